This is an optimization exercise on Yosys and OpenROAD, whose aim is small area, not a production implementation. At most, simulation tests tie the RTL to the original design; equivalence was not proved. Runs are listed by start time; runs that overlapped did not see each other's results, and the first one shown may already differ from the original design. The series may have gaps, and a smaller design here may also do less where the tests do not look. For runs 2, 12 and 15, only the layout was checked, not whether the RTL still works. Power and IR drop assume default switching activity.

==> design/flow/design.v <==
module Subtract(
	input wire n_rst,
	input wire clk,
	input wire signed [7:0] A,
	input wire signed [7:0] B,
	output reg signed [8:0] C,
	output reg signed [7:0] D,
	output reg signed [14:0] E,
	output reg signed [7:0] F
);
always@(posedge clk or negedge n_rst) begin
	if(!n_rst) begin
		C <= 9'sd0;
		D <= 8'sd0;
		E <= 15'sd0;
		F <= 8'sd0;
	end
	else begin
		C <= A + B;
		D <= A - B;
		E <= A * B;
		F <= (B == 8'sd0) ? 8'sd0 : A / B;
	end
end
endmodule
==> design/flow/run.sh <==
#!/bin/bash
# synth_recipe.tcl (not shown) runs the flow's synth.tcl, then flattens the netlist and writes it again
# the make line also repeats each setting of config.mk as NAME=value (left out here)
make -C /OpenROAD-flow-scripts/flow DESIGN_CONFIG=/design/flow/config.mk WORK_HOME=/design/flow/orfs CLKGATE_MAP_FILE= SYNTH_SCRIPT=/design/flow/synth_recipe.tcl finish
==> design/flow/config.mk <==
export PLATFORM = sky130hd
export DESIGN_NAME = Subtract
export DESIGN_NICKNAME = Subtract
export VERILOG_FILES = /design/flow/design.v
export SDC_FILE = /design/flow/constraint.sdc
export NUM_CORES = 4
export LEC_CHECK = 0
export CAP_MARGIN = 20
export CORE_MARGIN = 2
export CORE_UTILIZATION = 35
export PLACE_DENSITY = 0.6
export SLEW_MARGIN = 20
==> design/flow/constraint.sdc <==
create_clock -name core_clock -period 16.0 [get_ports {clk}]
set_input_delay 3.2000 -clock core_clock [delete_from_list [all_inputs] [get_ports {clk}]]
set_output_delay 3.2000 -clock core_clock [all_outputs]
set_load 0.01 [all_outputs]
==> results of run 1 <==
-- cell type report --
| cell class | count | area [um^2] |
|---|---|---|
| fill | 1590 | 9308 |
| multi-input combinational | 515 | 4757 |
| sequential | 39 | 975.9 |
| timing repair buffer | 91 | 830.8 |
| inverter | 86 | 322.8 |
| tap | 220 | 275.3 |
| clock buffer | 5 | 125.1 |
| clock inverter | 3 | 47.55 |
-- final timing paths --
check                       from     to  slack [ns]  cells after the start
max in group asynchronous  n_rst   D[0]       12.43                      1
worst max-delay path        B[0]   F[7]        0.60                     56
worst min-delay path       n_rst  E[12]        3.02                      1
min in group core_clock     B[1]   C[1]        3.54                      5
-- repair_timing --
action                                  CTS  global route
endpoints found under the setup margin    4             8
hold endpoints to repair                  0             0
pin swaps                                 0            15
setup buffers                             0             7
gates resized for setup                   2            32
-- synthesized netlist by cell type (8+ instances only) --
master                     number  area, um^2
sky130_fd_sc_hd__clkbuf_1      15       56.30
sky130_fd_sc_hd__dfrtp_1       39       975.9
sky130_fd_sc_hd__nand2b_1      13       81.33
sky130_fd_sc_hd__nand2_1       44       165.2
sky130_fd_sc_hd__inv_1         85       319.1
sky130_fd_sc_hd__and2_1        25       156.4
sky130_fd_sc_hd__nor2_1        38       142.6
sky130_fd_sc_hd__or3_1         10       62.56
sky130_fd_sc_hd__ha_1          80        1001
sky130_fd_sc_hd__o21ai_0       18       90.09
sky130_fd_sc_hd__nor3_1        10       50.05
sky130_fd_sc_hd__xor2_1        17       148.9
sky130_fd_sc_hd__a21o_1         9       67.56
sky130_fd_sc_hd__a21oi_1       33       165.2
sky130_fd_sc_hd__o21a_1         8       60.06
sky130_fd_sc_hd__xnor2_1       38       332.8
sky130_fd_sc_hd__fa_1          54        1081
sky130_fd_sc_hd__o31ai_1       11       82.58
-- sequential cells by signal, summed over array words and instances, names as in the netlist --
register	count
F	8
E	15
C	8
D	8
-- power groups by stage --
stage               Clock [mW]  Sequential [mW]  Combinational, mW
global route             0.128            0.149              0.783
finish                   0.119            0.145              0.698
CTS                      0.123            0.146              0.661
floorplan                    0            0.166              0.451
global placement             0            0.147              0.642
detailed placement           0            0.148              0.655
-- kinds of logic after synthesis --
family,Yosys count,share of synthesized area
xor+xnor,55,0.08059
flops,39,0.1633
simple gates,183,0.1664
compound gates,131,0.1509
buf+inv,107,0.06908
fa+ha+maj,134,0.3483
mux,12,0.02135
-- per-layer routing --
metal | vias to the layer above | share of wire | wire length (um)
li1 | 2398 | - | -
met1 | 2451 | 0.48 | 7558
met2 | 127 | 0.47 | 7365
met5 | - | 0 | 0
met3 | 20 | 0.041 | 642
met4 | 0 | 0.016 | 253
-- through the flow --
step | std cells | cell area (um^2) | TNS, ns
after floorplan | 661 | 5987 | 0
after global placement | 944 | 6940 | -0.07658
after detailed placement | 944 | 6940 | -1.994
after CTS | 952 | 7126 | 0
after global routing | 959 | 7335 | -0.09526
final | 959 | 7335 | 0
-- cells in the final DEF (no fill, tap or decap), drive strengths merged, types with 17 or more instances in the layout --
master         count
a21oi             33
fa                54
inv               86
and2              25
xnor2             38
xor2              17
clkdlybuf4s50     55
nor2              39
nand2             44
ha                80
dfrtp             39
buf               35
o21ai             18
==> impl.org, run 1 <==
** Synth
- For this run, asynchronously set or reset flops after synthesis account for 1.000.
- Mean instance size in the synthesized netlist :: 9.042 um^2
- For this run, the number of Yosys warnings is 1.
- The share of the Yosys chip area taken by registers is 0.1633.
- The most used flip-flop cell after synthesis is sky130_fd_sc_hd__dfrtp_1.
- Synthesis produced 661 cells.
- Number of storage elements in the synthesis netlist :: 39
- Area of the mapped netlist :: 5977 um^2
- Number of distinct standard cells referenced by the synthesized netlist :: 72
- Net Count, Synth :: 813
- Counting flops with a built-in enable in the synthesized netlist gives 0.

** GRT
- In the global route stage, overall resource usage came out at 0.1806.
- The first global-routing pass estimated 26.03 mm of wire.
- For met3 alone, demand over resource in global routing was 0.02027.
- Maximum number of pins on one net before global-route repair :: 40
- In the global route stage, met2 resource usage came out at 0.2919.
- met2 is the most crowded layer.
- Number of antenna violations at the first check in global routing :: 0
- The number of global-route vias before repair is 5060.
- In the global route stage, met1 resource usage came out at 0.2563.
- The total overflow left after global routing is 0.

** STA
- Maximum operating frequency :: about 65 MHz
- Relative slew slack :: 0.4249
- Final hold analysis gives a worst-case slack of 3.019 ns.
- Of the available clock period, the critical path in the final layout requires 0.9622.
- Number of failing setup endpoints in the final timing report :: 0
- Worst Tran Pin Value :: 0.8626 ns
- Minimum clock period after layout :: ~15 ns
- Final hold violation count :: 0
- Once routing completed, OpenROAD measured the worst setup slack at around 0.6 ns.
- The final max-slew violation count is 0.

** Critical path
- Crit path launch type :: input port
- The worst setup path is captured at a flip-flop.
- Delay of the slowest critical-path stage :: between 0.5 and 0.6 ns
- The slowest stage of the critical path belongs to the cell sky130_fd_sc_hd__or4_1.
- Largest fanout on the critical path :: 16
- Counting both buffers and inverters, the worst setup path holds a total of 7.
- Kind of cell with the highest combined delay on the critical path :: compound AO/OA/AOI/OAI gates
- Data arrives at the worst endpoint at 15.60 ns.
- Required time of the critical path :: 16.21 ns
- Start-to-end type of the worst setup path :: input port to flip-flop
- Most numerous cell on the critical path :: sky130_fd_sc_hd__ha_1

** Die
- During I/O placement, the number of pins put on the boundary was 58.
- The initialized floorplan defines 47 standard-cell rows.
- From left edge to right edge, the die measures about 130 um.
- The floorplan step defined a die boundary enclosing 18140 um^2.
- Die boundary height :: 134.7 um
- Core footprint :: 16640 um^2
- Initial standard-cell utilization of the core :: 0.3591

** CTS
- CTS tree :: done
- Clock slew at reported path FFs :: 0.07 ns
- H-tree levels :: 2
- CTS placed an instance of sky130_fd_sc_hd__clkbuf_16 at the clock tree root.
- For this design, the CTS-stage hold fixing added 0 buffers.
- Maximum number of buffers from clock root to sink :: 2
- Buffers inserted during clock tree synthesis total 5.
- The clock net in this run drives a total of 39 sinks.

** Routing
- The count of nets left with antenna violations once routing finished came out at 0.
- Before antenna repair, the detailed router went through 5 iterations.
- After detailed routing, the total wire length is 15.82 mm.
- Remaining DRCs :: 0
- Ratio of routed vias to standard cells :: around 5.2
- Dividing the detail-routed wire length by the instance count gives between 15 and 20 um.
- Via count :: 4996
- Starting DRT DRC Count :: between 300 and 400

** Pwr
- Proportion of total power due to net switching :: 0.4303
- Final Power :: 0.9624 mW
- The share of total power dissipated in sequential elements is 0.151.
- For this design the static power due to leakage is 3.425 nW.
- Peak supply drop :: 0.06380 mV
- Total power divided by cell area :: 131.2 nW/um^2
- Proportion of power drawn by combinational gates :: 0.725
- In this run the power spent charging and discharging nets is 0.4141 mW.
- Share of power burned in the clock network :: 0.124
- Cell Int Power :: 0.5482 mW

** Placement
- Port buffering added 57 buffers.
- Routability-driven placement finished with a final weighted congestion of 0.9131.
- Final HPWL from detailed placement :: 12.77 mm
- Pre-CTS setup slack :: -0.3764 ns

** Outcome
- The run finished with no timing, DRC or antenna violations.

** Final layout
- Growth of design area from synthesis to finish :: 22.71%
- Share of final-layout standard cells stronger than drive strength 1 :: 0.1218
- Antenna diode count :: 0
- After the last flow step, the layout net total stands at 890.
- For this run, the share of the core covered by cells in the final layout is 0.4407.

** Job
- The tool flagged a number of max-cap violations equal to 0.

** Min path
- The tightest min-delay check is of the input port to async pin type.
==> run 2, diff against run 1 <==
==> design/flow/design.v (replaced) <==
module Subtract(
	input wire n_rst,
	input wire clk,
	input wire signed [7:0] A,
	input wire signed [7:0] B,
	output wire signed [8:0] C,
	output wire signed [7:0] D,
	output wire signed [14:0] E,
	output wire signed [7:0] F
);
reg [7:0] a, b;
always@(posedge clk or negedge n_rst) begin
	if(!n_rst) begin
		a <= 8'd0;
		b <= 8'd0;
	end
	else begin
		a <= A;
		b <= B;
	end
end
wire s1;
assign s1 = a[0] ^ b[0];
wire c2;
assign c2 = a[0] & b[0];
wire s3;
assign s3 = a[1] ^ b[1] ^ c2;
wire c4;
assign c4 = (a[1] & b[1]) | (c2 & (a[1] ^ b[1]));
wire s5;
assign s5 = a[2] ^ b[2] ^ c4;
wire c6;
assign c6 = (a[2] & b[2]) | (c4 & (a[2] ^ b[2]));
wire s7;
assign s7 = a[3] ^ b[3] ^ c6;
wire c8;
assign c8 = (a[3] & b[3]) | (c6 & (a[3] ^ b[3]));
wire s9;
assign s9 = a[4] ^ b[4] ^ c8;
wire c10;
assign c10 = (a[4] & b[4]) | (c8 & (a[4] ^ b[4]));
wire s11;
assign s11 = a[5] ^ b[5] ^ c10;
wire c12;
assign c12 = (a[5] & b[5]) | (c10 & (a[5] ^ b[5]));
wire s13;
assign s13 = a[6] ^ b[6] ^ c12;
wire c14;
assign c14 = (a[6] & b[6]) | (c12 & (a[6] ^ b[6]));
wire s15;
assign s15 = a[7] ^ b[7] ^ c14;
wire c16;
assign c16 = (a[7] & b[7]) | (c14 & (a[7] ^ b[7]));
wire n17;
assign n17 = a[7] ^ b[7] ^ c16;
assign C = {n17, s15, s13, s11, s9, s7, s5, s3, s1};
wire n18;
assign n18 = ~b[0];
wire n19;
assign n19 = ~b[1];
wire n20;
assign n20 = ~b[2];
wire n21;
assign n21 = ~b[3];
wire n22;
assign n22 = ~b[4];
wire n23;
assign n23 = ~b[5];
wire n24;
assign n24 = ~b[6];
wire n25;
assign n25 = ~b[7];
wire s26;
assign s26 = a[0] ^ n18 ^ 1'b1;
wire c27;
assign c27 = (a[0] & n18) | (1'b1 & (a[0] ^ n18));
wire s28;
assign s28 = a[1] ^ n19 ^ c27;
wire c29;
assign c29 = (a[1] & n19) | (c27 & (a[1] ^ n19));
wire s30;
assign s30 = a[2] ^ n20 ^ c29;
wire c31;
assign c31 = (a[2] & n20) | (c29 & (a[2] ^ n20));
wire s32;
assign s32 = a[3] ^ n21 ^ c31;
wire c33;
assign c33 = (a[3] & n21) | (c31 & (a[3] ^ n21));
wire s34;
assign s34 = a[4] ^ n22 ^ c33;
wire c35;
assign c35 = (a[4] & n22) | (c33 & (a[4] ^ n22));
wire s36;
assign s36 = a[5] ^ n23 ^ c35;
wire c37;
assign c37 = (a[5] & n23) | (c35 & (a[5] ^ n23));
wire s38;
assign s38 = a[6] ^ n24 ^ c37;
wire c39;
assign c39 = (a[6] & n24) | (c37 & (a[6] ^ n24));
wire s40;
assign s40 = a[7] ^ n25 ^ c39;
wire c41;
assign c41 = (a[7] & n25) | (c39 & (a[7] ^ n25));
assign D = {s40, s38, s36, s34, s32, s30, s28, s26};
wire p42;
assign p42 = a[0] & b[0];
wire p43;
assign p43 = a[0] & b[1];
wire p44;
assign p44 = a[0] & b[2];
wire p45;
assign p45 = a[0] & b[3];
wire p46;
assign p46 = a[0] & b[4];
wire p47;
assign p47 = a[0] & b[5];
wire p48;
assign p48 = a[0] & b[6];
wire p49;
assign p49 = ~(a[0] & b[7]);
wire p50;
assign p50 = a[1] & b[0];
wire p51;
assign p51 = a[1] & b[1];
wire p52;
assign p52 = a[1] & b[2];
wire p53;
assign p53 = a[1] & b[3];
wire p54;
assign p54 = a[1] & b[4];
wire p55;
assign p55 = a[1] & b[5];
wire p56;
assign p56 = a[1] & b[6];
wire p57;
assign p57 = ~(a[1] & b[7]);
wire p58;
assign p58 = a[2] & b[0];
wire p59;
assign p59 = a[2] & b[1];
wire p60;
assign p60 = a[2] & b[2];
wire p61;
assign p61 = a[2] & b[3];
wire p62;
assign p62 = a[2] & b[4];
wire p63;
assign p63 = a[2] & b[5];
wire p64;
assign p64 = a[2] & b[6];
wire p65;
assign p65 = ~(a[2] & b[7]);
wire p66;
assign p66 = a[3] & b[0];
wire p67;
assign p67 = a[3] & b[1];
wire p68;
assign p68 = a[3] & b[2];
wire p69;
assign p69 = a[3] & b[3];
wire p70;
assign p70 = a[3] & b[4];
wire p71;
assign p71 = a[3] & b[5];
wire p72;
assign p72 = a[3] & b[6];
wire p73;
assign p73 = ~(a[3] & b[7]);
wire p74;
assign p74 = a[4] & b[0];
wire p75;
assign p75 = a[4] & b[1];
wire p76;
assign p76 = a[4] & b[2];
wire p77;
assign p77 = a[4] & b[3];
wire p78;
assign p78 = a[4] & b[4];
wire p79;
assign p79 = a[4] & b[5];
wire p80;
assign p80 = a[4] & b[6];
wire p81;
assign p81 = ~(a[4] & b[7]);
wire p82;
assign p82 = a[5] & b[0];
wire p83;
assign p83 = a[5] & b[1];
wire p84;
assign p84 = a[5] & b[2];
wire p85;
assign p85 = a[5] & b[3];
wire p86;
assign p86 = a[5] & b[4];
wire p87;
assign p87 = a[5] & b[5];
wire p88;
assign p88 = a[5] & b[6];
wire p89;
assign p89 = ~(a[5] & b[7]);
wire p90;
assign p90 = a[6] & b[0];
wire p91;
assign p91 = a[6] & b[1];
wire p92;
assign p92 = a[6] & b[2];
wire p93;
assign p93 = a[6] & b[3];
wire p94;
assign p94 = a[6] & b[4];
wire p95;
assign p95 = a[6] & b[5];
wire p96;
assign p96 = a[6] & b[6];
wire p97;
assign p97 = ~(a[6] & b[7]);
wire p98;
assign p98 = ~(a[7] & b[0]);
wire p99;
assign p99 = ~(a[7] & b[1]);
wire p100;
assign p100 = ~(a[7] & b[2]);
wire p101;
assign p101 = ~(a[7] & b[3]);
wire p102;
assign p102 = ~(a[7] & b[4]);
wire p103;
assign p103 = ~(a[7] & b[5]);
wire p104;
assign p104 = ~(a[7] & b[6]);
wire p105;
assign p105 = a[7] & b[7];
wire s106;
assign s106 = p48 ^ p55;
wire c107;
assign c107 = p48 & p55;
wire s108;
assign s108 = p49 ^ p56 ^ p63;
wire c109;
assign c109 = (p49 & p56) | (p63 & (p49 ^ p56));
wire s110;
assign s110 = p70 ^ p77;
wire c111;
assign c111 = p70 & p77;
wire s112;
assign s112 = p57 ^ p64 ^ p71;
wire c113;
assign c113 = (p57 & p64) | (p71 & (p57 ^ p64));
wire s114;
assign s114 = p78 ^ p85 ^ p92;
wire c115;
assign c115 = (p78 & p85) | (p92 & (p78 ^ p85));
wire s116;
assign s116 = p65 ^ p72 ^ p79;
wire c117;
assign c117 = (p65 & p72) | (p79 & (p65 ^ p72));
wire s118;
assign s118 = p46 ^ p53;
wire c119;
assign c119 = p46 & p53;
wire s120;
assign s120 = p47 ^ p54 ^ p61;
wire c121;
assign c121 = (p47 & p54) | (p61 & (p47 ^ p54));
wire s122;
assign s122 = p68 ^ p75;
wire c123;
assign c123 = p68 & p75;
wire s124;
assign s124 = s106 ^ p62 ^ p69;
wire c125;
assign c125 = (s106 & p62) | (p69 & (s106 ^ p62));
wire s126;
assign s126 = p76 ^ p83 ^ p90;
wire c127;
assign c127 = (p76 & p83) | (p90 & (p76 ^ p83));
wire s128;
assign s128 = c107 ^ s108 ^ s110;
wire c129;
assign c129 = (c107 & s108) | (s110 & (c107 ^ s108));
wire s130;
assign s130 = p84 ^ p91 ^ p98;
wire c131;
assign c131 = (p84 & p91) | (p98 & (p84 ^ p91));
wire s132;
assign s132 = c109 ^ c111 ^ s112;
wire c133;
assign c133 = (c109 & c111) | (s112 & (c109 ^ c111));
wire s134;
assign s134 = s114 ^ p99 ^ 1'b1;
wire c135;
assign c135 = (s114 & p99) | (1'b1 & (s114 ^ p99));
wire s136;
assign s136 = c113 ^ c115 ^ s116;
wire c137;
assign c137 = (c113 & c115) | (s116 & (c113 ^ c115));
wire s138;
assign s138 = p86 ^ p93 ^ p100;
wire c139;
assign c139 = (p86 & p93) | (p100 & (p86 ^ p93));
wire s140;
assign s140 = c117 ^ p73 ^ p80;
wire c141;
assign c141 = (c117 & p73) | (p80 & (c117 ^ p73));
wire s142;
assign s142 = p87 ^ p94 ^ p101;
wire c143;
assign c143 = (p87 & p94) | (p101 & (p87 ^ p94));
wire s144;
assign s144 = p81 ^ p88 ^ p95;
wire c145;
assign c145 = (p81 & p88) | (p95 & (p81 ^ p88));
wire s146;
assign s146 = p45 ^ p52;
wire c147;
assign c147 = p45 & p52;
wire s148;
assign s148 = s118 ^ p60 ^ p67;
wire c149;
assign c149 = (s118 & p60) | (p67 & (s118 ^ p60));
wire s150;
assign s150 = c119 ^ s120 ^ s122;
wire c151;
assign c151 = (c119 & s120) | (s122 & (c119 ^ s120));
wire s152;
assign s152 = c121 ^ c123 ^ s124;
wire c153;
assign c153 = (c121 & c123) | (s124 & (c121 ^ c123));
wire s154;
assign s154 = c125 ^ c127 ^ s128;
wire c155;
assign c155 = (c125 & c127) | (s128 & (c125 ^ c127));
wire s156;
assign s156 = c129 ^ c131 ^ s132;
wire c157;
assign c157 = (c129 & c131) | (s132 & (c129 ^ c131));
wire s158;
assign s158 = c133 ^ c135 ^ s136;
wire c159;
assign c159 = (c133 & c135) | (s136 & (c133 ^ c135));
wire s160;
assign s160 = c137 ^ c139 ^ s140;
wire c161;
assign c161 = (c137 & c139) | (s140 & (c137 ^ c139));
wire s162;
assign s162 = c141 ^ c143 ^ s144;
wire c163;
assign c163 = (c141 & c143) | (s144 & (c141 ^ c143));
wire s164;
assign s164 = c145 ^ p89 ^ p96;
wire c165;
assign c165 = (c145 & p89) | (p96 & (c145 ^ p89));
wire s166;
assign s166 = p44 ^ p51;
wire c167;
assign c167 = p44 & p51;
wire s168;
assign s168 = s146 ^ p59 ^ p66;
wire c169;
assign c169 = (s146 & p59) | (p66 & (s146 ^ p59));
wire s170;
assign s170 = c147 ^ s148 ^ p74;
wire c171;
assign c171 = (c147 & s148) | (p74 & (c147 ^ s148));
wire s172;
assign s172 = c149 ^ s150 ^ p82;
wire c173;
assign c173 = (c149 & s150) | (p82 & (c149 ^ s150));
wire s174;
assign s174 = c151 ^ s152 ^ s126;
wire c175;
assign c175 = (c151 & s152) | (s126 & (c151 ^ s152));
wire s176;
assign s176 = c153 ^ s154 ^ s130;
wire c177;
assign c177 = (c153 & s154) | (s130 & (c153 ^ s154));
wire s178;
assign s178 = c155 ^ s156 ^ s134;
wire c179;
assign c179 = (c155 & s156) | (s134 & (c155 ^ s156));
wire s180;
assign s180 = c157 ^ s158 ^ s138;
wire c181;
assign c181 = (c157 & s158) | (s138 & (c157 ^ s158));
wire s182;
assign s182 = c159 ^ s160 ^ s142;
wire c183;
assign c183 = (c159 & s160) | (s142 & (c159 ^ s160));
wire s184;
assign s184 = c161 ^ s162 ^ p102;
wire c185;
assign c185 = (c161 & s162) | (p102 & (c161 ^ s162));
wire s186;
assign s186 = c163 ^ s164 ^ p103;
wire c187;
assign c187 = (c163 & s164) | (p103 & (c163 ^ s164));
wire s188;
assign s188 = c165 ^ p97 ^ p104;
wire c189;
assign c189 = (c165 & p97) | (p104 & (c165 ^ p97));
wire s190;
assign s190 = p43 ^ p50;
wire c191;
assign c191 = p43 & p50;
wire s192;
assign s192 = s166 ^ p58 ^ c191;
wire c193;
assign c193 = (s166 & p58) | (c191 & (s166 ^ p58));
wire s194;
assign s194 = c167 ^ s168 ^ c193;
wire c195;
assign c195 = (c167 & s168) | (c193 & (c167 ^ s168));
wire s196;
assign s196 = c169 ^ s170 ^ c195;
wire c197;
assign c197 = (c169 & s170) | (c195 & (c169 ^ s170));
wire s198;
assign s198 = c171 ^ s172 ^ c197;
wire c199;
assign c199 = (c171 & s172) | (c197 & (c171 ^ s172));
wire s200;
assign s200 = c173 ^ s174 ^ c199;
wire c201;
assign c201 = (c173 & s174) | (c199 & (c173 ^ s174));
wire s202;
assign s202 = c175 ^ s176 ^ c201;
wire c203;
assign c203 = (c175 & s176) | (c201 & (c175 ^ s176));
wire s204;
assign s204 = c177 ^ s178 ^ c203;
wire c205;
assign c205 = (c177 & s178) | (c203 & (c177 ^ s178));
wire s206;
assign s206 = c179 ^ s180 ^ c205;
wire c207;
assign c207 = (c179 & s180) | (c205 & (c179 ^ s180));
wire s208;
assign s208 = c181 ^ s182 ^ c207;
wire c209;
assign c209 = (c181 & s182) | (c207 & (c181 ^ s182));
wire s210;
assign s210 = c183 ^ s184 ^ c209;
wire c211;
assign c211 = (c183 & s184) | (c209 & (c183 ^ s184));
wire s212;
assign s212 = c185 ^ s186 ^ c211;
wire c213;
assign c213 = (c185 & s186) | (c211 & (c185 ^ s186));
wire s214;
assign s214 = c187 ^ s188 ^ c213;
wire c215;
assign c215 = (c187 & s188) | (c213 & (c187 ^ s188));
wire n216;
assign n216 = c189 ^ p105 ^ c215;
assign E = {n216, s214, s212, s210, s208, s206, s204, s202, s200, s198, s196, s194, s192, s190, p42};
wire ua217;
assign ua217 = a[1] ^ (a[7] & a[0]);
wire or218;
assign or218 = a[0] | a[1];
wire ua219;
assign ua219 = a[2] ^ (a[7] & or218);
wire or220;
assign or220 = or218 | a[2];
wire ua221;
assign ua221 = a[3] ^ (a[7] & or220);
wire or222;
assign or222 = or220 | a[3];
wire ua223;
assign ua223 = a[4] ^ (a[7] & or222);
wire or224;
assign or224 = or222 | a[4];
wire ua225;
assign ua225 = a[5] ^ (a[7] & or224);
wire or226;
assign or226 = or224 | a[5];
wire ua227;
assign ua227 = a[6] ^ (a[7] & or226);
wire or228;
assign or228 = or226 | a[6];
wire ua229;
assign ua229 = a[7] ^ (a[7] & or228);
wire d230;
assign d230 = b[0] ^ ~b[7];
wire d231;
assign d231 = b[1] ^ ~b[7];
wire d232;
assign d232 = b[2] ^ ~b[7];
wire d233;
assign d233 = b[3] ^ ~b[7];
wire d234;
assign d234 = b[4] ^ ~b[7];
wire d235;
assign d235 = b[5] ^ ~b[7];
wire d236;
assign d236 = b[6] ^ ~b[7];
wire d237;
assign d237 = b[7] ^ ~b[7];
wire ci238;
assign ci238 = ~b[7];
wire bz239;
assign bz239 = ~(|b);
wire hd240;
assign hd240 = ~bz239;
wire hd241;
assign hd241 = hd240 & d237;
wire hd242;
assign hd242 = hd241 & d236;
wire hd243;
assign hd243 = hd242 & d235;
wire hd244;
assign hd244 = hd243 & d234;
wire hd245;
assign hd245 = hd244 & d233;
wire hd246;
assign hd246 = hd245 & d232;
wire hd247;
assign hd247 = hd246 & d231;
wire s248;
assign s248 = ua229 ^ d230 ^ ci238;
wire c249;
assign c249 = (ua229 & d230) | (ci238 & (ua229 ^ d230));
wire q250;
assign q250 = c249 & hd247;
wire r251;
assign r251 = q250 ? s248 : ua229;
wire s252;
assign s252 = ua227 ^ d230 ^ ci238;
wire c253;
assign c253 = (ua227 & d230) | (ci238 & (ua227 ^ d230));
wire s254;
assign s254 = r251 ^ d231 ^ c253;
wire c255;
assign c255 = (r251 & d231) | (c253 & (r251 ^ d231));
wire q256;
assign q256 = c255 & hd246;
wire r257;
assign r257 = q256 ? s252 : ua227;
wire r258;
assign r258 = q256 ? s254 : r251;
wire s259;
assign s259 = ua225 ^ d230 ^ ci238;
wire c260;
assign c260 = (ua225 & d230) | (ci238 & (ua225 ^ d230));
wire s261;
assign s261 = r257 ^ d231 ^ c260;
wire c262;
assign c262 = (r257 & d231) | (c260 & (r257 ^ d231));
wire s263;
assign s263 = r258 ^ d232 ^ c262;
wire c264;
assign c264 = (r258 & d232) | (c262 & (r258 ^ d232));
wire q265;
assign q265 = c264 & hd245;
wire r266;
assign r266 = q265 ? s259 : ua225;
wire r267;
assign r267 = q265 ? s261 : r257;
wire r268;
assign r268 = q265 ? s263 : r258;
wire s269;
assign s269 = ua223 ^ d230 ^ ci238;
wire c270;
assign c270 = (ua223 & d230) | (ci238 & (ua223 ^ d230));
wire s271;
assign s271 = r266 ^ d231 ^ c270;
wire c272;
assign c272 = (r266 & d231) | (c270 & (r266 ^ d231));
wire s273;
assign s273 = r267 ^ d232 ^ c272;
wire c274;
assign c274 = (r267 & d232) | (c272 & (r267 ^ d232));
wire s275;
assign s275 = r268 ^ d233 ^ c274;
wire c276;
assign c276 = (r268 & d233) | (c274 & (r268 ^ d233));
wire q277;
assign q277 = c276 & hd244;
wire r278;
assign r278 = q277 ? s269 : ua223;
wire r279;
assign r279 = q277 ? s271 : r266;
wire r280;
assign r280 = q277 ? s273 : r267;
wire r281;
assign r281 = q277 ? s275 : r268;
wire s282;
assign s282 = ua221 ^ d230 ^ ci238;
wire c283;
assign c283 = (ua221 & d230) | (ci238 & (ua221 ^ d230));
wire s284;
assign s284 = r278 ^ d231 ^ c283;
wire c285;
assign c285 = (r278 & d231) | (c283 & (r278 ^ d231));
wire s286;
assign s286 = r279 ^ d232 ^ c285;
wire c287;
assign c287 = (r279 & d232) | (c285 & (r279 ^ d232));
wire s288;
assign s288 = r280 ^ d233 ^ c287;
wire c289;
assign c289 = (r280 & d233) | (c287 & (r280 ^ d233));
wire s290;
assign s290 = r281 ^ d234 ^ c289;
wire c291;
assign c291 = (r281 & d234) | (c289 & (r281 ^ d234));
wire q292;
assign q292 = c291 & hd243;
wire r293;
assign r293 = q292 ? s282 : ua221;
wire r294;
assign r294 = q292 ? s284 : r278;
wire r295;
assign r295 = q292 ? s286 : r279;
wire r296;
assign r296 = q292 ? s288 : r280;
wire r297;
assign r297 = q292 ? s290 : r281;
wire s298;
assign s298 = ua219 ^ d230 ^ ci238;
wire c299;
assign c299 = (ua219 & d230) | (ci238 & (ua219 ^ d230));
wire s300;
assign s300 = r293 ^ d231 ^ c299;
wire c301;
assign c301 = (r293 & d231) | (c299 & (r293 ^ d231));
wire s302;
assign s302 = r294 ^ d232 ^ c301;
wire c303;
assign c303 = (r294 & d232) | (c301 & (r294 ^ d232));
wire s304;
assign s304 = r295 ^ d233 ^ c303;
wire c305;
assign c305 = (r295 & d233) | (c303 & (r295 ^ d233));
wire s306;
assign s306 = r296 ^ d234 ^ c305;
wire c307;
assign c307 = (r296 & d234) | (c305 & (r296 ^ d234));
wire s308;
assign s308 = r297 ^ d235 ^ c307;
wire c309;
assign c309 = (r297 & d235) | (c307 & (r297 ^ d235));
wire q310;
assign q310 = c309 & hd242;
wire r311;
assign r311 = q310 ? s298 : ua219;
wire r312;
assign r312 = q310 ? s300 : r293;
wire r313;
assign r313 = q310 ? s302 : r294;
wire r314;
assign r314 = q310 ? s304 : r295;
wire r315;
assign r315 = q310 ? s306 : r296;
wire r316;
assign r316 = q310 ? s308 : r297;
wire s317;
assign s317 = ua217 ^ d230 ^ ci238;
wire c318;
assign c318 = (ua217 & d230) | (ci238 & (ua217 ^ d230));
wire s319;
assign s319 = r311 ^ d231 ^ c318;
wire c320;
assign c320 = (r311 & d231) | (c318 & (r311 ^ d231));
wire s321;
assign s321 = r312 ^ d232 ^ c320;
wire c322;
assign c322 = (r312 & d232) | (c320 & (r312 ^ d232));
wire s323;
assign s323 = r313 ^ d233 ^ c322;
wire c324;
assign c324 = (r313 & d233) | (c322 & (r313 ^ d233));
wire s325;
assign s325 = r314 ^ d234 ^ c324;
wire c326;
assign c326 = (r314 & d234) | (c324 & (r314 ^ d234));
wire s327;
assign s327 = r315 ^ d235 ^ c326;
wire c328;
assign c328 = (r315 & d235) | (c326 & (r315 ^ d235));
wire s329;
assign s329 = r316 ^ d236 ^ c328;
wire c330;
assign c330 = (r316 & d236) | (c328 & (r316 ^ d236));
wire q331;
assign q331 = c330 & hd241;
wire r332;
assign r332 = q331 ? s317 : ua217;
wire r333;
assign r333 = q331 ? s319 : r311;
wire r334;
assign r334 = q331 ? s321 : r312;
wire r335;
assign r335 = q331 ? s323 : r313;
wire r336;
assign r336 = q331 ? s325 : r314;
wire r337;
assign r337 = q331 ? s327 : r315;
wire r338;
assign r338 = q331 ? s329 : r316;
wire s339;
assign s339 = a[0] ^ d230 ^ ci238;
wire c340;
assign c340 = (a[0] & d230) | (ci238 & (a[0] ^ d230));
wire s341;
assign s341 = r332 ^ d231 ^ c340;
wire c342;
assign c342 = (r332 & d231) | (c340 & (r332 ^ d231));
wire s343;
assign s343 = r333 ^ d232 ^ c342;
wire c344;
assign c344 = (r333 & d232) | (c342 & (r333 ^ d232));
wire s345;
assign s345 = r334 ^ d233 ^ c344;
wire c346;
assign c346 = (r334 & d233) | (c344 & (r334 ^ d233));
wire s347;
assign s347 = r335 ^ d234 ^ c346;
wire c348;
assign c348 = (r335 & d234) | (c346 & (r335 ^ d234));
wire s349;
assign s349 = r336 ^ d235 ^ c348;
wire c350;
assign c350 = (r336 & d235) | (c348 & (r336 ^ d235));
wire s351;
assign s351 = r337 ^ d236 ^ c350;
wire c352;
assign c352 = (r337 & d236) | (c350 & (r337 ^ d236));
wire s353;
assign s353 = r338 ^ d237 ^ c352;
wire c354;
assign c354 = (r338 & d237) | (c352 & (r338 ^ d237));
wire q355;
assign q355 = c354 & hd240;
wire sq356;
assign sq356 = a[7] ^ b[7];
wire f357;
assign f357 = q331 ^ (sq356 & q355);
wire or358;
assign or358 = q355 | q331;
wire f359;
assign f359 = q310 ^ (sq356 & or358);
wire or360;
assign or360 = or358 | q310;
wire f361;
assign f361 = q292 ^ (sq356 & or360);
wire or362;
assign or362 = or360 | q292;
wire f363;
assign f363 = q277 ^ (sq356 & or362);
wire or364;
assign or364 = or362 | q277;
wire f365;
assign f365 = q265 ^ (sq356 & or364);
wire or366;
assign or366 = or364 | q265;
wire f367;
assign f367 = q256 ^ (sq356 & or366);
wire or368;
assign or368 = or366 | q256;
wire f369;
assign f369 = q250 ^ (sq356 & or368);
assign F = {f369, f367, f365, f363, f361, f359, f357, q355};
endmodule
==> run 2 against run 1 <==
The layout now fails its checks (setup timing). Via count is 29% lower. Non-clock buffer count grew 57. Cell area shrank 21%. Clock power is 54% lower. Setup slack got worse by 1.2 ns. Hold slack better by 0.37 ns. Critical endpoint is now F[5]. Core utilization increased by 2.3 points.
==> impl.org, run 2 <==
** Pwr
- Share of power burned in the clock network :: 0.090 (was 0.124)
- The proportion of power drawn by combinational gates was 0.837 (was 0.725).
- The switching fraction of total power is 0.4203 (was 0.4303).
- Leakage component of the power :: 2.727 nW (was 3.425 nW)
- Total power divided by cell area :: 105.1 nW/um^2 (was 131.2 nW/um^2)
- Cell Int Power :: 0.3541 mW (was 0.5482 mW)
- Net Sw Power :: 0.2567 mW (was 0.4141 mW)
- The power after layout was 0.6108 mW (was 0.9624 mW).
- The portion of total power attributed to sequential cells was 0.073 (was 0.151).
- The maximum resistive drop on vdd came to 0.05765 mV (was 0.06380 mV).

** Synth
- Yosys warnings :: 1 (unchanged)
- Number of storage elements in the synthesis netlist :: 16 (was 39)
- The number of flops mapped to enable cells by yosys came to 0 (unchanged).
- Primary flip-flop cell chosen by synthesis mapping :: sky130_fd_sc_hd__dfrtp_1 (unchanged)
- Top cells by area, synth :: sky130_fd_sc_hd__fa_1 (37%), sky130_fd_sc_hd__dfrtp_1 (9.0%), sky130_fd_sc_hd__inv_1 (7.2%) (was sky130_fd_sc_hd__fa_1 (18%), sky130_fd_sc_hd__ha_1 (17%), sky130_fd_sc_hd__dfrtp_1 (16%))
- The synthesized area per cell is 9.316 um^2 (was 9.042 um^2).
- The cell type with the largest total area after synthesis is sky130_fd_sc_hd__fa_1 (unchanged).
- The fraction of synthesized cell area taken by the top area cell type came to 0.3702 (was 0.1809).
- The net count after synthesis was 600 (was 813).
- Share of flip-flops with an asynchronous set or reset after synthesis :: 1.000 (unchanged)
- Synthesized netlist cell count :: 476 (was 661)
- Number of distinct standard cells referenced by the synthesized netlist :: 56 (was 72)
- Sequential area share after synthesis :: 0.09029 (was 0.1633)
- Synth cell count leaders :: sky130_fd_sc_hd__inv_1 (85), sky130_fd_sc_hd__fa_1 (82), sky130_fd_sc_hd__buf_4 (40), sky130_fd_sc_hd__nor2_1 (34), sky130_fd_sc_hd__nand2_1 (33) (was sky130_fd_sc_hd__inv_1 (85), sky130_fd_sc_hd__ha_1 (80), sky130_fd_sc_hd__fa_1 (54), sky130_fd_sc_hd__nand2_1 (44), sky130_fd_sc_hd__dfrtp_1 (39))
- The netlist area before placement is 4434 um^2 (was 5977 um^2).
- The most common cell in the synthesized netlist is sky130_fd_sc_hd__inv_1 (unchanged).

** GRT
- The maximum number of pins on one net before global-route repair is 21 (was 40).
- The leftover overflow at the end of global routing is 0 (unchanged).
- First-pass GRT wire length :: 18.66 mm (was 26.03 mm)
- The number of antenna violations at the first check in global routing came to 0 (unchanged).
- GR Util All Layers :: 0.1798 (was 0.1806)
- The number of global-route vias before repair is 3720 (was 5060).

** Final layout
- The total inserted antenna cells was 0 (unchanged).
- The final design area excluding fillers came to 5811 um^2 (was 7335 um^2).
- The final instance count without filler cells came to 745 (was 959).
- Fin util :: 0.4642 (was 0.4407)
- Growth of design area from synthesis to finish :: 31.04% (was 22.71%)
- Highest-count cells in the layout ignoring fill and taps :: sky130_fd_sc_hd__buf_4 (86), sky130_fd_sc_hd__inv_1 (78), sky130_fd_sc_hd__fa_1 (61) (was sky130_fd_sc_hd__inv_1 (85), sky130_fd_sc_hd__ha_1 (77), sky130_fd_sc_hd__clkdlybuf4s50_1 (55))
- Share of final-layout standard cells stronger than drive strength 1 :: 0.3211 (was 0.1218)
- The net total in the final layout was 698 (was 890).
- Leading registers by flop count :: a x8, b x8
- Leading cell type in the layout, fill and taps excluded :: sky130_fd_sc_hd__buf_4 (was sky130_fd_sc_hd__inv_1)

** CTS
- Clock sink count :: 16 (was 39)
- CTS tree :: done (unchanged)
- The hold buffer count at CTS is 0 (unchanged).
- The buffer depth of the longest clock path came to 2 (unchanged).
- The total number of H-tree levels was 1 (was 2).
- The number of buffers inserted during clock tree synthesis came to 3 (was 5).
- Clock slew at reported path FFs :: 0.05 ns (was 0.07 ns)
- Library cell used as clock root buffer :: sky130_fd_sc_hd__clkbuf_16 (unchanged)

** Die
- Rows :: 41 (was 47)
- The full die area was 13590 um^2 (was 18140 um^2).
- The starting density of the core came to 0.3543 (was 0.3591).
- Die boundary height :: 116.6 um (was 134.7 um)
- Core footprint :: 12520 um^2 (was 16640 um^2)
- Count of boundary I/O pins :: 58 (unchanged)
- Width of the chip :: 116.6 um (was 134.7 um)

** Critical path
- Required time of the critical path :: 12.80 ns (was 16.21 ns)
- Delay of the slowest critical-path stage :: 0.55 ns (was 0.51 ns)
- The worst-path maximum fanout is 4 (was 16).
- Crit path max-delay cell type :: sky130_fd_sc_hd__or4_4 (was sky130_fd_sc_hd__or4_1)
- Worst EP arrival :: 13.42 ns (was 15.60 ns)
- Kind of end point of the critical path :: primary output (was flip-flop)
- Crit path launch type :: flip-flop (was input port)
- Start-to-end type of the worst setup path :: flip-flop to primary output (was input port to flip-flop)
- Most numerous cell on the critical path :: sky130_fd_sc_hd__fa_2 (was sky130_fd_sc_hd__ha_1)

** Outcome
- Run status :: failed layout checks (was no timing/DRC/antenna violations)
- Failed layout checks :: setup timing

** STA
- Final hold violation count :: 0 (unchanged)
- Setup repair after global routing could not meet its margin everywhere.
- Post-route clock period utilization :: 1.039 (was 0.9622)
- Worst-case setup margin in the final layout :: -0.6191 ns (was 0.6043 ns)
- Number of failing setup endpoints in the final timing report :: 8 (was 0)
- The minimum clock period is 16.62 ns (was 15.40 ns).
- The hold slack came to 3.387 ns (was 3.019 ns).
- The final max-slew violation count came to 0 (unchanged).
- Maximum operating frequency :: 60.17 MHz (was 64.95 MHz)
- Worst Tran Pin Value :: 0.8902 ns (was 0.8626 ns)
- The normalized max-slew margin is 0.4023 (was 0.4249).

** Routing
- Detailed-router iteration count before antenna repair :: 5 (unchanged)
- Total Routed Length :: 11.56 mm (was 15.82 mm)
- The remaining antenna violation count came to 0 (unchanged).
- The number of vias per cell is 4.765 (was 5.210).
- Routed len/inst :: 15.51 um (was 16.50 um)
- The total via count in the routed design came to 3550 (was 4996).
- Starting DRT DRC Count :: 183 (was 367)
- Remaining DRCs :: 0 (unchanged)

** Placement
- Instance count after placement with tap cells included :: 722 (was 944)
- The detailed-placement wirelength estimate came to 9.686 mm (was 12.77 mm).
- Total of buffers placed on input and output ports :: 57 (unchanged)
- Final RePlAce weighted congestion :: 0.8775 (was 0.9131)
- Dpl cell area :: 5489 um^2 (was 6940 um^2)

** Min path
- The worst hold path begins at B[6].
- Along the worst hold path, the cell count comes to 1.
- Min-Delay Path Class :: input port to flip-flop (was input port to async pin)
- Sink of the worst hold path :: b[6]

** Job
- The number of max-cap violations came to 0 (unchanged).
==> run 2: cell count changes after synthesis, sizes merged, moves of 7 or more <==
cell    change
a21oi      -23
buf        +41
clkbuf      -7
dfrtp      -23
fa         +28
ha         -56
nand2      -10
nand2b     -12
o21a        -7
o21ai      -10
xnor2      -21
xor2       -11
==> run 2: area by class of cell <==
cell class	count	area [um^2]
Clock buffer	4	88.84
Fill cell	1251	6706
Inverter	88	330.3
Multi-Input combinational cell	317	3541
Sequential cell	16	402.9
Tap cell	172	215.2
Timing Repair Buffer	148	1232
==> run 2: cell families after synthesis <==
kind of cell | Yosys count | share of synthesized area
muxes | 14 | 0.03471
buffers and inverters | 143 | 0.1665
AOI/OAI and AO/OA | 46 | 0.07477
adders and majority gates | 106 | 0.4379
xor gates and xnor gates | 23 | 0.04712
and+or+nand+nor | 128 | 0.1487
DFF | 16 | 0.09029
==> run 2: critical path: cells and delay by family, from the launching register on <==
family,cells,cell delay (ns)
xor+xnor,7,1.12
buf+inv,17,1.77
compound gates,6,1.09
flops,1,0.37
fa+ha+maj,21,6.35
mux,1,0.33
simple gates,12,2.15
==> run 2: metal layers <==
metal | global-route usage | up-vias | part of all wire
li1 | - | 1633 | -
met1 | 0.2488 | 1803 | 0.44
met2 | 0.3000 | 97 | 0.49
met3 | 0.02647 | 17 | 0.055
met4 | 0.04157 | 0 | 0.018
met5 | 0 | - | 0
==> run 2: timing repair <==
item	CTS	global route
pin swaps	8	13
setup buffers	15	5
gates resized for setup	39	22
endpoints found under the setup margin	8	8
==> run 2: power by group through the flow <==
stage | Combinational [mW] | Sequential (mW) | Clock [mW]
final | 0.511 | 0.0446 | 0.0549
after global placement | 0.470 | 0.0451 | 0
after CTS | 0.492 | 0.0446 | 0.0557
after floorplan | 0.349 | 0.0473 | 0
after detailed placement | 0.477 | 0.0453 | 0
after global routing | 0.569 | 0.0448 | 0.0568
==> run 2: worst max path at each step <==
stage | start | end | slack [ns] | cells after the start
after floorplan | a[1] | F[5] | -0.39 | 63
final | a[1] | F[5] | -0.62 | 64
after global placement | a[1] | F[5] | -0.35 | 60
after detailed placement | a[1] | F[5] | -0.74 | 60
after CTS | a[1] | F[5] | -0.55 | 62
after global routing | a[1] | F[5] | -1.09 | 62
==> run 2: metrics by stage <==
step | TNS [ns] | setup slack [ns]
2_1_floorplan | -1.379 | -0.3881
3_3_place_gp | -1.505 | -0.3527
3_5_place_dp | -4.332 | -0.7444
4_1_cts | -3.310 | -0.5459
5_1_grt | -7.160 | -1.086
6_report | -3.186 | -0.6191
==> run 3, diff against run 2 <==
--- a/design/flow/design.v
+++ b/design/flow/design.v
@@ -684,81 +684,67 @@
 assign c330 = (r316 & d236) | (c328 & (r316 ^ d236));
 wire q331;
 assign q331 = c330 & hd241;
-wire r332;
-assign r332 = q331 ? s317 : ua217;
-wire r333;
-assign r333 = q331 ? s319 : r311;
-wire r334;
-assign r334 = q331 ? s321 : r312;
-wire r335;
-assign r335 = q331 ? s323 : r313;
-wire r336;
-assign r336 = q331 ? s325 : r314;
-wire r337;
-assign r337 = q331 ? s327 : r315;
-wire r338;
-assign r338 = q331 ? s329 : r316;
-wire s339;
-assign s339 = a[0] ^ d230 ^ ci238;
-wire c340;
-assign c340 = (a[0] & d230) | (ci238 & (a[0] ^ d230));
-wire s341;
-assign s341 = r332 ^ d231 ^ c340;
-wire c342;
-assign c342 = (r332 & d231) | (c340 & (r332 ^ d231));
-wire s343;
-assign s343 = r333 ^ d232 ^ c342;
-wire c344;
-assign c344 = (r333 & d232) | (c342 & (r333 ^ d232));
-wire s345;
-assign s345 = r334 ^ d233 ^ c344;
-wire c346;
-assign c346 = (r334 & d233) | (c344 & (r334 ^ d233));
-wire s347;
-assign s347 = r335 ^ d234 ^ c346;
-wire c348;
-assign c348 = (r335 & d234) | (c346 & (r335 ^ d234));
-wire s349;
-assign s349 = r336 ^ d235 ^ c348;
-wire c350;
-assign c350 = (r336 & d235) | (c348 & (r336 ^ d235));
-wire s351;
-assign s351 = r337 ^ d236 ^ c350;
-wire c352;
-assign c352 = (r337 & d236) | (c350 & (r337 ^ d236));
-wire s353;
-assign s353 = r338 ^ d237 ^ c352;
-wire c354;
-assign c354 = (r338 & d237) | (c352 & (r338 ^ d237));
-wire q355;
-assign q355 = c354 & hd240;
-wire sq356;
-assign sq356 = a[7] ^ b[7];
-wire f357;
-assign f357 = q331 ^ (sq356 & q355);
-wire or358;
-assign or358 = q355 | q331;
-wire f359;
-assign f359 = q310 ^ (sq356 & or358);
-wire or360;
-assign or360 = or358 | q310;
-wire f361;
-assign f361 = q292 ^ (sq356 & or360);
-wire or362;
-assign or362 = or360 | q292;
-wire f363;
-assign f363 = q277 ^ (sq356 & or362);
-wire or364;
-assign or364 = or362 | q277;
-wire f365;
-assign f365 = q265 ^ (sq356 & or364);
-wire or366;
-assign or366 = or364 | q265;
-wire f367;
-assign f367 = q256 ^ (sq356 & or366);
-wire or368;
-assign or368 = or366 | q256;
-wire f369;
-assign f369 = q250 ^ (sq356 & or368);
-assign F = {f369, f367, f365, f363, f361, f359, f357, q355};
+wire m332;
+assign m332 = (a[0] & d230) | (ci238 & (a[0] | d230));
+wire m333;
+assign m333 = (s317 & d231) | (m332 & (s317 | d231));
+wire m334;
+assign m334 = (s319 & d232) | (m333 & (s319 | d232));
+wire m335;
+assign m335 = (s321 & d233) | (m334 & (s321 | d233));
+wire m336;
+assign m336 = (s323 & d234) | (m335 & (s323 | d234));
+wire m337;
+assign m337 = (s325 & d235) | (m336 & (s325 | d235));
+wire m338;
+assign m338 = (s327 & d236) | (m337 & (s327 | d236));
+wire m339;
+assign m339 = (s329 & d237) | (m338 & (s329 | d237));
+wire m340;
+assign m340 = (a[0] & d230) | (ci238 & (a[0] | d230));
+wire m341;
+assign m341 = (ua217 & d231) | (m340 & (ua217 | d231));
+wire m342;
+assign m342 = (r311 & d232) | (m341 & (r311 | d232));
+wire m343;
+assign m343 = (r312 & d233) | (m342 & (r312 | d233));
+wire m344;
+assign m344 = (r313 & d234) | (m343 & (r313 | d234));
+wire m345;
+assign m345 = (r314 & d235) | (m344 & (r314 | d235));
+wire m346;
+assign m346 = (r315 & d236) | (m345 & (r315 | d236));
+wire m347;
+assign m347 = (r316 & d237) | (m346 & (r316 | d237));
+wire q348;
+assign q348 = (q331 ? m339 : m347) & hd240;
+wire sq349;
+assign sq349 = a[7] ^ b[7];
+wire f350;
+assign f350 = q331 ^ (sq349 & q348);
+wire or351;
+assign or351 = q348 | q331;
+wire f352;
+assign f352 = q310 ^ (sq349 & or351);
+wire or353;
+assign or353 = or351 | q310;
+wire f354;
+assign f354 = q292 ^ (sq349 & or353);
+wire or355;
+assign or355 = or353 | q292;
+wire f356;
+assign f356 = q277 ^ (sq349 & or355);
+wire or357;
+assign or357 = or355 | q277;
+wire f358;
+assign f358 = q265 ^ (sq349 & or357);
+wire or359;
+assign or359 = or357 | q265;
+wire f360;
+assign f360 = q256 ^ (sq349 & or359);
+wire or361;
+assign or361 = or359 | q256;
+wire f362;
+assign f362 = q250 ^ (sq349 & or361);
+assign F = {f362, f360, f358, f356, f354, f352, f350, q348};
 endmodule
--- a/design/flow/config.mk
+++ b/design/flow/config.mk
@@ -5,6 +5,7 @@
 export SDC_FILE = /design/flow/constraint.sdc
 export NUM_CORES = 4
 export LEC_CHECK = 0
+export ABC_AREA = 1
 export CAP_MARGIN = 20
 export CORE_MARGIN = 2
 export CORE_UTILIZATION = 35
==> run 3 against run 2 <==
Power down 19%. Now clean on timing, DRC and antenna. Global-route usage down 3.0 points. Largest power group unchanged. Largest cell class unchanged. Critical endpoint is now F[7]. Routed wire length down 12%. Combinational power down 22%. Critical path depth up 4. Flip-flop and latch count unchanged.
==> impl.org, run 3 <==
** Die
- Die Area :: 14200 um^2 (was 13590 um^2)
- The vertical die dimension came to 119.2 um (was 116.6 um).
- The total number of placement rows was 42 (was 41).
- The I/O pin count came to 58 (unchanged).
- The horizontal die dimension came to 119.2 um (was 116.6 um).
- Initial standard-cell utilization of the core :: 0.3547 (was 0.3543)
- The area of the core is 13090 um^2 (was 12520 um^2).

** Routing
- Routed len/inst :: 12.64 um (was 15.51 um)
- The remaining antenna violation count is 0 (unchanged).
- Detailed-router iteration count before antenna repair :: 4 (was 5)
- The number of vias per cell came to 4.393 (was 4.765).
- The total detailed-routing wirelength is 10.18 mm (was 11.56 mm).
- The remaining routing DRC violations is 0 (unchanged).
- The number of DRC markers in iteration 0 was 154 (was 183).
- Via count :: 3536 (was 3550)

** Job
- Max-cap violation count :: 0 (unchanged)

** GRT
- The wire length of the first global-routing pass came to 17.27 mm (was 18.66 mm).
- GR Util All Layers :: 0.1501 (was 0.1798)
- The maximum number of pins on one net before global-route repair was 24 (was 21).
- The leftover overflow at the end of global routing was 0 (unchanged).
- The number of antenna violations at the first check in global routing was 0 (unchanged).
- The number of global-route vias before repair is 3592 (was 3720).

** Final layout
- The most common cell after layout, fill and taps aside is sky130_fd_sc_hd__inv_1 (was sky130_fd_sc_hd__buf_4).
- The sequential cell area is 406.6 um^2 (was 402.9 um^2).
- Final #Nets :: 749 (was 698)
- The layout cell share with drive strength beyond 1 is 0.1574 (was 0.3211).
- The area overhead of the layout relative to synthesis came to 18.25% (was 31.04%).
- # fillers :: 1326 (was 1251)
- Area of the multi-input gates :: 3292 um^2 (was 3541 um^2)
- Highest-count cells in the layout ignoring fill and taps :: sky130_fd_sc_hd__inv_1 (148), sky130_fd_sc_hd__nand2_1 (134), sky130_fd_sc_hd__fa_1 (80) (was sky130_fd_sc_hd__buf_4 (86), sky130_fd_sc_hd__inv_1 (78), sky130_fd_sc_hd__fa_1 (61))
- Leading registers by flop count: a x8, b x8 (unchanged).
- Antenna diode count :: 0 (unchanged)

** Synth
- The most common cell in the synthesized netlist was sky130_fd_sc_hd__inv_1 (unchanged).
- Number of storage elements in the synthesis netlist :: 16 (unchanged)
- The number of flops mapped to enable cells by yosys was 0 (unchanged).
- Synth top area share :: 0.3537 (was 0.3702)
- Adder-cell share of the synthesized area :: 0.4023 (was 0.4379)
- Top cells by area, synth :: sky130_fd_sc_hd__fa_1 (35%), sky130_fd_sc_hd__inv_1 (12%), sky130_fd_sc_hd__nand2_1 (11%) (was sky130_fd_sc_hd__fa_1 (37%), sky130_fd_sc_hd__dfrtp_1 (9.0%), sky130_fd_sc_hd__inv_1 (7.2%))
- Share of cell area taken by muxes after synthesis :: 0 (was 0.03471)
- The synthesis warning total is 1 (unchanged).
- Mean instance size in the synthesized netlist :: 7.879 um^2 (was 9.316 um^2)
- Sequential area share after synthesis :: 0.08628 (was 0.09029)
- The combinational family with the most area after synthesis was adder cells (unchanged).
- The netlist area before placement is 4641 um^2 (was 4434 um^2).
- The xor and xnor area share after synthesis was 0.04880 (was 0.04712).
- Synth cell count leaders :: sky130_fd_sc_hd__inv_1 (153), sky130_fd_sc_hd__nand2_1 (135), sky130_fd_sc_hd__fa_1 (82), sky130_fd_sc_hd__buf_4 (45) (was sky130_fd_sc_hd__inv_1 (85), sky130_fd_sc_hd__fa_1 (82), sky130_fd_sc_hd__buf_4 (40), sky130_fd_sc_hd__nor2_1 (34), sky130_fd_sc_hd__nand2_1 (33))
- Synthesized netlist cell count :: 589 (was 476)
- The cell type with the largest total area after synthesis was sky130_fd_sc_hd__fa_1 (unchanged).
- Number of distinct standard cells referenced by the synthesized netlist :: 38 (was 56)
- Compound-gate portion of the synthesized area :: 0.02831 (was 0.07477)
- The net count after synthesis is 707 (was 600).
- Primary flip-flop cell chosen by synthesis mapping :: sky130_fd_sc_hd__dfrtp_1 (unchanged)
- The post-synthesis simple-gate area fraction came to 0.2173 (was 0.1487).
- The share of synthesized flip-flops with an asynchronous set or reset was 1.000 (unchanged).

** Critical path
- Crit path max-delay cell type :: sky130_fd_sc_hd__dfrtp_2 (was sky130_fd_sc_hd__or4_4)
- Largest fanout on the critical path :: 8 (was 4)
- The class of the most critical setup path is flip-flop to primary output (unchanged).
- The kind of cell with the highest combined delay on the critical path is adder cells (unchanged).
- The critical path arrival is 12.01 ns (was 13.42 ns).
- The most frequent cell on the critical path was sky130_fd_sc_hd__fa_1 (was sky130_fd_sc_hd__fa_2).
- The stage delay of the slowest cell on the critical path is 0.45 ns (was 0.55 ns).
- Required time of the critical path :: 12.80 ns (about the same)
- The critical path endpoint category was a primary output (unchanged).
- The total buffers and inverters traversed by the critical path is 22 (was 17).
- The launching element type of the critical path is a flip-flop (unchanged).

** Placement
- Total of buffers placed on input and output ports :: 57 (unchanged)
- Final RePlAce weighted congestion :: 0.8614 (was 0.8775)
- The detailed-placement wirelength estimate came to 8.520 mm (was 9.686 mm).
- Pre-CTS setup slack :: 0.2011 ns (was -0.7444 ns)

** STA
- The minimum clock period came to 15.21 ns (was 16.62 ns).
- The final critical-path share of the clock period was 0.9507 (was 1.039).
- Number of slew-limit violations in the final report :: 0 (unchanged)
- The fmax is 65.74 MHz (was 60.17 MHz).
- Relative slew slack :: 0.4293 (was 0.4023)
- The transition at the pin with the smallest max-transition slack is 0.8534 ns (was 0.8902 ns).
- Final hold violation count :: 0 (unchanged)
- Worst-case setup margin in the final layout :: 0.7896 ns (was -0.6191 ns)
- Worst hold slack :: 3.389 ns (was 3.387 ns)
- The total setup violations reported at the end of the flow was 0 (was 8).

** CTS
- Hold buffers post-CTS :: 0 (unchanged)
- CTS tree :: done (unchanged)
- The CTS sink count was 16 (unchanged).
- H-tree levels :: 1 (unchanged)
- The library cell used as clock root buffer was sky130_fd_sc_hd__clkbuf_16 (unchanged).
- Clock slew at reported path FFs :: 0.05 ns (about the same)
- The number of buffers inserted during clock tree synthesis was 3 (unchanged).
- The buffer depth of the longest clock path came to 2 (unchanged).

** Pwr
- The maximum resistive drop on vdd is 0.06940 mV (was 0.05765 mV).
- Leakage component of the power :: 3.009 nW (was 2.727 nW)
- The ratio of total power to cell area is 89.95 nW/um^2 (was 105.1 nW/um^2).

** Outcome
- Run status: no timing/DRC/antenna violations (was failed layout checks).

** Min path
- The type of the tightest min-delay check is input port to flip-flop (unchanged).
## run 3: changes by cell type in the layout (fill, tap and decap cells not counted), moves of 8 or more
cell                      change
sky130_fd_sc_hd__and2_1      -19
sky130_fd_sc_hd__nand3_1     +11
sky130_fd_sc_hd__nor2_1      -18
sky130_fd_sc_hd__buf_2        -8
sky130_fd_sc_hd__inv_1       +70
sky130_fd_sc_hd__buf_4       -46
sky130_fd_sc_hd__fa_2        -19
sky130_fd_sc_hd__nand2_1    +107
sky130_fd_sc_hd__xnor2_1     -11
sky130_fd_sc_hd__fa_1        +19
## run 3: repair_timing
| item | CTS | global route |
|---|---|---|
| setup endpoints to repair | 3 | 8 |
| resized for setup | 2 | 29 |
| setup buffers | 0 | 20 |
| pin swaps | 0 | 3 |
## run 3: layout make-up
class,count,area share
multi-input combinational,353,0.5999
timing repair buffer,97,0.1610
inverter,160,0.1113
sequential,16,0.07410
tap,176,0.04013
clock buffer,3,0.01368
## run 3: cell families after synthesis
| group | Yosys count |
|---|---|
| buf+inv | 220 |
| simple gates | 214 |
| fa+ha+maj | 100 |
| compound gates | 20 |
| xor+xnor | 19 |
| flops | 16 |
## run 3: stage by stage
step | instance area [um^2] | util | std cells | total power [mW] | setup TNS, ns
2_1_floorplan | 4641 | - | 589 | 0.3539 | 0
3_3_place_gp | 5175 | 0.3955 | 782 | 0.4412 | 0
3_5_place_dp | 5175 | 0.3955 | 782 | 0.4434 | 0
4_1_cts | 5256 | 0.4017 | 785 | 0.4962 | 0
5_1_grt | 5488 | 0.4194 | 805 | 0.5479 | -0.03916
6_report | 5488 | 0.4194 | 805 | 0.4936 | 0
## run 3: per-layer routing
metal	GRT usage	part of all wire	vias up
met4	0.01339	0.0076	0
met5	0	0	-
met3	0.02490	0.047	6
met1	0.2072	0.45	1736
li1	-	-	1729
met2	0.2575	0.50	65
## run 3: worst paths after layout
| kind | startpoint | to | slack [ns] | cells after the start |
|---|---|---|---|---|
| setup / recovery | b[7] | F[7] | 0.79 | 68 |
| hold / removal | B[2] | b[2] | 3.39 | 1 |
| max in group asynchronous | n_rst | b[1] | 11.93 | 1 |
| min in group asynchronous | n_rst | a[7] | 3.44 | 1 |
## run 3: power breakdown
part | internal, mW | leakage (nW) | switching, mW
clock | 0.0329 | 0.0370 | 0.0165
sequential | 0.0427 | 0.184 | 0.00273
combinational | 0.201 | 2.79 | 0.197
==> run 4, diff against run 3 <==
--- a/design/flow/config.mk
+++ b/design/flow/config.mk
@@ -8,6 +8,6 @@
 export ABC_AREA = 1
 export CAP_MARGIN = 20
 export CORE_MARGIN = 2
-export CORE_UTILIZATION = 35
-export PLACE_DENSITY = 0.6
+export CORE_UTILIZATION = 60
+export PLACE_DENSITY = 0.75
 export SLEW_MARGIN = 20
==> run 4 against run 3 <==
Still clean on timing, DRC and antenna. Maximum frequency shrank 0.84%. Critical path depth down 1. Flip-flop and latch count stayed put. Non-clock buffer count decreased by 14. Power shrank 2.3%. Hold slack worse by 0.018 ns. Cell area down 3.8%. Critical path type unchanged. Largest power group unchanged.
==> impl.org, run 4 <==
** Synth
- The share of the yosys chip area belonging to registers is 0.08628 (unchanged).
- Synth top area share :: 0.3537 (unchanged)
- Synth cell count leaders :: sky130_fd_sc_hd__inv_1 (153), sky130_fd_sc_hd__nand2_1 (135), sky130_fd_sc_hd__fa_1 (82), sky130_fd_sc_hd__buf_4 (45) (unchanged)
- The flip-flop and latch count after synthesis came to 16 (unchanged).
- The netlist area before placement came to 4641 um^2 (unchanged).
- The share of synthesized flip-flops with an asynchronous set or reset is 1.000 (unchanged).
- Top cells by area, synth :: sky130_fd_sc_hd__fa_1 (35%), sky130_fd_sc_hd__inv_1 (12%), sky130_fd_sc_hd__nand2_1 (11%) (unchanged)
- Primary flip-flop cell chosen by synthesis mapping :: sky130_fd_sc_hd__dfrtp_1 (unchanged)
- Number of distinct standard cells referenced by the synthesized netlist :: 38 (unchanged)
- Mean instance size in the synthesized netlist :: 7.879 um^2 (unchanged)
- Net Count, Synth :: 707 (unchanged)
- The cell type with the largest total area after synthesis was sky130_fd_sc_hd__fa_1 (unchanged).
- The synthesized netlist cell count is 589 (unchanged).
- Yosys warnings :: 1 (unchanged)
- The number of flops mapped to enable cells by yosys is 0 (unchanged).
- The most common cell in the synthesized netlist was sky130_fd_sc_hd__inv_1 (unchanged).

** Placement
- The detailed-placement wirelength estimate came to 8.293 mm (was 8.520 mm).
- Total of buffers placed on input and output ports :: 57 (unchanged)
- The cell count after placement came to 705 (was 782).
- Final RePlAce weighted congestion :: 0.8954 (was 0.8614)

** Die
- Rows :: 32 (was 42)
- Count of boundary I/O pins :: 58 (unchanged)
- The starting density of the core is 0.6100 (was 0.3547).
- The area of the core came to 7607 um^2 (was 13090 um^2).
- The vertical die dimension came to 91.95 um (was 119.2 um).
- Width of the chip :: 91.95 um (was 119.2 um)
- The full die area was 8454 um^2 (was 14200 um^2).

** GRT
- The leftover overflow at the end of global routing came to 0 (unchanged).
- The maximum number of pins on one net before global-route repair was 24 (unchanged).
- Via count of the first global-routing pass :: 3677 (was 3592)
- The number of antenna violations at the first check in global routing is 0 (unchanged).
- GR Util All Layers :: 0.2574 (was 0.1501)
- The wire length of the first global-routing pass was 17.20 mm (was 17.27 mm).

** CTS
- Maximum number of buffers from clock root to sink :: 2 (unchanged)
- The total number of H-tree levels was 1 (unchanged).
- Library cell used as clock root buffer :: sky130_fd_sc_hd__clkbuf_8 (was sky130_fd_sc_hd__clkbuf_16)
- Clock sink count :: 16 (unchanged)
- The clock transition at the registers of the reported paths came to 0.08 ns (was 0.05 ns).
- Number of buffers created by CTS :: 3 (unchanged)
- The clock tree from TritonCTS is done (unchanged).
- The hold buffer count at CTS came to 0 (unchanged).

** Final layout
- Leading registers by flop count: a x8, b x8 (unchanged).
- Highest-count cells in the layout ignoring fill and taps: sky130_fd_sc_hd__inv_1 (150), sky130_fd_sc_hd__nand2_1 (133), sky130_fd_sc_hd__fa_1 (78) (was sky130_fd_sc_hd__inv_1 (148), sky130_fd_sc_hd__nand2_1 (134), sky130_fd_sc_hd__fa_1 (80)).
- The net total in the final layout came to 735 (was 749).
- Fin util :: 0.6941 (was 0.4194)
- The total inserted antenna cells came to 0 (unchanged).
- Final cell count without fillers :: 718 (was 805)
- The area overhead of the layout relative to synthesis was 13.78% (was 18.25%).
- Share of final-layout standard cells stronger than drive strength 1 :: 0.1412 (was 0.1574)
- Leading cell type in the layout, fill and taps excluded :: sky130_fd_sc_hd__inv_1 (unchanged)

** Routing
- Ratio of routed vias to standard cells :: 5.079 (was 4.393)
- The total detailed-routing wirelength is 10.26 mm (was 10.18 mm).
- Antenna Nets Post-Route :: 0 (unchanged)
- The number of DRC markers in iteration 0 came to 295 (was 154).
- The remaining routing DRC violations was 0 (unchanged).
- The routed wire length per instance came to 14.28 um (was 12.64 um).
- The total via count in the routed design came to 3647 (was 3536).
- The total iterations of the first detailed-routing run is 5 (was 4).

** Critical path
- The stage delay of the slowest cell on the critical path is 0.53 ns (was 0.45 ns).
- The critical path endpoint category was a primary output (unchanged).
- Kind of cell with the highest combined delay on the critical path :: adder cells (unchanged)
- Worst EP arrival :: 12.14 ns (was 12.01 ns)
- Start-to-end type of the worst setup path :: flip-flop to primary output (unchanged)
- Crit path max-delay cell type :: sky130_fd_sc_hd__fa_2 (was sky130_fd_sc_hd__dfrtp_2)
- Required time of the critical path :: 12.80 ns (about the same)
- Largest fanout on the critical path :: 7 (was 8)
- The launching element type of the critical path is a flip-flop (unchanged).
- Buf/Inv on CP :: 21 (was 22)

** STA
- Post-route clock period utilization :: 0.9587 (was 0.9507)
- Setup repair after global routing could not meet its margin everywhere.
- Worst Tran Pin Value :: 0.8388 ns (was 0.8534 ns)
- The total setup violations reported at the end of the flow came to 0 (unchanged).
- Relative slew slack :: 0.4391 (was 0.4293)
- Number of slew-limit violations in the final report :: 0 (unchanged)
- The minimum clock period came to 15.34 ns (was 15.21 ns).
- Final hold violation count :: 0 (unchanged)
- Maximum operating frequency :: 65.19 MHz (was 65.74 MHz)

** Pwr
- The ratio of total power to cell area is 91.32 nW/um^2 (was 89.95 nW/um^2).
- Leakage component of the power :: 2.934 nW (was 3.009 nW)
- Peak supply drop :: 0.1094 mV (was 0.06940 mV)

** Job
- The number of max-cap violations is 0 (unchanged).

** Min path
- The type of the tightest min-delay check is input port to flip-flop (unchanged).

** Outcome
- Run status: no timing/DRC/antenna violations (unchanged).
run 4: cell counts after synthesis:
No cell type changed its count.
run 4: cell families (layout without fill, tap and decap cells):
| family | count (synthesis) | count (layout) | share of synthesized area |
|---|---|---|---|
| flip-flops | 16 | 16 | 0.08628 |
| buffers and inverters | 220 | 247 | 0.2170 |
| AND/OR/NAND/NOR | 214 | 214 | 0.2173 |
| AO/OA/AOI/OAI | 20 | 20 | 0.02831 |
| adder cells (fa/ha/maj) | 100 | 100 | 0.4023 |
| XOR/XNOR | 19 | 19 | 0.04880 |
run 4: final timing paths:
check | from | to | depth (start not counted)
max | b[7] | F[7] | 67
min | A[2] | a[2] | 1
max in group asynchronous | n_rst | b[2] | 1
min in group asynchronous | n_rst | b[7] | 1
run 4: through the flow:
| step | setup WS [ns] | TNS, ns | hold slack, ns | cell area (um^2) | power (mW) |
|---|---|---|---|---|---|
| floorplan | 1.342 | 0 | 2.904 | 4641 | 0.3539 |
| global placement | 0.4982 | 0 | 3.645 | 5060 | 0.4317 |
| detailed placement | 0.1321 | 0 | 3.648 | 5060 | 0.4399 |
| CTS | 0.06374 | 0 | 3.368 | 5135 | 0.4821 |
| global route | -0.05293 | -0.07886 | 3.367 | 5280 | 0.5388 |
| finish | 0.6601 | 0 | 3.371 | 5280 | 0.4822 |
run 4: power by group:
part,total [mW],switching [mW],internal (mW)
sequential,0.0468,0.00424,0.0426
clock,0.0391,0.0172,0.0219
combinational,0.396,0.198,0.198
total,0.482,0.219,0.263
run 4: final cells by class:
| cell class | instances | area (um^2) |
|---|---|---|
| multi-input cells | 353 | 3291 |
| fillers | 611 | 2327 |
| flip-flops and latches | 16 | 405.4 |
| clock buffers | 4 | 55.05 |
| inverters | 160 | 605.6 |
| well taps | 102 | 127.6 |
| repair buffers | 83 | 795.8 |
run 4: layer usage:
layer	vias to the layer above	part of all wire	track usage
li1	1703	-	-
met1	1784	0.43	0.3731
met2	143	0.49	0.4252
met3	17	0.064	0.02465
met4	0	0.015	0.05597
met5	-	0	0
run 4: what timing repair did:
| action | 4_1_cts | 5_1_grt |
|---|---|---|
| setup endpoints to repair | 3 | 8 |
| buffers inserted | 0 | 9 |
| pin swaps | 0 | 6 |
| resized for setup | 5 | 28 |
==> run 5, diff against run 4 <==
==> design/flow/flow/run.sh (new file) <==
#!/bin/bash
# Standard layout (standard.sh) with two changes to synthesis:
#  - ABC maps with the area script in flow/abc_area.script
#  - no full/half-adder cell extraction (ADDER_MAP_FILE empty), so ABC maps all logic
# The ORFS scripts are copied unchanged except for abc_area.script.
set -euo pipefail
cp -r "$FLOW_HOME/scripts" ./scripts_mod
cp flow/abc_area.script ./scripts_mod/abc_area.script
bash standard.sh SCRIPTS_DIR="$PWD/scripts_mod" ABC_AREA=1 ADDER_MAP_FILE= finish > standard_flow.log 2>&1
==> design/flow/flow/abc_area.script (new file) <==
strash
dc2
dch -f
amap
strash
dch -f
amap
topo
stime -c
==> design/flow/standard.sh (new file) <==
#!/bin/bash
# synth_recipe.tcl (not shown) runs the flow's synth.tcl, then flattens the netlist and writes it again
# the make line also repeats each setting of config.mk as NAME=value (left out here)
make -C /OpenROAD-flow-scripts/flow DESIGN_CONFIG=/design/flow/config.mk WORK_HOME=/design/flow/orfs CLKGATE_MAP_FILE= SYNTH_SCRIPT=/design/flow/synth_recipe.tcl "${@:-finish}"
removed: design/flow/run.sh
==> run 5 against run 4 <==
Via count is 26% higher. Non-clock buffer count fell by 10. Maximum frequency rose by 1.5%.
==> impl.org, run 5 <==
** GRT
- First-pass GRT wire length :: 16.35 mm (was 17.20 mm)
- Via count of the first global-routing pass :: 3698 (was 3677)
- The global routing usage summed across all routing layers came to 0.3045 (was 0.2574).
- Maximum number of pins on one net before global-route repair :: 19 (was 24)
- The number of antenna violations at the first check in global routing came to 0 (unchanged).
- Overflow left after global routing :: 0 (unchanged)

** Synth
- Most repeated cell in the gate-level netlist after synthesis :: sky130_fd_sc_hd__nor2_1 (was sky130_fd_sc_hd__inv_1)
- The distinct cell type count after synthesis came to 30 (was 38).
- Synthesized netlist cell count :: 670 (was 589)
- Primary flip-flop cell chosen by synthesis mapping :: sky130_fd_sc_hd__dfrtp_1 (unchanged)
- The fraction of synthesized cell area taken by the top area cell type was 0.1692 (was 0.3537).
- The net count after synthesis is 688 (was 707).
- Yosys warnings :: 1 (unchanged)
- Top cells by area, synth: sky130_fd_sc_hd__nor2_1 (17%), sky130_fd_sc_hd__o21ai_0 (14%), sky130_fd_sc_hd__nand2_1 (11%) (was sky130_fd_sc_hd__fa_1 (35%), sky130_fd_sc_hd__inv_1 (12%), sky130_fd_sc_hd__nand2_1 (11%)).
- The number of flops mapped to enable cells by yosys is 0 (unchanged).
- Share of flip-flops with an asynchronous set or reset after synthesis :: 1.000 (unchanged)
- The netlist area before placement was 3595 um^2 (was 4641 um^2).
- The synthesized area per cell is 5.365 um^2 (was 7.879 um^2).
- The flip-flop and latch count after synthesis came to 16 (unchanged).
- Sequential area share after synthesis :: 0.1114 (was 0.08628)
- Synth cell count leaders :: sky130_fd_sc_hd__nor2_1 (162), sky130_fd_sc_hd__nand2_1 (110), sky130_fd_sc_hd__o21ai_0 (102), sky130_fd_sc_hd__a21oi_1 (68), sky130_fd_sc_hd__clkinv_1 (60) (was sky130_fd_sc_hd__inv_1 (153), sky130_fd_sc_hd__nand2_1 (135), sky130_fd_sc_hd__fa_1 (82), sky130_fd_sc_hd__buf_4 (45))
- Cell type with the largest total area after synthesis :: sky130_fd_sc_hd__nor2_1 (was sky130_fd_sc_hd__fa_1)

** Routing
- Ratio of routed vias to standard cells :: 5.896 (was 5.079)
- The routed wire length per instance is 13.50 um (was 14.28 um).
- The number of DRC markers in iteration 0 came to 510 (was 295).
- Antenna Nets Post-Route :: 0 (unchanged)
- Remaining DRCs :: 0 (unchanged)
- Via count :: 4611 (was 3647)
- The total detailed-routing wirelength was 10.55 mm (was 10.26 mm).
- The total iterations of the first detailed-routing run came to 6 (was 5).

** STA
- Minimum clock period after layout :: 15.12 ns (was 15.34 ns)
- The hold slack is 3.359 ns (was 3.371 ns).
- Number of failing setup endpoints in the final timing report :: 0 (unchanged)
- Final hold violation count :: 0 (unchanged)
- The sum of negative setup slack came to 0 ns (unchanged).
- The transition at the pin with the smallest max-transition slack was 0.7066 ns (was 0.8388 ns).
- The fmax is 66.14 MHz (was 65.19 MHz).
- Number of slew-limit violations in the final report :: 0 (unchanged)
- The normalized max-slew margin came to 0.5289 (was 0.4391).
- Post-route clock period utilization :: 0.9450 (was 0.9587)

** Placement
- The total of buffers placed on input and output ports came to 57 (unchanged).
- Final RePlAce weighted congestion :: 1.021 (was 0.8954)
- Final HPWL from detailed placement :: 8.154 mm (was 8.293 mm)

** CTS
- Clock sink count :: 16 (unchanged)
- Number of buffers created by CTS :: 3 (unchanged)
- The clock tree from TritonCTS was done (unchanged).
- Clock slew at reported path FFs :: 0.06 ns (was 0.08 ns)
- H-tree levels :: 1 (unchanged)
- The buffer depth of the longest clock path is 2 (unchanged).
- The library cell used as clock root buffer is sky130_fd_sc_hd__clkbuf_8 (unchanged).

** Critical path
- Kind of end point of the critical path :: primary output (unchanged)
- The worst-path maximum fanout was 7 (unchanged).
- Worst EP arrival :: 11.92 ns (was 12.14 ns)
- Delay of the slowest critical-path stage :: 0.55 ns (was 0.53 ns)
- Most numerous cell on the critical path :: sky130_fd_sc_hd__nor2_1
- Required time of the critical path :: 12.80 ns (about the same)
- Crit path max-delay cell type :: sky130_fd_sc_hd__clkdlybuf4s50_1 (was sky130_fd_sc_hd__fa_2)
- The launching element type of the critical path is a flip-flop (unchanged).
- The class of the most critical setup path was flip-flop to primary output (unchanged).

** Die
- Core footprint :: 5851 um^2 (was 7607 um^2)
- The horizontal die dimension was 81.40 um (was 91.95 um).
- Count of boundary I/O pins :: 58 (unchanged)
- Rows :: 28 (was 32)
- Die Area :: 6626 um^2 (was 8454 um^2)
- Die boundary height :: 81.40 um (was 91.95 um)
- Initial standard-cell utilization of the core :: 0.6144 (was 0.6100)

** Final layout
- The net total in the final layout is 726 (was 735).
- The final core utilization came to 0.7273 (was 0.6941).
- The most common cell after layout, fill and taps aside was sky130_fd_sc_hd__nor2_1 (was sky130_fd_sc_hd__inv_1).
- Antenna diode count :: 0 (unchanged)
- The area overhead of the layout relative to synthesis came to 18.38% (was 13.78%).
- Highest-count cells in the layout ignoring fill and taps: sky130_fd_sc_hd__nor2_1 (156), sky130_fd_sc_hd__nand2_1 (110), sky130_fd_sc_hd__o21ai_0 (98) (was sky130_fd_sc_hd__inv_1 (150), sky130_fd_sc_hd__nand2_1 (133), sky130_fd_sc_hd__fa_1 (78)).
- The number of fillers in the final layout is 540 (was 611).
- The layout cell share with drive strength beyond 1 was 0.06789 (was 0.1412).
- Leading registers by flop count :: a x8, b x8 (unchanged)

** Job
- Max-cap violation count :: 0 (unchanged)

** Pwr
- The switching power summed over all nets is 0.1520 mW (was 0.2194 mW).
- Proportion of power drawn by combinational gates :: 0.749 (was 0.822)
- The clock network power share is 0.106 (was 0.081).
- Peak supply drop :: 0.08001 mV (was 0.1094 mV)
- Cell Int Power :: 0.1760 mW (was 0.2627 mW)
- The portion of total power attributed to sequential cells was 0.145 (was 0.097).
- The ratio of total power to cell area came to 77.09 nW/um^2 (was 91.32 nW/um^2).
- Proportion of total power due to net switching :: 0.4634 (was 0.4551)
- The leakage component of the power came to 1.663 nW (was 2.934 nW).

** Min path
- Min-Delay Path Class :: input port to async pin (was input port to flip-flop)

** Outcome
- Run status: no timing/DRC/antenna violations (unchanged).
-- run 5: cell types whose count changed after synthesis, sizes merged, moves of 15 or more --
cell and change:
fa -82, nand2 -30, a22oi +18, o21ai +90
clkinv +60, o21a +27, nand3 -26, nor2 +143
o22ai +15, a21oi +65, ha -18, inv -160
-- run 5: worst max-delay path, delay by kind of cell (launching register included) --
family | cells | cell delay (ns)
DFF | 1 | 0.51
AOI/OAI and AO/OA | 31 | 4.57
and+or+nand+nor | 34 | 4.42
buffers and inverters | 14 | 2.14
-- run 5: layer usage --
layer  wire, um  part of all wire  track usage  vias to the layer above
li1           -                 -            -                     2363
met1       4522              0.43       0.4097                     1968
met2       4887              0.46       0.5148                      242
met3        928             0.088      0.03556                       38
met4        215             0.020      0.07627                        0
met5          0                 0            0                        -
-- run 5: final timing paths --
kind / start / to / depth (start not counted)
worst max-delay path: b[4] / F[7] / 79
max in group asynchronous: n_rst / b[2] / 1
min in group core_clock: B[2] / b[2] / 1
worst min-delay path: n_rst / a[4] / 1
-- run 5: kinds of logic after synthesis --
| kind of cell | Yosys count | synth area share |
|---|---|---|
| compound gates | 261 | 0.4236 |
| xor+xnor | 1 | 0.002437 |
| buf+inv | 100 | 0.1462 |
| flops | 16 | 0.1114 |
| simple gates | 292 | 0.3164 |
-- run 5: layout make-up --
cell class              count  area (um^2)  share of cell area
multi-input cells         554         2770              0.6510
repair buffers             73        690.7              0.1623
flip-flops and latches     16        402.9             0.09468
inverters                  60        242.7             0.05704
well taps                  75        93.84             0.02205
clock buffers               4        55.05             0.01294
-- run 5: power groups by stage --
stage	logic (mW)	registers (mW)	clock network, mW
CTS	0.239	0.0470	0.0351
floorplan	0.190	0.0461	0
global placement	0.231	0.0475	0
detailed placement	0.237	0.0476	0
finish	0.246	0.0475	0.0349
global route	0.275	0.0475	0.0375
-- run 5: repair_timing --
item                                    4_1_cts  5_1_grt
gates cloned                                  0        0
buffers inserted                              0       10
hold buffers                                  0        0
endpoints found under the setup margin        4        8
pin swaps                                     0        6
resized for setup                             5       31
-- run 5: per-stage QoR --
| step | cells | instance area [um^2] | setup WS, ns | power [mW] |
|---|---|---|---|---|
| floorplan | 670 | 3595 | 2.156 | 0.2358 |
| global placement | 768 | 4004 | 0.3873 | 0.2787 |
| detailed placement | 768 | 4004 | -0.07813 | 0.2846 |
| CTS | 772 | 4074 | 0.1276 | 0.3206 |
| global route | 782 | 4255 | -0.2033 | 0.3602 |
| finish | 782 | 4255 | 0.8803 | 0.3281 |
==> run 6, diff against run 5 <==
==> design/flow/flow/run.sh (replaced) <==
#!/bin/bash
# Standard layout (standard.sh) with two changes to synthesis:
#  - ABC maps with the area script in flow/abc_area.script
#  - port buffers are buf_1 cells
#  - no full/half-adder cell extraction (ADDER_MAP_FILE empty), so ABC maps all logic
# The ORFS scripts are copied unchanged except for abc_area.script.
set -euo pipefail
cp -r "$FLOW_HOME/scripts" ./scripts_mod
cp flow/abc_area.script ./scripts_mod/abc_area.script
bash standard.sh SCRIPTS_DIR="$PWD/scripts_mod" ABC_AREA=1 ADDER_MAP_FILE= BUFFER_PORTS_ARGS="-buffer_cell sky130_fd_sc_hd__buf_1" finish > standard_flow.log 2>&1
==> run 6 against run 5 <==
Still clean. Critical path depth rose by 1. Cell area shrank 8.5%. First-iteration DRC count down 39%. Sequential power about the same. Power fell by 12%. Maximum frequency increased by 0.61%. Setup slack better by 0.091 ns. Sequential share of layout area increased by 0.88 points. Core utilization fell by 6.2 points. Area after synthesis did not move. Largest power group unchanged. Highest routed layer unchanged.
==> impl.org, run 6 <==
** GRT
- The maximum number of pins on one net before global-route repair came to 19 (unchanged).
- The number of global-route vias before repair came to 3741 (was 3698).
- GR Util All Layers :: 0.2980 (was 0.3045)
- Overflow left after global routing :: 0 (unchanged)
- Number of antenna violations at the first check in global routing :: 0 (unchanged)
- The wire length of the first global-routing pass came to 16.09 mm (was 16.35 mm).

** CTS
- CTS tree :: done (unchanged)
- The library cell used as clock root buffer was sky130_fd_sc_hd__clkbuf_8 (unchanged).
- The total number of H-tree levels came to 1 (unchanged).
- The buffer depth of the longest clock path was 2 (unchanged).
- The CTS sink count came to 16 (unchanged).
- The number of buffers inserted during clock tree synthesis was 3 (unchanged).
- Clock slew at reported path FFs :: 0.06 ns (about the same)

** STA
- Relative slew slack :: 0.4571 (was 0.5289)
- Worst-case setup margin in the final layout :: 0.9715 ns (was 0.8803 ns)
- Final hold violation count :: 0 (unchanged)
- Post-route clock period utilization :: 0.9393 (was 0.9450)
- Minimum clock period after layout :: 15.03 ns (was 15.12 ns)
- Number of failing setup endpoints in the final timing report :: 0 (unchanged)
- The transition at the pin with the smallest max-transition slack was 0.8144 ns (was 0.7066 ns).
- The fmax came to 66.54 MHz (was 66.14 MHz).
- Number of slew-limit violations in the final report :: 0 (unchanged)

** Job
- Max-cap violation count :: 0 (unchanged)

** Final layout
- The total inserted antenna cells is 0 (unchanged).
- Highest-count cells in the layout ignoring fill and taps: sky130_fd_sc_hd__nor2_1 (157), sky130_fd_sc_hd__nand2_1 (110), sky130_fd_sc_hd__o21ai_0 (99) (was sky130_fd_sc_hd__nor2_1 (156), sky130_fd_sc_hd__nand2_1 (110), sky130_fd_sc_hd__o21ai_0 (98)).
- The layout cell share with drive strength beyond 1 is 0.06365 (was 0.06789).
- Final instance area :: 3895 um^2 (was 4255 um^2)
- Leading cell type in the layout, fill and taps excluded :: sky130_fd_sc_hd__nor2_1 (unchanged)
- The net total in the final layout is 726 (unchanged).
- Growth of design area from synthesis to finish :: 8.354% (was 18.38%)
- Leading registers by flop count :: a x8, b x8 (unchanged)

** Routing
- The total via count in the routed design came to 4625 (was 4611).
- The routed wire length per instance was 13.23 um (was 13.50 um).
- Detailed-router iteration count before antenna repair :: 5 (was 6)
- Total Routed Length :: 10.35 mm (was 10.55 mm)
- Antenna Nets Post-Route :: 0 (unchanged)
- The number of vias per cell came to 5.914 (was 5.896).
- The remaining routing DRC violations is 0 (unchanged).
- Starting DRT DRC Count :: 309 (was 510)

** Synth
- The distinct cell type count after synthesis was 30 (unchanged).
- Net Count, Synth :: 688 (unchanged)
- Synth cell count leaders :: sky130_fd_sc_hd__nor2_1 (162), sky130_fd_sc_hd__nand2_1 (110), sky130_fd_sc_hd__o21ai_0 (102), sky130_fd_sc_hd__a21oi_1 (68), sky130_fd_sc_hd__clkinv_1 (60) (unchanged)
- Yosys warnings :: 1 (unchanged)
- Most repeated cell in the gate-level netlist after synthesis :: sky130_fd_sc_hd__nor2_1 (unchanged)
- Area of the mapped netlist :: 3595 um^2 (unchanged)
- Cell type with the largest total area after synthesis :: sky130_fd_sc_hd__nor2_1 (unchanged)
- Primary flip-flop cell chosen by synthesis mapping :: sky130_fd_sc_hd__dfrtp_1 (unchanged)
- Top cells by area, synth :: sky130_fd_sc_hd__nor2_1 (17%), sky130_fd_sc_hd__o21ai_0 (14%), sky130_fd_sc_hd__nand2_1 (11%) (unchanged)
- Synthesized netlist cell count :: 670 (unchanged)
- Number of enable flip-flop cells after synthesis :: 0 (unchanged)
- Mean instance size in the synthesized netlist :: 5.365 um^2 (unchanged)
- Sequential area share after synthesis :: 0.1114 (unchanged)
- The share of synthesized flip-flops with an asynchronous set or reset is 1.000 (unchanged).
- The flip-flop and latch count after synthesis is 16 (unchanged).
- The fraction of synthesized cell area taken by the top area cell type came to 0.1692 (unchanged).

** Critical path
- Crit path launch type :: flip-flop (unchanged)
- The worst-path maximum fanout was 8 (was 7).
- Most numerous cell on the critical path :: sky130_fd_sc_hd__nor2_1 (unchanged)
- The stage delay of the slowest cell on the critical path came to 0.47 ns (was 0.55 ns).
- Buf/Inv on CP :: 14 (unchanged)
- Start-to-end type of the worst setup path :: flip-flop to primary output (unchanged)
- The required arrival time at the worst endpoint was 12.80 ns (about the same).
- Kind of cell with the highest combined delay on the critical path :: compound AO/OA/AOI/OAI gates (unchanged)
- The critical path endpoint category is a primary output (unchanged).
- Crit path max-delay cell type :: sky130_fd_sc_hd__dfrtp_1 (was sky130_fd_sc_hd__clkdlybuf4s50_1)
- The critical path arrival came to 11.83 ns (was 11.92 ns).
- The beginning of the critical path was b[1] (was b[4]).

** Placement
- The total of buffers placed on input and output ports came to 57 (unchanged).
- Dpl cell area :: 3647 um^2 (was 4004 um^2)
- Pre-CTS setup slack :: 0.4387 ns (was -0.07813 ns)
- Final HPWL from detailed placement :: 8.005 mm (was 8.154 mm)
- The weighted congestion reported at the end of routability-driven placement was 0.9436 (was 1.021).

** Die
- Width of the chip :: 81.40 um (unchanged)
- The full die area is 6626 um^2 (unchanged).
- Rows :: 28 (unchanged)
- Die boundary height :: 81.40 um (unchanged)
- Core footprint :: 5851 um^2 (unchanged)
- Count of boundary I/O pins :: 58 (unchanged)
- The starting density of the core is 0.6144 (unchanged).

** Pwr
- Total power divided by cell area :: 74.39 nW/um^2 (was 77.09 nW/um^2)
- The power after layout is 0.2897 mW (was 0.3281 mW).
- The maximum resistive drop on vdd came to 0.06208 mV (was 0.08001 mV).
- The leakage component of the power is 1.508 nW (was 1.663 nW).

** Min path
- The type of the tightest min-delay check is input port to async pin (unchanged).

** Outcome
- Run status :: no timing/DRC/antenna violations (unchanged)
==> run 6: cell type report <==
| type | instances | area (um^2) |
|---|---|---|
| Multi-Input combinational cell | 554 | 2765 |
| Fill cell | 575 | 1956 |
| Sequential cell | 16 | 402.9 |
| Timing Repair Buffer | 73 | 334.1 |
| Inverter | 60 | 244.0 |
| Tap cell | 75 | 93.84 |
| Clock buffer | 4 | 55.05 |
==> run 6: worst max path at each step <==
stage / endpoint / slack [ns] / cells after the start
after global routing: F[7] / -0.18 / 81
after detailed placement: F[7] / 0.44 / 79
final: F[7] / 0.97 / 80
after global placement: F[7] / 0.88 / 79
after CTS: F[7] / 0.12 / 79
after floorplan: F[7] / 2.16 / 79
==> run 6: metrics by stage <==
| stage | setup TNS (ns) | hold WS (ns) | std cells | util |
|---|---|---|---|---|
| floorplan | 0 | 2.904 | 670 | - |
| global placement | 0 | 3.299 | 768 | 0.6234 |
| detailed placement | 0 | 3.301 | 768 | 0.6234 |
| CTS | 0 | 3.043 | 772 | 0.6328 |
| global route | -0.3104 | 3.042 | 782 | 0.6657 |
| finish | 0 | 3.024 | 782 | 0.6657 |
==> run 6: report_power, final <==
group / leakage [nW] / switching [mW] / internal, mW / total [mW]
Combinational: 1.29 / 0.133 / 0.0745 / 0.208
Clock: 0.0288 / 0.0125 / 0.0218 / 0.0343
Sequential: 0.184 / 0.00499 / 0.0426 / 0.0476
Total: 1.51 / 0.151 / 0.139 / 0.290
==> run 6: timing repair <==
item,CTS,global route
endpoints found under the setup margin,0,8
gates resized for setup,0,32
endpoints found under the hold margin,0,0
hold buffers,0,0
buffers inserted,0,10
==> run 6: cells by family (layout without fill, tap and decap cells) <==
kind of cell,count (synthesis),count (layout),share of synthesized area
buffers and inverters,100,137,0.1462
AO/OA/AOI/OAI,261,261,0.4236
flip-flops,16,16,0.1114
AND/OR/NAND/NOR,292,292,0.3164
XOR/XNOR,1,1,0.002437
==> run 6: layer usage <==
metal  track usage  part of all wire  up-vias
met5             0                 0        -
met4       0.07288             0.022        0
met3       0.02222             0.081       36
met2        0.5074              0.45      221
met1        0.4067              0.44     1990
li1              -                 -     2378
==> run 7, diff against run 6 <==
==> design/flow/design.v (replaced) <==
module Subtract(
	input wire n_rst,
	input wire clk,
	input wire signed [7:0] A,
	input wire signed [7:0] B,
	output wire signed [8:0] C,
	output wire signed [7:0] D,
	output wire signed [14:0] E,
	output wire signed [7:0] F
);
reg [7:0] a, b;
always@(posedge clk or negedge n_rst) begin
	if(!n_rst) begin
		a <= 8'd0;
		b <= 8'd0;
	end
	else begin
		a <= A;
		b <= B;
	end
end
wire s1;
assign s1 = a[0] ^ b[0];
wire c2;
assign c2 = a[0] & b[0];
wire s3;
assign s3 = a[1] ^ b[1] ^ c2;
wire c4;
assign c4 = (a[1] & b[1]) | (c2 & (a[1] ^ b[1]));
wire s5;
assign s5 = a[2] ^ b[2] ^ c4;
wire c6;
assign c6 = (a[2] & b[2]) | (c4 & (a[2] ^ b[2]));
wire s7;
assign s7 = a[3] ^ b[3] ^ c6;
wire c8;
assign c8 = (a[3] & b[3]) | (c6 & (a[3] ^ b[3]));
wire s9;
assign s9 = a[4] ^ b[4] ^ c8;
wire c10;
assign c10 = (a[4] & b[4]) | (c8 & (a[4] ^ b[4]));
wire s11;
assign s11 = a[5] ^ b[5] ^ c10;
wire c12;
assign c12 = (a[5] & b[5]) | (c10 & (a[5] ^ b[5]));
wire s13;
assign s13 = a[6] ^ b[6] ^ c12;
wire c14;
assign c14 = (a[6] & b[6]) | (c12 & (a[6] ^ b[6]));
wire s15;
assign s15 = a[7] ^ b[7] ^ c14;
wire c16;
assign c16 = (a[7] & b[7]) | (c14 & (a[7] ^ b[7]));
wire n17;
assign n17 = a[7] ^ b[7] ^ c16;
assign C = {n17, s15, s13, s11, s9, s7, s5, s3, s1};
wire n18;
assign n18 = ~b[0];
wire n19;
assign n19 = ~b[1];
wire n20;
assign n20 = ~b[2];
wire n21;
assign n21 = ~b[3];
wire n22;
assign n22 = ~b[4];
wire n23;
assign n23 = ~b[5];
wire n24;
assign n24 = ~b[6];
wire n25;
assign n25 = ~b[7];
wire s26;
assign s26 = a[0] ^ n18 ^ 1'b1;
wire c27;
assign c27 = (a[0] & n18) | (1'b1 & (a[0] ^ n18));
wire s28;
assign s28 = a[1] ^ n19 ^ c27;
wire c29;
assign c29 = (a[1] & n19) | (c27 & (a[1] ^ n19));
wire s30;
assign s30 = a[2] ^ n20 ^ c29;
wire c31;
assign c31 = (a[2] & n20) | (c29 & (a[2] ^ n20));
wire s32;
assign s32 = a[3] ^ n21 ^ c31;
wire c33;
assign c33 = (a[3] & n21) | (c31 & (a[3] ^ n21));
wire s34;
assign s34 = a[4] ^ n22 ^ c33;
wire c35;
assign c35 = (a[4] & n22) | (c33 & (a[4] ^ n22));
wire s36;
assign s36 = a[5] ^ n23 ^ c35;
wire c37;
assign c37 = (a[5] & n23) | (c35 & (a[5] ^ n23));
wire s38;
assign s38 = a[6] ^ n24 ^ c37;
wire c39;
assign c39 = (a[6] & n24) | (c37 & (a[6] ^ n24));
wire s40;
assign s40 = a[7] ^ n25 ^ c39;
wire c41;
assign c41 = (a[7] & n25) | (c39 & (a[7] ^ n25));
assign D = {s40, s38, s36, s34, s32, s30, s28, s26};
wire p42;
assign p42 = a[0] & b[0];
wire p43;
assign p43 = a[0] & b[1];
wire p44;
assign p44 = a[0] & b[2];
wire p45;
assign p45 = a[0] & b[3];
wire p46;
assign p46 = a[0] & b[4];
wire p47;
assign p47 = a[0] & b[5];
wire p48;
assign p48 = a[0] & b[6];
wire p49;
assign p49 = ~(a[0] & b[7]);
wire p50;
assign p50 = a[1] & b[0];
wire p51;
assign p51 = a[1] & b[1];
wire p52;
assign p52 = a[1] & b[2];
wire p53;
assign p53 = a[1] & b[3];
wire p54;
assign p54 = a[1] & b[4];
wire p55;
assign p55 = a[1] & b[5];
wire p56;
assign p56 = a[1] & b[6];
wire p57;
assign p57 = ~(a[1] & b[7]);
wire p58;
assign p58 = a[2] & b[0];
wire p59;
assign p59 = a[2] & b[1];
wire p60;
assign p60 = a[2] & b[2];
wire p61;
assign p61 = a[2] & b[3];
wire p62;
assign p62 = a[2] & b[4];
wire p63;
assign p63 = a[2] & b[5];
wire p64;
assign p64 = a[2] & b[6];
wire p65;
assign p65 = ~(a[2] & b[7]);
wire p66;
assign p66 = a[3] & b[0];
wire p67;
assign p67 = a[3] & b[1];
wire p68;
assign p68 = a[3] & b[2];
wire p69;
assign p69 = a[3] & b[3];
wire p70;
assign p70 = a[3] & b[4];
wire p71;
assign p71 = a[3] & b[5];
wire p72;
assign p72 = a[3] & b[6];
wire p73;
assign p73 = ~(a[3] & b[7]);
wire p74;
assign p74 = a[4] & b[0];
wire p75;
assign p75 = a[4] & b[1];
wire p76;
assign p76 = a[4] & b[2];
wire p77;
assign p77 = a[4] & b[3];
wire p78;
assign p78 = a[4] & b[4];
wire p79;
assign p79 = a[4] & b[5];
wire p80;
assign p80 = a[4] & b[6];
wire p81;
assign p81 = ~(a[4] & b[7]);
wire p82;
assign p82 = a[5] & b[0];
wire p83;
assign p83 = a[5] & b[1];
wire p84;
assign p84 = a[5] & b[2];
wire p85;
assign p85 = a[5] & b[3];
wire p86;
assign p86 = a[5] & b[4];
wire p87;
assign p87 = a[5] & b[5];
wire p88;
assign p88 = a[5] & b[6];
wire p89;
assign p89 = ~(a[5] & b[7]);
wire p90;
assign p90 = a[6] & b[0];
wire p91;
assign p91 = a[6] & b[1];
wire p92;
assign p92 = a[6] & b[2];
wire p93;
assign p93 = a[6] & b[3];
wire p94;
assign p94 = a[6] & b[4];
wire p95;
assign p95 = a[6] & b[5];
wire p96;
assign p96 = a[6] & b[6];
wire p97;
assign p97 = ~(a[6] & b[7]);
wire p98;
assign p98 = ~(a[7] & b[0]);
wire p99;
assign p99 = ~(a[7] & b[1]);
wire p100;
assign p100 = ~(a[7] & b[2]);
wire p101;
assign p101 = ~(a[7] & b[3]);
wire p102;
assign p102 = ~(a[7] & b[4]);
wire p103;
assign p103 = ~(a[7] & b[5]);
wire p104;
assign p104 = ~(a[7] & b[6]);
wire p105;
assign p105 = a[7] & b[7];
wire bo106;
assign bo106 = b[0] ^ 1'b0;
wire bt107;
assign bt107 = (b[1] & ~b[0] & ~1'b0) | (~b[1] & b[0] & 1'b0);
wire pp108;
assign pp108 = (bo106 & a[0]) ^ b[1];
wire pp109;
assign pp109 = ((bo106 & a[1]) | (bt107 & a[0])) ^ b[1];
wire pp110;
assign pp110 = ((bo106 & a[2]) | (bt107 & a[1])) ^ b[1];
wire pp111;
assign pp111 = ((bo106 & a[3]) | (bt107 & a[2])) ^ b[1];
wire pp112;
assign pp112 = ((bo106 & a[4]) | (bt107 & a[3])) ^ b[1];
wire pp113;
assign pp113 = ((bo106 & a[5]) | (bt107 & a[4])) ^ b[1];
wire pp114;
assign pp114 = ((bo106 & a[6]) | (bt107 & a[5])) ^ b[1];
wire pp115;
assign pp115 = ((bo106 & a[7]) | (bt107 & a[6])) ^ b[1];
wire pp116;
assign pp116 = ((bo106 & a[7]) | (bt107 & a[7])) ^ b[1];
wire ps117;
assign ps117 = ~pp116;
wire bo118;
assign bo118 = b[2] ^ b[1];
wire bt119;
assign bt119 = (b[3] & ~b[2] & ~b[1]) | (~b[3] & b[2] & b[1]);
wire pp120;
assign pp120 = (bo118 & a[0]) ^ b[3];
wire pp121;
assign pp121 = ((bo118 & a[1]) | (bt119 & a[0])) ^ b[3];
wire pp122;
assign pp122 = ((bo118 & a[2]) | (bt119 & a[1])) ^ b[3];
wire pp123;
assign pp123 = ((bo118 & a[3]) | (bt119 & a[2])) ^ b[3];
wire pp124;
assign pp124 = ((bo118 & a[4]) | (bt119 & a[3])) ^ b[3];
wire pp125;
assign pp125 = ((bo118 & a[5]) | (bt119 & a[4])) ^ b[3];
wire pp126;
assign pp126 = ((bo118 & a[6]) | (bt119 & a[5])) ^ b[3];
wire pp127;
assign pp127 = ((bo118 & a[7]) | (bt119 & a[6])) ^ b[3];
wire pp128;
assign pp128 = ((bo118 & a[7]) | (bt119 & a[7])) ^ b[3];
wire ps129;
assign ps129 = ~pp128;
wire bo130;
assign bo130 = b[4] ^ b[3];
wire bt131;
assign bt131 = (b[5] & ~b[4] & ~b[3]) | (~b[5] & b[4] & b[3]);
wire pp132;
assign pp132 = (bo130 & a[0]) ^ b[5];
wire pp133;
assign pp133 = ((bo130 & a[1]) | (bt131 & a[0])) ^ b[5];
wire pp134;
assign pp134 = ((bo130 & a[2]) | (bt131 & a[1])) ^ b[5];
wire pp135;
assign pp135 = ((bo130 & a[3]) | (bt131 & a[2])) ^ b[5];
wire pp136;
assign pp136 = ((bo130 & a[4]) | (bt131 & a[3])) ^ b[5];
wire pp137;
assign pp137 = ((bo130 & a[5]) | (bt131 & a[4])) ^ b[5];
wire pp138;
assign pp138 = ((bo130 & a[6]) | (bt131 & a[5])) ^ b[5];
wire pp139;
assign pp139 = ((bo130 & a[7]) | (bt131 & a[6])) ^ b[5];
wire pp140;
assign pp140 = ((bo130 & a[7]) | (bt131 & a[7])) ^ b[5];
wire ps141;
assign ps141 = ~pp140;
wire bo142;
assign bo142 = b[6] ^ b[5];
wire bt143;
assign bt143 = (b[7] & ~b[6] & ~b[5]) | (~b[7] & b[6] & b[5]);
wire pp144;
assign pp144 = (bo142 & a[0]) ^ b[7];
wire pp145;
assign pp145 = ((bo142 & a[1]) | (bt143 & a[0])) ^ b[7];
wire pp146;
assign pp146 = ((bo142 & a[2]) | (bt143 & a[1])) ^ b[7];
wire pp147;
assign pp147 = ((bo142 & a[3]) | (bt143 & a[2])) ^ b[7];
wire pp148;
assign pp148 = ((bo142 & a[4]) | (bt143 & a[3])) ^ b[7];
wire pp149;
assign pp149 = ((bo142 & a[5]) | (bt143 & a[4])) ^ b[7];
wire pp150;
assign pp150 = ((bo142 & a[6]) | (bt143 & a[5])) ^ b[7];
wire pp151;
assign pp151 = ((bo142 & a[7]) | (bt143 & a[6])) ^ b[7];
wire pp152;
assign pp152 = ((bo142 & a[7]) | (bt143 & a[7])) ^ b[7];
wire ps153;
assign ps153 = ~pp152;
wire s154;
assign s154 = pp114 ^ pp124;
wire c155;
assign c155 = pp114 & pp124;
wire s156;
assign s156 = pp115 ^ pp125;
wire c157;
assign c157 = pp115 & pp125;
wire s158;
assign s158 = ps117 ^ pp126 ^ pp136;
wire c159;
assign c159 = (ps117 & pp126) | (pp136 & (ps117 ^ pp126));
wire s160;
assign s160 = pp127 ^ pp137;
wire c161;
assign c161 = pp127 & pp137;
wire s162;
assign s162 = pp112 ^ pp122;
wire c163;
assign c163 = pp112 & pp122;
wire s164;
assign s164 = pp113 ^ pp123;
wire c165;
assign c165 = pp113 & pp123;
wire s166;
assign s166 = s154 ^ pp134 ^ pp144;
wire c167;
assign c167 = (s154 & pp134) | (pp144 & (s154 ^ pp134));
wire s168;
assign s168 = c155 ^ s156 ^ pp135;
wire c169;
assign c169 = (c155 & s156) | (pp135 & (c155 ^ s156));
wire s170;
assign s170 = c157 ^ s158 ^ pp146;
wire c171;
assign c171 = (c157 & s158) | (pp146 & (c157 ^ s158));
wire s172;
assign s172 = c159 ^ s160 ^ pp147;
wire c173;
assign c173 = (c159 & s160) | (pp147 & (c159 ^ s160));
wire s174;
assign s174 = c161 ^ ps129 ^ pp138;
wire c175;
assign c175 = (c161 & ps129) | (pp138 & (c161 ^ ps129));
wire s176;
assign s176 = pp139 ^ pp149;
wire c177;
assign c177 = pp139 & pp149;
wire s178;
assign s178 = pp110 ^ pp120;
wire c179;
assign c179 = pp110 & pp120;
wire s180;
assign s180 = pp111 ^ pp121;
wire c181;
assign c181 = pp111 & pp121;
wire s182;
assign s182 = s162 ^ pp132 ^ b[5];
wire c183;
assign c183 = (s162 & pp132) | (b[5] & (s162 ^ pp132));
wire s184;
assign s184 = c163 ^ s164 ^ pp133;
wire c185;
assign c185 = (c163 & s164) | (pp133 & (c163 ^ s164));
wire s186;
assign s186 = c165 ^ s166 ^ b[7];
wire c187;
assign c187 = (c165 & s166) | (b[7] & (c165 ^ s166));
wire s188;
assign s188 = c167 ^ s168 ^ pp145;
wire c189;
assign c189 = (c167 & s168) | (pp145 & (c167 ^ s168));
wire s190;
assign s190 = c169 ^ s170 ^ 1'b1;
wire c191;
assign c191 = (c169 & s170) | (1'b1 & (c169 ^ s170));
wire s192;
assign s192 = c171 ^ s172 ^ 1'b1;
wire c193;
assign c193 = (c171 & s172) | (1'b1 & (c171 ^ s172));
wire s194;
assign s194 = c173 ^ s174 ^ pp148;
wire c195;
assign c195 = (c173 & s174) | (pp148 & (c173 ^ s174));
wire s196;
assign s196 = c175 ^ s176 ^ 1'b1;
wire c197;
assign c197 = (c175 & s176) | (1'b1 & (c175 ^ s176));
wire s198;
assign s198 = c177 ^ ps141 ^ pp150;
wire c199;
assign c199 = (c177 & ps141) | (pp150 & (c177 ^ ps141));
wire s200;
assign s200 = pp151 ^ 1'b1;
wire c201;
assign c201 = pp151 & 1'b1;
wire s202;
assign s202 = pp108 ^ b[1];
wire c203;
assign c203 = pp108 & b[1];
wire s204;
assign s204 = pp109 ^ c203;
wire c205;
assign c205 = pp109 & c203;
wire s206;
assign s206 = s178 ^ b[3] ^ c205;
wire c207;
assign c207 = (s178 & b[3]) | (c205 & (s178 ^ b[3]));
wire s208;
assign s208 = c179 ^ s180 ^ c207;
wire c209;
assign c209 = (c179 & s180) | (c207 & (c179 ^ s180));
wire s210;
assign s210 = c181 ^ s182 ^ c209;
wire c211;
assign c211 = (c181 & s182) | (c209 & (c181 ^ s182));
wire s212;
assign s212 = c183 ^ s184 ^ c211;
wire c213;
assign c213 = (c183 & s184) | (c211 & (c183 ^ s184));
wire s214;
assign s214 = c185 ^ s186 ^ c213;
wire c215;
assign c215 = (c185 & s186) | (c213 & (c185 ^ s186));
wire s216;
assign s216 = c187 ^ s188 ^ c215;
wire c217;
assign c217 = (c187 & s188) | (c215 & (c187 ^ s188));
wire s218;
assign s218 = c189 ^ s190 ^ c217;
wire c219;
assign c219 = (c189 & s190) | (c217 & (c189 ^ s190));
wire s220;
assign s220 = c191 ^ s192 ^ c219;
wire c221;
assign c221 = (c191 & s192) | (c219 & (c191 ^ s192));
wire s222;
assign s222 = c193 ^ s194 ^ c221;
wire c223;
assign c223 = (c193 & s194) | (c221 & (c193 ^ s194));
wire s224;
assign s224 = c195 ^ s196 ^ c223;
wire c225;
assign c225 = (c195 & s196) | (c223 & (c195 ^ s196));
wire s226;
assign s226 = c197 ^ s198 ^ c225;
wire c227;
assign c227 = (c197 & s198) | (c225 & (c197 ^ s198));
wire s228;
assign s228 = c199 ^ s200 ^ c227;
wire c229;
assign c229 = (c199 & s200) | (c227 & (c199 ^ s200));
wire n230;
assign n230 = c201 ^ ps153 ^ c229;
assign E = {n230, s228, s226, s224, s222, s220, s218, s216, s214, s212, s210, s208, s206, s204, s202};
wire ua231;
assign ua231 = a[1] ^ (a[7] & a[0]);
wire or232;
assign or232 = a[0] | a[1];
wire ua233;
assign ua233 = a[2] ^ (a[7] & or232);
wire or234;
assign or234 = or232 | a[2];
wire ua235;
assign ua235 = a[3] ^ (a[7] & or234);
wire or236;
assign or236 = or234 | a[3];
wire ua237;
assign ua237 = a[4] ^ (a[7] & or236);
wire or238;
assign or238 = or236 | a[4];
wire ua239;
assign ua239 = a[5] ^ (a[7] & or238);
wire or240;
assign or240 = or238 | a[5];
wire ua241;
assign ua241 = a[6] ^ (a[7] & or240);
wire or242;
assign or242 = or240 | a[6];
wire ua243;
assign ua243 = a[7] ^ (a[7] & or242);
wire d244;
assign d244 = b[0] ^ ~b[7];
wire d245;
assign d245 = b[1] ^ ~b[7];
wire d246;
assign d246 = b[2] ^ ~b[7];
wire d247;
assign d247 = b[3] ^ ~b[7];
wire d248;
assign d248 = b[4] ^ ~b[7];
wire d249;
assign d249 = b[5] ^ ~b[7];
wire d250;
assign d250 = b[6] ^ ~b[7];
wire d251;
assign d251 = b[7] ^ ~b[7];
wire ci252;
assign ci252 = ~b[7];
wire bz253;
assign bz253 = ~(|b);
wire hd254;
assign hd254 = ~bz253;
wire hd255;
assign hd255 = hd254 & d251;
wire hd256;
assign hd256 = hd255 & d250;
wire hd257;
assign hd257 = hd256 & d249;
wire hd258;
assign hd258 = hd257 & d248;
wire hd259;
assign hd259 = hd258 & d247;
wire hd260;
assign hd260 = hd259 & d246;
wire hd261;
assign hd261 = hd260 & d245;
wire s262;
assign s262 = ua243 ^ d244 ^ ci252;
wire c263;
assign c263 = (ua243 & d244) | (ci252 & (ua243 ^ d244));
wire q264;
assign q264 = c263 & hd261;
wire r265;
assign r265 = q264 ? s262 : ua243;
wire s266;
assign s266 = ua241 ^ d244 ^ ci252;
wire c267;
assign c267 = (ua241 & d244) | (ci252 & (ua241 ^ d244));
wire s268;
assign s268 = r265 ^ d245 ^ c267;
wire c269;
assign c269 = (r265 & d245) | (c267 & (r265 ^ d245));
wire q270;
assign q270 = c269 & hd260;
wire r271;
assign r271 = q270 ? s266 : ua241;
wire r272;
assign r272 = q270 ? s268 : r265;
wire s273;
assign s273 = ua239 ^ d244 ^ ci252;
wire c274;
assign c274 = (ua239 & d244) | (ci252 & (ua239 ^ d244));
wire s275;
assign s275 = r271 ^ d245 ^ c274;
wire c276;
assign c276 = (r271 & d245) | (c274 & (r271 ^ d245));
wire s277;
assign s277 = r272 ^ d246 ^ c276;
wire c278;
assign c278 = (r272 & d246) | (c276 & (r272 ^ d246));
wire q279;
assign q279 = c278 & hd259;
wire r280;
assign r280 = q279 ? s273 : ua239;
wire r281;
assign r281 = q279 ? s275 : r271;
wire r282;
assign r282 = q279 ? s277 : r272;
wire s283;
assign s283 = ua237 ^ d244 ^ ci252;
wire c284;
assign c284 = (ua237 & d244) | (ci252 & (ua237 ^ d244));
wire s285;
assign s285 = r280 ^ d245 ^ c284;
wire c286;
assign c286 = (r280 & d245) | (c284 & (r280 ^ d245));
wire s287;
assign s287 = r281 ^ d246 ^ c286;
wire c288;
assign c288 = (r281 & d246) | (c286 & (r281 ^ d246));
wire s289;
assign s289 = r282 ^ d247 ^ c288;
wire c290;
assign c290 = (r282 & d247) | (c288 & (r282 ^ d247));
wire q291;
assign q291 = c290 & hd258;
wire r292;
assign r292 = q291 ? s283 : ua237;
wire r293;
assign r293 = q291 ? s285 : r280;
wire r294;
assign r294 = q291 ? s287 : r281;
wire r295;
assign r295 = q291 ? s289 : r282;
wire s296;
assign s296 = ua235 ^ d244 ^ ci252;
wire c297;
assign c297 = (ua235 & d244) | (ci252 & (ua235 ^ d244));
wire s298;
assign s298 = r292 ^ d245 ^ c297;
wire c299;
assign c299 = (r292 & d245) | (c297 & (r292 ^ d245));
wire s300;
assign s300 = r293 ^ d246 ^ c299;
wire c301;
assign c301 = (r293 & d246) | (c299 & (r293 ^ d246));
wire s302;
assign s302 = r294 ^ d247 ^ c301;
wire c303;
assign c303 = (r294 & d247) | (c301 & (r294 ^ d247));
wire s304;
assign s304 = r295 ^ d248 ^ c303;
wire c305;
assign c305 = (r295 & d248) | (c303 & (r295 ^ d248));
wire q306;
assign q306 = c305 & hd257;
wire r307;
assign r307 = q306 ? s296 : ua235;
wire r308;
assign r308 = q306 ? s298 : r292;
wire r309;
assign r309 = q306 ? s300 : r293;
wire r310;
assign r310 = q306 ? s302 : r294;
wire r311;
assign r311 = q306 ? s304 : r295;
wire s312;
assign s312 = ua233 ^ d244 ^ ci252;
wire c313;
assign c313 = (ua233 & d244) | (ci252 & (ua233 ^ d244));
wire s314;
assign s314 = r307 ^ d245 ^ c313;
wire c315;
assign c315 = (r307 & d245) | (c313 & (r307 ^ d245));
wire s316;
assign s316 = r308 ^ d246 ^ c315;
wire c317;
assign c317 = (r308 & d246) | (c315 & (r308 ^ d246));
wire s318;
assign s318 = r309 ^ d247 ^ c317;
wire c319;
assign c319 = (r309 & d247) | (c317 & (r309 ^ d247));
wire s320;
assign s320 = r310 ^ d248 ^ c319;
wire c321;
assign c321 = (r310 & d248) | (c319 & (r310 ^ d248));
wire s322;
assign s322 = r311 ^ d249 ^ c321;
wire c323;
assign c323 = (r311 & d249) | (c321 & (r311 ^ d249));
wire q324;
assign q324 = c323 & hd256;
wire r325;
assign r325 = q324 ? s312 : ua233;
wire r326;
assign r326 = q324 ? s314 : r307;
wire r327;
assign r327 = q324 ? s316 : r308;
wire r328;
assign r328 = q324 ? s318 : r309;
wire r329;
assign r329 = q324 ? s320 : r310;
wire r330;
assign r330 = q324 ? s322 : r311;
wire s331;
assign s331 = ua231 ^ d244 ^ ci252;
wire c332;
assign c332 = (ua231 & d244) | (ci252 & (ua231 ^ d244));
wire s333;
assign s333 = r325 ^ d245 ^ c332;
wire c334;
assign c334 = (r325 & d245) | (c332 & (r325 ^ d245));
wire s335;
assign s335 = r326 ^ d246 ^ c334;
wire c336;
assign c336 = (r326 & d246) | (c334 & (r326 ^ d246));
wire s337;
assign s337 = r327 ^ d247 ^ c336;
wire c338;
assign c338 = (r327 & d247) | (c336 & (r327 ^ d247));
wire s339;
assign s339 = r328 ^ d248 ^ c338;
wire c340;
assign c340 = (r328 & d248) | (c338 & (r328 ^ d248));
wire s341;
assign s341 = r329 ^ d249 ^ c340;
wire c342;
assign c342 = (r329 & d249) | (c340 & (r329 ^ d249));
wire s343;
assign s343 = r330 ^ d250 ^ c342;
wire c344;
assign c344 = (r330 & d250) | (c342 & (r330 ^ d250));
wire q345;
assign q345 = c344 & hd255;
wire m346;
assign m346 = (a[0] & d244) | (ci252 & (a[0] | d244));
wire m347;
assign m347 = (s331 & d245) | (m346 & (s331 | d245));
wire m348;
assign m348 = (s333 & d246) | (m347 & (s333 | d246));
wire m349;
assign m349 = (s335 & d247) | (m348 & (s335 | d247));
wire m350;
assign m350 = (s337 & d248) | (m349 & (s337 | d248));
wire m351;
assign m351 = (s339 & d249) | (m350 & (s339 | d249));
wire m352;
assign m352 = (s341 & d250) | (m351 & (s341 | d250));
wire m353;
assign m353 = (s343 & d251) | (m352 & (s343 | d251));
wire m354;
assign m354 = (a[0] & d244) | (ci252 & (a[0] | d244));
wire m355;
assign m355 = (ua231 & d245) | (m354 & (ua231 | d245));
wire m356;
assign m356 = (r325 & d246) | (m355 & (r325 | d246));
wire m357;
assign m357 = (r326 & d247) | (m356 & (r326 | d247));
wire m358;
assign m358 = (r327 & d248) | (m357 & (r327 | d248));
wire m359;
assign m359 = (r328 & d249) | (m358 & (r328 | d249));
wire m360;
assign m360 = (r329 & d250) | (m359 & (r329 | d250));
wire m361;
assign m361 = (r330 & d251) | (m360 & (r330 | d251));
wire q362;
assign q362 = (q345 ? m353 : m361) & hd254;
wire sq363;
assign sq363 = a[7] ^ b[7];
wire f364;
assign f364 = q345 ^ (sq363 & q362);
wire or365;
assign or365 = q362 | q345;
wire f366;
assign f366 = q324 ^ (sq363 & or365);
wire or367;
assign or367 = or365 | q324;
wire f368;
assign f368 = q306 ^ (sq363 & or367);
wire or369;
assign or369 = or367 | q306;
wire f370;
assign f370 = q291 ^ (sq363 & or369);
wire or371;
assign or371 = or369 | q291;
wire f372;
assign f372 = q279 ^ (sq363 & or371);
wire or373;
assign or373 = or371 | q279;
wire f374;
assign f374 = q270 ^ (sq363 & or373);
wire or375;
assign or375 = or373 | q270;
wire f376;
assign f376 = q264 ^ (sq363 & or375);
assign F = {f376, f374, f372, f370, f368, f366, f364, q362};
endmodule
==> run 7 against run 6 <==
First-iteration DRC count down 27%. Critical path depth down 11. Clock power down 2%. Global-route usage down 1.9 points. Setup slack better by 0.68 ns. Sequential power down 3%. Hold slack worse by 0.013 ns. Routed wire length down 15%. Flip-flop and latch count unchanged. Largest power group unchanged. Highest routed layer unchanged.
==> impl.org, run 7 <==
** Critical path
- The launching element type of the critical path is a flip-flop (unchanged).
- The worst-path cell with the longest stage delay was sky130_fd_sc_hd__o22ai_1 (was sky130_fd_sc_hd__dfrtp_1).
- Delay of the slowest critical-path stage :: 0.47 ns (about the same)
- The beginning of the critical path is b[7] (was b[1]).
- The instance count on the critical path was 69 (was 80).
- Required time of the critical path :: 12.80 ns (about the same)
- Kind of cell with the highest combined delay on the critical path :: compound AO/OA/AOI/OAI gates (unchanged)
- The critical path arrival came to 11.15 ns (was 11.83 ns).
- The endpoint of the most critical setup path is F[7] (unchanged).
- Buf/Inv on CP :: 12 (was 14)
- The class of the most critical setup path is flip-flop to primary output (unchanged).
- The worst-path maximum fanout was 27 (was 8).
- Kind of end point of the critical path :: primary output (unchanged)

** Final layout
- Highest-count cells in the layout ignoring fill and taps: sky130_fd_sc_hd__nor2_1 (128), sky130_fd_sc_hd__nand2_1 (94), sky130_fd_sc_hd__a21oi_1 (80) (was sky130_fd_sc_hd__nor2_1 (157), sky130_fd_sc_hd__nand2_1 (110), sky130_fd_sc_hd__o21ai_0 (99)).
- Growth of design area from synthesis to finish :: 7.300% (was 8.354%)
- The layout cell share with drive strength beyond 1 came to 0.05496 (was 0.06365).
- The most common cell after layout, fill and taps aside was sky130_fd_sc_hd__nor2_1 (unchanged).
- Antenna diode count :: 0 (unchanged)
- Final instance area :: 3660 um^2 (was 3895 um^2)
- The net total in the final layout came to 674 (was 726).
- Leading registers by flop count: a x8, b x8 (unchanged).
- Final cell count without fillers :: 727 (was 782)

** STA
- The final critical-path share of the clock period came to 0.8970 (was 0.9393).
- The sum of negative setup slack is 0 ns (unchanged).
- Unrepaired setup endpoints after global routing :: no
- The normalized max-slew margin came to 0.3815 (was 0.4571).
- Maximum operating frequency :: 69.67 MHz (was 66.54 MHz)
- Number of slew-limit violations in the final report :: 0 (unchanged)
- Worst Tran Pin Value :: 0.9181 ns (was 0.8144 ns)
- The minimum clock period is 14.35 ns (was 15.03 ns).
- The number of hold violations in the final report came to 0 (unchanged).
- Number of failing setup endpoints in the final timing report :: 0 (unchanged)

** Placement
- Total of buffers placed on input and output ports :: 57 (unchanged)
- Dpl cell area :: 3520 um^2 (was 3647 um^2)
- The detailed-placement wirelength estimate was 7.075 mm (was 8.005 mm).
- The weighted congestion reported at the end of routability-driven placement was 0.9763 (was 0.9436).
- The cell count after placement came to 721 (was 768).

** GRT
- The layer with the highest usage is met2 (unchanged).
- Via count of the first global-routing pass :: 3481 (was 3741)
- Overflow left after global routing :: 0 (unchanged)
- Met3 capacity usage during global routing :: 0.01697 (was 0.02222)
- The number of antenna violations at the first check in global routing is 0 (unchanged).
- The wire length of the first global-routing pass was 14.79 mm (was 16.09 mm).
- GR Util All Layers :: 0.2788 (was 0.2980)
- Maximum number of pins on one net before global-route repair :: 28 (was 19)
- Met1 Track Usage GR :: 0.3944 (was 0.4067)
- The met2 global-route usage is 0.4754 (was 0.5074).

** Routing
- The routed wire length per instance was 12.16 um (was 13.23 um).
- Via count :: 4210 (was 4625)
- Starting DRT DRC Count :: 226 (was 309)
- The total detailed-routing wirelength was 8.838 mm (was 10.35 mm).
- Detailed-router iteration count before antenna repair :: 5 (unchanged)
- The number of vias per cell is 5.791 (was 5.914).
- Remaining DRCs :: 0 (unchanged)
- The remaining antenna violation count is 0 (unchanged).

** Synth
- Synth cell count leaders :: sky130_fd_sc_hd__nor2_1 (129), sky130_fd_sc_hd__nand2_1 (94), sky130_fd_sc_hd__a21oi_1 (80), sky130_fd_sc_hd__o21ai_0 (79), sky130_fd_sc_hd__clkinv_1 (52) (was sky130_fd_sc_hd__nor2_1 (162), sky130_fd_sc_hd__nand2_1 (110), sky130_fd_sc_hd__o21ai_0 (102), sky130_fd_sc_hd__a21oi_1 (68), sky130_fd_sc_hd__clkinv_1 (60))
- Number of distinct standard cells referenced by the synthesized netlist :: 30 (unchanged)
- The synthesized area per cell came to 5.519 um^2 (was 5.365 um^2).
- Share of flip-flops with an asynchronous set or reset after synthesis :: 1.000 (unchanged)
- The most common cell in the synthesized netlist is sky130_fd_sc_hd__nor2_1 (unchanged).
- The synthesis warning total came to 1 (unchanged).
- The netlist area before placement is 3411 um^2 (was 3595 um^2).
- The share of the yosys chip area belonging to registers is 0.1174 (was 0.1114).
- The flip-flop and latch count after synthesis is 16 (unchanged).
- The fraction of synthesized cell area taken by the top area cell type was 0.1420 (was 0.1692).
- The synthesized netlist cell count was 618 (was 670).
- Net Count, Synth :: 636 (was 688)
- Primary flip-flop cell chosen by synthesis mapping :: sky130_fd_sc_hd__dfrtp_1 (unchanged)
- Top cells by area, synth: sky130_fd_sc_hd__nor2_1 (14%), sky130_fd_sc_hd__a21oi_1 (12%), sky130_fd_sc_hd__dfrtp_1 (12%) (was sky130_fd_sc_hd__nor2_1 (17%), sky130_fd_sc_hd__o21ai_0 (14%), sky130_fd_sc_hd__nand2_1 (11%)).
- The cell type with the largest total area after synthesis is sky130_fd_sc_hd__nor2_1 (unchanged).
- Number of enable flip-flop cells after synthesis :: 0 (unchanged)

** Die
- The vertical die dimension is 79.40 um (was 81.40 um).
- The full die area came to 6304 um^2 (was 6626 um^2).
- Rows :: 27 (was 28)
- The horizontal die dimension came to 79.40 um (was 81.40 um).
- Initial standard-cell utilization of the core :: 0.6194 (was 0.6144)
- The area of the core is 5507 um^2 (was 5851 um^2).
- The I/O pin count came to 58 (unchanged).

** Pwr
- Peak supply drop :: 0.09088 mV (was 0.06208 mV)
- The ratio of total power to cell area came to 78.83 nW/um^2 (was 74.39 nW/um^2).
- Leakage component of the power :: 1.337 nW (was 1.508 nW)

** CTS
- The clock tree from TritonCTS was done (unchanged).
- The buffer depth of the longest clock path is 2 (unchanged).
- Number of buffers created by CTS :: 3 (unchanged)
- H-tree levels :: 1 (unchanged)
- The library cell used as clock root buffer was sky130_fd_sc_hd__clkbuf_8 (unchanged).
- Clock slew at reported path FFs :: 0.06 ns (about the same)
- The CTS sink count came to 16 (unchanged).

** Min path
- The type of the tightest min-delay check is input port to async pin (unchanged).

** Job
- The number of max-cap violations was 0 (unchanged).

** Outcome
- Run status :: no timing/DRC/antenna violations (unchanged)
==> run 7: per-stage QoR <==
stage / hold WS, ns / util / setup slack (ns) / power [mW]
2_1_floorplan: 2.904 / - / 1.582 / 0.2405
3_3_place_gp: 3.288 / 0.6392 / 1.358 / 0.2458
3_5_place_dp: 3.294 / 0.6392 / 0.9574 / 0.2509
4_1_cts: 3.034 / 0.6492 / 0.6521 / 0.2857
5_1_grt: 3.038 / 0.6646 / 0.01596 / 0.3217
6_report: 3.011 / 0.6646 / 1.647 / 0.2885
==> run 7: cell type report <==
type | count | area (um^2)
tap | 72 | 90.09
clock buffer | 4 | 55.05
sequential | 16 | 401.6
timing repair buffer | 73 | 334.1
inverter | 52 | 202.7
multi-input combinational | 510 | 2576
fill | 543 | 1847
==> run 7: per-layer routing <==
metal  up-vias  routed length [um]
met4         0                  78
met1      1794                4332
met5         -                   0
met3         8                 537
li1       2256                   -
met2       152                3889
==> run 7: worst min path at each step <==
stage                      from    to  slack [ns]  cells after the start
after floorplan           n_rst  a[0]        2.90                      0
after global placement    n_rst  b[5]        3.29                      1
after detailed placement  n_rst  b[7]        3.29                      1
after CTS                 n_rst  b[7]        3.03                      1
after global routing       A[5]  a[5]        3.04                      1
final                     n_rst  b[5]        3.01                      1
==> run 7: where the power goes <==
group	switching, mW	total (mW)	internal [mW]
registers	0.00350	0.0461	0.0426
clock network	0.0118	0.0335	0.0217
logic	0.134	0.209	0.0747
total	0.149	0.288	0.139
==> run 7: repair_timing <==
action / in CTS / in global routing
endpoints found under the setup margin: 0 / 8
setup buffers: 0 / 2
hold buffers: 0 / 0
gates resized for setup: 0 / 18
==> run 7: cell families (layout without fill, tap and decap cells) <==
| kind of cell | after synthesis | count (layout) | synth area share |
|---|---|---|---|
| and+or+nand+nor | 249 | 249 | 0.2902 |
| DFF | 16 | 16 | 0.1174 |
| buffers and inverters | 92 | 129 | 0.1453 |
| AOI/OAI and AO/OA | 261 | 261 | 0.4472 |
==> run 8, diff against run 7 <==
--- a/design/flow/config.mk
+++ b/design/flow/config.mk
@@ -9,5 +9,6 @@
 export CAP_MARGIN = 20
 export CORE_MARGIN = 2
 export CORE_UTILIZATION = 60
+export GPL_TIMING_DRIVEN = 0
 export PLACE_DENSITY = 0.75
 export SLEW_MARGIN = 20
==> run 8 against run 7 <==
Global-route usage increased by 1.7 points. Setup slack got worse by 0.67 ns. Power increased by 15%. Sequential share of layout area decreased by 0.77 points. Final cell count increased by 5.4%. Clock-buffer cell count decreased by 1. Cell area increased by 11%. Still clean. Largest power group unchanged. Hold slack improved by 0.015 ns. Combinational power increased by 22%. Synthesized cell count unchanged. Via count increased by 9.2%.
==> impl.org, run 8 <==
** Placement
- Total of buffers placed on input and output ports :: 57 (unchanged)
- Dpl cell area :: 3715 um^2 (was 3520 um^2)
- Final HPWL from detailed placement :: 7.278 mm (was 7.075 mm)
- Final RePlAce weighted congestion :: 0.9131 (was 0.9763)
- Instance count after placement with tap cells included :: 747 (was 721)

** Die
- The horizontal die dimension came to 79.40 um (unchanged).
- The starting density of the core is 0.6194 (unchanged).
- Count of boundary I/O pins :: 58 (unchanged)
- The area of the core is 5507 um^2 (unchanged).
- Rows :: 27 (unchanged)
- Die Area :: 6304 um^2 (unchanged)
- The vertical die dimension came to 79.40 um (unchanged).

** Synth
- The fraction of synthesized area in multiplexers was 0 (unchanged).
- The top flip-flop cell by instance count after synthesis is sky130_fd_sc_hd__dfrtp_1 (unchanged).
- The xor and xnor area share after synthesis came to 0 (unchanged).
- The combinational family with the most area after synthesis was compound AO/OA/AOI/OAI gates (unchanged).
- Share of flip-flops with an asynchronous set or reset after synthesis :: 1.000 (unchanged)
- The flip-flop and latch count after synthesis was 16 (unchanged).
- Synth cell count leaders: sky130_fd_sc_hd__nor2_1 (129), sky130_fd_sc_hd__nand2_1 (94), sky130_fd_sc_hd__a21oi_1 (80), sky130_fd_sc_hd__o21ai_0 (79), sky130_fd_sc_hd__clkinv_1 (52) (unchanged).
- Number of enable flip-flop cells after synthesis :: 0 (unchanged)
- The synthesized area per cell is 5.519 um^2 (unchanged).
- Synthesized netlist cell count :: 618 (unchanged)
- Net Count, Synth :: 636 (unchanged)
- The area fraction in compound gates after synthesis came to 0.4472 (unchanged).
- The cell type with the largest total area after synthesis is sky130_fd_sc_hd__nor2_1 (unchanged).
- The post-synthesis simple-gate area fraction came to 0.2902 (unchanged).
- The most common cell in the synthesized netlist is sky130_fd_sc_hd__nor2_1 (unchanged).
- Sequential area share after synthesis :: 0.1174 (unchanged)
- The fraction of synthesized cell area taken by the top area cell type is 0.1420 (unchanged).
- Number of distinct standard cells referenced by the synthesized netlist :: 30 (unchanged)
- Adder-cell share of the synthesized area :: 0 (unchanged)
- The synthesis warning total came to 1 (unchanged).
- Area of the mapped netlist :: 3411 um^2 (unchanged)
- Top cells by area, synth :: sky130_fd_sc_hd__nor2_1 (14%), sky130_fd_sc_hd__a21oi_1 (12%), sky130_fd_sc_hd__dfrtp_1 (12%) (unchanged)

** Final layout
- The number of fillers in the final layout is 497 (was 543).
- The final design area excluding fillers came to 4048 um^2 (was 3660 um^2).
- Highest-count cells in the layout ignoring fill and taps: sky130_fd_sc_hd__nor2_1 (127), sky130_fd_sc_hd__nand2_1 (94), sky130_fd_sc_hd__a21oi_1 (79) (was sky130_fd_sc_hd__nor2_1 (128), sky130_fd_sc_hd__nand2_1 (94), sky130_fd_sc_hd__a21oi_1 (80)).
- Antenna diode count :: 0 (unchanged)
- The total area of multi-input combinational cells is 2648 um^2 (was 2576 um^2).
- Leading registers by flop count: a x8, b x8 (unchanged).
- Growth of design area from synthesis to finish :: 18.67% (was 7.300%)
- The final instance count without filler cells is 766 (was 727).
- The net total in the final layout came to 714 (was 674).
- Share of final-layout standard cells stronger than drive strength 1 :: 0.1297 (was 0.05496)
- Area taken by flip-flops and latches :: 412.9 um^2 (was 401.6 um^2)
- The most common cell after layout, fill and taps aside is sky130_fd_sc_hd__nor2_1 (unchanged).

** Routing
- Total Routed Length :: 10.07 mm (was 8.838 mm)
- The number of DRC markers in iteration 0 was 376 (was 226).
- The total via count in the routed design is 4596 (was 4210).
- Detailed-router iteration count before antenna repair :: 5 (unchanged)
- The number of vias per cell is 6.000 (was 5.791).
- Antenna Nets Post-Route :: 0 (unchanged)
- Remaining DRCs :: 0 (unchanged)
- Routed len/inst :: 13.15 um (was 12.16 um)

** STA
- Worst hold slack :: 3.026 ns (was 3.011 ns)
- Relative slew slack :: 0.3722 (was 0.3815)
- The transition at the pin with the smallest max-transition slack is 0.9319 ns (was 0.9181 ns).
- Post-route clock period utilization :: 0.9389 (was 0.8970)
- The number of hold violations in the final report is 0 (unchanged).
- Minimum clock period after layout :: 15.02 ns (was 14.35 ns)
- Number of slew-limit violations in the final report :: 0 (unchanged)
- Number of failing setup endpoints in the final timing report :: 0 (unchanged)
- Maximum operating frequency :: 66.56 MHz (was 69.67 MHz)

** CTS
- Hold buffers post-CTS :: 0 (unchanged)
- The clock transition at the registers of the reported paths came to 0.06 ns (about the same).
- Maximum number of buffers from clock root to sink :: 2 (unchanged)
- The CTS sink count is 16 (unchanged).
- CTS tree :: done (unchanged)
- H-tree levels :: 1 (unchanged)
- The library cell used as clock root buffer is sky130_fd_sc_hd__clkbuf_8 (unchanged).
- The number of buffers inserted during clock tree synthesis came to 3 (unchanged).

** Pwr
- Final Power :: 0.3308 mW (was 0.2885 mW)
- Leakage component of the power :: 1.534 nW (was 1.337 nW)
- The ratio of total power to cell area was 81.74 nW/um^2 (was 78.83 nW/um^2).
- The maximum resistive drop on vdd is 0.09295 mV (was 0.09088 mV).

** Critical path
- The required arrival time at the worst endpoint is 12.80 ns (about the same).
- Start-to-end type of the worst setup path :: flip-flop to primary output (unchanged)
- Most numerous cell on the critical path :: sky130_fd_sc_hd__nor2_1
- Delay of the slowest critical-path stage :: 0.55 ns (was 0.47 ns)
- Buf/Inv on CP :: 11 (was 12)
- The critical path arrival came to 11.82 ns (was 11.15 ns).
- Kind of end point of the critical path :: primary output (unchanged)
- The kind of cell with the highest combined delay on the critical path is compound AO/OA/AOI/OAI gates (unchanged).
- Crit path max-delay cell type :: sky130_fd_sc_hd__dfrtp_4 (was sky130_fd_sc_hd__o22ai_1)
- The launching element type of the critical path is a flip-flop (unchanged).
- The beginning of the critical path was b[5] (was b[7]).
- The worst-path maximum fanout was 13 (was 27).

** GRT
- The global routing usage summed across all routing layers came to 0.2957 (was 0.2788).
- First-pass GRT wire length :: 15.70 mm (was 14.79 mm)
- Via count of the first global-routing pass :: 3769 (was 3481)
- Maximum number of pins on one net before global-route repair :: 29 (was 28)
- Number of antenna violations at the first check in global routing :: 0 (unchanged)
- Overflow left after global routing :: 0 (unchanged)

** Job
- Max-cap violation count :: 0 (unchanged)

** Min path
- Min-Delay Path Class :: input port to async pin (unchanged)

** Outcome
- Run status :: no timing/DRC/antenna violations (unchanged)
-- run 8: cell counts after synthesis --
Identical to the previous run, type by type.
-- run 8: cells by family after synthesis --
kind of cell,count (synthesis)
and+or+nand+nor,249
AOI/OAI and AO/OA,261
DFF,16
buffers and inverters,92
-- run 8: layer usage --
| layer | share of wire | up-vias | global-route usage |
|---|---|---|---|
| li1 | - | 2330 | - |
| met1 | 0.44 | 1982 | 0.3983 |
| met2 | 0.46 | 258 | 0.5017 |
| met3 | 0.075 | 26 | 0.01923 |
| met4 | 0.018 | 0 | 0.1000 |
| met5 | 0 | - | 0 |
-- run 8: cell type report --
type,instances,share of cell area
multi-input combinational,510,0.6541
timing repair buffer,73,0.08408
inverter,52,0.05317
clock buffer,3,0.01020
sequential,16,0.1020
tap,72,0.02226
buffer,40,0.07419
-- run 8: final timing paths --
path / endpoint / cells past startpoint
hold / removal: b[5] / 1
max in group asynchronous: b[3] / 1
setup / recovery: F[7] / 70
min in group core_clock: b[0] / 1
-- run 8: per-stage QoR --
stage | utilization | setup WS, ns | setup TNS [ns]
floorplan | - | 1.582 | 0
CTS | 0.6905 | 0.04608 | 0
finish | 0.7351 | 0.9771 | 0
global placement | 0.6746 | -0.4251 | -1.032
detailed placement | 0.6746 | -0.9632 | -4.019
global route | 0.7351 | -0.1584 | -0.2994
-- run 8: what timing repair did --
action                     CTS  global route
hold endpoints to repair     0             0
pin swaps                    0             7
resized for setup           12            30
setup endpoints to repair    8             8
setup buffers                0            16
-- run 8: report_power, final --
| group | internal, mW | switching, mW |
|---|---|---|
| Clock | 0.0166 | 0.0118 |
| Combinational | 0.108 | 0.147 |
| Sequential | 0.0428 | 0.00508 |
| Total | 0.167 | 0.163 |
==> run 9, diff against run 8 <==
==> design/flow/flow/abc_area.script (replaced) <==
strash
&get -n
&deepsyn -T 30
&put
dch -f
amap
topo
stime -c
--- a/design/flow/config.mk
+++ b/design/flow/config.mk
@@ -9,6 +9,5 @@
 export CAP_MARGIN = 20
 export CORE_MARGIN = 2
 export CORE_UTILIZATION = 60
-export GPL_TIMING_DRIVEN = 0
 export PLACE_DENSITY = 0.75
 export SLEW_MARGIN = 20
==> run 9 against run 8 <==
Flip-flop and latch count unchanged. Critical path depth shrank 14. Maximum frequency up 4.3%. Die area fell by 2.8%. Sequential share of layout area up 1.7 points. Cell area fell by 17%. Clock power up 32%. Non-clock buffer count fell by 56. Power fell by 14%. Hold slack improved by 0.0059 ns. Routed wire length decreased by 8.5%. Area after synthesis decreased by 2.9%. Critical endpoint unchanged.
==> impl.org, run 9 <==
** Placement
- Final HPWL from detailed placement :: 7.386 mm (was 7.278 mm)
- The pre-CTS setup slack came to 2.176 ns (was -0.9632 ns).
- Dpl cell area :: 3316 um^2 (was 3715 um^2)
- The cell count after placement was 686 (was 747).
- Total of buffers placed on input and output ports :: 57 (unchanged)
- Final RePlAce weighted congestion :: 0.9639 (was 0.9131)

** Pwr
- Peak supply drop :: 0.06987 mV (was 0.09295 mV)
- The switching fraction of total power was 0.5362 (was 0.4940).
- The leakage component of the power came to 1.208 nW (was 1.534 nW).
- Share of power burned in the clock network :: 0.132 (was 0.086)
- The proportion of power drawn by combinational gates came to 0.697 (was 0.769).
- Cell Int Power :: 0.1315 mW (was 0.1674 mW)
- The ratio of total power to cell area came to 84.13 nW/um^2 (was 81.74 nW/um^2).
- The switching power summed over all nets is 0.1521 mW (was 0.1634 mW).
- Seq pwr share :: 0.172 (was 0.145)
- The power after layout came to 0.2836 mW (was 0.3308 mW).

** Synth
- The distinct cell type count after synthesis came to 31 (was 30).
- Synth cell count leaders :: sky130_fd_sc_hd__nor2_1 (111), sky130_fd_sc_hd__o21ai_0 (88), sky130_fd_sc_hd__nand2_1 (87), sky130_fd_sc_hd__a21oi_1 (80), sky130_fd_sc_hd__clkinv_1 (55) (was sky130_fd_sc_hd__nor2_1 (129), sky130_fd_sc_hd__nand2_1 (94), sky130_fd_sc_hd__a21oi_1 (80), sky130_fd_sc_hd__o21ai_0 (79), sky130_fd_sc_hd__clkinv_1 (52))
- The synthesized area per cell was 5.548 um^2 (was 5.519 um^2).
- The top flip-flop cell by instance count after synthesis is sky130_fd_sc_hd__dfrtp_1 (unchanged).
- Area of the mapped netlist :: 3312 um^2 (was 3411 um^2)
- The net count after synthesis is 615 (was 636).
- Top cells by area, synth :: sky130_fd_sc_hd__o21ai_0 (13%), sky130_fd_sc_hd__nor2_1 (13%), sky130_fd_sc_hd__a21oi_1 (12%) (was sky130_fd_sc_hd__nor2_1 (14%), sky130_fd_sc_hd__a21oi_1 (12%), sky130_fd_sc_hd__dfrtp_1 (12%))
- Cell type with the largest total area after synthesis :: sky130_fd_sc_hd__o21ai_0 (was sky130_fd_sc_hd__nor2_1)
- The flip-flop and latch count after synthesis came to 16 (unchanged).
- The synthesis warning total came to 1 (unchanged).
- Synthesized netlist cell count :: 597 (was 618)
- Number of enable flip-flop cells after synthesis :: 0 (unchanged)
- The share of the yosys chip area belonging to registers is 0.1209 (was 0.1174).
- The fraction of synthesized cell area taken by the top area cell type is 0.1330 (was 0.1420).
- Share of flip-flops with an asynchronous set or reset after synthesis :: 1.000 (unchanged)
- Most repeated cell in the gate-level netlist after synthesis :: sky130_fd_sc_hd__nor2_1 (unchanged)

** CTS
- H-tree levels :: 1 (unchanged)
- Resized Gates After CTS :: 0 (was 12)
- The number of buffers inserted during clock tree synthesis is 3 (unchanged).
- Hold buffers post-CTS :: 0 (unchanged)
- Maximum number of buffers from clock root to sink :: 2 (unchanged)
- The clock transition at the registers of the reported paths is 0.07 ns (was 0.06 ns).
- The CTS sink count is 16 (unchanged).
- The number of setup buffers added after CTS came to 0 (unchanged).
- CTS tree :: done (unchanged)
- The library cell used as clock root buffer is sky130_fd_sc_hd__clkbuf_8 (unchanged).

** Final layout
- Final instance area :: 3371 um^2 (was 4048 um^2)
- Leading cell type in the layout, fill and taps excluded :: sky130_fd_sc_hd__nor2_1 (unchanged)
- The final core utilization is 0.6236 (was 0.7351).
- The layout cell share with drive strength beyond 1 came to 0.006472 (was 0.1297).
- Leading registers by flop count :: a x8, b x8 (unchanged)
- Highest-count cells in the layout ignoring fill and taps :: sky130_fd_sc_hd__nor2_1 (111), sky130_fd_sc_hd__o21ai_0 (88), sky130_fd_sc_hd__nand2_1 (87) (was sky130_fd_sc_hd__nor2_1 (127), sky130_fd_sc_hd__nand2_1 (94), sky130_fd_sc_hd__a21oi_1 (79))
- Final #Nets :: 637 (was 714)
- The final instance count without filler cells came to 690 (was 766).
- The area overhead of the layout relative to synthesis came to 1.776% (was 18.67%).
- Antenna diode count :: 0 (unchanged)

** Die
- The full die area came to 6130 um^2 (was 6304 um^2).
- Width of the chip :: 78.30 um (was 79.40 um)
- Count of boundary I/O pins :: 58 (unchanged)
- The area of the core is 5405 um^2 (was 5507 um^2).
- Initial standard-cell utilization of the core :: 0.6127 (was 0.6194)
- The total number of placement rows came to 27 (unchanged).
- Die boundary height :: 78.30 um (was 79.40 um)

** Routing
- The total via count in the routed design came to 4156 (was 4596).
- The remaining routing DRC violations was 0 (unchanged).
- The routed wire length per instance is 13.35 um (was 13.15 um).
- Ratio of routed vias to standard cells :: 6.023 (was 6.000)
- The total iterations of the first detailed-routing run came to 5 (unchanged).
- Antenna Nets Post-Route :: 0 (unchanged)
- The number of DRC markers in iteration 0 came to 508 (was 376).
- The total detailed-routing wirelength was 9.211 mm (was 10.07 mm).

** Critical path
- Kind of end point of the critical path :: primary output (unchanged)
- Required time of the critical path :: 12.80 ns (about the same)
- Largest fanout on the critical path :: 21 (was 13)
- Worst EP arrival :: 11.20 ns (was 11.82 ns)
- The most frequent cell on the critical path is sky130_fd_sc_hd__nor2_1 (unchanged).
- The class of the most critical setup path is flip-flop to primary output (unchanged).
- The worst-path cell with the longest stage delay was sky130_fd_sc_hd__o21ai_0 (was sky130_fd_sc_hd__dfrtp_4).
- The launching element type of the critical path was a flip-flop (unchanged).
- Delay of the slowest critical-path stage :: 0.86 ns (was 0.55 ns)

** STA
- The sum of negative setup slack came to 0 ns (unchanged).
- The final max-slew violation count came to 0 (unchanged).
- Minimum clock period after layout :: 14.40 ns (was 15.02 ns)
- Final hold violation count :: 0 (unchanged)
- The normalized max-slew margin came to 0.3292 (was 0.3722).
- The final critical-path share of the clock period is 0.9000 (was 0.9389).
- The fmax came to 69.45 MHz (was 66.56 MHz).
- Worst Tran Pin Value :: 0.9956 ns (was 0.9319 ns)
- The hold slack was 3.031 ns (was 3.026 ns).
- Worst-case setup margin in the final layout :: 1.601 ns (was 0.9771 ns)
- Unrepaired setup endpoints after global routing :: no
- Number of failing setup endpoints in the final timing report :: 0 (unchanged)

** GRT
- The leftover overflow at the end of global routing is 0 (unchanged).
- The number of global-route vias before repair came to 3536 (was 3769).
- The maximum number of pins on one net before global-route repair came to 25 (was 29).
- Number of antenna violations at the first check in global routing :: 0 (unchanged)
- The wire length of the first global-routing pass is 15.77 mm (was 15.70 mm).
- The global routing usage summed across all routing layers is 0.3084 (was 0.2957).

** Outcome
- Run status :: no timing/DRC/antenna violations (unchanged)

** Job
- The number of max-cap violations came to 0 (unchanged).

** Min path
- The type of the tightest min-delay check is input port to async pin (unchanged).
[run 9: cell types whose count changed in the layout (fill, tap and decap cells not counted), sizes merged, moves of 4 or more]
cell and change:
buf -54, and2 -5, nor2 -18, inv -6, nand2 -7, o21ai +9, clkinv +13, o21a -8
clkinvlp -4, a22oi -4, o22ai +7
[run 9: worst max-delay path by stage]
stage | from | to | slack [ns]
2_1_floorplan | b[5] | F[7] | 3.89
6_report | b[5] | F[7] | 1.60
3_3_place_gp | b[5] | F[7] | 2.28
3_5_place_dp | b[7] | F[7] | 2.18
5_1_grt | b[5] | F[7] | 0.08
4_1_cts | b[7] | F[7] | 1.83
[run 9: worst max-delay path: cells and delay by family, from the launching register on]
family / cells / cell delay, ns
flops: 1 / 0.74
simple gates: 23 / 3.35
buf+inv: 5 / 0.98
compound gates: 28 / 5.87
[run 9: power groups by stage]
stage                     sequential (mW)  combinational [mW]  clock, mW
final                              0.0487               0.198     0.0374
after global routing               0.0491               0.226     0.0386
after CTS                          0.0483               0.196     0.0371
after detailed placement           0.0490               0.195          0
after global placement             0.0489               0.192          0
after floorplan                    0.0472               0.188          0
[run 9: cells by family after synthesis]
kind of cell,synth area share
AO/OA/AOI/OAI,0.4666
buffers and inverters,0.1530
flip-flops,0.1209
AND/OR/NAND/NOR,0.2595
[run 9: layout make-up]
| cell class | count | area [um^2] |
|---|---|---|
| sequential | 16 | 400.4 |
| tap | 72 | 90.09 |
| timing repair buffer | 57 | 214.0 |
| fill | 560 | 2034 |
| inverter | 55 | 206.4 |
| clock buffer | 4 | 55.05 |
| multi-input combinational | 486 | 2405 |
[run 9: routing by layer]
| metal | routed length [um] | track usage | up-vias |
|---|---|---|---|
| li1 | - | - | 2168 |
| met1 | 4098 | 0.4297 | 1746 |
| met2 | 4043 | 0.5017 | 206 |
| met3 | 852 | 0.02874 | 36 |
| met4 | 217 | 0.1018 | 0 |
| met5 | 0 | 0 | - |
==> run 10, diff against run 9 <==
--- a/design/flow/config.mk
+++ b/design/flow/config.mk
@@ -9,5 +9,6 @@
 export CAP_MARGIN = 20
 export CORE_MARGIN = 2
 export CORE_UTILIZATION = 60
+export CTS_BUF_LIST = sky130_fd_sc_hd__clkbuf_4
 export PLACE_DENSITY = 0.75
 export SLEW_MARGIN = 20
==> run 10 against run 9 <==
Clock-buffer cell count down 1. Routed wire length up 0.25%. Clock power is 38% lower. Highest routed layer unchanged. First-iteration DRC count is 12% lower. Global-route usage decreased by 0.097 points. Flip-flop and latch count unchanged. Via count increased by 0.60%. Core utilization fell by 0.53 points. Area after synthesis stayed put. Hold slack worse by 0.055 ns. Combinational power hardly changed. Maximum frequency down 0.17%. Critical path type unchanged.
==> impl.org, run 10 <==
** Routing
- Remaining DRCs :: 0 (unchanged)
- Routed len/inst :: 13.38 um (was 13.35 um)
- Ratio of routed vias to standard cells :: 6.059 (was 6.023)
- Via count :: 4181 (was 4156)
- The total detailed-routing wirelength came to 9.234 mm (was 9.211 mm).
- The number of DRC markers in iteration 0 is 446 (was 508).
- The remaining antenna violation count is 0 (unchanged).
- The total iterations of the first detailed-routing run was 5 (unchanged).

** Final layout
- The total inserted antenna cells is 0 (unchanged).
- The layout cell share with drive strength beyond 1 was 0.004854 (was 0.006472).
- The final instance count without filler cells was 690 (unchanged).
- The most common cell after layout, fill and taps aside was sky130_fd_sc_hd__nor2_1 (unchanged).
- Leading registers by flop count: a x8, b x8 (unchanged).
- Highest-count cells in the layout ignoring fill and taps :: sky130_fd_sc_hd__nor2_1 (111), sky130_fd_sc_hd__o21ai_0 (88), sky130_fd_sc_hd__nand2_1 (87) (unchanged)
- The area overhead of the layout relative to synthesis came to 0.9068% (was 1.776%).
- Final instance area :: 3342 um^2 (was 3371 um^2)
- The net total in the final layout is 637 (unchanged).

** Placement
- Total of buffers placed on input and output ports :: 57 (unchanged)
- The cell count after placement is 686 (unchanged).
- The weighted congestion reported at the end of routability-driven placement was 0.9639 (unchanged).
- The placement-stage cell area was 3316 um^2 (unchanged).
- Final HPWL from detailed placement :: 7.386 mm (unchanged)

** STA
- The fmax was 69.33 MHz (was 69.45 MHz).
- Final hold violation count :: 0 (unchanged)
- The transition at the pin with the smallest max-transition slack is 0.9532 ns (was 0.9956 ns).
- The final max-slew violation count is 0 (unchanged).
- The minimum clock period is 14.42 ns (was 14.40 ns).
- The sum of negative setup slack came to 0 ns (unchanged).
- The hold slack came to 2.976 ns (was 3.031 ns).
- The final critical-path share of the clock period was 0.9015 (was 0.9000).
- Unrepaired setup endpoints after global routing :: no (unchanged)
- The total setup violations reported at the end of the flow was 0 (unchanged).
- Relative slew slack :: 0.3579 (was 0.3292)

** CTS
- The clock tree from TritonCTS is done (unchanged).
- Library cell used as clock root buffer :: sky130_fd_sc_hd__clkbuf_4 (was sky130_fd_sc_hd__clkbuf_8)
- Clock slew at reported path FFs :: 0.10 ns (was 0.07 ns)
- H-tree levels :: 1 (unchanged)
- Clock sink count :: 16 (unchanged)
- Resized Gates After CTS :: 0 (unchanged)
- The number of setup buffers added after CTS was 0 (unchanged).
- Maximum number of buffers from clock root to sink :: 2 (unchanged)
- The number of buffers inserted during clock tree synthesis is 3 (unchanged).
- The hold buffer count at CTS came to 0 (unchanged).

** Job
- The number of max-cap violations is 0 (unchanged).

** Synth
- The net count after synthesis was 615 (unchanged).
- Cell type with the largest total area after synthesis :: sky130_fd_sc_hd__o21ai_0 (unchanged)
- The fraction of synthesized cell area taken by the top area cell type came to 0.1330 (unchanged).
- Top cells by area, synth :: sky130_fd_sc_hd__o21ai_0 (13%), sky130_fd_sc_hd__nor2_1 (13%), sky130_fd_sc_hd__a21oi_1 (12%) (unchanged)
- The synthesis warning total is 1 (unchanged).
- Number of enable flip-flop cells after synthesis :: 0 (unchanged)
- The top flip-flop cell by instance count after synthesis was sky130_fd_sc_hd__dfrtp_1 (unchanged).
- The flip-flop and latch count after synthesis is 16 (unchanged).
- Number of distinct standard cells referenced by the synthesized netlist :: 31 (unchanged)
- Mean instance size in the synthesized netlist :: 5.548 um^2 (unchanged)
- The synthesized netlist cell count is 597 (unchanged).
- Share of flip-flops with an asynchronous set or reset after synthesis :: 1.000 (unchanged)
- Synth cell count leaders: sky130_fd_sc_hd__nor2_1 (111), sky130_fd_sc_hd__o21ai_0 (88), sky130_fd_sc_hd__nand2_1 (87), sky130_fd_sc_hd__a21oi_1 (80), sky130_fd_sc_hd__clkinv_1 (55) (unchanged).
- The share of the yosys chip area belonging to registers came to 0.1209 (unchanged).
- Area of the mapped netlist :: 3312 um^2 (unchanged)
- Most repeated cell in the gate-level netlist after synthesis :: sky130_fd_sc_hd__nor2_1 (unchanged)

** GRT
- Met3 capacity usage during global routing :: 0.02759 (was 0.02874)
- GR Util All Layers :: 0.3074 (was 0.3084)
- The number of antenna violations at the first check in global routing came to 0 (unchanged).
- The met2 global-route usage is 0.4966 (was 0.5017).
- The number of global-route vias before repair came to 3524 (was 3536).
- First-pass GRT wire length :: 15.74 mm (was 15.77 mm)
- The layer with the highest usage is met2 (unchanged).
- Met1 Track Usage GR :: 0.4283 (was 0.4297)
- The maximum number of pins on one net before global-route repair is 25 (unchanged).
- The leftover overflow at the end of global routing is 0 (unchanged).

** Die
- Initial standard-cell utilization of the core :: 0.6127 (unchanged)
- Die boundary height :: 78.30 um (unchanged)
- Die Area :: 6130 um^2 (unchanged)
- The total number of placement rows came to 27 (unchanged).
- Core footprint :: 5405 um^2 (unchanged)
- Width of the chip :: 78.30 um (unchanged)
- Count of boundary I/O pins :: 58 (unchanged)

** Pwr
- The leakage component of the power is 1.195 nW (was 1.208 nW).
- Peak supply drop :: 0.05674 mV (was 0.06987 mV)
- The ratio of total power to cell area is 80.69 nW/um^2 (was 84.13 nW/um^2).

** Critical path
- Start-to-end type of the worst setup path :: flip-flop to primary output (unchanged)
- Worst EP arrival :: 11.22 ns (was 11.20 ns)
- The most frequent cell on the critical path is sky130_fd_sc_hd__nor2_1 (unchanged).
- Delay of the slowest critical-path stage :: 0.83 ns (was 0.86 ns)
- The critical path endpoint category is a primary output (unchanged).
- Required time of the critical path :: 12.80 ns (about the same)
- Crit path launch type :: flip-flop (unchanged)
- The worst-path maximum fanout came to 21 (unchanged).
- Crit path max-delay cell type :: sky130_fd_sc_hd__o21ai_0 (unchanged)

** Outcome
- Run status: no timing/DRC/antenna violations (unchanged).

** Min path
- The type of the tightest min-delay check was input port to async pin (unchanged).
[run 10: cell counts after synthesis]
Identical to the previous run, type by type.
[run 10: power by group]
group          switching, mW  leakage, nW  internal, mW
clock                 0.0142       0.0154       0.00912
sequential           0.00627        0.186        0.0424
combinational          0.130        0.993        0.0672
[run 10: area by class of cell]
type,count,area (um^2)
multi-input combinational,486,2405
tap,72,90.09
sequential,16,400.4
inverter,55,206.4
clock inverter,1,3.754
timing repair buffer,57,214.0
clock buffer,3,22.52
fill,561,2063
[run 10: metal layers]
layer	up-vias	share of wire
li1	2163	-
met1	1781	0.45
met2	202	0.44
met3	35	0.088
met4	0	0.026
met5	-	0
[run 10: cell families (layout without fill, tap and decap cells)]
| kind of cell | after synthesis | after routing | synth area share |
|---|---|---|---|
| buf+inv | 95 | 116 | 0.1530 |
| simple gates | 218 | 218 | 0.2595 |
| compound gates | 268 | 268 | 0.4666 |
| flops | 16 | 16 | 0.1209 |
[run 10: worst max path at each step]
stage,startpoint,endpoint,slack [ns],cells past startpoint
2_1_floorplan,b[5],F[7],3.89,56
3_3_place_gp,b[5],F[7],2.28,56
3_5_place_dp,b[7],F[7],2.18,53
4_1_cts,b[7],F[7],1.77,53
5_1_grt,b[5],F[7],0.02,56
6_report,b[5],F[7],1.58,56
[run 10: critical path, delay by kind of cell, from the launching register on]
family          cells  cell delay [ns]
simple gates       23             3.34
compound gates     28             5.85
flops               1             0.75
buf+inv             5             0.97
[run 10: metrics by stage]
stage	total power, mW	util	setup WS (ns)
floorplan	0.2357	-	3.889
global placement	0.2409	0.6134	2.283
detailed placement	0.2440	0.6134	2.176
CTS	0.2677	0.6183	1.771
global route	0.2998	0.6183	0.02149
finish	0.2697	0.6183	1.576
==> run 11, diff against run 10 <==
==> design/flow/flow/run.sh (replaced) <==
#!/bin/bash
# Standard layout (standard.sh) with two changes to synthesis:
#  - ABC maps with the area script in flow/abc_area.script
#  - port buffers are buf_1 cells
#  - clock tree: clkbuf_4 buffers, larger sink clusters, no dummy loads
#  - no full/half-adder cell extraction (ADDER_MAP_FILE empty), so ABC maps all logic
# The ORFS scripts are copied unchanged except for abc_area.script.
set -euo pipefail
cp -r "$FLOW_HOME/scripts" ./scripts_mod
cp flow/abc_area.script ./scripts_mod/abc_area.script
bash standard.sh SCRIPTS_DIR="$PWD/scripts_mod" ABC_AREA=1 ADDER_MAP_FILE= BUFFER_PORTS_ARGS="-buffer_cell sky130_fd_sc_hd__buf_1" CTS_ARGS="-sink_clustering_enable -repair_clock_nets -buf_list sky130_fd_sc_hd__clkbuf_4 -dont_use_dummy_load -sink_clustering_size 20 -sink_clustering_max_diameter 200" finish > standard_flow.log 2>&1
--- a/design/flow/config.mk
+++ b/design/flow/config.mk
@@ -9,6 +9,5 @@
 export CAP_MARGIN = 20
 export CORE_MARGIN = 2
 export CORE_UTILIZATION = 60
-export CTS_BUF_LIST = sky130_fd_sc_hd__clkbuf_4
 export PLACE_DENSITY = 0.75
 export SLEW_MARGIN = 20
==> run 11 against run 10 <==
Still clean on timing, DRC and antenna. Power down 0.25%. Combinational power hardly changed. Area after synthesis unchanged. Clock-buffer cell count is the same. Highest routed layer unchanged.
==> impl.org, run 11 <==
** Placement
- The detailed-placement wirelength estimate is 7.386 mm (unchanged).
- Total of buffers placed on input and output ports :: 57 (unchanged)
- Final RePlAce weighted congestion :: 0.9639 (unchanged)

** Final layout
- Share of final-layout standard cells stronger than drive strength 1 :: 0.004862 (was 0.004854)
- Leading cell type in the layout, fill and taps excluded :: sky130_fd_sc_hd__nor2_1 (unchanged)
- Area of the multi-input gates :: 2405 um^2 (unchanged)
- # fillers :: 563 (was 561)
- The total inserted antenna cells is 0 (unchanged).
- Highest-count cells in the layout ignoring fill and taps: sky130_fd_sc_hd__nor2_1 (111), sky130_fd_sc_hd__o21ai_0 (88), sky130_fd_sc_hd__nand2_1 (87) (unchanged).
- Growth of design area from synthesis to finish :: 0.7933% (was 0.9068%)
- Area taken by flip-flops and latches :: 400.4 um^2 (unchanged)
- Leading registers by flop count: a x8, b x8 (unchanged).
- The net total in the final layout came to 637 (unchanged).

** Pwr
- The switching fraction of total power is 0.5599 (was 0.5598).
- Net Sw Power :: 0.1506 mW (was 0.1510 mW)
- Total power divided by cell area :: 80.58 nW/um^2 (was 80.69 nW/um^2)
- The proportion of power drawn by combinational gates came to 0.735 (was 0.733).
- Share of power burned in the clock network :: 0.084 (was 0.087)
- The maximum resistive drop on vdd is 0.05674 mV (about the same).
- Cell Int Power :: 0.1184 mW (was 0.1187 mW)
- The leakage component of the power came to 1.193 nW (was 1.195 nW).
- The portion of total power attributed to sequential cells was 0.181 (was 0.180).

** CTS
- The CTS sink count came to 16 (unchanged).
- Library cell used as clock root buffer :: sky130_fd_sc_hd__clkbuf_4 (unchanged)
- The number of setup buffers added after CTS came to 0 (unchanged).
- Number of buffers created by CTS :: 3 (unchanged)
- Maximum number of buffers from clock root to sink :: 2 (unchanged)
- H-tree levels :: 1 (unchanged)
- Resized Gates After CTS :: 0 (unchanged)
- The hold buffer count at CTS was 0 (unchanged).
- The clock transition at the registers of the reported paths is 0.10 ns (about the same).
- CTS tree :: done (unchanged)

** STA
- Maximum operating frequency :: 69.04 MHz (was 69.33 MHz)
- The final critical-path share of the clock period came to 0.9052 (was 0.9015).
- The total setup violations reported at the end of the flow came to 0 (unchanged).
- The sum of negative setup slack is 0 ns (unchanged).
- The number of hold violations in the final report was 0 (unchanged).
- The minimum clock period was 14.48 ns (was 14.42 ns).
- Relative slew slack :: 0.3379 (was 0.3579)
- Unrepaired setup endpoints after global routing :: no (unchanged)
- Worst Tran Pin Value :: 0.9828 ns (was 0.9532 ns)
- The final max-slew violation count was 0 (unchanged).
- The hold slack is 2.981 ns (was 2.976 ns).

** Synth
- The net count after synthesis was 615 (unchanged).
- Synth cell count leaders: sky130_fd_sc_hd__nor2_1 (111), sky130_fd_sc_hd__o21ai_0 (88), sky130_fd_sc_hd__nand2_1 (87), sky130_fd_sc_hd__a21oi_1 (80), sky130_fd_sc_hd__clkinv_1 (55) (unchanged).
- Number of storage elements in the synthesis netlist :: 16 (unchanged)
- The distinct cell type count after synthesis is 31 (unchanged).
- The share of the yosys chip area belonging to registers is 0.1209 (unchanged).
- Number of enable flip-flop cells after synthesis :: 0 (unchanged)
- Most repeated cell in the gate-level netlist after synthesis :: sky130_fd_sc_hd__nor2_1 (unchanged)
- Yosys warnings :: 1 (unchanged)
- Area of the mapped netlist :: 3312 um^2 (unchanged)
- Mean instance size in the synthesized netlist :: 5.548 um^2 (unchanged)
- The synthesized netlist cell count came to 597 (unchanged).
- The top flip-flop cell by instance count after synthesis is sky130_fd_sc_hd__dfrtp_1 (unchanged).
- Cell type with the largest total area after synthesis :: sky130_fd_sc_hd__o21ai_0 (unchanged)
- Share of flip-flops with an asynchronous set or reset after synthesis :: 1.000 (unchanged)
- Top cells by area, synth: sky130_fd_sc_hd__o21ai_0 (13%), sky130_fd_sc_hd__nor2_1 (13%), sky130_fd_sc_hd__a21oi_1 (12%) (unchanged).
- The fraction of synthesized cell area taken by the top area cell type came to 0.1330 (unchanged).

** GRT
- Overflow left after global routing :: 0 (unchanged)
- The number of antenna violations at the first check in global routing is 0 (unchanged).
- The maximum number of pins on one net before global-route repair was 25 (unchanged).
- GR Util All Layers :: 0.3074 (unchanged)
- Via count of the first global-routing pass :: 3524 (unchanged)
- First-pass GRT wire length :: 15.74 mm (unchanged)

** Routing
- Via count :: 4164 (was 4181)
- Ratio of routed vias to standard cells :: 6.044 (was 6.059)
- Remaining DRCs :: 0 (unchanged)
- The number of DRC markers in iteration 0 is 380 (was 446).
- The total iterations of the first detailed-routing run was 5 (unchanged).
- The remaining antenna violation count was 0 (unchanged).
- Routed len/inst :: 13.45 um (was 13.38 um)
- Total Routed Length :: 9.265 mm (was 9.234 mm)

** Critical path
- The launching element type of the critical path is a flip-flop (unchanged).
- The worst-path maximum fanout came to 21 (unchanged).
- Start-to-end type of the worst setup path :: flip-flop to primary output (unchanged)
- The most frequent cell on the critical path was sky130_fd_sc_hd__nor2_1 (unchanged).
- The worst-path cell with the longest stage delay is sky130_fd_sc_hd__o21ai_0 (unchanged).
- Required time of the critical path :: 12.80 ns (about the same)
- The critical path endpoint category is a primary output (unchanged).
- Delay of the slowest critical-path stage :: 0.85 ns (was 0.83 ns)
- The critical path arrival came to 11.28 ns (was 11.22 ns).

** Die
- Core footprint :: 5405 um^2 (unchanged)
- Width of the chip :: 78.30 um (unchanged)
- The I/O pin count is 58 (unchanged).
- Initial standard-cell utilization of the core :: 0.6127 (unchanged)
- The vertical die dimension was 78.30 um (unchanged).
- The full die area is 6130 um^2 (unchanged).
- The total number of placement rows came to 27 (unchanged).

** Min path
- The type of the tightest min-delay check was input port to async pin (unchanged).

** Outcome
- Run status :: no timing/DRC/antenna violations (unchanged)

** Job
- Max-cap violation count :: 0 (unchanged)
run 11: cell types whose count changed in the layout (fill, tap and decap cells not counted), sizes merged:
cell,change
clkinv,-1
run 11: how the worst max path moves through the flow:
| stage | startpoint | to | slack (ns) | cells after the start |
|---|---|---|---|---|
| 2_1_floorplan | b[5] | F[7] | 3.89 | 56 |
| 3_3_place_gp | b[5] | F[7] | 2.28 | 56 |
| 3_5_place_dp | b[7] | F[7] | 2.18 | 53 |
| 4_1_cts | b[7] | F[7] | 1.78 | 53 |
| 5_1_grt | b[5] | F[7] | 0.03 | 56 |
| 6_report | b[5] | F[7] | 1.52 | 56 |
run 11: layout make-up:
type / instances / share of cell area
tap: 72 / 0.02699
inverter: 55 / 0.06184
timing repair buffer: 57 / 0.06409
sequential: 16 / 0.1199
multi-input combinational: 486 / 0.7204
clock buffer: 3 / 0.006747
run 11: kinds of logic after synthesis:
family / synth area share
AOI/OAI and AO/OA: 0.4666
buffers and inverters: 0.1530
DFF: 0.1209
and+or+nand+nor: 0.2595
run 11: power groups by stage:
| stage | Clock [mW] | Sequential (mW) | Combinational (mW) |
|---|---|---|---|
| final | 0.0227 | 0.0487 | 0.198 |
| after floorplan | 0 | 0.0472 | 0.188 |
| after detailed placement | 0 | 0.0490 | 0.195 |
| after global routing | 0.0240 | 0.0491 | 0.226 |
| after global placement | 0 | 0.0489 | 0.192 |
| after CTS | 0.0222 | 0.0482 | 0.196 |
run 11: per-layer routing:
layer  share of wire  vias up  wire [um]  global-route usage
li1                -     2164          -                   -
met1            0.44     1750       4068              0.4283
met2            0.44      217       4066              0.4966
met3           0.097       33        896             0.02759
met4           0.025        0        233              0.1105
met5               0        -          0                   0
run 11: metrics by stage:
stage / instances / setup WS, ns / instance area [um^2] / util / total power [mW]
after global routing: 689 / 0.03338 / 3338 / 0.6176 / 0.2987
after global placement: 686 / 2.283 / 3316 / 0.6134 / 0.2409
final: 689 / 1.516 / 3338 / 0.6176 / 0.2690
after CTS: 689 / 1.782 / 3338 / 0.6176 / 0.2666
after floorplan: 597 / 3.889 / 3312 / - / 0.2357
after detailed placement: 686 / 2.176 / 3316 / 0.6134 / 0.2440
run 11: worst max-delay path, delay by kind of cell, from the launching register on:
kind            cells  cell delay [ns]
compound gates     28             5.85
buf+inv             5             0.98
flops               1             0.77
simple gates       23             3.36
==> run 12, diff against run 11 <==
--- a/design/flow/design.v
+++ b/design/flow/design.v
@@ -482,297 +482,247 @@
 wire n230;
 assign n230 = c201 ^ ps153 ^ c229;
 assign E = {n230, s228, s226, s224, s222, s220, s218, s216, s214, s212, s210, s208, s206, s204, s202};
-wire ua231;
-assign ua231 = a[1] ^ (a[7] & a[0]);
-wire or232;
-assign or232 = a[0] | a[1];
-wire ua233;
-assign ua233 = a[2] ^ (a[7] & or232);
-wire or234;
-assign or234 = or232 | a[2];
-wire ua235;
-assign ua235 = a[3] ^ (a[7] & or234);
-wire or236;
-assign or236 = or234 | a[3];
-wire ua237;
-assign ua237 = a[4] ^ (a[7] & or236);
-wire or238;
-assign or238 = or236 | a[4];
-wire ua239;
-assign ua239 = a[5] ^ (a[7] & or238);
-wire or240;
-assign or240 = or238 | a[5];
-wire ua241;
-assign ua241 = a[6] ^ (a[7] & or240);
-wire or242;
-assign or242 = or240 | a[6];
-wire ua243;
-assign ua243 = a[7] ^ (a[7] & or242);
-wire d244;
-assign d244 = b[0] ^ ~b[7];
-wire d245;
-assign d245 = b[1] ^ ~b[7];
-wire d246;
-assign d246 = b[2] ^ ~b[7];
-wire d247;
-assign d247 = b[3] ^ ~b[7];
-wire d248;
-assign d248 = b[4] ^ ~b[7];
-wire d249;
-assign d249 = b[5] ^ ~b[7];
-wire d250;
-assign d250 = b[6] ^ ~b[7];
-wire d251;
-assign d251 = b[7] ^ ~b[7];
-wire ci252;
-assign ci252 = ~b[7];
-wire bz253;
-assign bz253 = ~(|b);
-wire hd254;
-assign hd254 = ~bz253;
-wire hd255;
-assign hd255 = hd254 & d251;
-wire hd256;
-assign hd256 = hd255 & d250;
-wire hd257;
-assign hd257 = hd256 & d249;
-wire hd258;
-assign hd258 = hd257 & d248;
-wire hd259;
-assign hd259 = hd258 & d247;
-wire hd260;
-assign hd260 = hd259 & d246;
-wire hd261;
-assign hd261 = hd260 & d245;
-wire s262;
-assign s262 = ua243 ^ d244 ^ ci252;
-wire c263;
-assign c263 = (ua243 & d244) | (ci252 & (ua243 ^ d244));
-wire q264;
-assign q264 = c263 & hd261;
-wire r265;
-assign r265 = q264 ? s262 : ua243;
-wire s266;
-assign s266 = ua241 ^ d244 ^ ci252;
-wire c267;
-assign c267 = (ua241 & d244) | (ci252 & (ua241 ^ d244));
-wire s268;
-assign s268 = r265 ^ d245 ^ c267;
-wire c269;
-assign c269 = (r265 & d245) | (c267 & (r265 ^ d245));
-wire q270;
-assign q270 = c269 & hd260;
-wire r271;
-assign r271 = q270 ? s266 : ua241;
-wire r272;
-assign r272 = q270 ? s268 : r265;
+wire [7:0] uabs231 = a[7] ? -a : a;
+wire d232;
+assign d232 = b[0] ^ ~b[7];
+wire d233;
+assign d233 = b[1] ^ ~b[7];
+wire d234;
+assign d234 = b[2] ^ ~b[7];
+wire d235;
+assign d235 = b[3] ^ ~b[7];
+wire d236;
+assign d236 = b[4] ^ ~b[7];
+wire d237;
+assign d237 = b[5] ^ ~b[7];
+wire d238;
+assign d238 = b[6] ^ ~b[7];
+wire d239;
+assign d239 = b[7] ^ ~b[7];
+wire ci240;
+assign ci240 = ~b[7];
+wire bz241;
+assign bz241 = ~(|b);
+wire hd242;
+assign hd242 = ~bz241;
+wire hd243;
+assign hd243 = hd242 & d239;
+wire hd244;
+assign hd244 = hd243 & d238;
+wire hd245;
+assign hd245 = hd244 & d237;
+wire hd246;
+assign hd246 = hd245 & d236;
+wire hd247;
+assign hd247 = hd246 & d235;
+wire hd248;
+assign hd248 = hd247 & d234;
+wire hd249;
+assign hd249 = hd248 & d233;
+wire s250;
+assign s250 = uabs231[7] ^ d232 ^ ci240;
+wire c251;
+assign c251 = (uabs231[7] & d232) | (ci240 & (uabs231[7] ^ d232));
+wire q252;
+assign q252 = c251 & hd249;
+wire r253;
+assign r253 = q252 ? s250 : uabs231[7];
+wire s254;
+assign s254 = uabs231[6] ^ d232 ^ ci240;
+wire c255;
+assign c255 = (uabs231[6] & d232) | (ci240 & (uabs231[6] ^ d232));
+wire s256;
+assign s256 = r253 ^ d233 ^ c255;
+wire c257;
+assign c257 = (r253 & d233) | (c255 & (r253 ^ d233));
+wire q258;
+assign q258 = c257 & hd248;
+wire r259;
+assign r259 = q258 ? s254 : uabs231[6];
+wire r260;
+assign r260 = q258 ? s256 : r253;
+wire s261;
+assign s261 = uabs231[5] ^ d232 ^ ci240;
+wire c262;
+assign c262 = (uabs231[5] & d232) | (ci240 & (uabs231[5] ^ d232));
+wire s263;
+assign s263 = r259 ^ d233 ^ c262;
+wire c264;
+assign c264 = (r259 & d233) | (c262 & (r259 ^ d233));
+wire s265;
+assign s265 = r260 ^ d234 ^ c264;
+wire c266;
+assign c266 = (r260 & d234) | (c264 & (r260 ^ d234));
+wire q267;
+assign q267 = c266 & hd247;
+wire r268;
+assign r268 = q267 ? s261 : uabs231[5];
+wire r269;
+assign r269 = q267 ? s263 : r259;
+wire r270;
+assign r270 = q267 ? s265 : r260;
+wire s271;
+assign s271 = uabs231[4] ^ d232 ^ ci240;
+wire c272;
+assign c272 = (uabs231[4] & d232) | (ci240 & (uabs231[4] ^ d232));
 wire s273;
-assign s273 = ua239 ^ d244 ^ ci252;
+assign s273 = r268 ^ d233 ^ c272;
 wire c274;
-assign c274 = (ua239 & d244) | (ci252 & (ua239 ^ d244));
+assign c274 = (r268 & d233) | (c272 & (r268 ^ d233));
 wire s275;
-assign s275 = r271 ^ d245 ^ c274;
+assign s275 = r269 ^ d234 ^ c274;
 wire c276;
-assign c276 = (r271 & d245) | (c274 & (r271 ^ d245));
+assign c276 = (r269 & d234) | (c274 & (r269 ^ d234));
 wire s277;
-assign s277 = r272 ^ d246 ^ c276;
+assign s277 = r270 ^ d235 ^ c276;
 wire c278;
-assign c278 = (r272 & d246) | (c276 & (r272 ^ d246));
+assign c278 = (r270 & d235) | (c276 & (r270 ^ d235));
 wire q279;
-assign q279 = c278 & hd259;
+assign q279 = c278 & hd246;
 wire r280;
-assign r280 = q279 ? s273 : ua239;
+assign r280 = q279 ? s271 : uabs231[4];
 wire r281;
-assign r281 = q279 ? s275 : r271;
+assign r281 = q279 ? s273 : r268;
 wire r282;
-assign r282 = q279 ? s277 : r272;
-wire s283;
-assign s283 = ua237 ^ d244 ^ ci252;
-wire c284;
-assign c284 = (ua237 & d244) | (ci252 & (ua237 ^ d244));
-wire s285;
-assign s285 = r280 ^ d245 ^ c284;
-wire c286;
-assign c286 = (r280 & d245) | (c284 & (r280 ^ d245));
-wire s287;
-assign s287 = r281 ^ d246 ^ c286;
-wire c288;
-assign c288 = (r281 & d246) | (c286 & (r281 ^ d246));
-wire s289;
-assign s289 = r282 ^ d247 ^ c288;
-wire c290;
-assign c290 = (r282 & d247) | (c288 & (r282 ^ d247));
-wire q291;
-assign q291 = c290 & hd258;
-wire r292;
-assign r292 = q291 ? s283 : ua237;
-wire r293;
-assign r293 = q291 ? s285 : r280;
-wire r294;
-assign r294 = q291 ? s287 : r281;
+assign r282 = q279 ? s275 : r269;
+wire r283;
+assign r283 = q279 ? s277 : r270;
+wire s284;
+assign s284 = uabs231[3] ^ d232 ^ ci240;
+wire c285;
+assign c285 = (uabs231[3] & d232) | (ci240 & (uabs231[3] ^ d232));
+wire s286;
+assign s286 = r280 ^ d233 ^ c285;
+wire c287;
+assign c287 = (r280 & d233) | (c285 & (r280 ^ d233));
+wire s288;
+assign s288 = r281 ^ d234 ^ c287;
+wire c289;
+assign c289 = (r281 & d234) | (c287 & (r281 ^ d234));
+wire s290;
+assign s290 = r282 ^ d235 ^ c289;
+wire c291;
+assign c291 = (r282 & d235) | (c289 & (r282 ^ d235));
+wire s292;
+assign s292 = r283 ^ d236 ^ c291;
+wire c293;
+assign c293 = (r283 & d236) | (c291 & (r283 ^ d236));
+wire q294;
+assign q294 = c293 & hd245;
 wire r295;
-assign r295 = q291 ? s289 : r282;
-wire s296;
-assign s296 = ua235 ^ d244 ^ ci252;
-wire c297;
-assign c297 = (ua235 & d244) | (ci252 & (ua235 ^ d244));
-wire s298;
-assign s298 = r292 ^ d245 ^ c297;
-wire c299;
-assign c299 = (r292 & d245) | (c297 & (r292 ^ d245));
+assign r295 = q294 ? s284 : uabs231[3];
+wire r296;
+assign r296 = q294 ? s286 : r280;
+wire r297;
+assign r297 = q294 ? s288 : r281;
+wire r298;
+assign r298 = q294 ? s290 : r282;
+wire r299;
+assign r299 = q294 ? s292 : r283;
 wire s300;
-assign s300 = r293 ^ d246 ^ c299;
+assign s300 = uabs231[2] ^ d232 ^ ci240;
 wire c301;
-assign c301 = (r293 & d246) | (c299 & (r293 ^ d246));
+assign c301 = (uabs231[2] & d232) | (ci240 & (uabs231[2] ^ d232));
 wire s302;
-assign s302 = r294 ^ d247 ^ c301;
+assign s302 = r295 ^ d233 ^ c301;
 wire c303;
-assign c303 = (r294 & d247) | (c301 & (r294 ^ d247));
+assign c303 = (r295 & d233) | (c301 & (r295 ^ d233));
 wire s304;
-assign s304 = r295 ^ d248 ^ c303;
+assign s304 = r296 ^ d234 ^ c303;
 wire c305;
-assign c305 = (r295 & d248) | (c303 & (r295 ^ d248));
-wire q306;
-assign q306 = c305 & hd257;
-wire r307;
-assign r307 = q306 ? s296 : ua235;
-wire r308;
-assign r308 = q306 ? s298 : r292;
-wire r309;
-assign r309 = q306 ? s300 : r293;
-wire r310;
-assign r310 = q306 ? s302 : r294;
-wire r311;
-assign r311 = q306 ? s304 : r295;
-wire s312;
-assign s312 = ua233 ^ d244 ^ ci252;
-wire c313;
-assign c313 = (ua233 & d244) | (ci252 & (ua233 ^ d244));
-wire s314;
-assign s314 = r307 ^ d245 ^ c313;
-wire c315;
-assign c315 = (r307 & d245) | (c313 & (r307 ^ d245));
-wire s316;
-assign s316 = r308 ^ d246 ^ c315;
-wire c317;
-assign c317 = (r308 & d246) | (c315 & (r308 ^ d246));
-wire s318;
-assign s318 = r309 ^ d247 ^ c317;
-wire c319;
-assign c319 = (r309 & d247) | (c317 & (r309 ^ d247));
-wire s320;
-assign s320 = r310 ^ d248 ^ c319;
-wire c321;
-assign c321 = (r310 & d248) | (c319 & (r310 ^ d248));
-wire s322;
-assign s322 = r311 ^ d249 ^ c321;
-wire c323;
-assign c323 = (r311 & d249) | (c321 & (r311 ^ d249));
-wire q324;
-assign q324 = c323 & hd256;
-wire r325;
-assign r325 = q324 ? s312 : ua233;
-wire r326;
-assign r326 = q324 ? s314 : r307;
-wire r327;
-assign r327 = q324 ? s316 : r308;
-wire r328;
-assign r328 = q324 ? s318 : r309;
-wire r329;
-assign r329 = q324 ? s320 : r310;
-wire r330;
-assign r330 = q324 ? s322 : r311;
+assign c305 = (r296 & d234) | (c303 & (r296 ^ d234));
+wire s306;
+assign s306 = r297 ^ d235 ^ c305;
+wire c307;
+assign c307 = (r297 & d235) | (c305 & (r297 ^ d235));
+wire s308;
+assign s308 = r298 ^ d236 ^ c307;
+wire c309;
+assign c309 = (r298 & d236) | (c307 & (r298 ^ d236));
+wire s310;
+assign s310 = r299 ^ d237 ^ c309;
+wire c311;
+assign c311 = (r299 & d237) | (c309 & (r299 ^ d237));
+wire q312;
+assign q312 = c311 & hd244;
+wire r313;
+assign r313 = q312 ? s300 : uabs231[2];
+wire r314;
+assign r314 = q312 ? s302 : r295;
+wire r315;
+assign r315 = q312 ? s304 : r296;
+wire r316;
+assign r316 = q312 ? s306 : r297;
+wire r317;
+assign r317 = q312 ? s308 : r298;
+wire r318;
+assign r318 = q312 ? s310 : r299;
+wire s319;
+assign s319 = uabs231[1] ^ d232 ^ ci240;
+wire c320;
+assign c320 = (uabs231[1] & d232) | (ci240 & (uabs231[1] ^ d232));
+wire s321;
+assign s321 = r313 ^ d233 ^ c320;
+wire c322;
+assign c322 = (r313 & d233) | (c320 & (r313 ^ d233));
+wire s323;
+assign s323 = r314 ^ d234 ^ c322;
+wire c324;
+assign c324 = (r314 & d234) | (c322 & (r314 ^ d234));
+wire s325;
+assign s325 = r315 ^ d235 ^ c324;
+wire c326;
+assign c326 = (r315 & d235) | (c324 & (r315 ^ d235));
+wire s327;
+assign s327 = r316 ^ d236 ^ c326;
+wire c328;
+assign c328 = (r316 & d236) | (c326 & (r316 ^ d236));
+wire s329;
+assign s329 = r317 ^ d237 ^ c328;
+wire c330;
+assign c330 = (r317 & d237) | (c328 & (r317 ^ d237));
 wire s331;
-assign s331 = ua231 ^ d244 ^ ci252;
+assign s331 = r318 ^ d238 ^ c330;
 wire c332;
-assign c332 = (ua231 & d244) | (ci252 & (ua231 ^ d244));
-wire s333;
-assign s333 = r325 ^ d245 ^ c332;
-wire c334;
-assign c334 = (r325 & d245) | (c332 & (r325 ^ d245));
-wire s335;
-assign s335 = r326 ^ d246 ^ c334;
-wire c336;
-assign c336 = (r326 & d246) | (c334 & (r326 ^ d246));
-wire s337;
-assign s337 = r327 ^ d247 ^ c336;
-wire c338;
-assign c338 = (r327 & d247) | (c336 & (r327 ^ d247));
-wire s339;
-assign s339 = r328 ^ d248 ^ c338;
-wire c340;
-assign c340 = (r328 & d248) | (c338 & (r328 ^ d248));
-wire s341;
-assign s341 = r329 ^ d249 ^ c340;
-wire c342;
-assign c342 = (r329 & d249) | (c340 & (r329 ^ d249));
-wire s343;
-assign s343 = r330 ^ d250 ^ c342;
-wire c344;
-assign c344 = (r330 & d250) | (c342 & (r330 ^ d250));
-wire q345;
-assign q345 = c344 & hd255;
+assign c332 = (r318 & d238) | (c330 & (r318 ^ d238));
+wire q333;
+assign q333 = c332 & hd243;
+wire m334;
+assign m334 = (uabs231[0] & d232) | (ci240 & (uabs231[0] | d232));
+wire m335;
+assign m335 = (s319 & d233) | (m334 & (s319 | d233));
+wire m336;
+assign m336 = (s321 & d234) | (m335 & (s321 | d234));
+wire m337;
+assign m337 = (s323 & d235) | (m336 & (s323 | d235));
+wire m338;
+assign m338 = (s325 & d236) | (m337 & (s325 | d236));
+wire m339;
+assign m339 = (s327 & d237) | (m338 & (s327 | d237));
+wire m340;
+assign m340 = (s329 & d238) | (m339 & (s329 | d238));
+wire m341;
+assign m341 = (s331 & d239) | (m340 & (s331 | d239));
+wire m342;
+assign m342 = (uabs231[0] & d232) | (ci240 & (uabs231[0] | d232));
+wire m343;
+assign m343 = (uabs231[1] & d233) | (m342 & (uabs231[1] | d233));
+wire m344;
+assign m344 = (r313 & d234) | (m343 & (r313 | d234));
+wire m345;
+assign m345 = (r314 & d235) | (m344 & (r314 | d235));
 wire m346;
-assign m346 = (a[0] & d244) | (ci252 & (a[0] | d244));
+assign m346 = (r315 & d236) | (m345 & (r315 | d236));
 wire m347;
-assign m347 = (s331 & d245) | (m346 & (s331 | d245));
+assign m347 = (r316 & d237) | (m346 & (r316 | d237));
 wire m348;
-assign m348 = (s333 & d246) | (m347 & (s333 | d246));
+assign m348 = (r317 & d238) | (m347 & (r317 | d238));
 wire m349;
-assign m349 = (s335 & d247) | (m348 & (s335 | d247));
-wire m350;
-assign m350 = (s337 & d248) | (m349 & (s337 | d248));
-wire m351;
-assign m351 = (s339 & d249) | (m350 & (s339 | d249));
-wire m352;
-assign m352 = (s341 & d250) | (m351 & (s341 | d250));
-wire m353;
-assign m353 = (s343 & d251) | (m352 & (s343 | d251));
-wire m354;
-assign m354 = (a[0] & d244) | (ci252 & (a[0] | d244));
-wire m355;
-assign m355 = (ua231 & d245) | (m354 & (ua231 | d245));
-wire m356;
-assign m356 = (r325 & d246) | (m355 & (r325 | d246));
-wire m357;
-assign m357 = (r326 & d247) | (m356 & (r326 | d247));
-wire m358;
-assign m358 = (r327 & d248) | (m357 & (r327 | d248));
-wire m359;
-assign m359 = (r328 & d249) | (m358 & (r328 | d249));
-wire m360;
-assign m360 = (r329 & d250) | (m359 & (r329 | d250));
-wire m361;
-assign m361 = (r330 & d251) | (m360 & (r330 | d251));
-wire q362;
-assign q362 = (q345 ? m353 : m361) & hd254;
-wire sq363;
-assign sq363 = a[7] ^ b[7];
-wire f364;
-assign f364 = q345 ^ (sq363 & q362);
-wire or365;
-assign or365 = q362 | q345;
-wire f366;
-assign f366 = q324 ^ (sq363 & or365);
-wire or367;
-assign or367 = or365 | q324;
-wire f368;
-assign f368 = q306 ^ (sq363 & or367);
-wire or369;
-assign or369 = or367 | q306;
-wire f370;
-assign f370 = q291 ^ (sq363 & or369);
-wire or371;
-assign or371 = or369 | q291;
-wire f372;
-assign f372 = q279 ^ (sq363 & or371);
-wire or373;
-assign or373 = or371 | q279;
-wire f374;
-assign f374 = q270 ^ (sq363 & or373);
-wire or375;
-assign or375 = or373 | q270;
-wire f376;
-assign f376 = q264 ^ (sq363 & or375);
-assign F = {f376, f374, f372, f370, f368, f366, f364, q362};
+assign m349 = (r318 & d239) | (m348 & (r318 | d239));
+wire q350;
+assign q350 = (q333 ? m341 : m349) & hd242;
+wire sq351;
+assign sq351 = a[7] ^ b[7];
+wire [7:0] qmag = {q252, q258, q267, q279, q294, q312, q333, q350};
+assign F = sq351 ? -qmag : qmag;
 endmodule
==> run 12 against run 11 <==
Via count fell by 1.8%. First-iteration DRC count grew 12%. Power fell by 0.26%. Largest power group unchanged. Highest routed layer unchanged. Hold slack improved by 0.0073 ns.
==> impl.org, run 12 <==
** Pwr
- The leakage component of the power is 1.218 nW (was 1.193 nW).
- The maximum resistive drop on vdd came to 0.07130 mV (was 0.05674 mV).
- Total power divided by cell area :: 79.54 nW/um^2 (was 80.58 nW/um^2)

** Placement
- Instance count after placement with tap cells included :: 689 (was 686)
- Final RePlAce weighted congestion :: 0.9705 (was 0.9639)
- Total of buffers placed on input and output ports :: 57 (unchanged)
- The detailed-placement wirelength estimate was 7.079 mm (was 7.386 mm).

** STA
- Relative slew slack :: 0.3746 (was 0.3379)
- The number of hold violations in the final report is 0 (unchanged).
- The fmax came to 69.63 MHz (was 69.04 MHz).
- The transition at the pin with the smallest max-transition slack is 0.9381 ns (was 0.9828 ns).
- The sum of negative setup slack is 0 ns (unchanged).
- Post-route clock period utilization :: 0.8977 (was 0.9052)
- Worst hold slack :: 2.989 ns (was 2.981 ns)
- Unrepaired setup endpoints after global routing: no (unchanged).
- The final max-slew violation count was 0 (unchanged).
- The minimum clock period was 14.36 ns (was 14.48 ns).
- The total setup violations reported at the end of the flow came to 0 (unchanged).

** Final layout
- Leading registers by flop count :: a x8, b x8 (unchanged)
- The final core utilization is 0.6522 (was 0.6176).
- Final cell count without fillers :: 692 (was 689)
- Leading cell type in the layout, fill and taps excluded :: sky130_fd_sc_hd__nor2_1 (unchanged)
- Highest-count cells in the layout ignoring fill and taps :: sky130_fd_sc_hd__nor2_1 (107), sky130_fd_sc_hd__nand2_1 (97), sky130_fd_sc_hd__a21oi_1 (85) (was sky130_fd_sc_hd__nor2_1 (111), sky130_fd_sc_hd__o21ai_0 (88), sky130_fd_sc_hd__nand2_1 (87))
- Growth of design area from synthesis to finish :: 2.980% (was 0.7933%)
- Final #Nets :: 642 (was 637)
- Antenna diode count :: 0 (unchanged)
- The layout cell share with drive strength beyond 1 came to 0.01286 (was 0.004862).

** Min path
- Min-Delay Path Class :: input port to async pin (unchanged)

** Routing
- The routed wire length per instance came to 12.85 um (was 13.45 um).
- The total iterations of the first detailed-routing run is 5 (unchanged).
- The number of vias per cell was 5.910 (was 6.044).
- The total via count in the routed design came to 4090 (was 4164).
- The remaining routing DRC violations came to 0 (unchanged).
- Starting DRT DRC Count :: 427 (was 380)
- Antenna Nets Post-Route :: 0 (unchanged)
- The total detailed-routing wirelength is 8.893 mm (was 9.265 mm).

** Synth
- The top flip-flop cell by instance count after synthesis is sky130_fd_sc_hd__dfrtp_1 (unchanged).
- Top cells by area, synth :: sky130_fd_sc_hd__a21oi_1 (13%), sky130_fd_sc_hd__o21ai_0 (13%), sky130_fd_sc_hd__nor2_1 (12%) (was sky130_fd_sc_hd__o21ai_0 (13%), sky130_fd_sc_hd__nor2_1 (13%), sky130_fd_sc_hd__a21oi_1 (12%))
- The synthesized area per cell came to 5.524 um^2 (was 5.548 um^2).
- The netlist area before placement is 3276 um^2 (was 3312 um^2).
- The fraction of synthesized cell area taken by the top area cell type is 0.1299 (was 0.1330).
- Number of storage elements in the synthesis netlist :: 16 (unchanged)
- Synthesized netlist cell count :: 593 (was 597)
- The distinct cell type count after synthesis was 30 (was 31).
- The cell type with the largest total area after synthesis was sky130_fd_sc_hd__a21oi_1 (was sky130_fd_sc_hd__o21ai_0).
- The number of flops mapped to enable cells by yosys was 0 (unchanged).
- Net Count, Synth :: 611 (was 615)
- Synth cell count leaders: sky130_fd_sc_hd__nor2_1 (107), sky130_fd_sc_hd__nand2_1 (97), sky130_fd_sc_hd__a21oi_1 (85), sky130_fd_sc_hd__o21ai_0 (83), sky130_fd_sc_hd__o22ai_1 (50) (was sky130_fd_sc_hd__nor2_1 (111), sky130_fd_sc_hd__o21ai_0 (88), sky130_fd_sc_hd__nand2_1 (87), sky130_fd_sc_hd__a21oi_1 (80), sky130_fd_sc_hd__clkinv_1 (55)).
- The share of the yosys chip area belonging to registers was 0.1222 (was 0.1209).
- The synthesis warning total was 1 (unchanged).
- Most repeated cell in the gate-level netlist after synthesis :: sky130_fd_sc_hd__nor2_1 (unchanged)
- Share of flip-flops with an asynchronous set or reset after synthesis :: 1.000 (unchanged)

** Die
- Rows :: 26 (was 27)
- Core footprint :: 5172 um^2 (was 5405 um^2)
- The starting density of the core is 0.6333 (was 0.6127).
- Count of boundary I/O pins :: 58 (unchanged)
- Width of the chip :: 77.89 um (was 78.30 um)
- Die boundary height :: 77.89 um (was 78.30 um)
- The full die area was 6066 um^2 (was 6130 um^2).

** GRT
- GR Util All Layers :: 0.2979 (was 0.3074)
- The maximum number of pins on one net before global-route repair is 28 (was 25).
- The number of global-route vias before repair came to 3575 (was 3524).
- Number of antenna violations at the first check in global routing :: 0 (unchanged)
- The wire length of the first global-routing pass was 15.44 mm (was 15.74 mm).
- The leftover overflow at the end of global routing was 0 (unchanged).

** CTS
- The CTS sink count is 16 (unchanged).
- Resized Gates After CTS :: 0 (unchanged)
- H-tree levels :: 1 (unchanged)
- Maximum number of buffers from clock root to sink :: 2 (unchanged)
- Number of buffers created by CTS :: 3 (unchanged)
- The library cell used as clock root buffer was sky130_fd_sc_hd__clkbuf_4 (unchanged).
- CTS tree :: done (unchanged)
- The number of setup buffers added after CTS came to 0 (unchanged).
- Clock slew at reported path FFs :: 0.10 ns (about the same)
- Hold buffers post-CTS :: 0 (unchanged)

** Critical path
- The class of the most critical setup path is flip-flop to primary output (unchanged).
- Crit path launch type :: flip-flop (unchanged)
- The total buffers and inverters traversed by the critical path is 6 (was 5).
- The worst-path maximum fanout is 22 (was 21).
- Kind of end point of the critical path :: primary output (unchanged)
- The required arrival time at the worst endpoint is 12.80 ns (about the same).
- Crit path max-delay cell type :: sky130_fd_sc_hd__o22ai_1 (was sky130_fd_sc_hd__o21ai_0)
- Delay of the slowest critical-path stage :: 0.56 ns (was 0.85 ns)
- Kind of cell with the highest combined delay on the critical path :: compound AO/OA/AOI/OAI gates (unchanged)
- Worst EP arrival :: 11.16 ns (was 11.28 ns)

** Job
- Max-cap violation count :: 0 (unchanged)

** Outcome
- Run status :: no timing/DRC/antenna violations (unchanged)
==> run 12: cell types whose count changed in the layout (fill, tap and decap cells not counted), sizes merged, moves of 3 or more <==
cell / change
nand2: +10
o21a: +7
clkinv: -6
a21oi: +5
o21ai: -5
a211oi: -4
nor2: -4
a221oi: -3
nand3: +3
o32ai: -3
==> run 12: cell families (layout without fill, tap and decap cells) <==
family	Yosys count	count (layout)	synth area share
simple gates	227	227	0.2731
compound gates	268	268	0.4729
buf+inv	82	111	0.1318
flops	16	16	0.1222
==> run 12: area by class of cell <==
cell class / count / area (um^2)
clock buffer: 3 / 22.52
fill: 527 / 1799
inverter: 49 / 183.9
multi-input combinational: 495 / 2447
sequential: 16 / 402.9
tap: 70 / 87.58
timing repair buffer: 59 / 229.0
==> run 12: routing by layer <==
metal | vias up | GRT usage | share of wire
met1 | 1699 | 0.4101 | 0.46
met5 | - | 0 | 0
met2 | 188 | 0.4828 | 0.44
li1 | 2180 | - | -
met4 | 0 | 0.09107 | 0.015
met3 | 23 | 0.03837 | 0.084
==> run 12: metrics by stage <==
step           power, mW  setup slack, ns  area [um^2]
2_1_floorplan     0.2297            3.538         3276
3_3_place_gp      0.2393            2.425         3344
3_5_place_dp      0.2437            1.883         3344
4_1_cts           0.2676            1.476         3367
5_1_grt           0.3009           0.1792         3373
6_report          0.2683            1.638         3373
==> run 12: final timing paths <==
check	startpoint	slack (ns)	endpoint	cells past startpoint
worst max-delay path	b[7]	1.64	F[6]	58
min in group core_clock	B[3]	2.99	b[3]	1
worst min-delay path	n_rst	2.99	a[7]	1
max in group asynchronous	n_rst	12.39	b[5]	1
==> run 12: power breakdown <==
group	total [mW]	leakage [nW]	switching, mW	internal (mW)
combinational	0.198	1.02	0.130	0.0684
sequential	0.0477	0.184	0.00522	0.0425
clock	0.0227	0.0138	0.0139	0.00879
total	0.268	1.22	0.149	0.120
==> run 13, diff against run 12 <==
==> design/flow/design.v (replaced) <==
module Subtract(
	input wire n_rst,
	input wire clk,
	input wire signed [7:0] A,
	input wire signed [7:0] B,
	output wire signed [8:0] C,
	output wire signed [7:0] D,
	output wire signed [14:0] E,
	output wire signed [7:0] F
);
reg [7:0] a, b;
always@(posedge clk or negedge n_rst) begin
	if(!n_rst) begin
		a <= 8'd0;
		b <= 8'd0;
	end
	else begin
		a <= A;
		b <= B;
	end
end
wire s1;
assign s1 = a[0] ^ b[0];
wire c2;
assign c2 = a[0] & b[0];
wire s3;
assign s3 = a[1] ^ b[1] ^ c2;
wire c4;
assign c4 = (a[1] & b[1]) | (c2 & (a[1] ^ b[1]));
wire s5;
assign s5 = a[2] ^ b[2] ^ c4;
wire c6;
assign c6 = (a[2] & b[2]) | (c4 & (a[2] ^ b[2]));
wire s7;
assign s7 = a[3] ^ b[3] ^ c6;
wire c8;
assign c8 = (a[3] & b[3]) | (c6 & (a[3] ^ b[3]));
wire s9;
assign s9 = a[4] ^ b[4] ^ c8;
wire c10;
assign c10 = (a[4] & b[4]) | (c8 & (a[4] ^ b[4]));
wire s11;
assign s11 = a[5] ^ b[5] ^ c10;
wire c12;
assign c12 = (a[5] & b[5]) | (c10 & (a[5] ^ b[5]));
wire s13;
assign s13 = a[6] ^ b[6] ^ c12;
wire c14;
assign c14 = (a[6] & b[6]) | (c12 & (a[6] ^ b[6]));
wire s15;
assign s15 = a[7] ^ b[7] ^ c14;
wire c16;
assign c16 = (a[7] & b[7]) | (c14 & (a[7] ^ b[7]));
wire n17;
assign n17 = a[7] ^ b[7] ^ c16;
assign C = {a[7], a} + {b[7], b};
wire n18;
assign n18 = ~b[0];
wire n19;
assign n19 = ~b[1];
wire n20;
assign n20 = ~b[2];
wire n21;
assign n21 = ~b[3];
wire n22;
assign n22 = ~b[4];
wire n23;
assign n23 = ~b[5];
wire n24;
assign n24 = ~b[6];
wire n25;
assign n25 = ~b[7];
wire s26;
assign s26 = a[0] ^ n18 ^ 1'b1;
wire c27;
assign c27 = (a[0] & n18) | (1'b1 & (a[0] ^ n18));
wire s28;
assign s28 = a[1] ^ n19 ^ c27;
wire c29;
assign c29 = (a[1] & n19) | (c27 & (a[1] ^ n19));
wire s30;
assign s30 = a[2] ^ n20 ^ c29;
wire c31;
assign c31 = (a[2] & n20) | (c29 & (a[2] ^ n20));
wire s32;
assign s32 = a[3] ^ n21 ^ c31;
wire c33;
assign c33 = (a[3] & n21) | (c31 & (a[3] ^ n21));
wire s34;
assign s34 = a[4] ^ n22 ^ c33;
wire c35;
assign c35 = (a[4] & n22) | (c33 & (a[4] ^ n22));
wire s36;
assign s36 = a[5] ^ n23 ^ c35;
wire c37;
assign c37 = (a[5] & n23) | (c35 & (a[5] ^ n23));
wire s38;
assign s38 = a[6] ^ n24 ^ c37;
wire c39;
assign c39 = (a[6] & n24) | (c37 & (a[6] ^ n24));
wire s40;
assign s40 = a[7] ^ n25 ^ c39;
wire c41;
assign c41 = (a[7] & n25) | (c39 & (a[7] ^ n25));
assign D = a - b;
wire p42;
assign p42 = a[0] & b[0];
wire p43;
assign p43 = a[0] & b[1];
wire p44;
assign p44 = a[0] & b[2];
wire p45;
assign p45 = a[0] & b[3];
wire p46;
assign p46 = a[0] & b[4];
wire p47;
assign p47 = a[0] & b[5];
wire p48;
assign p48 = a[0] & b[6];
wire p49;
assign p49 = ~(a[0] & b[7]);
wire p50;
assign p50 = a[1] & b[0];
wire p51;
assign p51 = a[1] & b[1];
wire p52;
assign p52 = a[1] & b[2];
wire p53;
assign p53 = a[1] & b[3];
wire p54;
assign p54 = a[1] & b[4];
wire p55;
assign p55 = a[1] & b[5];
wire p56;
assign p56 = a[1] & b[6];
wire p57;
assign p57 = ~(a[1] & b[7]);
wire p58;
assign p58 = a[2] & b[0];
wire p59;
assign p59 = a[2] & b[1];
wire p60;
assign p60 = a[2] & b[2];
wire p61;
assign p61 = a[2] & b[3];
wire p62;
assign p62 = a[2] & b[4];
wire p63;
assign p63 = a[2] & b[5];
wire p64;
assign p64 = a[2] & b[6];
wire p65;
assign p65 = ~(a[2] & b[7]);
wire p66;
assign p66 = a[3] & b[0];
wire p67;
assign p67 = a[3] & b[1];
wire p68;
assign p68 = a[3] & b[2];
wire p69;
assign p69 = a[3] & b[3];
wire p70;
assign p70 = a[3] & b[4];
wire p71;
assign p71 = a[3] & b[5];
wire p72;
assign p72 = a[3] & b[6];
wire p73;
assign p73 = ~(a[3] & b[7]);
wire p74;
assign p74 = a[4] & b[0];
wire p75;
assign p75 = a[4] & b[1];
wire p76;
assign p76 = a[4] & b[2];
wire p77;
assign p77 = a[4] & b[3];
wire p78;
assign p78 = a[4] & b[4];
wire p79;
assign p79 = a[4] & b[5];
wire p80;
assign p80 = a[4] & b[6];
wire p81;
assign p81 = ~(a[4] & b[7]);
wire p82;
assign p82 = a[5] & b[0];
wire p83;
assign p83 = a[5] & b[1];
wire p84;
assign p84 = a[5] & b[2];
wire p85;
assign p85 = a[5] & b[3];
wire p86;
assign p86 = a[5] & b[4];
wire p87;
assign p87 = a[5] & b[5];
wire p88;
assign p88 = a[5] & b[6];
wire p89;
assign p89 = ~(a[5] & b[7]);
wire p90;
assign p90 = a[6] & b[0];
wire p91;
assign p91 = a[6] & b[1];
wire p92;
assign p92 = a[6] & b[2];
wire p93;
assign p93 = a[6] & b[3];
wire p94;
assign p94 = a[6] & b[4];
wire p95;
assign p95 = a[6] & b[5];
wire p96;
assign p96 = a[6] & b[6];
wire p97;
assign p97 = ~(a[6] & b[7]);
wire p98;
assign p98 = ~(a[7] & b[0]);
wire p99;
assign p99 = ~(a[7] & b[1]);
wire p100;
assign p100 = ~(a[7] & b[2]);
wire p101;
assign p101 = ~(a[7] & b[3]);
wire p102;
assign p102 = ~(a[7] & b[4]);
wire p103;
assign p103 = ~(a[7] & b[5]);
wire p104;
assign p104 = ~(a[7] & b[6]);
wire p105;
assign p105 = a[7] & b[7];
wire bo106;
assign bo106 = b[0] ^ 1'b0;
wire bt107;
assign bt107 = (b[1] & ~b[0] & ~1'b0) | (~b[1] & b[0] & 1'b0);
wire pp108;
assign pp108 = (bo106 & a[0]) ^ b[1];
wire pp109;
assign pp109 = ((bo106 & a[1]) | (bt107 & a[0])) ^ b[1];
wire pp110;
assign pp110 = ((bo106 & a[2]) | (bt107 & a[1])) ^ b[1];
wire pp111;
assign pp111 = ((bo106 & a[3]) | (bt107 & a[2])) ^ b[1];
wire pp112;
assign pp112 = ((bo106 & a[4]) | (bt107 & a[3])) ^ b[1];
wire pp113;
assign pp113 = ((bo106 & a[5]) | (bt107 & a[4])) ^ b[1];
wire pp114;
assign pp114 = ((bo106 & a[6]) | (bt107 & a[5])) ^ b[1];
wire pp115;
assign pp115 = ((bo106 & a[7]) | (bt107 & a[6])) ^ b[1];
wire pp116;
assign pp116 = ((bo106 & a[7]) | (bt107 & a[7])) ^ b[1];
wire ps117;
assign ps117 = ~pp116;
wire bo118;
assign bo118 = b[2] ^ b[1];
wire bt119;
assign bt119 = (b[3] & ~b[2] & ~b[1]) | (~b[3] & b[2] & b[1]);
wire pp120;
assign pp120 = (bo118 & a[0]) ^ b[3];
wire pp121;
assign pp121 = ((bo118 & a[1]) | (bt119 & a[0])) ^ b[3];
wire pp122;
assign pp122 = ((bo118 & a[2]) | (bt119 & a[1])) ^ b[3];
wire pp123;
assign pp123 = ((bo118 & a[3]) | (bt119 & a[2])) ^ b[3];
wire pp124;
assign pp124 = ((bo118 & a[4]) | (bt119 & a[3])) ^ b[3];
wire pp125;
assign pp125 = ((bo118 & a[5]) | (bt119 & a[4])) ^ b[3];
wire pp126;
assign pp126 = ((bo118 & a[6]) | (bt119 & a[5])) ^ b[3];
wire pp127;
assign pp127 = ((bo118 & a[7]) | (bt119 & a[6])) ^ b[3];
wire pp128;
assign pp128 = ((bo118 & a[7]) | (bt119 & a[7])) ^ b[3];
wire ps129;
assign ps129 = ~pp128;
wire bo130;
assign bo130 = b[4] ^ b[3];
wire bt131;
assign bt131 = (b[5] & ~b[4] & ~b[3]) | (~b[5] & b[4] & b[3]);
wire pp132;
assign pp132 = (bo130 & a[0]) ^ b[5];
wire pp133;
assign pp133 = ((bo130 & a[1]) | (bt131 & a[0])) ^ b[5];
wire pp134;
assign pp134 = ((bo130 & a[2]) | (bt131 & a[1])) ^ b[5];
wire pp135;
assign pp135 = ((bo130 & a[3]) | (bt131 & a[2])) ^ b[5];
wire pp136;
assign pp136 = ((bo130 & a[4]) | (bt131 & a[3])) ^ b[5];
wire pp137;
assign pp137 = ((bo130 & a[5]) | (bt131 & a[4])) ^ b[5];
wire pp138;
assign pp138 = ((bo130 & a[6]) | (bt131 & a[5])) ^ b[5];
wire pp139;
assign pp139 = ((bo130 & a[7]) | (bt131 & a[6])) ^ b[5];
wire pp140;
assign pp140 = ((bo130 & a[7]) | (bt131 & a[7])) ^ b[5];
wire ps141;
assign ps141 = ~pp140;
wire bo142;
assign bo142 = b[6] ^ b[5];
wire bt143;
assign bt143 = (b[7] & ~b[6] & ~b[5]) | (~b[7] & b[6] & b[5]);
wire pp144;
assign pp144 = (bo142 & a[0]) ^ b[7];
wire pp145;
assign pp145 = ((bo142 & a[1]) | (bt143 & a[0])) ^ b[7];
wire pp146;
assign pp146 = ((bo142 & a[2]) | (bt143 & a[1])) ^ b[7];
wire pp147;
assign pp147 = ((bo142 & a[3]) | (bt143 & a[2])) ^ b[7];
wire pp148;
assign pp148 = ((bo142 & a[4]) | (bt143 & a[3])) ^ b[7];
wire pp149;
assign pp149 = ((bo142 & a[5]) | (bt143 & a[4])) ^ b[7];
wire pp150;
assign pp150 = ((bo142 & a[6]) | (bt143 & a[5])) ^ b[7];
wire pp151;
assign pp151 = ((bo142 & a[7]) | (bt143 & a[6])) ^ b[7];
wire pp152;
assign pp152 = ((bo142 & a[7]) | (bt143 & a[7])) ^ b[7];
wire ps153;
assign ps153 = ~pp152;
wire [14:0] esum = {ps153, pp151, ps141, pp139, ps129, pp127, ps117, pp115, pp114, pp113, pp112, pp111, pp110, pp109, pp108} + {1'b0, 1'b1, pp150, pp149, pp138, pp137, pp126, pp125, pp124, pp123, pp122, pp121, pp120, 1'b0, b[1]} + {1'b0, 1'b0, 1'b0, 1'b1, pp148, pp147, pp136, pp135, pp134, pp133, pp132, 1'b0, b[3], 1'b0, 1'b0} + {1'b0, 1'b0, 1'b0, 1'b0, 1'b0, 1'b1, pp146, pp145, pp144, 1'b0, b[5], 1'b0, 1'b0, 1'b0, 1'b0} + {1'b0, 1'b0, 1'b0, 1'b0, 1'b0, 1'b0, 1'b1, 1'b0, b[7], 1'b0, 1'b0, 1'b0, 1'b0, 1'b0, 1'b0};
assign E = esum;
wire [7:0] uabs154 = a[7] ? -a : a;
wire d155;
assign d155 = b[0] ^ ~b[7];
wire d156;
assign d156 = b[1] ^ ~b[7];
wire d157;
assign d157 = b[2] ^ ~b[7];
wire d158;
assign d158 = b[3] ^ ~b[7];
wire d159;
assign d159 = b[4] ^ ~b[7];
wire d160;
assign d160 = b[5] ^ ~b[7];
wire d161;
assign d161 = b[6] ^ ~b[7];
wire d162;
assign d162 = b[7] ^ ~b[7];
wire ci163;
assign ci163 = ~b[7];
wire bz164;
assign bz164 = ~(|b);
wire hd165;
assign hd165 = ~bz164;
wire hd166;
assign hd166 = hd165 & d162;
wire hd167;
assign hd167 = hd166 & d161;
wire hd168;
assign hd168 = hd167 & d160;
wire hd169;
assign hd169 = hd168 & d159;
wire hd170;
assign hd170 = hd169 & d158;
wire hd171;
assign hd171 = hd170 & d157;
wire hd172;
assign hd172 = hd171 & d156;
wire [1:0] st173 = {1'b0, uabs154[7]} + {1'b0, d155} + ci163;
wire q174;
assign q174 = st173[1] & hd172;
wire r175;
assign r175 = q174 ? st173[0] : uabs154[7];
wire [2:0] st176 = {1'b0, r175, uabs154[6]} + {1'b0, d156, d155} + ci163;
wire q177;
assign q177 = st176[2] & hd171;
wire r178;
assign r178 = q177 ? st176[0] : uabs154[6];
wire r179;
assign r179 = q177 ? st176[1] : r175;
wire [3:0] st180 = {1'b0, r179, r178, uabs154[5]} + {1'b0, d157, d156, d155} + ci163;
wire q181;
assign q181 = st180[3] & hd170;
wire r182;
assign r182 = q181 ? st180[0] : uabs154[5];
wire r183;
assign r183 = q181 ? st180[1] : r178;
wire r184;
assign r184 = q181 ? st180[2] : r179;
wire [4:0] st185 = {1'b0, r184, r183, r182, uabs154[4]} + {1'b0, d158, d157, d156, d155} + ci163;
wire q186;
assign q186 = st185[4] & hd169;
wire r187;
assign r187 = q186 ? st185[0] : uabs154[4];
wire r188;
assign r188 = q186 ? st185[1] : r182;
wire r189;
assign r189 = q186 ? st185[2] : r183;
wire r190;
assign r190 = q186 ? st185[3] : r184;
wire [5:0] st191 = {1'b0, r190, r189, r188, r187, uabs154[3]} + {1'b0, d159, d158, d157, d156, d155} + ci163;
wire q192;
assign q192 = st191[5] & hd168;
wire r193;
assign r193 = q192 ? st191[0] : uabs154[3];
wire r194;
assign r194 = q192 ? st191[1] : r187;
wire r195;
assign r195 = q192 ? st191[2] : r188;
wire r196;
assign r196 = q192 ? st191[3] : r189;
wire r197;
assign r197 = q192 ? st191[4] : r190;
wire [6:0] st198 = {1'b0, r197, r196, r195, r194, r193, uabs154[2]} + {1'b0, d160, d159, d158, d157, d156, d155} + ci163;
wire q199;
assign q199 = st198[6] & hd167;
wire r200;
assign r200 = q199 ? st198[0] : uabs154[2];
wire r201;
assign r201 = q199 ? st198[1] : r193;
wire r202;
assign r202 = q199 ? st198[2] : r194;
wire r203;
assign r203 = q199 ? st198[3] : r195;
wire r204;
assign r204 = q199 ? st198[4] : r196;
wire r205;
assign r205 = q199 ? st198[5] : r197;
wire [7:0] st206 = {1'b0, r205, r204, r203, r202, r201, r200, uabs154[1]} + {1'b0, d161, d160, d159, d158, d157, d156, d155} + ci163;
wire q207;
assign q207 = st206[7] & hd166;
wire [8:0] st208 = {1'b0, st206[6], st206[5], st206[4], st206[3], st206[2], st206[1], st206[0], uabs154[0]} + {1'b0, d162, d161, d160, d159, d158, d157, d156, d155} + ci163;
wire [8:0] st209 = {1'b0, r205, r204, r203, r202, r201, r200, uabs154[1], uabs154[0]} + {1'b0, d162, d161, d160, d159, d158, d157, d156, d155} + ci163;
wire q210;
assign q210 = (q207 ? st208[8] : st209[8]) & hd165;
wire sq211;
assign sq211 = a[7] ^ b[7];
wire [7:0] qmag = {q174, q177, q181, q186, q192, q199, q207, q210};
assign F = sq211 ? -qmag : qmag;
endmodule
==> design/flow/flow/run.sh (replaced) <==
#!/bin/bash
# Standard layout (standard.sh) with two changes to synthesis:
#  - ABC maps with the area script in flow/abc_area.script
#  - port buffers are buf_1 cells
#  - clock tree: clkbuf_4 buffers, larger sink clusters, no dummy loads
#  - no full/half-adder cell extraction (ADDER_MAP_FILE empty), so ABC maps all logic
# The ORFS scripts are copied unchanged except for abc_area.script.
set -euo pipefail
cp -r "$FLOW_HOME/scripts" ./scripts_mod
cp flow/abc_area.script ./scripts_mod/abc_area.script
bash standard.sh SCRIPTS_DIR="$PWD/scripts_mod" ABC_AREA=1 ADDER_MAP_FILE= BUFFER_PORTS_ARGS="-buffer_cell sky130_fd_sc_hd__buf_1" CTS_ARGS="-sink_clustering_enable -repair_clock_nets -buf_list sky130_fd_sc_hd__clkbuf_4 -dont_use_dummy_load -sink_clustering_size 32 -sink_clustering_max_diameter 1000 -root_buf sky130_fd_sc_hd__clkbuf_4" finish > standard_flow.log 2>&1
==> run 13 against run 12 <==
Critical endpoint is now F[7]. Clock power fell by 15%. Maximum frequency is 1.9% lower. Sequential power about the same.
==> impl.org, run 13 <==
** Critical path
- Start-to-end type of the worst setup path :: flip-flop to primary output (unchanged)
- Worst EP arrival :: 11.45 ns (was 11.16 ns)
- The stage delay of the slowest cell on the critical path came to 0.62 ns (was 0.56 ns).
- The launching element type of the critical path is a flip-flop (unchanged).
- Most numerous cell on the critical path :: sky130_fd_sc_hd__o21ai_0
- Largest fanout on the critical path :: 23 (was 22)
- Crit path max-delay cell type :: sky130_fd_sc_hd__dfrtp_1 (was sky130_fd_sc_hd__o22ai_1)
- Kind of end point of the critical path :: primary output (unchanged)
- Required time of the critical path :: 12.80 ns (about the same)

** Synth
- The flip-flop and latch count after synthesis was 16 (unchanged).
- The synthesized netlist cell count was 545 (was 593).
- Sequential area share after synthesis :: 0.1331 (was 0.1222)
- The net count after synthesis is 563 (was 611).
- Primary flip-flop cell chosen by synthesis mapping :: sky130_fd_sc_hd__dfrtp_1 (unchanged)
- The synthesis warning total was 1 (unchanged).
- Cell type with the largest total area after synthesis :: sky130_fd_sc_hd__o21ai_0 (was sky130_fd_sc_hd__a21oi_1)
- Area of the mapped netlist :: 3008 um^2 (was 3276 um^2)
- Top cells by area, synth :: sky130_fd_sc_hd__o21ai_0 (14%), sky130_fd_sc_hd__dfrtp_1 (13%), sky130_fd_sc_hd__nor2_1 (13%) (was sky130_fd_sc_hd__a21oi_1 (13%), sky130_fd_sc_hd__o21ai_0 (13%), sky130_fd_sc_hd__nor2_1 (12%))
- Most repeated cell in the gate-level netlist after synthesis :: sky130_fd_sc_hd__nor2_1 (unchanged)
- Number of enable flip-flop cells after synthesis :: 0 (unchanged)
- The distinct cell type count after synthesis came to 31 (was 30).
- Share of flip-flops with an asynchronous set or reset after synthesis :: 1.000 (unchanged)
- Synth top area share :: 0.1398 (was 0.1299)
- Synth cell count leaders: sky130_fd_sc_hd__nor2_1 (106), sky130_fd_sc_hd__nand2_1 (95), sky130_fd_sc_hd__o21ai_0 (84), sky130_fd_sc_hd__a21oi_1 (69), sky130_fd_sc_hd__o22ai_1 (51) (was sky130_fd_sc_hd__nor2_1 (107), sky130_fd_sc_hd__nand2_1 (97), sky130_fd_sc_hd__a21oi_1 (85), sky130_fd_sc_hd__o21ai_0 (83), sky130_fd_sc_hd__o22ai_1 (50)).
- Mean instance size in the synthesized netlist :: 5.519 um^2 (was 5.524 um^2)

** GRT
- GR Util All Layers :: 0.3270 (was 0.2979)
- The maximum number of pins on one net before global-route repair is 25 (was 28).
- The leftover overflow at the end of global routing came to 0 (unchanged).
- The number of antenna violations at the first check in global routing came to 0 (unchanged).
- The number of global-route vias before repair was 3359 (was 3575).
- The wire length of the first global-routing pass came to 14.70 mm (was 15.44 mm).

** Placement
- The weighted congestion reported at the end of routability-driven placement is 0.9215 (was 0.9705).
- The detailed-placement wirelength estimate is 7.236 mm (was 7.079 mm).
- Total of buffers placed on input and output ports :: 57 (unchanged)

** Die
- Count of boundary I/O pins :: 58 (unchanged)
- The area of the core is 4786 um^2 (was 5172 um^2).
- Rows :: 25 (was 26)
- Die boundary height :: 74.81 um (was 77.89 um)
- The starting density of the core came to 0.6285 (was 0.6333).
- The horizontal die dimension is 74.81 um (was 77.89 um).
- The full die area came to 5596 um^2 (was 6066 um^2).

** Routing
- Ratio of routed vias to standard cells :: 6.292 (was 5.910)
- The number of DRC markers in iteration 0 came to 459 (was 427).
- The remaining antenna violation count is 0 (unchanged).
- The total detailed-routing wirelength is 9.208 mm (was 8.893 mm).
- Remaining DRCs :: 0 (unchanged)
- The total via count in the routed design came to 4228 (was 4090).
- The routed wire length per instance came to 13.70 um (was 12.85 um).
- Detailed-router iteration count before antenna repair :: 5 (unchanged)

** CTS
- The total number of H-tree levels is 1 (unchanged).
- CTS tree :: done (unchanged)
- Clock slew at reported path FFs :: 0.08 ns (was 0.10 ns)
- Maximum number of buffers from clock root to sink :: 2 (unchanged)
- The number of buffers inserted during clock tree synthesis is 3 (unchanged).
- The post-cts resize count was 0 (unchanged).
- Post-CTS setup-driven buffer insertion count :: 0 (unchanged)
- Library cell used as clock root buffer :: sky130_fd_sc_hd__clkbuf_4 (unchanged)
- The hold buffer count at CTS is 0 (unchanged).
- Clock sink count :: 16 (unchanged)

** STA
- The number of hold violations in the final report came to 0 (unchanged).
- The minimum clock period was 14.65 ns (was 14.36 ns).
- Maximum operating frequency :: 68.27 MHz (was 69.63 MHz)
- The normalized max-slew margin came to 0.3537 (was 0.3746).
- Unrepaired setup endpoints after global routing :: no (unchanged)
- The hold slack was 2.974 ns (was 2.989 ns).
- Setup TNS Final :: 0 ns (unchanged)
- The total setup violations reported at the end of the flow was 0 (unchanged).
- Number of slew-limit violations in the final report :: 0 (unchanged)
- The transition at the pin with the smallest max-transition slack is 0.9594 ns (was 0.9381 ns).
- The final critical-path share of the clock period came to 0.9155 (was 0.8977).

** Final layout
- The area overhead of the layout relative to synthesis is 10.65% (was 2.980%).
- The layout cell share with drive strength beyond 1 came to 0.008264 (was 0.01286).
- Highest-count cells in the layout ignoring fill and taps :: sky130_fd_sc_hd__nor2_1 (106), sky130_fd_sc_hd__nand2_1 (95), sky130_fd_sc_hd__o21ai_0 (84) (was sky130_fd_sc_hd__nor2_1 (107), sky130_fd_sc_hd__nand2_1 (97), sky130_fd_sc_hd__a21oi_1 (85))
- The number of fillers in the final layout is 459 (was 527).
- The most common cell after layout, fill and taps aside is sky130_fd_sc_hd__nor2_1 (unchanged).
- Antenna diode count :: 0 (unchanged)
- Leading registers by flop count :: a x8, b x8 (unchanged)
- The net total in the final layout is 625 (was 642).

** Outcome
- Run status :: no timing/DRC/antenna violations (unchanged)

** Pwr
- The ratio of total power to cell area was 82.05 nW/um^2 (was 79.54 nW/um^2).
- The power after layout came to 0.2731 mW (was 0.2683 mW).
- Peak supply drop :: 0.07491 mV (was 0.07130 mV)
- Leakage component of the power :: 1.199 nW (was 1.218 nW)

** Min path
- The type of the tightest min-delay check is input port to async pin (unchanged).

** Job
- The number of max-cap violations is 0 (unchanged).
-- run 13: changes by cell type after synthesis, sizes merged, moves of 3 or more --
cell	delta
a221oi	+3
a211oi	+3
o31ai	-3
o21a	+4
a22oi	+4
nor3	-6
a21oi	-16
buf	-31
clkinv	-7
-- run 13: worst paths after layout --
path / start / end / slack, ns / cells past startpoint
max: b[7] / F[7] / 1.35 / 52
min: n_rst / b[4] / 2.97 / 1
max in group asynchronous: n_rst / a[4] / 12.54 / 1
min in group core_clock: B[3] / b[3] / 3.02 / 1
-- run 13: power by group --
part / switching, mW / internal [mW]
Clock: 0.0106 / 0.00872
Combinational: 0.134 / 0.0720
Sequential: 0.00505 / 0.0424
Total: 0.150 / 0.123
-- run 13: cells by family (layout without fill, tap and decap cells) --
kind of cell    after synthesis  count (layout)  synth area share
simple gates                218             218            0.2841
flops                        16              16            0.1331
buf+inv                      44             104           0.05740
compound gates              267             267            0.5254
-- run 13: through the flow --
| stage | utilization | area (um^2) | std cells | setup slack [ns] |
|---|---|---|---|---|
| floorplan | - | 3008 | 545 | 3.681 |
| global placement | 0.6907 | 3306 | 669 | 2.586 |
| detailed placement | 0.6907 | 3306 | 669 | 1.999 |
| CTS | 0.6954 | 3328 | 672 | 1.627 |
| global route | 0.6954 | 3328 | 672 | 0.1833 |
| finish | 0.6954 | 3328 | 672 | 1.353 |
-- run 13: final cells by class --
type / instances / area [um^2] / share of cell area
Multi-Input combinational cell: 485 / 2435 / 0.7316
Inverter: 42 / 157.7 / 0.04737
Clock buffer: 3 / 22.52 / 0.006767
Sequential cell: 16 / 400.4 / 0.1203
Tap cell: 67 / 83.83 / 0.02519
Timing Repair Buffer: 59 / 229.0 / 0.06880
-- run 13: per-layer routing --
metal	wire, um	GRT usage	up-vias	part of all wire
met5	0	0	-	0
met3	814	0.03347	25	0.088
li1	-	-	2152	-
met4	216	0.09722	0	0.023
met1	3999	0.4519	1820	0.43
met2	4179	0.5418	231	0.45
-- run 13: worst max-delay path, delay by kind of cell, from the launching register on --
kind            cells  cell delay (ns)
compound gates     30             6.58
simple gates       17             2.78
flops               1             0.62
buf+inv             5             1.21
==> run 14, diff against run 13 <==
==> design/flow/flow/run.sh (replaced) <==
#!/bin/bash
# Standard layout (standard.sh) with two changes to synthesis:
#  - ABC maps with the area script in flow/abc_area.script
#  - port buffers are buf_1 cells
#  - clock tree: clkbuf_4 buffers, larger sink clusters, no dummy loads
#  - no full/half-adder cell extraction (ADDER_MAP_FILE empty), so ABC maps all logic
# The ORFS scripts are copied unchanged except for abc_area.script.
set -euo pipefail
cp -r "$FLOW_HOME/scripts" ./scripts_mod
cp flow/abc_area.script ./scripts_mod/abc_area.script
bash standard.sh SCRIPTS_DIR="$PWD/scripts_mod" ABC_AREA=1 ADDER_MAP_FILE= BUFFER_PORTS_ARGS="-buffer_cell sky130_fd_sc_hd__buf_1" CTS_ARGS="-sink_clustering_enable -repair_clock_nets -buf_list sky130_fd_sc_hd__clkbuf_4 -dont_use_dummy_load -sink_clustering_size 20 -sink_clustering_max_diameter 200" finish > standard_flow.log 2>&1
==> run 14 against run 13 <==
Clock-buffer cell count did not move. Power unchanged. Cell area did not move. Hold slack stayed put. Critical endpoint unchanged. Flip-flop and latch count unchanged.
==> impl.org, run 14 <==
** Routing
- The number of DRC markers in iteration 0 came to 459 (unchanged).
- Via count :: 4228 (unchanged)
- Total Routed Length :: 9.208 mm (unchanged)
- The remaining antenna violation count came to 0 (unchanged).
- The routed wire length per instance was 13.70 um (unchanged).
- The number of vias per cell is 6.292 (unchanged).
- The remaining routing DRC violations came to 0 (unchanged).
- The total iterations of the first detailed-routing run came to 5 (unchanged).

** Placement
- Final HPWL from detailed placement :: 7.236 mm (unchanged)
- The weighted congestion reported at the end of routability-driven placement was 0.9215 (unchanged).
- Total of buffers placed on input and output ports :: 57 (unchanged)
- The placement-stage cell area came to 3306 um^2 (unchanged).

** GRT
- Met1 Track Usage GR :: 0.4519 (unchanged)
- The maximum number of pins on one net before global-route repair was 25 (unchanged).
- The number of antenna violations at the first check in global routing came to 0 (unchanged).
- GR Util All Layers :: 0.3270 (unchanged)
- Overflow left after global routing :: 0 (unchanged)
- Via count of the first global-routing pass :: 3359 (unchanged)
- The met2 global-route usage came to 0.5418 (unchanged).
- The global routing usage on met3 came to 0.03347 (unchanged).
- The wire length of the first global-routing pass came to 14.70 mm (unchanged).
- The layer with the highest usage is met2 (unchanged).

** Synth
- The net count after synthesis is 563 (unchanged).
- The area fraction in compound gates after synthesis was 0.5254 (unchanged).
- The synthesized area per cell is 5.519 um^2 (unchanged).
- The share of the yosys chip area belonging to registers came to 0.1331 (unchanged).
- Yosys warnings :: 1 (unchanged)
- The combinational family with the most area after synthesis was compound AO/OA/AOI/OAI gates (unchanged).
- Number of storage elements in the synthesis netlist :: 16 (unchanged)
- Parity-gate share of the synthesized area counting xor and xnor cells :: 0 (unchanged)
- The fraction of synthesized cell area taken by the top area cell type was 0.1398 (unchanged).
- Area of the mapped netlist :: 3008 um^2 (unchanged)
- Top cells by area, synth :: sky130_fd_sc_hd__o21ai_0 (14%), sky130_fd_sc_hd__dfrtp_1 (13%), sky130_fd_sc_hd__nor2_1 (13%) (unchanged)
- Synth cell count leaders :: sky130_fd_sc_hd__nor2_1 (106), sky130_fd_sc_hd__nand2_1 (95), sky130_fd_sc_hd__o21ai_0 (84), sky130_fd_sc_hd__a21oi_1 (69), sky130_fd_sc_hd__o22ai_1 (51) (unchanged)
- The cell type with the largest total area after synthesis was sky130_fd_sc_hd__o21ai_0 (unchanged).
- The synthesized netlist cell count is 545 (unchanged).
- The share of synthesized flip-flops with an asynchronous set or reset was 1.000 (unchanged).
- Simple-gate share of the synthesized area :: 0.2841 (unchanged)
- The most common cell in the synthesized netlist is sky130_fd_sc_hd__nor2_1 (unchanged).
- Adder-cell share of the synthesized area :: 0 (unchanged)
- Number of enable flip-flop cells after synthesis :: 0 (unchanged)
- The distinct cell type count after synthesis was 31 (unchanged).
- The top flip-flop cell by instance count after synthesis is sky130_fd_sc_hd__dfrtp_1 (unchanged).
- Share of cell area taken by muxes after synthesis :: 0 (unchanged)

** Critical path
- Start-to-end type of the worst setup path :: flip-flop to primary output (unchanged)
- Start point of the critical path :: b[7] (unchanged)
- The worst-path maximum fanout is 23 (unchanged).
- The stage delay of the slowest cell on the critical path was 0.62 ns (about the same).
- The most frequent cell on the critical path is sky130_fd_sc_hd__o21ai_0 (unchanged).
- The worst-path cell with the longest stage delay is sky130_fd_sc_hd__dfrtp_1 (unchanged).
- The critical path arrival was 11.45 ns (about the same).
- The critical path endpoint category is a primary output (unchanged).
- Capture point of the critical path :: F[7] (unchanged)
- The launching element type of the critical path was a flip-flop (unchanged).
- The required arrival time at the worst endpoint was 12.80 ns (about the same).

** Die
- The full die area came to 5596 um^2 (unchanged).
- Core footprint :: 4786 um^2 (unchanged)
- The I/O pin count was 58 (unchanged).
- Width of the chip :: 74.81 um (unchanged)
- Rows :: 25 (unchanged)
- Die boundary height :: 74.81 um (unchanged)
- Initial standard-cell utilization of the core :: 0.6285 (unchanged)

** Final layout
- The total area of multi-input combinational cells was 2435 um^2 (unchanged).
- # fillers :: 459 (unchanged)
- Highest-count cells in the layout ignoring fill and taps :: sky130_fd_sc_hd__nor2_1 (106), sky130_fd_sc_hd__nand2_1 (95), sky130_fd_sc_hd__o21ai_0 (84) (unchanged)
- The area overhead of the layout relative to synthesis is 10.65% (unchanged).
- Leading registers by flop count: a x8, b x8 (unchanged).
- Share of final-layout standard cells stronger than drive strength 1 :: 0.008264 (unchanged)
- The sequential cell area is 400.4 um^2 (unchanged).
- The final core utilization came to 0.6954 (unchanged).
- Final #Nets :: 625 (unchanged)
- The final design area excluding fillers came to 3328 um^2 (unchanged).
- Leading cell type in the layout, fill and taps excluded :: sky130_fd_sc_hd__nor2_1 (unchanged)
- Antenna diode count :: 0 (unchanged)

** Pwr
- Peak supply drop :: 0.07491 mV (unchanged)
- Total power divided by cell area :: 82.05 nW/um^2 (unchanged)
- Leakage component of the power :: 1.199 nW (unchanged)

** CTS
- Number of buffers created by CTS :: 3 (unchanged)
- Clock sink count :: 16 (unchanged)
- H-tree levels :: 1 (unchanged)
- Post-CTS setup-driven buffer insertion count :: 0 (unchanged)
- The clock tree from TritonCTS was done (unchanged).
- The buffer depth of the longest clock path was 2 (unchanged).
- Hold buffers post-CTS :: 0 (unchanged)
- Library cell used as clock root buffer :: sky130_fd_sc_hd__clkbuf_4 (unchanged)
- The post-cts resize count is 0 (unchanged).
- The clock transition at the registers of the reported paths came to 0.08 ns (about the same).

** Min path
- The type of the tightest min-delay check is input port to async pin (unchanged).

** STA
- The final critical-path share of the clock period was 0.9155 (unchanged).
- The total setup violations reported at the end of the flow came to 0 (unchanged).
- Worst Tran Pin Value :: 0.9594 ns (unchanged)
- The normalized max-slew margin is 0.3537 (unchanged).
- Unrepaired setup endpoints after global routing: no (unchanged).
- Minimum clock period after layout :: 14.65 ns (unchanged)
- Final hold violation count :: 0 (unchanged)
- Setup TNS Final :: 0 ns (unchanged)
- Number of slew-limit violations in the final report :: 0 (unchanged)
- The fmax came to 68.27 MHz (unchanged).

** Job
- Max-cap violation count :: 0 (unchanged)

** Outcome
- Run status :: no timing/DRC/antenna violations (unchanged)
## run 14: cell counts after synthesis
No cell type changed its count.
## run 14: critical path: cells and delay by family (launching register included)
family | cells | cell delay (ns)
AOI/OAI and AO/OA | 30 | 6.58
buffers and inverters | 5 | 1.21
DFF | 1 | 0.62
and+or+nand+nor | 17 | 2.78
## run 14: how the worst min path moves through the flow
stage	from	endpoint	slack, ns
final	n_rst	b[4]	2.97
after global routing	A[2]	a[2]	3.00
after CTS	n_rst	b[4]	2.99
after detailed placement	n_rst	b[4]	3.29
after global placement	n_rst	b[5]	3.29
after floorplan	n_rst	a[0]	2.90
## run 14: layout make-up
cell class,instances,area share
timing repair buffer,59,0.06880
tap,67,0.02519
inverter,42,0.04737
clock buffer,3,0.006767
multi-input combinational,485,0.7316
sequential,16,0.1203
## run 14: power breakdown
group          internal (mW)  leakage, nW  switching (mW)
Combinational         0.0720        0.999           0.134
Clock                0.00872       0.0138          0.0106
Sequential            0.0424        0.186         0.00505
Total                  0.123         1.20           0.150
## run 14: routing by layer
layer	part of all wire	up-vias
met5	0	-
met4	0.023	0
met3	0.088	25
met2	0.45	231
met1	0.43	1820
li1	-	2152
## run 14: through the flow
| stage | hold slack [ns] | worst slack (ns) | std cells | power (mW) |
|---|---|---|---|---|
| 2_1_floorplan | 2.904 | 3.681 | 545 | 0.2016 |
| 3_3_place_gp | 3.285 | 2.586 | 669 | 0.2448 |
| 3_5_place_dp | 3.295 | 1.999 | 669 | 0.2507 |
| 4_1_cts | 2.991 | 1.627 | 672 | 0.2709 |
| 5_1_grt | 2.997 | 0.1833 | 672 | 0.3031 |
| 6_report | 2.974 | 1.353 | 672 | 0.2731 |
## run 14: cells by family after synthesis
group	Yosys count
compound gates	267
simple gates	218
flops	16
buf+inv	44
==> run 15, diff against run 14 <==
==> design/flow/design.v (replaced) <==
module Subtract(
	input wire n_rst,
	input wire clk,
	input wire signed [7:0] A,
	input wire signed [7:0] B,
	output wire signed [8:0] C,
	output wire signed [7:0] D,
	output wire signed [14:0] E,
	output wire signed [7:0] F
);
reg [7:0] a, b;
always@(posedge clk or negedge n_rst) begin
	if(!n_rst) begin
		a <= 8'd0;
		b <= 8'd0;
	end
	else begin
		a <= A;
		b <= B;
	end
end
assign C = {a[7], a} + {b[7], b};
assign D = a - b;
wire [8:0] b_lo = {b, 1'b0};
wire [8:0] ax = {a[7], a};       
wire [8:0] a2 = {a, 1'b0};       
wire [8:0] p [0:3];              
wire [3:0] ng;                   
genvar k;
generate
	for (k = 0; k < 4; k = k + 1) begin : booth
		wire bh = b_lo[2*k+2], bm = b_lo[2*k+1], bl = b_lo[2*k];
		wire one = bm ^ bl;
		wire two = (bh & ~bm & ~bl) | (~bh & bm & bl);
		assign p[k] = (({9{one}} & ax) | ({9{two}} & a2)) ^ {9{bh}};
		assign ng[k] = bh;
	end
endgenerate
wire [14:0] e1 = {~p[3][8], p[3][7], ~p[2][8], p[2][7], ~p[1][8], p[1][7], ~p[0][8], p[0][7:0]};
wire [14:0] e2 = {2'b01, p[3][6:5], p[2][6:5], p[1][6:0], 1'b0, ng[0]};
wire [14:0] e3 = {4'b0001, p[3][4:3], p[2][4:0], 1'b0, ng[1], 2'b00};
wire [14:0] e4 = {6'b000001, p[3][2:0], 1'b0, ng[2], 4'b0000};
wire [14:0] e5 = {8'b00000010, ng[3], 6'b000000};
assign E = e1 + e2 + e3 + e4 + e5;
wire [7:0] ua = a[7] ? -a : a;
wire [7:0] d = b ^ {8{~b[7]}};
wire cin = ~b[7];
wire [8:1] hd;
assign hd[8] = |b;
genvar j;
generate
	for (j = 7; j >= 1; j = j - 1) begin : hdc
		assign hd[j] = hd[j+1] & d[j];
	end
endgenerate
wire [7:0] q;
wire [7:0] rem [1:8];    
wire [7:0] tt [1:7];     
wire [7:0] ss [1:7];     
assign rem[8] = 8'd0;
genvar i;
generate
	for (i = 7; i >= 1; i = i - 1) begin : step
		localparam K = 8 - i;
		wire [K-1:0] t;
		if (K == 1) begin : first
			assign t = ua[7];
		end else begin : later
			assign t = {rem[i+1][K-2:0], ua[i]};
		end
		wire [K:0] s = {1'b0, t} + {1'b0, d[K-1:0]} + {{K{1'b0}}, cin};
		assign q[i] = s[K] & hd[K];
		assign tt[i] = t;
		assign ss[i] = s[K-1:0];
		assign rem[i] = q[i] ? s[K-1:0] : t;
	end
endgenerate
wire [8:0] last_s = {1'b0, ss[1][6:0], ua[0]} + {1'b0, d} + {8'd0, cin};
wire [8:0] last_t = {1'b0, tt[1][6:0], ua[0]} + {1'b0, d} + {8'd0, cin};
assign q[0] = (q[1] ? last_s[8] : last_t[8]) & hd[8];
assign F = (a[7] ^ b[7]) ? -q : q;
endmodule
==> run 15 against run 14 <==
Sequential power is 1% higher. Critical endpoint unchanged. First-iteration DRC count is 9.8% lower. Synthesized cell count is 2.0% higher. Die area is 0.94% higher. Global-route usage is 0.45 points higher. Clock-buffer cell count stayed put. Non-clock buffer count is 1 lower. Setup slack better by 0.24 ns. Hold slack better by 0.0022 ns. Via count is 1.3% higher.
==> impl.org, run 15 <==
** Die
- Initial standard-cell utilization of the core :: 0.6306 (was 0.6285)
- Rows :: 25 (unchanged)
- Width of the chip :: 75.16 um (was 74.81 um)
- The vertical die dimension was 75.16 um (was 74.81 um).
- The I/O pin count came to 58 (unchanged).
- Die Area :: 5648 um^2 (was 5596 um^2)
- Core footprint :: 4817 um^2 (was 4786 um^2)

** STA
- The transition at the pin with the smallest max-transition slack is 0.8427 ns (was 0.9594 ns).
- The final max-slew violation count came to 0 (unchanged).
- Setup TNS Final :: 0 ns (unchanged)
- The final critical-path share of the clock period came to 0.9005 (was 0.9155).
- The fmax came to 69.40 MHz (was 68.27 MHz).
- Relative slew slack :: 0.4382 (was 0.3537)
- The total setup violations reported at the end of the flow came to 0 (unchanged).
- Final hold violation count :: 0 (unchanged)
- Minimum clock period after layout :: 14.41 ns (was 14.65 ns)
- The post-route worst setup slack is 1.591 ns (was 1.353 ns).
- Unrepaired setup endpoints after global routing :: no (unchanged)

** CTS
- Hold buffers post-CTS :: 0 (unchanged)
- Clock sink count :: 16 (unchanged)
- Number of buffers created by CTS :: 3 (unchanged)
- Clock slew at reported path FFs :: 0.09 ns (was 0.08 ns)
- Post-CTS setup-driven buffer insertion count :: 0 (unchanged)
- The library cell used as clock root buffer is sky130_fd_sc_hd__clkbuf_4 (unchanged).
- The total number of H-tree levels came to 1 (unchanged).
- Resized Gates After CTS :: 0 (unchanged)
- Maximum number of buffers from clock root to sink :: 2 (unchanged)
- CTS tree :: done (unchanged)

** Routing
- Remaining DRCs :: 0 (unchanged)
- The number of DRC markers in iteration 0 is 414 (was 459).
- Total Routed Length :: 9.333 mm (was 9.208 mm)
- Antenna Nets Post-Route :: 0 (unchanged)
- The total iterations of the first detailed-routing run is 6 (was 5).
- The routed wire length per instance was 13.66 um (was 13.70 um).
- Ratio of routed vias to standard cells :: 6.272 (was 6.292)
- Via count :: 4284 (was 4228)

** Synth
- The netlist area before placement was 3038 um^2 (was 3008 um^2).
- Share of flip-flops with an asynchronous set or reset after synthesis :: 1.000 (unchanged)
- Primary flip-flop cell chosen by synthesis mapping :: sky130_fd_sc_hd__dfrtp_1 (unchanged)
- Top cells by area, synth :: sky130_fd_sc_hd__o21ai_0 (16%), sky130_fd_sc_hd__dfrtp_1 (13%), sky130_fd_sc_hd__nor2_1 (13%) (was sky130_fd_sc_hd__o21ai_0 (14%), sky130_fd_sc_hd__dfrtp_1 (13%), sky130_fd_sc_hd__nor2_1 (13%))
- Synthesized netlist cell count :: 556 (was 545)
- The synthesized area per cell is 5.464 um^2 (was 5.519 um^2).
- Synth cell count leaders :: sky130_fd_sc_hd__nor2_1 (106), sky130_fd_sc_hd__nand2_1 (99), sky130_fd_sc_hd__o21ai_0 (99), sky130_fd_sc_hd__a21oi_1 (66), sky130_fd_sc_hd__clkinv_1 (46) (was sky130_fd_sc_hd__nor2_1 (106), sky130_fd_sc_hd__nand2_1 (95), sky130_fd_sc_hd__o21ai_0 (84), sky130_fd_sc_hd__a21oi_1 (69), sky130_fd_sc_hd__o22ai_1 (51))
- Number of storage elements in the synthesis netlist :: 16 (unchanged)
- Sequential area share after synthesis :: 0.1318 (was 0.1331)
- Synth top area share :: 0.1631 (was 0.1398)
- Most repeated cell in the gate-level netlist after synthesis :: sky130_fd_sc_hd__nor2_1 (unchanged)
- The net count after synthesis is 574 (was 563).
- Number of enable flip-flop cells after synthesis :: 0 (unchanged)
- The synthesis warning total came to 1 (unchanged).
- Number of distinct standard cells referenced by the synthesized netlist :: 34 (was 31)
- The cell type with the largest total area after synthesis is sky130_fd_sc_hd__o21ai_0 (unchanged).

** Critical path
- Largest fanout on the critical path :: 19 (was 23)
- The critical path endpoint category is a primary output (unchanged).
- Worst EP arrival :: 11.21 ns (was 11.45 ns)
- The launching element type of the critical path was a flip-flop (unchanged).
- The most frequent cell on the critical path is sky130_fd_sc_hd__nor2_1 (was sky130_fd_sc_hd__o21ai_0).
- The stage delay of the slowest cell on the critical path came to 0.72 ns (was 0.62 ns).
- Required time of the critical path :: 12.80 ns (about the same)
- The worst-path cell with the longest stage delay is sky130_fd_sc_hd__dfrtp_1 (unchanged).
- Start-to-end type of the worst setup path :: flip-flop to primary output (unchanged)

** Placement
- Final HPWL from detailed placement :: 7.328 mm (was 7.236 mm)
- Final RePlAce weighted congestion :: 0.9794 (was 0.9215)
- The pre-CTS setup slack is 1.411 ns (was 1.999 ns).
- The total of buffers placed on input and output ports came to 57 (unchanged).
- Instance count after placement with tap cells included :: 680 (was 669)

** Final layout
- Leading registers by flop count :: a x8, b x8 (unchanged)
- Area of the multi-input gates :: 2489 um^2 (was 2435 um^2)
- The layout cell share with drive strength beyond 1 was 0.01623 (was 0.008264).
- The total inserted antenna cells was 0 (unchanged).
- # fillers :: 481 (was 459)
- Highest-count cells in the layout ignoring fill and taps :: sky130_fd_sc_hd__nor2_1 (106), sky130_fd_sc_hd__nand2_1 (99), sky130_fd_sc_hd__o21ai_0 (99) (was sky130_fd_sc_hd__nor2_1 (106), sky130_fd_sc_hd__nand2_1 (95), sky130_fd_sc_hd__o21ai_0 (84))
- Final #Nets :: 636 (was 625)
- The final instance count without filler cells came to 683 (was 672).
- The final core utilization is 0.7044 (was 0.6954).
- The sequential cell area was 400.4 um^2 (unchanged).
- The most common cell after layout, fill and taps aside was sky130_fd_sc_hd__nor2_1 (unchanged).
- The area overhead of the layout relative to synthesis is 11.70% (was 10.65%).

** GRT
- First-pass GRT wire length :: 14.80 mm (was 14.70 mm)
- The number of global-route vias before repair is 3473 (was 3359).
- The maximum number of pins on one net before global-route repair was 27 (was 25).
- GR Util All Layers :: 0.3315 (was 0.3270)
- The leftover overflow at the end of global routing is 0 (unchanged).
- Number of antenna violations at the first check in global routing :: 0 (unchanged)

** Pwr
- Total power divided by cell area :: 80.37 nW/um^2 (was 82.05 nW/um^2)
- Cell Int Power :: 0.1228 mW (was 0.1231 mW)
- The power after layout came to 0.2727 mW (was 0.2731 mW).
- The clock network power share is 0.079 (was 0.071).
- The leakage component of the power is 1.226 nW (was 1.199 nW).
- Net Sw Power :: 0.1499 mW (was 0.1500 mW)
- Proportion of power drawn by combinational gates :: 0.744 (was 0.755)
- Peak supply drop :: 0.06149 mV (was 0.07491 mV)
- Seq pwr share :: 0.177 (was 0.174)
- Proportion of total power due to net switching :: 0.5498 (was 0.5492)

** Job
- The number of max-cap violations came to 0 (unchanged).

** Min path
- The type of the tightest min-delay check was input port to async pin (unchanged).

** Outcome
- Run status :: no timing/DRC/antenna violations (unchanged)
-- run 15: power groups by stage --
stage / clock network [mW] / logic, mW / registers, mW
6_report: 0.0215 / 0.203 / 0.0482
5_1_grt: 0.0228 / 0.230 / 0.0486
4_1_cts: 0.0212 / 0.200 / 0.0476
3_5_place_dp: 0 / 0.199 / 0.0484
3_3_place_gp: 0 / 0.193 / 0.0483
2_1_floorplan: 0 / 0.151 / 0.0468
-- run 15: final cells by class --
class	count	share of cell area
Multi-Input combinational cell	493	0.7334
Timing Repair Buffer	58	0.06527
Tap cell	67	0.02471
Inverter	46	0.05199
Sequential cell	16	0.1180
Clock buffer	3	0.006637
-- run 15: per-stage QoR --
| step | hold slack [ns] | area [um^2] |
|---|---|---|
| 2_1_floorplan | 2.904 | 3038 |
| 3_3_place_gp | 3.298 | 3336 |
| 3_5_place_dp | 3.301 | 3336 |
| 4_1_cts | 2.996 | 3358 |
| 5_1_grt | 2.982 | 3393 |
| 6_report | 2.976 | 3393 |
-- run 15: worst paths after layout --
path | startpoint | end | cells past startpoint
setup / recovery | b[7] | F[7] | 53
hold / removal | n_rst | b[2] | 1
max in group asynchronous | n_rst | a[6] | 1
min in group core_clock | B[6] | b[6] | 1
-- run 15: worst max-delay path: cells and delay by family (launching register included) --
family,cells,cell delay [ns]
buf+inv,6,1.34
flops,1,0.72
compound gates,28,5.71
simple gates,19,3.11
-- run 15: per-layer routing --
layer / vias to the layer above / wire length, um / global-route usage / share of wire
met4: 0 / 297 / 0.1326 / 0.032
li1: 2152 / - / - / -
met3: 34 / 1105 / 0.05221 / 0.12
met5: - / 0 / 0 / 0
met1: 1821 / 4045 / 0.4462 / 0.43
met2: 277 / 3884 / 0.5322 / 0.42
-- run 15: kinds of logic (layout without fill, tap and decap cells) --
| kind of cell | after synthesis | count (layout) | synth area share |
|---|---|---|---|
| compound gates | 265 | 265 | 0.5099 |
| buf+inv | 47 | 107 | 0.05931 |
| flops | 16 | 16 | 0.1318 |
| simple gates | 228 | 228 | 0.2990 |
==> run 16, diff against run 15 <==
--- a/design/flow/design.v
+++ b/design/flow/design.v
@@ -32,8 +32,10 @@
 		wire bh = b_lo[2*k+2], bm = b_lo[2*k+1], bl = b_lo[2*k];
 		wire one = bm ^ bl;
 		wire two = (bh & ~bm & ~bl) | (~bh & bm & bl);
-		assign p[k] = (({9{one}} & ax) | ({9{two}} & a2)) ^ {9{bh}};
-		assign ng[k] = bh;
+		wire neg = bh & ~(bm & bl);
+		wire [9:0] x = {ax, 1'b0} ^ {10{neg}};
+		assign p[k] = ({9{one}} & x[9:1]) | ({9{two}} & x[8:0]);
+		assign ng[k] = neg;
 	end
 endgenerate
 wire [14:0] e1 = {~p[3][8], p[3][7], ~p[2][8], p[2][7], ~p[1][8], p[1][7], ~p[0][8], p[0][7:0]};
==> run 16 against run 15 <==
Power increased by 3.9%. Via count increased by 4.7%. Clock power decreased by 2%. Setup slack improved by 0.56 ns. Maximum frequency increased by 4.1%. Combinational power increased by 5%. Largest power group unchanged. Synthesized cell count decreased by 0.90%. Sequential power increased by 1%. Highest routed layer unchanged. Final cell count decreased by 0.73%. Cell area decreased by 1.5%. Critical endpoint unchanged. Flip-flop and latch count unchanged. Sequential share of layout area increased by 0.19 points.
==> impl.org, run 16 <==
** Critical path
- Required time of the critical path :: 12.80 ns (about the same)
- Kind of end point of the critical path :: primary output (unchanged)
- Delay of the slowest critical-path stage :: 0.78 ns (was 0.72 ns)
- The critical path arrival is 10.65 ns (was 11.21 ns).
- The most frequent cell on the critical path is sky130_fd_sc_hd__nor2_1 (unchanged).
- The class of the most critical setup path is flip-flop to primary output (unchanged).
- The worst-path cell with the longest stage delay is sky130_fd_sc_hd__o22ai_1 (was sky130_fd_sc_hd__dfrtp_1).
- The launching element type of the critical path is a flip-flop (unchanged).
- The worst-path maximum fanout was 16 (was 19).

** Placement
- Pre-CTS setup slack :: 2.900 ns (was 1.411 ns)
- The weighted congestion reported at the end of routability-driven placement came to 1.026 (was 0.9794).
- The placement-stage cell area is 3318 um^2 (was 3336 um^2).
- Final HPWL from detailed placement :: 8.285 mm (was 7.328 mm)
- Total of buffers placed on input and output ports :: 57 (unchanged)

** Pwr
- Leakage component of the power :: 1.194 nW (was 1.226 nW)
- The internal power is 0.1239 mW (was 0.1228 mW).
- Share of power burned in the clock network :: 0.074 (was 0.079)
- The portion of total power attributed to sequential cells came to 0.172 (was 0.177).
- Total power divided by cell area :: 84.79 nW/um^2 (was 80.37 nW/um^2)
- Net Sw Power :: 0.1594 mW (was 0.1499 mW)
- The switching fraction of total power was 0.5626 (was 0.5498).
- Proportion of power drawn by combinational gates :: 0.753 (was 0.744)
- Peak supply drop :: 0.07744 mV (was 0.06149 mV)

** CTS
- Maximum number of buffers from clock root to sink :: 2 (unchanged)
- The total number of H-tree levels came to 1 (unchanged).
- CTS tree :: done (unchanged)
- The clock transition at the registers of the reported paths came to 0.09 ns (about the same).
- Number of buffers created by CTS :: 3 (unchanged)
- Resized Gates After CTS :: 0 (unchanged)
- Hold buffers post-CTS :: 0 (unchanged)
- The library cell used as clock root buffer is sky130_fd_sc_hd__clkbuf_4 (unchanged).
- The CTS sink count is 16 (unchanged).
- Post-CTS setup-driven buffer insertion count :: 0 (unchanged)

** Synth
- Number of enable flip-flop cells after synthesis :: 0 (unchanged)
- Mean instance size in the synthesized netlist :: 5.482 um^2 (was 5.464 um^2)
- Number of distinct standard cells referenced by the synthesized netlist :: 33 (was 34)
- The flip-flop and latch count after synthesis is 16 (unchanged).
- Synth cell count leaders :: sky130_fd_sc_hd__nor2_1 (140), sky130_fd_sc_hd__a21oi_1 (75), sky130_fd_sc_hd__o21ai_0 (68), sky130_fd_sc_hd__nand2_1 (66), sky130_fd_sc_hd__clkinv_1 (58) (was sky130_fd_sc_hd__nor2_1 (106), sky130_fd_sc_hd__nand2_1 (99), sky130_fd_sc_hd__o21ai_0 (99), sky130_fd_sc_hd__a21oi_1 (66), sky130_fd_sc_hd__clkinv_1 (46))
- Top cells by area, synth :: sky130_fd_sc_hd__nor2_1 (17%), sky130_fd_sc_hd__dfrtp_1 (13%), sky130_fd_sc_hd__a21oi_1 (12%) (was sky130_fd_sc_hd__o21ai_0 (16%), sky130_fd_sc_hd__dfrtp_1 (13%), sky130_fd_sc_hd__nor2_1 (13%))
- The top flip-flop cell by instance count after synthesis was sky130_fd_sc_hd__dfrtp_1 (unchanged).
- Share of flip-flops with an asynchronous set or reset after synthesis :: 1.000 (unchanged)
- The cell type with the largest total area after synthesis is sky130_fd_sc_hd__nor2_1 (was sky130_fd_sc_hd__o21ai_0).
- Sequential area share after synthesis :: 0.1326 (was 0.1318)
- Synth top area share :: 0.1740 (was 0.1631)
- Most repeated cell in the gate-level netlist after synthesis :: sky130_fd_sc_hd__nor2_1 (unchanged)
- The netlist area before placement is 3020 um^2 (was 3038 um^2).
- The net count after synthesis came to 569 (was 574).
- The synthesized netlist cell count was 551 (was 556).
- Yosys warnings :: 1 (unchanged)

** Die
- The vertical die dimension came to 74.95 um (was 75.16 um).
- Count of boundary I/O pins :: 58 (unchanged)
- The horizontal die dimension was 74.95 um (was 75.16 um).
- Die Area :: 5618 um^2 (was 5648 um^2)
- The area of the core was 4786 um^2 (was 4817 um^2).
- Rows :: 25 (unchanged)
- The starting density of the core came to 0.6311 (was 0.6306).

** STA
- The post-route worst setup slack was 2.153 ns (was 1.591 ns).
- Setup TNS Final :: 0 ns (unchanged)
- The total setup violations reported at the end of the flow came to 0 (unchanged).
- Final hold violation count :: 0 (unchanged)
- The final critical-path share of the clock period is 0.8655 (was 0.9005).
- Maximum operating frequency :: 72.22 MHz (was 69.40 MHz)
- The transition at the pin with the smallest max-transition slack is 0.8485 ns (was 0.8427 ns).
- Unrepaired setup endpoints after global routing :: no (unchanged)
- Relative slew slack :: 0.4343 (was 0.4382)
- Worst hold slack :: 2.986 ns (was 2.976 ns)
- The minimum clock period came to 13.85 ns (was 14.41 ns).
- The final max-slew violation count was 0 (unchanged).

** GRT
- The maximum number of pins on one net before global-route repair was 18 (was 27).
- Number of antenna violations at the first check in global routing :: 0 (unchanged)
- The leftover overflow at the end of global routing is 0 (unchanged).
- The global routing usage summed across all routing layers was 0.3633 (was 0.3315).
- The wire length of the first global-routing pass is 16.31 mm (was 14.80 mm).
- The number of global-route vias before repair was 3677 (was 3473).

** Min path
- Min-Delay Path Class :: input port to async pin (unchanged)

** Final layout
- The final design area excluding fillers came to 3341 um^2 (was 3393 um^2).
- Highest-count cells in the layout ignoring fill and taps: sky130_fd_sc_hd__nor2_1 (140), sky130_fd_sc_hd__a21oi_1 (75), sky130_fd_sc_hd__o21ai_0 (68) (was sky130_fd_sc_hd__nor2_1 (106), sky130_fd_sc_hd__nand2_1 (99), sky130_fd_sc_hd__o21ai_0 (99)).
- The layout cell share with drive strength beyond 1 was 0.006547 (was 0.01623).
- The most common cell after layout, fill and taps aside was sky130_fd_sc_hd__nor2_1 (unchanged).
- The total inserted antenna cells came to 0 (unchanged).
- The number of fillers in the final layout is 450 (was 481).
- Final #Nets :: 631 (was 636)
- The area overhead of the layout relative to synthesis was 10.60% (was 11.70%).
- Leading registers by flop count :: a x8, b x8 (unchanged)

** Job
- Max-cap violation count :: 0 (unchanged)

** Routing
- The routed wire length per instance was 15.43 um (was 13.66 um).
- Detailed-router iteration count before antenna repair :: 7 (was 6)
- The number of DRC markers in iteration 0 is 701 (was 414).
- Ratio of routed vias to standard cells :: 6.617 (was 6.272)
- The total via count in the routed design came to 4486 (was 4284).
- Remaining DRCs :: 0 (unchanged)
- The remaining antenna violation count is 0 (unchanged).
- The total detailed-routing wirelength came to 10.46 mm (was 9.333 mm).

** Outcome
- Run status: no timing/DRC/antenna violations (unchanged).
## run 16: path summary, 6_finish.rpt
| check | from | to | slack [ns] | cells past startpoint |
|---|---|---|---|---|
| min | n_rst | b[2] | 2.99 | 1 |
| max | b[7] | F[7] | 2.15 | 53 |
| max in group asynchronous | n_rst | a[2] | 12.49 | 1 |
| min in group core_clock | B[3] | b[3] | 3.00 | 1 |
## run 16: logic make-up after synthesis
group,after synthesis,share of synthesized area
flops,16,0.1326
simple gates,224,0.2887
buf+inv,59,0.07457
compound gates,252,0.5042
## run 16: routing by layer
metal,vias up,global-route usage,wire (um)
li1,2141,-,-
met1,1957,0.4852,4277
met2,332,0.6043,4583
met3,56,0.05087,1219
met4,0,0.1190,382
met5,-,0,0
## run 16: area by class of cell
class,instances,area [um^2],area share
Sequential cell,16,400.4,0.1199
Clock buffer,3,22.52,0.006742
Timing Repair Buffer,58,221.5,0.06629
Inverter,58,217.7,0.06517
Tap cell,67,83.83,0.02509
Multi-Input combinational cell,476,2395,0.7169
## run 16: worst max-delay path: cells and delay by family (launching register included)
family | cells | cell delay [ns]
AOI/OAI and AO/OA | 24 | 4.94
and+or+nand+nor | 24 | 3.57
buffers and inverters | 5 | 1.19
DFF | 1 | 0.63
## run 16: power groups by stage
| stage | logic (mW) | clock network (mW) | registers [mW] |
|---|---|---|---|
| floorplan | 0.158 | 0 | 0.0470 |
| global placement | 0.201 | 0 | 0.0490 |
| detailed placement | 0.208 | 0 | 0.0490 |
| CTS | 0.209 | 0.0208 | 0.0482 |
| global route | 0.239 | 0.0221 | 0.0488 |
| finish | 0.213 | 0.0211 | 0.0488 |
## run 16: per-stage QoR
stage | std cells | util | power, mW
finish | 678 | 0.6980 | 0.2833
detailed placement | 675 | 0.6933 | 0.2566
global placement | 675 | 0.6933 | 0.2503
CTS | 678 | 0.6980 | 0.2778
floorplan | 551 | - | 0.2045
global route | 678 | 0.6980 | 0.3101
==> run 17, diff against run 16 <==
==> design/flow/flow/run.sh (replaced) <==
#!/bin/bash
# Standard layout (standard.sh) with these changes:
#  - synthesis: no full/half-adder cell extraction (ADDER_MAP_FILE empty), so
#    ABC maps all logic, with the area script in flow/abc_area.script
#    (deepsyn AIG optimisation, then area mapping)
#  - port buffers are buf_1 cells (every port still gets its own buffer)
#  - clock tree: clkbuf_4 buffers, no dummy loads
# The ORFS scripts are copied unchanged except for abc_area.script.
# standard.sh writes each tool's log under orfs/logs; its own output goes to
# standard_flow.log.
set -euo pipefail
cp -r "$FLOW_HOME/scripts" ./scripts_mod
cp flow/abc_area.script ./scripts_mod/abc_area.script
bash standard.sh SCRIPTS_DIR="$PWD/scripts_mod" ABC_AREA=1 ADDER_MAP_FILE= BUFFER_PORTS_ARGS="-buffer_cell sky130_fd_sc_hd__buf_1" CTS_ARGS="-sink_clustering_enable -repair_clock_nets -buf_list sky130_fd_sc_hd__clkbuf_4 -dont_use_dummy_load -sink_clustering_size 20 -sink_clustering_max_diameter 200" finish > standard_flow.log 2>&1
==> run 17 against run 16 <==
Still clean on timing, DRC and antenna. Clock power barely moved. Hold slack stayed put. Die area is the same. Clock-buffer cell count unchanged. Global-route usage did not move. Critical path type unchanged. Largest cell class unchanged.
==> impl.org, run 17 <==
** Synth
- The distinct cell type count after synthesis was 33 (unchanged).
- The synthesized netlist cell count came to 551 (unchanged).
- Number of enable flip-flop cells after synthesis :: 0 (unchanged)
- Sequential area share after synthesis :: 0.1326 (unchanged)
- Synth cell count leaders :: sky130_fd_sc_hd__nor2_1 (140), sky130_fd_sc_hd__a21oi_1 (75), sky130_fd_sc_hd__o21ai_0 (68), sky130_fd_sc_hd__nand2_1 (66), sky130_fd_sc_hd__clkinv_1 (58) (unchanged)
- The most common cell in the synthesized netlist is sky130_fd_sc_hd__nor2_1 (unchanged).
- The flip-flop and latch count after synthesis is 16 (unchanged).
- The share of synthesized flip-flops with an asynchronous set or reset came to 1.000 (unchanged).
- Net Count, Synth :: 569 (unchanged)
- The fraction of synthesized cell area taken by the top area cell type is 0.1740 (unchanged).
- Top cells by area, synth :: sky130_fd_sc_hd__nor2_1 (17%), sky130_fd_sc_hd__dfrtp_1 (13%), sky130_fd_sc_hd__a21oi_1 (12%) (unchanged)
- Cell type with the largest total area after synthesis :: sky130_fd_sc_hd__nor2_1 (unchanged)
- The netlist area before placement is 3020 um^2 (unchanged).
- The synthesis warning total was 1 (unchanged).
- The top flip-flop cell by instance count after synthesis was sky130_fd_sc_hd__dfrtp_1 (unchanged).
- Mean instance size in the synthesized netlist :: 5.482 um^2 (unchanged)

** GRT
- The global routing usage summed across all routing layers came to 0.3633 (unchanged).
- Via count of the first global-routing pass :: 3677 (unchanged)
- Number of antenna violations at the first check in global routing :: 0 (unchanged)
- Overflow left after global routing :: 0 (unchanged)
- Maximum number of pins on one net before global-route repair :: 18 (unchanged)
- First-pass GRT wire length :: 16.31 mm (unchanged)

** Pwr
- Final Power :: 0.2833 mW (unchanged)
- The maximum resistive drop on vdd was 0.07744 mV (unchanged).
- The leakage component of the power was 1.194 nW (unchanged).
- Total power divided by cell area :: 84.79 nW/um^2 (unchanged)

** Placement
- The detailed-placement wirelength estimate is 8.285 mm (unchanged).
- Final RePlAce weighted congestion :: 1.026 (unchanged)
- Instance count after placement with tap cells included :: 675 (unchanged)
- The total of buffers placed on input and output ports came to 57 (unchanged).

** Routing
- The remaining antenna violation count is 0 (unchanged).
- The routed wire length per instance was 15.43 um (unchanged).
- The routed length on met1 came to 4.277 mm (unchanged).
- Total Routed Length :: 10.46 mm (unchanged)
- Highest routed metal layer :: met4 (unchanged)
- The total iterations of the first detailed-routing run was 7 (unchanged).
- The number of DRC markers in iteration 0 was 701 (unchanged).
- The number of vias per cell was 6.617 (unchanged).
- Via count :: 4486 (unchanged)
- Remaining DRCs :: 0 (unchanged)
- The met2 wire length is 4.583 mm (unchanged).
- The wire length on met3 came to 1.219 mm (unchanged).

** Critical path
- Most numerous cell on the critical path :: sky130_fd_sc_hd__nor2_1 (unchanged)
- The class of the most critical setup path is flip-flop to primary output (unchanged).
- Largest fanout on the critical path :: 16 (unchanged)
- Delay of the slowest critical-path stage :: 0.78 ns (about the same)
- Required time of the critical path :: 12.80 ns (about the same)
- The critical path endpoint category is a primary output (unchanged).
- Buf/Inv on CP :: 5 (unchanged)
- Worst EP arrival :: 10.65 ns (about the same)
- The kind of cell with the highest combined delay on the critical path is compound AO/OA/AOI/OAI gates (unchanged).
- Crit path launch type :: flip-flop (unchanged)
- Crit path max-delay cell type :: sky130_fd_sc_hd__o22ai_1 (unchanged)

** Die
- Core footprint :: 4786 um^2 (unchanged)
- The I/O pin count came to 58 (unchanged).
- The starting density of the core came to 0.6311 (unchanged).
- The horizontal die dimension is 74.95 um (unchanged).
- The full die area was 5618 um^2 (unchanged).
- Rows :: 25 (unchanged)
- The vertical die dimension came to 74.95 um (unchanged).

** CTS
- Resized Gates After CTS :: 0 (unchanged)
- CTS tree :: done (unchanged)
- Post-CTS setup-driven buffer insertion count :: 0 (unchanged)
- Maximum number of buffers from clock root to sink :: 2 (unchanged)
- The CTS sink count was 16 (unchanged).
- Number of buffers created by CTS :: 3 (unchanged)
- The library cell used as clock root buffer was sky130_fd_sc_hd__clkbuf_4 (unchanged).
- The total number of H-tree levels was 1 (unchanged).
- Clock slew at reported path FFs :: 0.09 ns (about the same)
- The hold buffer count at CTS was 0 (unchanged).

** Outcome
- Run status :: no timing/DRC/antenna violations (unchanged)

** STA
- Relative slew slack :: 0.4343 (unchanged)
- Number of slew-limit violations in the final report :: 0 (unchanged)
- The minimum clock period came to 13.85 ns (unchanged).
- The sum of negative setup slack is 0 ns (unchanged).
- Number of failing setup endpoints in the final timing report :: 0 (unchanged)
- Worst hold slack :: 2.986 ns (unchanged)
- Maximum operating frequency :: 72.22 MHz (unchanged)
- Worst Tran Pin Value :: 0.8485 ns (unchanged)
- The number of hold violations in the final report is 0 (unchanged).
- The final critical-path share of the clock period is 0.8655 (unchanged).
- Unrepaired setup endpoints after global routing: no (unchanged).

** Final layout
- Leading cell type in the layout, fill and taps excluded :: sky130_fd_sc_hd__nor2_1 (unchanged)
- The total area of multi-input combinational cells came to 2395 um^2 (unchanged).
- Highest-count cells in the layout ignoring fill and taps: sky130_fd_sc_hd__nor2_1 (140), sky130_fd_sc_hd__a21oi_1 (75), sky130_fd_sc_hd__o21ai_0 (68) (unchanged).
- The layout cell share with drive strength beyond 1 is 0.006547 (unchanged).
- The net total in the final layout came to 631 (unchanged).
- Antenna diode count :: 0 (unchanged)
- The final instance count without filler cells is 678 (unchanged).
- The sequential cell area is 400.4 um^2 (unchanged).
- The number of fillers in the final layout is 450 (unchanged).
- Leading registers by flop count: a x8, b x8 (unchanged).
- The area overhead of the layout relative to synthesis came to 10.60% (unchanged).

** Min path
- The type of the tightest min-delay check is input port to async pin (unchanged).

** Job
- The number of max-cap violations is 0 (unchanged).
run 17: cell counts after synthesis:
No cell type changed its count.
run 17: layout make-up:
cell class	instances	share of cell area
well taps	67	0.02509
inverters	58	0.06517
repair buffers	58	0.06629
flip-flops and latches	16	0.1199
multi-input cells	476	0.7169
clock buffers	3	0.006742
run 17: power by group:
group | switching, mW | total [mW] | leakage (nW) | internal, mW
Sequential | 0.00637 | 0.0488 | 0.186 | 0.0424
Clock | 0.0123 | 0.0211 | 0.0138 | 0.00876
Combinational | 0.141 | 0.213 | 0.994 | 0.0728
run 17: kinds of logic (layout without fill, tap and decap cells):
| logic type | count (synthesis) | count (layout) | synth area share |
|---|---|---|---|
| buf+inv | 59 | 119 | 0.07457 |
| compound gates | 252 | 252 | 0.5042 |
| simple gates | 224 | 224 | 0.2887 |
| flops | 16 | 16 | 0.1326 |
run 17: worst paths after layout:
path	startpoint	to	slack [ns]	depth (start not counted)
max in group asynchronous	n_rst	a[2]	12.49	1
min in group core_clock	B[3]	b[3]	3.00	1
worst min-delay path	n_rst	b[2]	2.99	1
worst max-delay path	b[7]	F[7]	2.15	53
run 17: per-layer routing:
layer / vias to the layer above / track usage
met1: 1957 / 0.4852
li1: 2141 / -
met3: 56 / 0.05087
met5: - / 0
met2: 332 / 0.6043
met4: 0 / 0.1190
run 17: through the flow:
| stage | worst slack [ns] | instance area (um^2) | utilization |
|---|---|---|---|
| after floorplan | 4.490 | 3020 | - |
| after global placement | 3.380 | 3318 | 0.6933 |
| after detailed placement | 2.900 | 3318 | 0.6933 |
| after CTS | 2.526 | 3341 | 0.6980 |
| after global routing | 0.9880 | 3341 | 0.6980 |
| final | 2.153 | 3341 | 0.6980 |

afterwards: timing with drivers on the ports:
No port has a modelled driver above. Below, the same layouts with a new extraction and two added sets of constraints. Step 1: set_driving_cell puts a clkbuf_16 on clk and a buf_2 on each other input, an assumption about the parent block. Step 2, shift: input delay + t, output delay - t, t = (earliest + latest rising clock arrival at the registers) / 2. This alone moves slack from input paths to output paths. Three values: ideal, step 1, step 2; two values: the first two.
| run | t, ns | setup slack, ns | worst setup path after step 2 | cell pins on the clock port's net |
|---|---|---|---|---|
| run 1 | 0.325 | 0.604 / 0.616 / 0.291 | input to register | 1 |
| run 2 | 0.283 | -0.619 / -0.652 / -0.369 | register to output | 1 |
| run 3 | 0.278 | 0.790 / 0.756 / 1.034 | register to output | 1 |
| run 4 | 0.290 | 0.660 / 0.632 / 0.922 | register to output | 1 |
| run 5 | 0.270 | 0.880 / 0.859 / 1.129 | register to output | 1 |
| run 6 | 0.260 | 0.972 / 0.954 / 1.214 | register to output | 1 |
| run 7 | 0.255 | 1.647 / 1.630 / 1.885 | register to output | 1 |
| run 8 | 0.260 | 0.977 / 0.957 / 1.216 | register to output | 1 |
| run 9 | 0.278 | 1.601 / 1.579 / 1.857 | register to output | 1 |
| run 10 | 0.320 | 1.576 / 1.556 / 1.876 | register to output | 1 |
| run 11 | 0.322 | 1.516 / 1.496 / 1.818 | register to output | 1 |
| run 12 | 0.319 | 1.638 / 1.615 / 1.934 | register to output | 1 |
| run 13 | 0.289 | 1.353 / 1.337 / 1.626 | register to output | 1 |
| run 14 | 0.289 | 1.353 / 1.337 / 1.626 | register to output | 1 |
| run 15 | 0.316 | 1.591 / 1.569 / 1.885 | register to output | 1 |
| run 16 | 0.303 | 2.153 / 2.135 / 2.438 | register to output | 1 |
| run 17 | 0.303 | 2.153 / 2.135 / 2.438 | register to output | 1 |
For run 1, which loses most, drivers alone change the setup slack by +0.012 ns; drivers and shift together by -0.313 ns.
